Source: an optimization exercise on an open RTL-to-GDS flow (aim: small area, a short achievable clock period and few clock cycles per item). Production flows keep margins and buffers that such runs may drop. At most, simulation tests tie the RTL to the original design; equivalence was not proved. Runs are listed by start time; runs that overlapped did not see each other's results, and the first one shown may already differ from the original design. Not every run is shown, and edits may drop behaviour that the tests do not exercise. The RTL of run 6 was laid out without a check of its function.

===== design/flow/run.sh =====
#!/bin/bash
# synth_recipe.tcl (not shown) runs the flow's synth.tcl, then flattens the netlist and writes it again
# the make line also repeats each setting of config.mk as NAME=value (left out here)
make -C /OpenROAD-flow-scripts/flow DESIGN_CONFIG=/design/flow/config.mk WORK_HOME=/design/flow/orfs CLKGATE_MAP_FILE= SYNTH_SCRIPT=/design/flow/synth_recipe.tcl finish

===== design/flow/config.mk =====
export PLATFORM = sky130hd
export DESIGN_NAME = fir_top
export DESIGN_NICKNAME = fir_top
export VERILOG_FILES = /design/flow/design.v
export SDC_FILE = /design/flow/constraint.sdc
export NUM_CORES = 4
export LEC_CHECK = 0
export CAP_MARGIN = 20
export CORE_MARGIN = 2
export CORE_UTILIZATION = 40
export SLEW_MARGIN = 20

===== design/flow/constraint.sdc =====
create_clock -name core_clock -period 33.0 [get_ports {clk}]
set_input_delay 6.6000 -clock core_clock [delete_from_list [all_inputs] [get_ports {clk}]]
set_output_delay 6.6000 -clock core_clock [all_outputs]
set_load 0.01 [all_outputs]

===== design/flow/design.v =====
`timescale 1ns / 1ps
module CLA #(parameter bits = 64) (  
input [bits-1:0] A, B,  
input Cin,   
output [bits-1:0] Sum,  
output Cout  
);
wire [bits-1:0]P_in, G_in;  
wire [bits-1:0]carries;  
assign Cout = carries[bits-1];  
PFA PFA0(
.A(A[0]),
.B(B[0]),
.Cin(Cin),
.P(P_in[0]),
.G(G_in[0]),
.S(Sum[0])
);
genvar i;
generate  
    for(i=1; i<bits; i=i+1) begin : PFAS
        PFA PFA_I(
            .A(A[i]),
            .B(B[i]),
            .Cin(carries[i-1]),
            .P(P_in[i]),
            .G(G_in[i]),
            .S(Sum[i])        
        );    
    end
endgenerate
CLL #(.bits(bits)) CLL_INST(
.Cin(Cin),
.P(P_in),
.G(G_in),
.Cout(carries)
);
endmodule
module CLL #(parameter bits = 8) (
    input Cin,
    input [bits-1: 0] P, G, 
    output [bits-1: 0] Cout
);
CARRY_GEN INST0(
        .G(G[0]),
        .P(P[0]),
        .Cin(Cin),
        .Cout(Cout[0])        
);
genvar i;
generate  
    for(i=1; i < bits; i=i+1) begin : CARRIES
        CARRY_GEN INST_I(
        .G(G[i]),
        .P(P[i]),
        .Cin(Cout[i-1]),
        .Cout(Cout[i])        
        );
    end
endgenerate
endmodule
module ADD_HALF(
    output cout,
    output sum,
    input a,
    input b
);
    xor(sum, a, b);
    and(cout, a, b);
endmodule
module PFA(
    input A, B, Cin,
    output P, G, S
);
    assign P = A ^ B;    
    assign G = A & B;    
    assign S = Cin ^ P;  
endmodule
module FULL_ADDER(
    input a,b,cin,
    output cout,sum
);
wire half1_cout, half1_sum, half2_cout;
ADD_HALF HALF1(
.cout(half1_cout),
.sum(half1_sum),
.a(a),
.b(b)
);
ADD_HALF HALF2(
.cout(half2_cout),
.sum(sum),
.a(cin),
.b(half1_sum)
);
or(cout, half2_cout, half1_cout);
endmodule
module CARRY_GEN(
    input G, P, Cin,
    output Cout    
);
assign Cout = G | P&Cin;  
endmodule
module ARRAY_MULTIPLIER #(parameter bits = 32) (
    input [bits-1:0] a, b,
    output [bits*2-1:0] p
);
wire [bits-1:0]     carries [bits-1:1];
wire [bits*2-1:0]   sums [bits-1:1];
assign p[0] = a[0] & b[0];  
genvar i,j;
generate
    for(i=1; i < bits; i=i+1) begin : GEN_PARTIALS
        for(j=0; j < bits; j=j+1) begin: GEN_ADDERS   
            if(i==1) begin 
                if(j==0) begin
                    ADD_HALF INSTF_HA_FIRST (
                        .a(a[i]&b[j]),
                        .b(a[i-1]&b[i]),
                        .sum(p[i]),
                        .cout(carries[i][j])
                    );            
                end 
                else if(j==(bits-1)) begin
                    ADD_HALF INSTF_HA_LAST (
                        .a(a[i]&b[j]),
                        .b(carries[i][j-1]),
                        .sum(sums[i][j]),
                        .cout(carries[i][j])  
                    );
                end  
                else begin
                    FULL_ADDER INSTF_FA (
                        .a(a[i]&b[j]),
                        .b(a[i-1]&b[j+1]),
                        .cin(carries[i][j-1]),
                        .sum(sums[i][j]),
                        .cout(carries[i][j])       
                    );
                end
            end  
            else if(i==(bits-1)) begin
                if(j==0) begin 
                    ADD_HALF INSTL_HA_FIRST (
                        .a(sums[i-1][j+1]),
                        .b(a[i]&b[j]),
                        .sum(p[i+j]),
                        .cout(carries[i][j]) 
                    );                
                end
                else if(j==(bits-1)) begin
                    FULL_ADDER INSTL_FA_LAST (
                        .a(carries[i-1][j]),
                        .b(a[i]&b[j]),
                        .cin(carries[i][j-1]),
                        .sum(p[i+j]),
                        .cout(p[i+j+1])
                    );
                end
                else begin
                    FULL_ADDER INSTL_FA (
                        .a(sums[i-1][j+1]),
                        .b(a[i]&b[j]),
                        .cin(carries[i][j-1]),                  
                        .sum(p[i+j]),
                        .cout(carries[i][j])
                    );                
                end
            end  
            else begin
                if(j==0) begin
                    ADD_HALF INSTB_HA_FIRST (
                        .a(sums[i-1][j+1]),
                        .b(a[i]&b[j]),
                        .sum(p[i]),
                        .cout(carries[i][j])
                    );
                end
                else if(j==(bits-1)) begin
                    FULL_ADDER INSTB_FA_LAST (
                        .a(carries[i-1][j]),
                        .b(a[i]&b[j]),
                        .cin(carries[i][j-1]),
                        .sum(sums[i][j]),                    
                        .cout(carries[i][j])
                    );
                end
                else begin
                    FULL_ADDER INSTB_FA (
                        .a(sums[i-1][j+1]),
                        .b(a[i]&b[j]),
                        .cin(carries[i][j-1]),
                        .sum(sums[i][j]),
                        .cout(carries[i][j])                        
                    );          
                end
            end  
        end  
    end  
endgenerate
endmodule
`timescale 1ns / 1ps
module fir_top (
    input         clk,
    input         rst,
    input         coef_we,
    input  [2:0]  coef_addr,
    input  [15:0] coef_data,
    input         x_valid,
    output        x_ready,
    input  [15:0] x_in,
    output        y_valid,
    output [31:0] y
);
localparam BITS  = 16;
localparam ORDER = 4;
wire take = x_valid & ~rst;
assign x_ready = 1'b1;
reg y_valid_r;
always @(posedge clk) begin
    if (rst) y_valid_r <= 1'b0;
    else     y_valid_r <= x_valid;
end
assign y_valid = y_valid_r;
wire [BITS*2-1:0] tap_data [ORDER:0];
assign y = tap_data[0];
genvar i;
generate
for (i = ORDER; i >= 0; i = i - 1) begin : TAPS
    wire load = coef_we & ~rst & (coef_addr == i);
    if (i == ORDER) begin : M
        TAP_M #(BITS) TAP_M_INST (
            .coef(coef_data),
            .load(load),
            .x(x_in),
            .clr(rst),
            .enable(take),
            .clk(clk),
            .out(tap_data[i])
        );
    end else begin : X
        TAP_X #(BITS) TAP_X_INST (
            .coef(coef_data),
            .load(load),
            .x(x_in),
            .prev_stage(tap_data[i+1]),
            .clr(rst),
            .enable(take),
            .clk(clk),
            .out(tap_data[i])
        );
    end
end
endgenerate
endmodule
module TAP_M #(parameter BITS = 16) (
input [BITS-1:0] coef,
input load,
input [BITS-1:0] x,
input clr,
input enable,
input clk,
output reg [BITS*2-1:0] out
);
reg [BITS-1:0] tap_reg;
always @(posedge clk) begin
    if (clr)       tap_reg <= {BITS{1'b0}};
    else if (load) tap_reg <= coef;
end
wire [BITS*2-1:0] mult_out;
ARRAY_MULTIPLIER #(BITS) MULT (
.a(tap_reg),
.b(x),
.p(mult_out)
);
always @(posedge clk) begin
    if (clr)         out <= {(BITS*2){1'b0}};
    else if (enable) out <= mult_out;
end
endmodule
module TAP_X #(parameter BITS = 16) (
input [BITS-1:0] coef,
input load,
input [BITS-1:0] x,
input [BITS*2-1:0] prev_stage,
input clr,
input enable,
input clk,
output reg [BITS*2-1:0] out
);
reg [BITS-1:0] tap_reg;
always @(posedge clk) begin
    if (clr)       tap_reg <= {BITS{1'b0}};
    else if (load) tap_reg <= coef;
end
wire [BITS*2-1:0] mult_out;
ARRAY_MULTIPLIER #(BITS) MULT (
.a(tap_reg),
.b(x),
.p(mult_out)
);
wire [BITS*2-1:0] cla_out;
CLA #(BITS*2) ADDER(
.A(mult_out),
.B(prev_stage),
.Cin(1'b0),
.Sum(cla_out),
.Cout()
);
always @(posedge clk) begin
    if (clr)         out <= {(BITS*2){1'b0}};
    else if (enable) out <= cla_out;
end
endmodule

==> results of run 1 <==
-- cell usage after synthesis (31+ instances only) --
master,count,area share
o21ai_0,33,0.0037
ha_1,84,0.024
nand2_1,162,0.014
mux2i_1,47,0.011
nor2_1,160,0.014
and2_1,1133,0.16
a21oi_1,49,0.0055
a211oi_1,112,0.019
inv_1,407,0.034
fa_1,1240,0.56
dfxtp_1,241,0.11
buf_2,31,0.0035
nand3_1,65,0.0073
clkbuf_1,254,0.021
-- cell families after synthesis --
logic type               count (synthesis)  synth area share
buffers and inverters                  712            0.0617
AND/OR/NAND/NOR                       1548             0.199
multiplexers                            47            0.0106
flip-flops                             241             0.108
AO/OA/AOI/OAI                          241            0.0368
XOR/XNOR                                 8           0.00158
other                                    1         0.0000843
adder cells (fa/ha/maj)               1324             0.582
-- routing by layer --
layer,wire length (microns),track usage
met2,50600,0.342
met3,3320,0.0217
met4,2100,0.0382
met1,39200,0.225
met5,34,0
-- how the worst max path moves through the flow --
stage | startpoint | endpoint | slack [ns]
after floorplan | x_in[1] | TAPS[0].X.TAP_X_INST.out[31] | 4.75
after global placement | x_in[1] | TAPS[1].X.TAP_X_INST.out[31] | 3.29
after detailed placement | x_in[1] | TAPS[2].X.TAP_X_INST.out[31] | 3.06
after CTS | x_in[1] | TAPS[2].X.TAP_X_INST.out[31] | 3.64
after global routing | x_in[1] | TAPS[2].X.TAP_X_INST.out[31] | 2.77
final | x_in[1] | TAPS[2].X.TAP_X_INST.out[31] | 3.80
-- final cells by class --
class / instances / area, sq um
Inverter: 407 / 1530
Multi-Input combinational cell: 3169 / 36900
Clock inverter: 11 / 141
Tap cell: 1488 / 1860
Timing Repair Buffer: 108 / 917
Sequential cell: 241 / 4820
Fill cell: 10800 / 63300
Antenna cell: 3 / 7.51
Clock buffer: 48 / 1020
-- stage by stage --
step | instances | hold WS [ns] | setup WS (ns) | cell area [sq um] | util
2_1_floorplan | 4122 | 0.450 | 4.75 | 44500 | -
4_1_cts | 5472 | 0.483 | 3.64 | 47200 | 0.427
3_3_place_gp | 5413 | 0.462 | 3.29 | 46000 | 0.417
6_report | 5475 | 0.479 | 3.80 | 47200 | 0.427
3_5_place_dp | 5413 | 0.475 | 3.06 | 46000 | 0.417
5_1_grt | 5472 | 0.511 | 2.77 | 47200 | 0.427
-- worst max-delay path, delay by kind of cell --
| family | cells | cell delay, ns |
|---|---|---|
| and+or+nand+nor | 1 | 0.22 |
| xor gates and xnor gates | 2 | 0.41 |
| AOI/OAI and AO/OA | 1 | 0.12 |
| adders and majority gates | 45 | 20.76 |
| buffers and inverters | 8 | 1.43 |
==> flow_summary.toml, run 1 <==
[timing]
finClkSkew_ns = 0.0198
setup-tns-final_ns = 0
fin_crit_sh = 0.885
rsz0062_at_grt = "no"
finalSetupViolCount = 0
maxSlewHeadroom = 0.294
finalHoldViolCount = 0
max_freq_mhz = 34.3
min_period_ns = 29.20
drv_slew = 0
tightest_slew_ns = 1.06

[synthesis]
ys_seq_area_frac = 0.108
async_flop_share = 0
synth_seq_cells = 241
synth_area_sq_um = 44500
postSynthCellCount = 4122
ys_types = 35
yosys_warnings = 4
synth-edff-count = 0
syn_avg_cell_area_sq_um = 10.8
synth-main-ff-cell = "dfxtp_1"

[global_routing]
grt_pass1_wl_mm = 164
grt_max_degree = 167
antenna_found_initial = 6
gr-total-overflow = 0
grt_pass1_vias = 31400
grt_use_total = 0.183

[floorplanning]
die-area_sq_um = 114000
die_x_microns = 337
core_area_sq_um = 111000
die_h_microns = 337
start_util = 0.402
rows = 122
boundaryPins = 73

[worst_setup_path]
r2r_end = "TAPS[3].X.TAP_X_INST.out[31]"
worst_setup_path_end_kind = "register"
slowest_delay_ns = 0.61
rrSetupSlack_ns = 10.28
reg2reg_depth = 55
cpMostUsedCell = "fa_1"
crit_path_max_fanout = 49
r2r-start = "TAPS[3].X.TAP_X_INST.tap_reg[0]"
critPathArrivalTime_ns = 29.58
critical_path_class = "in2reg"
crit_slowest_cell = "fa_1"
cp.required_ns = 33.38
startpoint_type = "primary input"

[final_layout]
finalNetCount = 5324
most-common-layout-cells = "fa_1, and2_1, inv_1"
areaGrowthSynthToFinish_pct = 6.17
largest_reg_flops = 128
final_common_cell = "fa_1"
drive_gt1_frac = 0.0356

[min_path]
hold_end = "TAPS[4].M.TAP_M_INST.out[0]"
hp-class = "reg2reg"
hold_depth = 2
min_from = "TAPS[4].M.TAP_M_INST.out[0]"

[drt]
antenna_left = 0
first_pass_iters = 5
detail_route.iter0.violations = 999
vias_per_cell = 4.94
drc = 0
wirelength_mm = 95.3
via_count = 27100
detail_route.wl_per_cell_microns = 17.4

[clocking]
clkTransAtPathRegs_ns = 0.06
clk_latency_ns = 0.56
postCtsSetupRepairBufs = 0
postCtsHoldBufs = 0
clock_path_buffers = 3
ctsResizeCount = 0
cts_tree = "built"
cts_buffers = 34
cts.sinks = 241
htreeDepth = 2
cts_root_buf = "clkbuf_16"

[placed_design]
hpwl_mm = 74.5
numPortBuffers = 71
gp_congestion = 0.776

[run]
maxCapViolCount = 0

[status]
outcome = "finished clean"
Testbench counts, summed over its fixed seeds: cycles 8,224, items 8,192.
Power of run 1 is not shown: the default activity estimate is doubtful for this run.
--- run 2: outline of the changes from run 1 ---
design/flow/design.v: 314 -> 3806 lines; modules unchanged: 0
  fir_sop: new, 3747 lines, shown in part
  FA: new, 4 lines
  fir_top: edited, 53 -> 54 lines
  removed: CLA, CLL, ADD_HALF, PFA, FULL_ADDER, CARRY_GEN, ARRAY_MULTIPLIER, TAP_M, TAP_X
  code outside the modules changed too, not shown
==> module fir_sop as of run 2, first 54 of 3747 lines <==
module fir_sop (
    input  [15:0] h0, h1, h2, h3, h4,
    input  [15:0] x0, x1, x2, x3, x4,
    output [31:0] acc
);
wire pp0_0_0 = ~(h0[0] & x0[0]);
wire pp0_0_1 = ~(h0[0] & x0[1]);
wire pp0_0_2 = ~(h0[0] & x0[2]);
wire pp0_0_3 = ~(h0[0] & x0[3]);
wire pp0_0_4 = ~(h0[0] & x0[4]);
wire pp0_0_5 = ~(h0[0] & x0[5]);
wire pp0_0_6 = ~(h0[0] & x0[6]);
wire pp0_0_7 = ~(h0[0] & x0[7]);
wire pp0_0_8 = ~(h0[0] & x0[8]);
wire pp0_0_9 = ~(h0[0] & x0[9]);
wire pp0_0_10 = ~(h0[0] & x0[10]);
wire pp0_0_11 = ~(h0[0] & x0[11]);
wire pp0_0_12 = ~(h0[0] & x0[12]);
wire pp0_0_13 = ~(h0[0] & x0[13]);
wire pp0_0_14 = ~(h0[0] & x0[14]);
wire pp0_0_15 = ~(h0[0] & x0[15]);
wire pp0_1_0 = ~(h0[1] & x0[0]);
wire pp0_1_1 = ~(h0[1] & x0[1]);
wire pp0_1_2 = ~(h0[1] & x0[2]);
wire pp0_1_3 = ~(h0[1] & x0[3]);
wire pp0_1_4 = ~(h0[1] & x0[4]);
wire pp0_1_5 = ~(h0[1] & x0[5]);
wire pp0_1_6 = ~(h0[1] & x0[6]);
wire pp0_1_7 = ~(h0[1] & x0[7]);
wire pp0_1_8 = ~(h0[1] & x0[8]);
wire pp0_1_9 = ~(h0[1] & x0[9]);
wire pp0_1_10 = ~(h0[1] & x0[10]);
wire pp0_1_11 = ~(h0[1] & x0[11]);
wire pp0_1_12 = ~(h0[1] & x0[12]);
wire pp0_1_13 = ~(h0[1] & x0[13]);
wire pp0_1_14 = ~(h0[1] & x0[14]);
wire pp0_1_15 = ~(h0[1] & x0[15]);
wire pp0_2_0 = ~(h0[2] & x0[0]);
wire pp0_2_1 = ~(h0[2] & x0[1]);
wire pp0_2_2 = ~(h0[2] & x0[2]);
wire pp0_2_3 = ~(h0[2] & x0[3]);
wire pp0_2_4 = ~(h0[2] & x0[4]);
wire pp0_2_5 = ~(h0[2] & x0[5]);
wire pp0_2_6 = ~(h0[2] & x0[6]);
wire pp0_2_7 = ~(h0[2] & x0[7]);
wire pp0_2_8 = ~(h0[2] & x0[8]);
wire pp0_2_9 = ~(h0[2] & x0[9]);
wire pp0_2_10 = ~(h0[2] & x0[10]);
wire pp0_2_11 = ~(h0[2] & x0[11]);
wire pp0_2_12 = ~(h0[2] & x0[12]);
wire pp0_2_13 = ~(h0[2] & x0[13]);
wire pp0_2_14 = ~(h0[2] & x0[14]);
wire pp0_2_15 = ~(h0[2] & x0[15]);
wire pp0_3_0 = ~(h0[3] & x0[0]);
==> module FA as of run 2 <==
module FA (input a, b, ci, output s, co);
assign s = a ^ b ^ ci;
assign co = (a & b) | (a & ci) | (b & ci);
endmodule
==> module fir_top as of run 2 <==
module fir_top (
    input         clk,
    input         rst,
    input         coef_we,
    input  [2:0]  coef_addr,
    input  [15:0] coef_data,
    input         x_valid,
    output        x_ready,
    input  [15:0] x_in,
    output        y_valid,
    output [31:0] y
);
wire take = x_valid & ~rst;
assign x_ready = 1'b1;
reg [15:0] h0, h1, h2, h3, h4;
reg [15:0] x0, x1, x2, x3, x4;
reg        v1, v2;
reg [31:0] y_r;
always @(posedge clk) begin
    if (rst) begin
        h0 <= 16'd0; h1 <= 16'd0; h2 <= 16'd0; h3 <= 16'd0; h4 <= 16'd0;
    end else if (coef_we) begin
        case (coef_addr)
            3'd0: h0 <= coef_data;
            3'd1: h1 <= coef_data;
            3'd2: h2 <= coef_data;
            3'd3: h3 <= coef_data;
            3'd4: h4 <= coef_data;
            default: ;
        endcase
    end
end
always @(posedge clk) begin
    if (rst) begin
        x0 <= 16'd0; x1 <= 16'd0; x2 <= 16'd0; x3 <= 16'd0; x4 <= 16'd0;
    end else if (x_valid) begin
        x0 <= x_in; x1 <= x0; x2 <= x1; x3 <= x2; x4 <= x3;
    end
end
always @(posedge clk) begin
    if (rst) begin
        v1 <= 1'b0;
        v2 <= 1'b0;
    end else begin
        v1 <= x_valid;
        v2 <= v1;
    end
end
wire [31:0] acc;
fir_sop SOP (.h0(h0), .h1(h1), .h2(h2), .h3(h3), .h4(h4), .x0(x0), .x1(x1), .x2(x2), .x3(x3), .x4(x4), .acc(acc));
always @(posedge clk) y_r <= acc;
assign y_valid = v2;
assign y = y_r;
endmodule
--- a/design/flow/config.mk
+++ b/design/flow/config.mk
@@ -9,3 +9,5 @@
 export CORE_MARGIN = 2
 export CORE_UTILIZATION = 40
 export SLEW_MARGIN = 20
+export SYNTH_HIERARCHICAL = 1
+export SYNTH_MINIMUM_KEEP_SIZE = 0
==> run 2 against run 1 <==
Compared with the run above:
- via count grew 5.0%
- clock skew grew 0.0045 ns
- cell count shrank 13%
- design area shrank 13%
- register-to-register slack gained 12 ns
- area after synthesis shrank 13%
- count of clock-buffer cells in the layout shrank 31
- worst hold slack lost 0.030 ns
- fmax grew to 2.7 times the previous value
==> flow_summary.toml, run 2 <==
[worst_setup_path]
r2r-start = "x3[0]"
startpoint = "x3[0]"
cp.required_ns = 33.41
crit_path_max_fanout = 18
critical_path_class = "reg2reg"
worst_setup_path_end_kind = "register"
critPathArrivalTime_ns = 11.30
startpoint_type = "register"

[timing]
setup-tns-final_ns = 0
min_period_ns = 10.88
rsz0062_at_grt = "no"
hold_slack_ns = 0.449
finClkSkew_ns = 0.0244
drv_slew = 0
finalSetupViolCount = 0
tightest_slew_ns = 1.01
maxSlewHeadroom = 0.324
fin_crit_sh = 0.330
max_freq_mhz = 91.9
finalHoldViolCount = 0

[clocking]
ctsResizeCount = 0
clkTransAtPathRegs_ns = 0.09
postCtsHoldBufs = 0
cts.sinks = 194
postCtsSetupRepairBufs = 0
htreeDepth = 4
cts_buffers = 17
cts_tree = "built"
clock_path_buffers = 2
cts_root_buf = "clkbuf_16"
clk_latency_ns = 0.54

[drt]
via_count = 28400
antenna_left = 0
detail_route.wl_per_cell_microns = 33.6
drc = 0
vias_per_cell = 5.99
detail_route.iter0.violations = 3464
first_pass_iters = 8
wirelength_mm = 160

[global_routing]
grt_max_degree = 95
grt_pass1_vias = 31300
gr-total-overflow = 0
antenna_found_initial = 3
grt_use_total = 0.337
grt_pass1_wl_mm = 230

[synthesis]
postSynthCellCount = 3595
ys_seq_area_frac = 0.101
synth_common_cells = "nand2_1, fa_1, clkbuf_1, dfxtp_1, mux2i_1"
synth_seq_cells = 194
syn_avg_cell_area_sq_um = 10.7
synthTopCellsByArea = "fa_1, nand2_1, dfxtp_1"
synth-main-ff-cell = "dfxtp_1"
synth_area_sq_um = 38600
synth_top_cell_area_share = 0.638
synth_most_common_cell = "nand2_1"
async_flop_share = 0
synth-edff-count = 0
ys_types = 57
yosys.area.top_type = "fa_1"
yosys_warnings = 7

[final_layout]
areaGrowthSynthToFinish_pct = 6.79
finalNetCount = 4752
final_common_cell = "nand2_1"
largest_reg_flops = 32
utilization = 0.432
most-common-layout-cells = "nand2_1, fa_1, dfxtp_1"
largest_register = "y_r"
drive_gt1_frac = 0.0557

[placed_design]
numPortBuffers = 71
hpwl_mm = 121
gp_congestion = 1.04

[floorplanning]
die_h_microns = 315
die_x_microns = 315
die-area_sq_um = 98900
boundaryPins = 73
rows = 113
start_util = 0.405
core_area_sq_um = 95300

[status]
outcome = "finished clean"

[run]
maxCapViolCount = 0

[min_path]
hp-class = "reg2reg"
min_from = "v1"
run 2: cell count changes after synthesis, sizes merged, moves of 16 or more:
cell,previous run,this run
inv,407,36
a211oi,112,2
nor2,160,90
nand3,65,3
a21oi,49,13
nand2b,2,96
mux2i,47,160
dfxtp,241,194
a31o,16,0
ha,84,15
clkbuf,254,325
nand2,163,1287
o21ai,48,4
and2,1133,3
run 2: routing by layer:
| metal | GRT usage | share of wire | vias up |
|---|---|---|---|
| li1 | - | - | 10500 |
| met1 | 0.387 | 0.31 | 14800 |
| met2 | 0.500 | 0.44 | 2365 |
| met3 | 0.106 | 0.12 | 779 |
| met4 | 0.314 | 0.12 | 0 |
| met5 | 0 | 0 | - |
run 2: through the flow:
stage          setup WS [ns]  cell area (sq um)  cells
2_1_floorplan          23.37              38600   3595
3_3_place_gp           22.29              40500   4714
3_5_place_dp           22.18              40500   4714
4_1_cts                22.14              41200   4746
5_1_grt                21.83              41200   4746
6_report               22.12              41200   4748
run 2: modules after synthesis (local to each module, per instance):
module / area, sq um / cells inside / flip-flops and latches
FA: 20.0 / 1 / 0
fir_sop: 7310 / 1789 / 0
fir_top: 6660 / 577 / 194
run 2: worst paths after layout:
check	endpoint	slack, ns	depth (start not counted)
max reg2reg	y_r[31]	22.12	26
max	y_r[31]	22.12	26
min reg2reg	v2	0.45	1
min	v2	0.45	1
run 2: logic make-up after synthesis:
family          after synthesis  share of synthesized area
simple gates               1522                      0.159
fa+ha+maj                  1245                      0.643
buf+inv                     399                     0.0405
flops                       194                      0.101
mux                         161                     0.0418
compound gates               47                    0.00928
xor+xnor                     26                    0.00590
other cells                   1                  0.0000972
run 2: area by class of cell:
class / instances / area, sq um
clock buffer: 17 / 425
multi-input combinational: 3002 / 33100
sequential: 194 / 3880
timing repair buffer: 217 / 1800
tap: 1265 / 1580
fill: 9047 / 54100
inverter: 36 / 135
antenna: 2 / 5.00
clock inverter: 15 / 224
run 2: critical path: stages (launching register included):
cell       delay (ns)
dfxtp_1          0.93
nand2_1          0.16
fa_1             0.56
fa_1             0.47
fa_1             0.51
fa_1             0.43
fa_1             0.41
fa_1             0.43
fa_1             0.42
fa_1             0.40
fa_1             0.39
fa_1             0.39
fa_1             0.44
fa_1             0.40
fa_1             0.39
fa_1             0.46
fa_1             0.41
fa_1             0.41
fa_1             0.39
fa_1             0.38
inv_1            0.07
ha_1             0.21
nor3b_1          0.67
nand4_1          0.39
o211ai_2         0.32
a2111oi_0        0.13
nand4b_1         0.20
Testbench counts for the RTL of run 2, summed over its fixed seeds: cycles 8,256, items 8,192.
Power of run 2 is not shown: the default activity estimate is doubtful for this run.
==> run 3: too many edits to list; what changed since run 2 <==
design/flow/design.v: 3806 -> 3828 lines; modules unchanged: 2
  fir_sop: edited, 3747 -> 3765 lines, shown in part
  HAN: new, 4 lines
==> module fir_sop, changes in run 3, first 35 of 3730 lines <==
@@ -1284,2464 +1284,2482 @@
 wire pp4_15_14 = ~(h4[15] & x4[14]);
 wire pp4_15_15 = ~(h4[15] & x4[15]);
 wire f0_s, f0_c;
-FA f0 (.a(pp0_0_0), .b(pp1_0_0), .ci(pp2_0_0), .s(f0_s), .co(f0_c));
+FA f0 (.a(pp0_0_12), .b(pp0_10_2), .ci(pp0_11_1), .s(f0_s), .co(f0_c));
 wire f1_s, f1_c;
-FA f1 (.a(pp3_0_0), .b(pp4_0_0), .ci(f0_s), .s(f1_s), .co(f1_c));
+FA f1 (.a(pp0_0_13), .b(pp0_10_3), .ci(pp0_11_2), .s(f1_s), .co(f1_c));
 wire f2_s, f2_c;
-FA f2 (.a(pp0_0_1), .b(pp0_1_0), .ci(pp1_0_1), .s(f2_s), .co(f2_c));
+FA f2 (.a(pp0_12_1), .b(pp0_13_0), .ci(pp0_1_12), .s(f2_s), .co(f2_c));
 wire f3_s, f3_c;
-FA f3 (.a(pp1_1_0), .b(pp2_0_1), .ci(pp2_1_0), .s(f3_s), .co(f3_c));
+FA f3 (.a(pp0_2_11), .b(pp0_3_10), .ci(pp0_4_9), .s(f3_s), .co(f3_c));
 wire f4_s, f4_c;
-FA f4 (.a(pp3_0_1), .b(pp3_1_0), .ci(pp4_0_1), .s(f4_s), .co(f4_c));
+FA f4 (.a(pp0_5_8), .b(pp0_6_7), .ci(pp0_7_6), .s(f4_s), .co(f4_c));
 wire f5_s, f5_c;
-FA f5 (.a(pp4_1_0), .b(f0_c), .ci(f2_s), .s(f5_s), .co(f5_c));
+FA f5 (.a(pp0_0_14), .b(pp0_10_4), .ci(pp0_11_3), .s(f5_s), .co(f5_c));
 wire f6_s, f6_c;
-FA f6 (.a(f3_s), .b(f4_s), .ci(f1_c), .s(f6_s), .co(f6_c));
+FA f6 (.a(pp0_12_2), .b(pp0_13_1), .ci(pp0_14_0), .s(f6_s), .co(f6_c));
 wire f7_s, f7_c;
-FA f7 (.a(pp0_0_2), .b(pp0_1_1), .ci(pp0_2_0), .s(f7_s), .co(f7_c));
+FA f7 (.a(pp0_1_13), .b(pp0_2_12), .ci(pp0_3_11), .s(f7_s), .co(f7_c));
 wire f8_s, f8_c;
-FA f8 (.a(pp1_0_2), .b(pp1_1_1), .ci(pp1_2_0), .s(f8_s), .co(f8_c));
+FA f8 (.a(pp0_4_10), .b(pp0_5_9), .ci(pp0_6_8), .s(f8_s), .co(f8_c));
 wire f9_s, f9_c;
-FA f9 (.a(pp2_0_2), .b(pp2_1_1), .ci(pp2_2_0), .s(f9_s), .co(f9_c));
+FA f9 (.a(pp0_7_7), .b(pp0_8_6), .ci(pp0_9_5), .s(f9_s), .co(f9_c));
 wire f10_s, f10_c;
-FA f10 (.a(pp3_0_2), .b(pp3_1_1), .ci(pp3_2_0), .s(f10_s), .co(f10_c));
==> module HAN as of run 3 <==
module HAN (input a, b, output s, co);
assign s = ~(a ^ b);
assign co = a | b;
endmodule
==> run 3 against run 2 <==
Compared with the run above:
- via count grew 4.6%
- synthesized cell count increased by 5.4%
- core utilization shrank 0.33 points
- cell count increased by 4.6%
- register-to-register slack improved by 2.3 ns
- setup slack gained 2.3 ns
- count of clock-buffer cells in the layout unchanged
- sequential cell count did not move
- routed wire length is 1.2% lower
- die area up 2.3%
- critical path type unchanged
- largest cell class unchanged
==> flow_summary.toml, run 3 <==
[global_routing]
antenna_found_initial = 0
grt_pass1_wl_mm = 229
grt_max_degree = 120
grt_pass1_vias = 32900
grt_use_total = 0.322
gr-total-overflow = 0

[clocking]
clkTransAtPathRegs_ns = 0.10
cts_root_buf = "clkbuf_16"
htreeDepth = 4
clk_latency_ns = 0.54
cts_tree = "built"
cts.sinks = 194
clock_path_buffers = 2
ctsResizeCount = 0
postCtsSetupRepairBufs = 0
postCtsHoldBufs = 0
cts_buffers = 17

[placed_design]
gp_congestion = 1.00
numPortBuffers = 71
hpwl_mm = 113

[synthesis]
postSynthCellCount = 3790
synthTopCellsByArea = "fa_1, nand2_1, dfxtp_1"
ys_seq_area_frac = 0.0984
synth-edff-count = 0
yosys.area_share.simple = 0.153
ys_types = 51
synth_seq_cells = 194
synthAdderAreaFrac = 0.633
synthXorXnorAreaFrac = 0.00688
syn_avg_cell_area_sq_um = 10.4
synth_top_cell_area_share = 0.616
synth_mux_area_frac = 0.0406
yosys_warnings = 7
synth_compound_area_frac = 0.0153
synth_common_cells = "nand2_1, fa_1, clkbuf_1, dfxtp_1, inv_1"
synth_top_family_by_area = "adder cells"
async_flop_share = 0
synth_most_common_cell = "nand2_1"
yosys.area.top_type = "fa_1"
synth_area_sq_um = 39500
synth-main-ff-cell = "dfxtp_1"

[timing]
rsz0062_at_grt = "no"
drv_slew = 0
finClkSkew_ns = 0.0249
setup-tns-final_ns = 0
maxSlewHeadroom = 0.120
finalSetupViolCount = 0
fin_crit_sh = 0.261
min_period_ns = 8.63
finalHoldViolCount = 0
tightest_slew_ns = 1.32
max_freq_mhz = 116

[final_layout]
final_common_cell = "nand2_1"
most-common-layout-cells = "nand2_1, fa_1, dfxtp_1"
utilization = 0.429
fillers = 9366
drive_gt1_frac = 0.0533
largest_reg_flops = 32
areaGrowthSynthToFinish_pct = 6.65
largest_register = "y_r"
finalNetCount = 4970

[worst_setup_path]
crit_chain = "nand2_1 > fa_1 > fa_1 > fa_1 > fa_1 > fa_1 > fa_1 > fa_1 > fa_1 > fa_1 > fa_1 > inv_1 > ha_1 > a21o_1 > or4_4 > a2111oi_4 > o31ai_2 > a21oi_2 > o21ai_2 > xor2_1"
worst_setup_path_end_kind = "register"
cpMostUsedCell = "fa_1"
slowest_delay_ns = 1.21
critical_path_class = "reg2reg"
startpoint_type = "register"
cp.required_ns = 33.43
crit_path_max_fanout = 18
crit_slowest_cell = "dfxtp_1"
critPathArrivalTime_ns = 9.05

[floorplanning]
core_area_sq_um = 98100
boundaryPins = 73
die-area_sq_um = 101000
rows = 115
start_util = 0.402
die_x_microns = 318
die_h_microns = 318

[drt]
vias_per_cell = 5.99
via_count = 29700
first_pass_iters = 6
met2_length_mm = 70.0
detail_route.wl_per_cell_microns = 31.8
dr_wl_met3_mm = 20.1
wl_met1_mm = 50.9
drc = 0
detail_route.iter0.violations = 3643
antenna_left = 0
wirelength_mm = 158
highest_layer = "met5"

[min_path]
hp-class = "reg2reg"

[status]
outcome = "finished clean"

[run]
maxCapViolCount = 0
==> run 3: cell families (layout without fill, tap and decap cells) <==
logic type,Yosys count,after routing
AND/OR/NAND/NOR,1516,1516
other,1,6
multiplexers,160,160
flip-flops,194,194
AO/OA/AOI/OAI,86,86
buffers and inverters,532,416
XOR/XNOR,31,31
adder cells (fa/ha/maj),1270,1270
==> run 3: final cells by class <==
| cell class | instances | area, sq um | area share |
|---|---|---|---|
| Antenna cell | 5 | 12.5 | 0.000297 |
| Clock buffer | 17 | 425 | 0.0101 |
| Clock inverter | 15 | 214 | 0.00508 |
| Inverter | 169 | 634 | 0.0151 |
| Multi-Input combinational cell | 3064 | 33500 | 0.796 |
| Sequential cell | 194 | 3890 | 0.0924 |
| Tap cell | 1287 | 1610 | 0.0383 |
| Timing Repair Buffer | 215 | 1790 | 0.0425 |
==> run 3: critical path, delay by kind of cell (launching register included) <==
kind,cells,cell delay (ns)
compound gates,5,1.26
xor+xnor,1,0.14
fa+ha+maj,11,5.16
buf+inv,1,0.06
flops,1,1.21
simple gates,2,0.67
==> run 3: per-module statistics from Yosys, one instance, submodules excluded <==
module | flops+latches | cells | times used | area, sq um
fir_sop | 0 | 1875 | 1 | 7840
fir_top | 194 | 577 | 1 | 6660
HAN | 0 | 5 | 25 | 27.5
FA | 0 | 1 | 1213 | 20.0
==> run 3: path summary, 6_finish.rpt <==
check,start,to,slack [ns],depth (start not counted)
worst max register to register,x2[2],y_r[28],24.38,20
worst max-delay path,x2[2],y_r[28],24.38,20
worst min register to register,v1,v2,0.45,1
worst min-delay path,v1,v2,0.45,1
==> run 3: through the flow <==
step           hold WS [ns]  area (sq um)  setup slack [ns]  cells
3_5_place_dp          0.430         41400             24.44   4929
4_1_cts               0.458         42100             24.56   4961
3_3_place_gp          0.423         41400             24.48   4929
2_1_floorplan         0.414         39500             25.35   3790
5_1_grt               0.470         42100             24.24   4961
6_report              0.452         42100             24.38   4966
==> run 3: layer usage <==
metal	up-vias	GRT usage
met5	-	0.00378
met4	2	0.271
met3	907	0.102
met2	2447	0.487
met1	15400	0.373
li1	11000	-
Testbench counts for the RTL of run 3, summed over its fixed seeds: cycles 8,256, items 8,192.
Power of run 3 is not shown: the default activity estimate is doubtful for this run.
==> run 4, diff against run 3 <==
--- a/design/flow/design.v
+++ b/design/flow/design.v
@@ -1333,8 +1333,8 @@
 FA f23 (.a(pp1_8_7), .b(pp1_9_6), .ci(pp2_0_15), .s(f23_s), .co(f23_c));
 wire f24_s, f24_c;
 FA f24 (.a(pp2_10_5), .b(pp2_11_4), .ci(pp2_12_3), .s(f24_s), .co(f24_c));
-wire g0_s, g0_c;
-HAN g0 (.a(pp2_13_2), .b(pp2_14_1), .s(g0_s), .co(g0_c));
+wire ha0_s, ha0_c;
+HAN ha0 (.a(pp2_13_2), .b(pp2_14_1), .s(ha0_s), .co(ha0_c));
 wire f25_s, f25_c;
 FA f25 (.a(pp0_10_6), .b(pp0_11_5), .ci(pp0_12_4), .s(f25_s), .co(f25_c));
 wire f26_s, f26_c;
@@ -1359,8 +1359,8 @@
 FA f35 (.a(pp2_10_6), .b(pp2_11_5), .ci(pp2_12_4), .s(f35_s), .co(f35_c));
 wire f36_s, f36_c;
 FA f36 (.a(pp2_13_3), .b(pp2_14_2), .ci(pp2_15_1), .s(f36_s), .co(f36_c));
-wire g1_s, g1_c;
-HAN g1 (.a(pp2_1_15), .b(pp2_2_14), .s(g1_s), .co(g1_c));
+wire ha1_s, ha1_c;
+HAN ha1 (.a(pp2_1_15), .b(pp2_2_14), .s(ha1_s), .co(ha1_c));
 wire f37_s, f37_c;
 FA f37 (.a(pp0_10_7), .b(pp0_11_6), .ci(pp0_12_5), .s(f37_s), .co(f37_c));
 wire f38_s, f38_c;
@@ -1395,12 +1395,12 @@
 FA f52 (.a(pp1_12_6), .b(pp1_13_5), .ci(pp1_14_4), .s(f52_s), .co(f52_c));
 wire f53_s, f53_c;
 FA f53 (.a(pp0_10_9), .b(pp0_11_8), .ci(pp0_12_7), .s(f53_s), .co(f53_c));
-wire g2_s, g2_c;
-HAN g2 (.a(pp0_13_6), .b(pp0_14_5), .s(g2_s), .co(g2_c));
+wire ha2_s, ha2_c;
+HAN ha2 (.a(pp0_13_6), .b(pp0_14_5), .s(ha2_s), .co(ha2_c));
 wire f54_s, f54_c;
 FA f54 (.a(pp0_0_8), .b(pp0_1_7), .ci(pp0_2_6), .s(f54_s), .co(f54_c));
-wire g3_s, g3_c;
-HAN g3 (.a(pp0_3_5), .b(pp0_4_4), .s(g3_s), .co(g3_c));
+wire ha3_s, ha3_c;
+HAN ha3 (.a(pp0_3_5), .b(pp0_4_4), .s(ha3_s), .co(ha3_c));
 wire f55_s, f55_c;
 FA f55 (.a(pp0_0_9), .b(pp0_1_8), .ci(pp0_2_7), .s(f55_s), .co(f55_c));
 wire f56_s, f56_c;
@@ -1455,8 +1455,8 @@
 FA f80 (.a(pp2_7_4), .b(pp2_8_3), .ci(pp2_9_2), .s(f80_s), .co(f80_c));
 wire f81_s, f81_c;
 FA f81 (.a(pp3_0_11), .b(pp3_10_1), .ci(pp3_11_0), .s(f81_s), .co(f81_c));
-wire g4_s, g4_c;
-HAN g4 (.a(pp3_1_10), .b(pp3_2_9), .s(g4_s), .co(g4_c));
+wire ha4_s, ha4_c;
+HAN ha4 (.a(pp3_1_10), .b(pp3_2_9), .s(ha4_s), .co(ha4_c));
 wire f82_s, f82_c;
 FA f82 (.a(pp0_12_0), .b(pp0_1_11), .ci(pp0_2_10), .s(f82_s), .co(f82_c));
 wire f83_s, f83_c;
@@ -1491,8 +1491,8 @@
 FA f97 (.a(pp3_6_6), .b(pp3_7_5), .ci(pp3_8_4), .s(f97_s), .co(f97_c));
 wire f98_s, f98_c;
 FA f98 (.a(pp3_9_3), .b(pp4_0_12), .ci(pp4_10_2), .s(f98_s), .co(f98_c));
-wire g5_s, g5_c;
-HAN g5 (.a(pp4_11_1), .b(pp4_12_0), .s(g5_s), .co(g5_c));
+wire ha5_s, ha5_c;
+HAN ha5 (.a(pp4_11_1), .b(pp4_12_0), .s(ha5_s), .co(ha5_c));
 wire f99_s, f99_c;
 FA f99 (.a(pp0_8_5), .b(pp0_9_4), .ci(pp1_0_13), .s(f99_s), .co(f99_c));
 wire f100_s, f100_c;
@@ -1531,8 +1531,8 @@
 FA f116 (.a(pp4_3_10), .b(pp4_4_9), .ci(pp4_5_8), .s(f116_s), .co(f116_c));
 wire f117_s, f117_c;
 FA f117 (.a(pp4_6_7), .b(pp4_7_6), .ci(pp4_8_5), .s(f117_s), .co(f117_c));
-wire g6_s, g6_c;
-HAN g6 (.a(pp4_9_4), .b(f0_c), .s(g6_s), .co(g6_c));
+wire ha6_s, ha6_c;
+HAN ha6 (.a(pp4_9_4), .b(f0_c), .s(ha6_s), .co(ha6_c));
 wire f118_s, f118_c;
 FA f118 (.a(pp1_4_10), .b(pp1_5_9), .ci(pp1_6_8), .s(f118_s), .co(f118_c));
 wire f119_s, f119_c;
@@ -1573,8 +1573,8 @@
 FA f136 (.a(f4_c), .b(f10_s), .ci(f11_s), .s(f136_s), .co(f136_c));
 wire f137_s, f137_c;
 FA f137 (.a(f12_s), .b(f5_s), .ci(f6_s), .s(f137_s), .co(f137_c));
-wire g7_s, g7_c;
-HAN g7 (.a(f7_s), .b(f8_s), .s(g7_s), .co(g7_c));
+wire ha7_s, ha7_c;
+HAN ha7 (.a(f7_s), .b(f8_s), .s(ha7_s), .co(ha7_c));
 wire f138_s, f138_c;
 FA f138 (.a(pp2_15_0), .b(pp2_1_14), .ci(pp2_2_13), .s(f138_s), .co(f138_c));
 wire f139_s, f139_c;
@@ -1604,7 +1604,7 @@
 wire f151_s, f151_c;
 FA f151 (.a(pp4_7_8), .b(pp4_8_7), .ci(pp4_9_6), .s(f151_s), .co(f151_c));
 wire f152_s, f152_c;
-FA f152 (.a(g0_s), .b(f10_c), .ci(f11_c), .s(f152_s), .co(f152_c));
+FA f152 (.a(ha0_s), .b(f10_c), .ci(f11_c), .s(f152_s), .co(f152_c));
 wire f153_s, f153_c;
 FA f153 (.a(f12_c), .b(f5_c), .ci(f6_c), .s(f153_s), .co(f153_c));
 wire f154_s, f154_c;
@@ -1642,7 +1642,7 @@
 wire f170_s, f170_c;
 FA f170 (.a(pp4_6_10), .b(pp4_7_9), .ci(pp4_8_8), .s(f170_s), .co(f170_c));
 wire f171_s, f171_c;
-FA f171 (.a(pp4_9_7), .b(g0_c), .ci(g1_s), .s(f171_s), .co(f171_c));
+FA f171 (.a(pp4_9_7), .b(ha0_c), .ci(ha1_s), .s(f171_s), .co(f171_c));
 wire f172_s, f172_c;
 FA f172 (.a(f13_c), .b(f14_c), .ci(f15_c), .s(f172_s), .co(f172_c));
 wire f173_s, f173_c;
@@ -1686,7 +1686,7 @@
 wire f192_s, f192_c;
 FA f192 (.a(pp4_6_11), .b(pp4_7_10), .ci(pp4_8_9), .s(f192_s), .co(f192_c));
 wire f193_s, f193_c;
-FA f193 (.a(pp4_9_8), .b(g1_c), .ci(f25_c), .s(f193_s), .co(f193_c));
+FA f193 (.a(pp4_9_8), .b(ha1_c), .ci(f25_c), .s(f193_s), .co(f193_c));
 wire f194_s, f194_c;
 FA f194 (.a(f26_c), .b(f27_c), .ci(f28_c), .s(f194_s), .co(f194_c));
 wire f195_s, f195_c;
@@ -1780,7 +1780,7 @@
 wire f239_s, f239_c;
 FA f239 (.a(pp4_6_13), .b(pp4_7_12), .ci(pp4_8_11), .s(f239_s), .co(f239_c));
 wire f240_s, f240_c;
-FA f240 (.a(pp4_9_10), .b(g2_s), .ci(f47_c), .s(f240_s), .co(f240_c));
+FA f240 (.a(pp4_9_10), .b(ha2_s), .ci(f47_c), .s(f240_s), .co(f240_c));
 wire f241_s, f241_c;
 FA f241 (.a(f48_c), .b(f49_c), .ci(f50_c), .s(f241_s), .co(f241_c));
 wire f242_s, f242_c;
@@ -1940,9 +1940,9 @@
 wire f319_s, f319_c;
 FA f319 (.a(pp4_5_4), .b(pp4_6_3), .ci(pp4_7_2), .s(f319_s), .co(f319_c));
 wire f320_s, f320_c;
-FA f320 (.a(pp4_8_1), .b(pp4_9_0), .ci(g3_c), .s(f320_s), .co(f320_c));
-wire g8_s, g8_c;
-HAN g8 (.a(f54_c), .b(f55_s), .s(g8_s), .co(g8_c));
+FA f320 (.a(pp4_8_1), .b(pp4_9_0), .ci(ha3_c), .s(f320_s), .co(f320_c));
+wire ha8_s, ha8_c;
+HAN ha8 (.a(f54_c), .b(f55_s), .s(ha8_s), .co(ha8_c));
 wire f321_s, f321_c;
 FA f321 (.a(pp2_4_6), .b(pp2_5_5), .ci(pp2_6_4), .s(f321_s), .co(f321_c));
 wire f322_s, f322_c;
@@ -1969,8 +1969,8 @@
 FA f332 (.a(f60_s), .b(f61_s), .ci(f62_s), .s(f332_s), .co(f332_c));
 wire f333_s, f333_c;
 FA f333 (.a(f63_s), .b(f64_s), .ci(f65_s), .s(f333_s), .co(f333_c));
-wire g9_s, g9_c;
-HAN g9 (.a(f66_s), .b(f67_s), .s(g9_s), .co(g9_c));
+wire ha9_s, ha9_c;
+HAN ha9 (.a(f66_s), .b(f67_s), .s(ha9_s), .co(ha9_c));
 wire f334_s, f334_c;
 FA f334 (.a(pp3_3_8), .b(pp3_4_7), .ci(pp3_5_6), .s(f334_s), .co(f334_c));
 wire f335_s, f335_c;
@@ -1984,7 +1984,7 @@
 wire f339_s, f339_c;
 FA f339 (.a(pp4_6_5), .b(pp4_7_4), .ci(pp4_8_3), .s(f339_s), .co(f339_c));
 wire f340_s, f340_c;
-FA f340 (.a(pp4_9_2), .b(g4_s), .ci(f60_c), .s(f340_s), .co(f340_c));
+FA f340 (.a(pp4_9_2), .b(ha4_s), .ci(f60_c), .s(f340_s), .co(f340_c));
 wire f341_s, f341_c;
 FA f341 (.a(f61_c), .b(f62_c), .ci(f63_c), .s(f341_s), .co(f341_c));
 wire f342_s, f342_c;
@@ -2006,7 +2006,7 @@
 wire f350_s, f350_c;
 FA f350 (.a(pp4_7_5), .b(pp4_8_4), .ci(pp4_9_3), .s(f350_s), .co(f350_c));
 wire f351_s, f351_c;
-FA f351 (.a(g4_c), .b(g5_s), .ci(f69_c), .s(f351_s), .co(f351_c));
+FA f351 (.a(ha4_c), .b(ha5_s), .ci(f69_c), .s(f351_s), .co(f351_c));
 wire f352_s, f352_c;
 FA f352 (.a(f70_c), .b(f71_c), .ci(f72_c), .s(f352_s), .co(f352_c));
 wire f353_s, f353_c;
@@ -2028,7 +2028,7 @@
 wire f361_s, f361_c;
 FA f361 (.a(f96_s), .b(f97_s), .ci(f98_s), .s(f361_s), .co(f361_c));
 wire f362_s, f362_c;
-FA f362 (.a(g5_c), .b(f82_c), .ci(f83_c), .s(f362_s), .co(f362_c));
+FA f362 (.a(ha5_c), .b(f82_c), .ci(f83_c), .s(f362_s), .co(f362_c));
 wire f363_s, f363_c;
 FA f363 (.a(f84_c), .b(f85_c), .ci(f86_c), .s(f363_s), .co(f363_c));
 wire f364_s, f364_c;
@@ -2054,7 +2054,7 @@
 wire f374_s, f374_c;
 FA f374 (.a(f1_s), .b(f2_s), .ci(f3_s), .s(f374_s), .co(f374_c));
 wire f375_s, f375_c;
-FA f375 (.a(f4_s), .b(f99_s), .ci(g6_s), .s(f375_s), .co(f375_c));
+FA f375 (.a(f4_s), .b(f99_s), .ci(ha6_s), .s(f375_s), .co(f375_c));
 wire f376_s, f376_c;
 FA f376 (.a(f100_c), .b(f101_c), .ci(f102_c), .s(f376_s), .co(f376_c));
 wire f377_s, f377_c;
@@ -2080,7 +2080,7 @@
 wire f387_s, f387_c;
 FA f387 (.a(f132_s), .b(f133_s), .ci(f134_s), .s(f387_s), .co(f387_c));
 wire f388_s, f388_c;
-FA f388 (.a(f9_s), .b(g6_c), .ci(g7_s), .s(f388_s), .co(f388_c));
+FA f388 (.a(f9_s), .b(ha6_c), .ci(ha7_s), .s(f388_s), .co(f388_c));
 wire f389_s, f389_c;
 FA f389 (.a(f135_s), .b(f136_s), .ci(f137_s), .s(f389_s), .co(f389_c));
 wire f390_s, f390_c;
@@ -2104,7 +2104,7 @@
 wire f399_s, f399_c;
 FA f399 (.a(f148_s), .b(f149_s), .ci(f150_s), .s(f399_s), .co(f399_c));
 wire f400_s, f400_c;
-FA f400 (.a(f151_s), .b(g7_c), .ci(f135_c), .s(f400_s), .co(f400_c));
+FA f400 (.a(f151_s), .b(ha7_c), .ci(f135_c), .s(f400_s), .co(f400_c));
 wire f401_s, f401_c;
 FA f401 (.a(f136_c), .b(f137_c), .ci(f152_s), .s(f401_s), .co(f401_c));
 wire f402_s, f402_c;
@@ -2224,7 +2224,7 @@
 wire f459_s, f459_c;
 FA f459 (.a(f240_s), .b(f241_s), .ci(f242_s), .s(f459_s), .co(f459_c));
 wire f460_s, f460_c;
-FA f460 (.a(pp4_9_11), .b(g2_c), .ci(f222_c), .s(f460_s), .co(f460_c));
+FA f460 (.a(pp4_9_11), .b(ha2_c), .ci(f222_c), .s(f460_s), .co(f460_c));
 wire f461_s, f461_c;
 FA f461 (.a(f223_c), .b(f224_c), .ci(f225_c), .s(f461_s), .co(f461_c));
 wire f462_s, f462_c;
@@ -2377,16 +2377,16 @@
 FA f535 (.a(pp0_11_15), .b(pp0_12_14), .ci(pp0_13_13), .s(f535_s), .co(f535_c));
 wire f536_s, f536_c;
 FA f536 (.a(pp0_14_12), .b(pp0_15_11), .ci(pp1_11_15), .s(f536_s), .co(f536_c));
-wire g10_s, g10_c;
-HAN g10 (.a(pp0_0_3), .b(pp0_1_2), .s(g10_s), .co(g10_c));
+wire ha10_s, ha10_c;
+HAN ha10 (.a(pp0_0_3), .b(pp0_1_2), .s(ha10_s), .co(ha10_c));
 wire f537_s, f537_c;
 FA f537 (.a(pp0_0_4), .b(pp0_1_3), .ci(pp0_2_2), .s(f537_s), .co(f537_c));
 wire f538_s, f538_c;
 FA f538 (.a(pp0_3_1), .b(pp0_4_0), .ci(pp1_0_4), .s(f538_s), .co(f538_c));
 wire f539_s, f539_c;
 FA f539 (.a(pp1_1_3), .b(pp1_2_2), .ci(pp1_3_1), .s(f539_s), .co(f539_c));
-wire g11_s, g11_c;
-HAN g11 (.a(pp1_4_0), .b(pp2_0_4), .s(g11_s), .co(g11_c));
+wire ha11_s, ha11_c;
+HAN ha11 (.a(pp1_4_0), .b(pp2_0_4), .s(ha11_s), .co(ha11_c));
 wire f540_s, f540_c;
 FA f540 (.a(pp0_3_2), .b(pp0_4_1), .ci(pp0_5_0), .s(f540_s), .co(f540_c));
 wire f541_s, f541_c;
@@ -2399,8 +2399,8 @@
 FA f544 (.a(pp2_3_2), .b(pp2_4_1), .ci(pp2_5_0), .s(f544_s), .co(f544_c));
 wire f545_s, f545_c;
 FA f545 (.a(pp3_0_5), .b(pp3_1_4), .ci(pp3_2_3), .s(f545_s), .co(f545_c));
-wire g12_s, g12_c;
-HAN g12 (.a(pp3_3_2), .b(pp3_4_1), .s(g12_s), .co(g12_c));
+wire ha12_s, ha12_c;
+HAN ha12 (.a(pp3_3_2), .b(pp3_4_1), .s(ha12_s), .co(ha12_c));
 wire f546_s, f546_c;
 FA f546 (.a(pp1_5_1), .b(pp1_6_0), .ci(pp2_0_6), .s(f546_s), .co(f546_c));
 wire f547_s, f547_c;
@@ -2433,14 +2433,14 @@
 FA f560 (.a(f288_c), .b(f289_c), .ci(f290_s), .s(f560_s), .co(f560_c));
 wire f561_s, f561_c;
 FA f561 (.a(f291_s), .b(f292_s), .ci(f293_s), .s(f561_s), .co(f561_c));
-wire g13_s, g13_c;
-HAN g13 (.a(f294_s), .b(f295_s), .s(g13_s), .co(g13_c));
+wire ha13_s, ha13_c;
+HAN ha13 (.a(f294_s), .b(f295_s), .s(ha13_s), .co(ha13_c));
 wire f562_s, f562_c;
 FA f562 (.a(pp4_2_6), .b(pp4_3_5), .ci(pp4_4_4), .s(f562_s), .co(f562_c));
 wire f563_s, f563_c;
 FA f563 (.a(pp4_5_3), .b(pp4_6_2), .ci(pp4_7_1), .s(f563_s), .co(f563_c));
 wire f564_s, f564_c;
-FA f564 (.a(pp4_8_0), .b(g3_s), .ci(f290_c), .s(f564_s), .co(f564_c));
+FA f564 (.a(pp4_8_0), .b(ha3_s), .ci(f290_c), .s(f564_s), .co(f564_c));
 wire f565_s, f565_c;
 FA f565 (.a(f291_c), .b(f292_c), .ci(f293_c), .s(f565_s), .co(f565_c));
 wire f566_s, f566_c;
@@ -2470,7 +2470,7 @@
 wire f578_s, f578_c;
 FA f578 (.a(f319_s), .b(f56_s), .ci(f57_s), .s(f578_s), .co(f578_c));
 wire f579_s, f579_c;
-FA f579 (.a(f58_s), .b(f59_s), .ci(g8_s), .s(f579_s), .co(f579_c));
+FA f579 (.a(f58_s), .b(f59_s), .ci(ha8_s), .s(f579_s), .co(f579_c));
 wire f580_s, f580_c;
 FA f580 (.a(f309_c), .b(f310_c), .ci(f311_c), .s(f580_s), .co(f580_c));
 wire f581_s, f581_c;
@@ -2486,7 +2486,7 @@
 wire f586_s, f586_c;
 FA f586 (.a(f328_s), .b(f329_s), .ci(f68_s), .s(f586_s), .co(f586_c));
 wire f587_s, f587_c;
-FA f587 (.a(f320_c), .b(g8_c), .ci(g9_s), .s(f587_s), .co(f587_c));
+FA f587 (.a(f320_c), .b(ha8_c), .ci(ha9_s), .s(f587_s), .co(f587_c));
 wire f588_s, f588_c;
 FA f588 (.a(f330_s), .b(f331_s), .ci(f332_s), .s(f588_s), .co(f588_c));
 wire f589_s, f589_c;
@@ -2500,7 +2500,7 @@
 wire f593_s, f593_c;
 FA f593 (.a(f337_s), .b(f338_s), .ci(f339_s), .s(f593_s), .co(f593_c));
 wire f594_s, f594_c;
-FA f594 (.a(g9_c), .b(f330_c), .ci(f331_c), .s(f594_s), .co(f594_c));
+FA f594 (.a(ha9_c), .b(f330_c), .ci(f331_c), .s(f594_s), .co(f594_c));
 wire f595_s, f595_c;
 FA f595 (.a(f332_c), .b(f333_c), .ci(f340_s), .s(f595_s), .co(f595_c));
 wire f596_s, f596_c;
@@ -2799,8 +2799,8 @@
 FA f742 (.a(pp1_1_2), .b(pp1_2_1), .ci(pp1_3_0), .s(f742_s), .co(f742_c));
 wire f743_s, f743_c;
 FA f743 (.a(pp2_0_3), .b(pp2_1_2), .ci(pp2_2_1), .s(f743_s), .co(f743_c));
-wire g14_s, g14_c;
-HAN g14 (.a(pp2_3_0), .b(pp3_0_3), .s(g14_s), .co(g14_c));
+wire ha14_s, ha14_c;
+HAN ha14 (.a(pp2_3_0), .b(pp3_0_3), .s(ha14_s), .co(ha14_c));
 wire f744_s, f744_c;
 FA f744 (.a(pp2_1_3), .b(pp2_2_2), .ci(pp2_3_1), .s(f744_s), .co(f744_c));
 wire f745_s, f745_c;
@@ -2810,21 +2810,21 @@
 wire f747_s, f747_c;
 FA f747 (.a(pp4_0_4), .b(pp4_1_3), .ci(pp4_2_2), .s(f747_s), .co(f747_c));
 wire f748_s, f748_c;
-FA f748 (.a(pp4_3_1), .b(pp4_4_0), .ci(g10_c), .s(f748_s), .co(f748_c));
+FA f748 (.a(pp4_3_1), .b(pp4_4_0), .ci(ha10_c), .s(f748_s), .co(f748_c));
 wire f749_s, f749_c;
 FA f749 (.a(pp3_5_0), .b(pp4_0_5), .ci(pp4_1_4), .s(f749_s), .co(f749_c));
 wire f750_s, f750_c;
 FA f750 (.a(pp4_2_3), .b(pp4_3_2), .ci(pp4_4_1), .s(f750_s), .co(f750_c));
 wire f751_s, f751_c;
-FA f751 (.a(pp4_5_0), .b(g11_c), .ci(g12_s), .s(f751_s), .co(f751_c));
+FA f751 (.a(pp4_5_0), .b(ha11_c), .ci(ha12_s), .s(f751_s), .co(f751_c));
 wire f752_s, f752_c;
 FA f752 (.a(f537_c), .b(f538_c), .ci(f539_c), .s(f752_s), .co(f752_c));
 wire f753_s, f753_c;
 FA f753 (.a(f285_s), .b(f540_s), .ci(f541_s), .s(f753_s), .co(f753_c));
-wire g15_s, g15_c;
-HAN g15 (.a(f542_s), .b(f543_s), .s(g15_s), .co(g15_c));
+wire ha15_s, ha15_c;
+HAN ha15 (.a(f542_s), .b(f543_s), .s(ha15_s), .co(ha15_c));
 wire f754_s, f754_c;
-FA f754 (.a(g12_c), .b(f540_c), .ci(f541_c), .s(f754_s), .co(f754_c));
+FA f754 (.a(ha12_c), .b(f540_c), .ci(f541_c), .s(f754_s), .co(f754_c));
 wire f755_s, f755_c;
 FA f755 (.a(f542_c), .b(f543_c), .ci(f544_c), .s(f755_s), .co(f755_c));
 wire f756_s, f756_c;
@@ -2844,7 +2844,7 @@
 wire f763_s, f763_c;
 FA f763 (.a(f554_s), .b(f555_s), .ci(f556_s), .s(f763_s), .co(f763_c));
 wire f764_s, f764_c;
-FA f764 (.a(f557_s), .b(f558_s), .ci(g13_s), .s(f764_s), .co(f764_c));
+FA f764 (.a(f557_s), .b(f558_s), .ci(ha13_s), .s(f764_s), .co(f764_c));
 wire f765_s, f765_c;
 FA f765 (.a(f553_c), .b(f559_s), .ci(f560_s), .s(f765_s), .co(f765_c));
 wire f766_s, f766_c;
@@ -2852,7 +2852,7 @@
 wire f767_s, f767_c;
 FA f767 (.a(f557_c), .b(f558_c), .ci(f54_s), .s(f767_s), .co(f767_c));
 wire f768_s, f768_c;
-FA f768 (.a(f562_s), .b(f563_s), .ci(g13_c), .s(f768_s), .co(f768_c));
+FA f768 (.a(f562_s), .b(f563_s), .ci(ha13_c), .s(f768_s), .co(f768_c));
 wire f769_s, f769_c;
 FA f769 (.a(f559_c), .b(f560_c), .ci(f561_c), .s(f769_s), .co(f769_c));
 wire f770_s, f770_c;
@@ -3103,24 +3103,24 @@
 FA f892 (.a(pp0_14_15), .b(pp0_15_14), .ci(pp1_14_15), .s(f892_s), .co(f892_c));
 wire f893_s, f893_c;
 FA f893 (.a(pp1_15_14), .b(pp2_14_15), .ci(pp2_15_14), .s(f893_s), .co(f893_c));
-wire g16_s, g16_c;
-HAN g16 (.a(pp0_0_1), .b(pp0_1_0), .s(g16_s), .co(g16_c));
+wire ha16_s, ha16_c;
+HAN ha16 (.a(pp0_0_1), .b(pp0_1_0), .s(ha16_s), .co(ha16_c));
 wire f894_s, f894_c;
 FA f894 (.a(pp1_0_2), .b(pp1_1_1), .ci(pp1_2_0), .s(f894_s), .co(f894_c));
 wire f895_s, f895_c;
 FA f895 (.a(pp2_0_2), .b(pp2_1_1), .ci(pp2_2_0), .s(f895_s), .co(f895_c));
-wire g17_s, g17_c;
-HAN g17 (.a(pp3_0_2), .b(pp3_1_1), .s(g17_s), .co(g17_c));
+wire ha17_s, ha17_c;
+HAN ha17 (.a(pp3_0_2), .b(pp3_1_1), .s(ha17_s), .co(ha17_c));
 wire f896_s, f896_c;
 FA f896 (.a(pp3_1_2), .b(pp3_2_1), .ci(pp3_3_0), .s(f896_s), .co(f896_c));
 wire f897_s, f897_c;
 FA f897 (.a(pp4_0_3), .b(pp4_1_2), .ci(pp4_2_1), .s(f897_s), .co(f897_c));
 wire f898_s, f898_c;
-FA f898 (.a(pp4_3_0), .b(g10_s), .ci(g14_s), .s(f898_s), .co(f898_c));
-wire g18_s, g18_c;
-HAN g18 (.a(f740_c), .b(f741_s), .s(g18_s), .co(g18_c));
+FA f898 (.a(pp4_3_0), .b(ha10_s), .ci(ha14_s), .s(f898_s), .co(f898_c));
+wire ha18_s, ha18_c;
+HAN ha18 (.a(f740_c), .b(f741_s), .s(ha18_s), .co(ha18_c));
 wire f899_s, f899_c;
-FA f899 (.a(g11_s), .b(g14_c), .ci(f741_c), .s(f899_s), .co(f899_c));
+FA f899 (.a(ha11_s), .b(ha14_c), .ci(f741_c), .s(f899_s), .co(f899_c));
 wire f900_s, f900_c;
 FA f900 (.a(f742_c), .b(f743_c), .ci(f537_s), .s(f900_s), .co(f900_c));
 wire f901_s, f901_c;
@@ -3134,11 +3134,11 @@
 wire f905_s, f905_c;
 FA f905 (.a(f749_s), .b(f750_s), .ci(f748_c), .s(f905_s), .co(f905_c));
 wire f906_s, f906_c;
-FA f906 (.a(g15_s), .b(f751_s), .ci(f752_s), .s(f906_s), .co(f906_c));
+FA f906 (.a(ha15_s), .b(f751_s), .ci(f752_s), .s(f906_s), .co(f906_c));
 wire f907_s, f907_c;
 FA f907 (.a(f749_c), .b(f750_c), .ci(f751_c), .s(f907_s), .co(f907_c));
 wire f908_s, f908_c;
-FA f908 (.a(g15_c), .b(f752_c), .ci(f553_s), .s(f908_s), .co(f908_c));
+FA f908 (.a(ha15_c), .b(f752_c), .ci(f553_s), .s(f908_s), .co(f908_c));
 wire f909_s, f909_c;
 FA f909 (.a(f753_c), .b(f754_s), .ci(f755_s), .s(f909_s), .co(f909_c));
 wire f910_s, f910_c;
@@ -3331,24 +3331,24 @@
 FA f1003 (.a(pp0_15_15), .b(pp1_15_15), .ci(pp2_15_15), .s(f1003_s), .co(f1003_c));
 wire f1004_s, f1004_c;
 FA f1004 (.a(pp1_0_1), .b(pp1_1_0), .ci(pp2_0_1), .s(f1004_s), .co(f1004_c));
-wire g19_s, g19_c;
-HAN g19 (.a(pp2_1_0), .b(pp3_0_1), .s(g19_s), .co(g19_c));
+wire ha19_s, ha19_c;
+HAN ha19 (.a(pp2_1_0), .b(pp3_0_1), .s(ha19_s), .co(ha19_c));
 wire f1005_s, f1005_c;
 FA f1005 (.a(pp3_2_0), .b(pp4_0_2), .ci(pp4_1_1), .s(f1005_s), .co(f1005_c));
 wire f1006_s, f1006_c;
-FA f1006 (.a(pp4_2_0), .b(g16_c), .ci(g17_s), .s(f1006_s), .co(f1006_c));
-wire g20_s, g20_c;
-HAN g20 (.a(f740_s), .b(f894_s), .s(g20_s), .co(g20_c));
+FA f1006 (.a(pp4_2_0), .b(ha16_c), .ci(ha17_s), .s(f1006_s), .co(f1006_c));
+wire ha20_s, ha20_c;
+HAN ha20 (.a(f740_s), .b(f894_s), .s(ha20_s), .co(ha20_c));
 wire f1007_s, f1007_c;
-FA f1007 (.a(g17_c), .b(f894_c), .ci(f895_c), .s(f1007_s), .co(f1007_c));
+FA f1007 (.a(ha17_c), .b(f894_c), .ci(f895_c), .s(f1007_s), .co(f1007_c));
 wire f1008_s, f1008_c;
 FA f1008 (.a(f742_s), .b(f743_s), .ci(f896_s), .s(f1008_s), .co(f1008_c));
 wire f1009_s, f1009_c;
-FA f1009 (.a(f897_s), .b(g18_s), .ci(f898_s), .s(f1009_s), .co(f1009_c));
+FA f1009 (.a(f897_s), .b(ha18_s), .ci(f898_s), .s(f1009_s), .co(f1009_c));
 wire f1010_s, f1010_c;
 FA f1010 (.a(f896_c), .b(f897_c), .ci(f898_c), .s(f1010_s), .co(f1010_c));
 wire f1011_s, f1011_c;
-FA f1011 (.a(g18_c), .b(f748_s), .ci(f899_s), .s(f1011_s), .co(f1011_c));
+FA f1011 (.a(ha18_c), .b(f748_s), .ci(f899_s), .s(f1011_s), .co(f1011_c));
 wire f1012_s, f1012_c;
 FA f1012 (.a(f900_s), .b(f901_s), .ci(f902_s), .s(f1012_s), .co(f1012_c));
 wire f1013_s, f1013_c;
@@ -3507,18 +3507,18 @@
 FA f1089 (.a(f893_c), .b(f999_c), .ci(f1003_s), .s(f1089_s), .co(f1089_c));
 wire f1090_s, f1090_c;
 FA f1090 (.a(f1000_c), .b(f1001_c), .ci(f1002_c), .s(f1090_s), .co(f1090_c));
-wire g21_s, g21_c;
-HAN g21 (.a(pp0_0_0), .b(pp1_0_0), .s(g21_s), .co(g21_c));
+wire ha21_s, ha21_c;
+HAN ha21 (.a(pp0_0_0), .b(pp1_0_0), .s(ha21_s), .co(ha21_c));
 wire f1091_s, f1091_c;
 FA f1091 (.a(pp3_1_0), .b(pp4_0_1), .ci(pp4_1_0), .s(f1091_s), .co(f1091_c));
-wire g22_s, g22_c;
-HAN g22 (.a(g16_s), .b(g19_s), .s(g22_s), .co(g22_c));
+wire ha22_s, ha22_c;
+HAN ha22 (.a(ha16_s), .b(ha19_s), .s(ha22_s), .co(ha22_c));
 wire f1092_s, f1092_c;
-FA f1092 (.a(g19_c), .b(f1004_c), .ci(f1005_s), .s(f1092_s), .co(f1092_c));
+FA f1092 (.a(ha19_c), .b(f1004_c), .ci(f1005_s), .s(f1092_s), .co(f1092_c));
 wire f1093_s, f1093_c;
-FA f1093 (.a(f895_s), .b(g20_s), .ci(f1006_s), .s(f1093_s), .co(f1093_c));
+FA f1093 (.a(f895_s), .b(ha20_s), .ci(f1006_s), .s(f1093_s), .co(f1093_c));
 wire f1094_s, f1094_c;
-FA f1094 (.a(f1005_c), .b(f1006_c), .ci(g20_c), .s(f1094_s), .co(f1094_c));
+FA f1094 (.a(f1005_c), .b(f1006_c), .ci(ha20_c), .s(f1094_s), .co(f1094_c));
 wire f1095_s, f1095_c;
 FA f1095 (.a(f1007_s), .b(f1008_s), .ci(f1009_s), .s(f1095_s), .co(f1095_c));
 wire f1096_s, f1096_c;
@@ -3631,12 +3631,12 @@
 FA f1149 (.a(f1086_c), .b(f1087_c), .ci(f1090_s), .s(f1149_s), .co(f1149_c));
 wire f1150_s, f1150_c;
 FA f1150 (.a(f1003_c), .b(f1088_c), .ci(f1089_c), .s(f1150_s), .co(f1150_c));
-wire g23_s, g23_c;
-HAN g23 (.a(pp2_0_0), .b(pp3_0_0), .s(g23_s), .co(g23_c));
+wire ha23_s, ha23_c;
+HAN ha23 (.a(pp2_0_0), .b(pp3_0_0), .s(ha23_s), .co(ha23_c));
 wire f1151_s, f1151_c;
-FA f1151 (.a(g21_c), .b(f1004_s), .ci(f1091_s), .s(f1151_s), .co(f1151_c));
+FA f1151 (.a(ha21_c), .b(f1004_s), .ci(f1091_s), .s(f1151_s), .co(f1151_c));
 wire f1152_s, f1152_c;
-FA f1152 (.a(f1091_c), .b(g22_c), .ci(f1092_s), .s(f1152_s), .co(f1152_c));
+FA f1152 (.a(f1091_c), .b(ha22_c), .ci(f1092_s), .s(f1152_s), .co(f1152_c));
 wire f1153_s, f1153_c;
 FA f1153 (.a(f1092_c), .b(f1093_c), .ci(f1094_s), .s(f1153_s), .co(f1153_c));
 wire f1154_s, f1154_c;
@@ -3695,10 +3695,10 @@
 FA f1180 (.a(f1148_s), .b(f1146_c), .ci(f1149_s), .s(f1180_s), .co(f1180_c));
 wire f1181_s, f1181_c;
 FA f1181 (.a(f1150_s), .b(f1090_c), .ci(f1148_c), .s(f1181_s), .co(f1181_c));
-wire g24_s, g24_c;
-HAN g24 (.a(pp4_0_0), .b(g21_s), .s(g24_s), .co(g24_c));
+wire ha24_s, ha24_c;
+HAN ha24 (.a(pp4_0_0), .b(ha21_s), .s(ha24_s), .co(ha24_c));
 wire f1182_s, f1182_c;
-FA f1182 (.a(g23_c), .b(g22_s), .ci(f1151_s), .s(f1182_s), .co(f1182_c));
+FA f1182 (.a(ha23_c), .b(ha22_s), .ci(f1151_s), .s(f1182_s), .co(f1182_c));
 wire f1183_s, f1183_c;
 FA f1183 (.a(f1151_c), .b(f1093_s), .ci(f1152_s), .s(f1183_s), .co(f1183_c));
 wire f1184_s, f1184_c;
@@ -3759,9 +3759,210 @@
 FA f1211 (.a(f1147_c), .b(f1180_s), .ci(f1179_c), .s(f1211_s), .co(f1211_c));
 wire f1212_s, f1212_c;
 FA f1212 (.a(f1149_c), .b(f1181_s), .ci(f1180_c), .s(f1212_s), .co(f1212_c));
-wire [31:0] ra = {~f1211_c, ~f1210_c, ~f1209_c, ~f1208_c, ~f1207_c, ~f1206_c, ~f1205_c, ~f1204_c, ~f1203_c, ~f1202_c, ~f1201_c, ~f1200_c, ~f1199_c, ~f1198_c, ~f1197_c, ~f1196_c, ~f1195_c, ~f1194_c, ~f1193_c, ~f1192_c, ~f1191_c, ~f1190_c, ~f1189_c, ~f1188_c, ~f1187_c, ~f1186_c, ~f1185_c, ~f1184_c, ~f1183_c, ~f1182_c, ~g24_c, ~g24_s};
-wire [31:0] rb = {~f1212_s, ~f1211_s, ~f1210_s, ~f1209_s, ~f1208_s, ~f1207_s, ~f1206_s, ~f1205_s, ~f1204_s, ~f1203_s, ~f1202_s, ~f1201_s, ~f1200_s, ~f1199_s, ~f1198_s, ~f1197_s, ~f1196_s, ~f1195_s, ~f1194_s, ~f1193_s, ~f1192_s, ~f1191_s, ~f1190_s, ~f1189_s, ~f1188_s, ~f1187_s, ~f1186_s, ~f1185_s, ~f1184_s, ~f1183_s, ~f1182_s, ~g23_s};
-assign acc = ra + rb;
+wire r0_s, r0_c;
+FA r0 (.a(ha23_s), .b(ha24_s), .ci(1'b1), .s(r0_s), .co(r0_c));
+assign acc[0] = ~r0_s;
+wire r1_s, r1_c;
+FA r1 (.a(ha24_c), .b(f1182_s), .ci(r0_c), .s(r1_s), .co(r1_c));
+assign acc[1] = ~r1_s;
+wire r2_s, r2_c;
+FA r2 (.a(f1182_c), .b(f1183_s), .ci(r1_c), .s(r2_s), .co(r2_c));
+assign acc[2] = ~r2_s;
+wire r3_s, r3_c;
+FA r3 (.a(f1183_c), .b(f1184_s), .ci(r2_c), .s(r3_s), .co(r3_c));
+assign acc[3] = ~r3_s;
+wire r4_s, r4_c;
+FA r4 (.a(f1184_c), .b(f1185_s), .ci(r3_c), .s(r4_s), .co(r4_c));
+assign acc[4] = ~r4_s;
+wire r5_s, r5_c;
+FA r5 (.a(f1185_c), .b(f1186_s), .ci(r4_c), .s(r5_s), .co(r5_c));
+assign acc[5] = ~r5_s;
+wire r6_s, r6_c;
+FA r6 (.a(f1186_c), .b(f1187_s), .ci(r5_c), .s(r6_s), .co(r6_c));
+assign acc[6] = ~r6_s;
+wire r7_s, r7_c;
+FA r7 (.a(f1187_c), .b(f1188_s), .ci(r6_c), .s(r7_s), .co(r7_c));
+assign acc[7] = ~r7_s;
+wire g8, p8;
+PG pg8 (.a(f1188_c), .b(f1189_s), .g(g8), .p(p8));
+wire g9, p9;
+PG pg9 (.a(f1189_c), .b(f1190_s), .g(g9), .p(p9));
+wire g10, p10;
+PG pg10 (.a(f1190_c), .b(f1191_s), .g(g10), .p(p10));
+wire g11, p11;
+PG pg11 (.a(f1191_c), .b(f1192_s), .g(g11), .p(p11));
+wire g12, p12;
+PG pg12 (.a(f1192_c), .b(f1193_s), .g(g12), .p(p12));
+wire g13, p13;
+PG pg13 (.a(f1193_c), .b(f1194_s), .g(g13), .p(p13));
+wire g14, p14;
+PG pg14 (.a(f1194_c), .b(f1195_s), .g(g14), .p(p14));
+wire g15, p15;
+PG pg15 (.a(f1195_c), .b(f1196_s), .g(g15), .p(p15));
+wire g16, p16;
+PG pg16 (.a(f1196_c), .b(f1197_s), .g(g16), .p(p16));
+wire g17, p17;
+PG pg17 (.a(f1197_c), .b(f1198_s), .g(g17), .p(p17));
+wire g18, p18;
+PG pg18 (.a(f1198_c), .b(f1199_s), .g(g18), .p(p18));
+wire g19, p19;
+PG pg19 (.a(f1199_c), .b(f1200_s), .g(g19), .p(p19));
+wire g20, p20;
+PG pg20 (.a(f1200_c), .b(f1201_s), .g(g20), .p(p20));
+wire g21, p21;
+PG pg21 (.a(f1201_c), .b(f1202_s), .g(g21), .p(p21));
+wire g22, p22;
+PG pg22 (.a(f1202_c), .b(f1203_s), .g(g22), .p(p22));
+wire g23, p23;
+PG pg23 (.a(f1203_c), .b(f1204_s), .g(g23), .p(p23));
+wire g24, p24;
+PG pg24 (.a(f1205_s), .b(f1204_c), .g(g24), .p(p24));
+wire g25, p25;
+PG pg25 (.a(f1205_c), .b(f1206_s), .g(g25), .p(p25));
+wire g26, p26;
+PG pg26 (.a(f1206_c), .b(f1207_s), .g(g26), .p(p26));
+wire g27, p27;
+PG pg27 (.a(f1207_c), .b(f1208_s), .g(g27), .p(p27));
+wire g28, p28;
+PG pg28 (.a(f1208_c), .b(f1209_s), .g(g28), .p(p28));
+wire g29, p29;
+PG pg29 (.a(f1210_s), .b(f1209_c), .g(g29), .p(p29));
+wire g30, p30;
+PG pg30 (.a(f1210_c), .b(f1211_s), .g(g30), .p(p30));
+wire g31, p31;
+PG pg31 (.a(f1212_s), .b(f1211_c), .g(g31), .p(p31));
+wire k1_1_g;
+GRY k1_1 (.gh(g8), .ph(p8), .gl(r7_c), .g(k1_1_g));
+wire k1_3_g, k1_3_p;
+BLK k1_3 (.gh(g10), .ph(p10), .gl(g9), .pl(p9), .g(k1_3_g), .p(k1_3_p));
+wire k1_5_g, k1_5_p;
+BLK k1_5 (.gh(g12), .ph(p12), .gl(g11), .pl(p11), .g(k1_5_g), .p(k1_5_p));
+wire k1_7_g, k1_7_p;
+BLK k1_7 (.gh(g14), .ph(p14), .gl(g13), .pl(p13), .g(k1_7_g), .p(k1_7_p));
+wire k1_9_g, k1_9_p;
+BLK k1_9 (.gh(g16), .ph(p16), .gl(g15), .pl(p15), .g(k1_9_g), .p(k1_9_p));
+wire k1_11_g, k1_11_p;
+BLK k1_11 (.gh(g18), .ph(p18), .gl(g17), .pl(p17), .g(k1_11_g), .p(k1_11_p));
+wire k1_13_g, k1_13_p;
+BLK k1_13 (.gh(g20), .ph(p20), .gl(g19), .pl(p19), .g(k1_13_g), .p(k1_13_p));
+wire k1_15_g, k1_15_p;
+BLK k1_15 (.gh(g22), .ph(p22), .gl(g21), .pl(p21), .g(k1_15_g), .p(k1_15_p));
+wire k1_17_g, k1_17_p;
+BLK k1_17 (.gh(g24), .ph(p24), .gl(g23), .pl(p23), .g(k1_17_g), .p(k1_17_p));
+wire k1_19_g, k1_19_p;
+BLK k1_19 (.gh(g26), .ph(p26), .gl(g25), .pl(p25), .g(k1_19_g), .p(k1_19_p));
+wire k1_21_g, k1_21_p;
+BLK k1_21 (.gh(g28), .ph(p28), .gl(g27), .pl(p27), .g(k1_21_g), .p(k1_21_p));
+wire k1_23_g, k1_23_p;
+BLK k1_23 (.gh(g30), .ph(p30), .gl(g29), .pl(p29), .g(k1_23_g), .p(k1_23_p));
+wire k2_2_g;
+GRY k2_2 (.gh(g9), .ph(p9), .gl(k1_1_g), .g(k2_2_g));
+wire k2_3_g;
+GRY k2_3 (.gh(k1_3_g), .ph(k1_3_p), .gl(k1_1_g), .g(k2_3_g));
+wire k2_6_g, k2_6_p;
+BLK k2_6 (.gh(g13), .ph(p13), .gl(k1_5_g), .pl(k1_5_p), .g(k2_6_g), .p(k2_6_p));
+wire k2_7_g, k2_7_p;
+BLK k2_7 (.gh(k1_7_g), .ph(k1_7_p), .gl(k1_5_g), .pl(k1_5_p), .g(k2_7_g), .p(k2_7_p));
+wire k2_10_g, k2_10_p;
+BLK k2_10 (.gh(g17), .ph(p17), .gl(k1_9_g), .pl(k1_9_p), .g(k2_10_g), .p(k2_10_p));
+wire k2_11_g, k2_11_p;
+BLK k2_11 (.gh(k1_11_g), .ph(k1_11_p), .gl(k1_9_g), .pl(k1_9_p), .g(k2_11_g), .p(k2_11_p));
+wire k2_14_g, k2_14_p;
+BLK k2_14 (.gh(g21), .ph(p21), .gl(k1_13_g), .pl(k1_13_p), .g(k2_14_g), .p(k2_14_p));
+wire k2_15_g, k2_15_p;
+BLK k2_15 (.gh(k1_15_g), .ph(k1_15_p), .gl(k1_13_g), .pl(k1_13_p), .g(k2_15_g), .p(k2_15_p));
+wire k2_18_g, k2_18_p;
+BLK k2_18 (.gh(g25), .ph(p25), .gl(k1_17_g), .pl(k1_17_p), .g(k2_18_g), .p(k2_18_p));
+wire k2_19_g, k2_19_p;
+BLK k2_19 (.gh(k1_19_g), .ph(k1_19_p), .gl(k1_17_g), .pl(k1_17_p), .g(k2_19_g), .p(k2_19_p));
+wire k2_22_g, k2_22_p;
+BLK k2_22 (.gh(g29), .ph(p29), .gl(k1_21_g), .pl(k1_21_p), .g(k2_22_g), .p(k2_22_p));
+wire k2_23_g, k2_23_p;
+BLK k2_23 (.gh(k1_23_g), .ph(k1_23_p), .gl(k1_21_g), .pl(k1_21_p), .g(k2_23_g), .p(k2_23_p));
+wire k4_4_g;
+GRY k4_4 (.gh(g11), .ph(p11), .gl(k2_3_g), .g(k4_4_g));
+wire k4_5_g;
+GRY k4_5 (.gh(k1_5_g), .ph(k1_5_p), .gl(k2_3_g), .g(k4_5_g));
+wire k4_6_g;
+GRY k4_6 (.gh(k2_6_g), .ph(k2_6_p), .gl(k2_3_g), .g(k4_6_g));
+wire k4_7_g;
+GRY k4_7 (.gh(k2_7_g), .ph(k2_7_p), .gl(k2_3_g), .g(k4_7_g));
+wire k4_12_g, k4_12_p;
+BLK k4_12 (.gh(g19), .ph(p19), .gl(k2_11_g), .pl(k2_11_p), .g(k4_12_g), .p(k4_12_p));
+wire k4_13_g, k4_13_p;
+BLK k4_13 (.gh(k1_13_g), .ph(k1_13_p), .gl(k2_11_g), .pl(k2_11_p), .g(k4_13_g), .p(k4_13_p));
+wire k4_14_g, k4_14_p;
+BLK k4_14 (.gh(k2_14_g), .ph(k2_14_p), .gl(k2_11_g), .pl(k2_11_p), .g(k4_14_g), .p(k4_14_p));
+wire k4_15_g, k4_15_p;
+BLK k4_15 (.gh(k2_15_g), .ph(k2_15_p), .gl(k2_11_g), .pl(k2_11_p), .g(k4_15_g), .p(k4_15_p));
+wire k4_20_g, k4_20_p;
+BLK k4_20 (.gh(g27), .ph(p27), .gl(k2_19_g), .pl(k2_19_p), .g(k4_20_g), .p(k4_20_p));
+wire k4_21_g, k4_21_p;
+BLK k4_21 (.gh(k1_21_g), .ph(k1_21_p), .gl(k2_19_g), .pl(k2_19_p), .g(k4_21_g), .p(k4_21_p));
+wire k4_22_g, k4_22_p;
+BLK k4_22 (.gh(k2_22_g), .ph(k2_22_p), .gl(k2_19_g), .pl(k2_19_p), .g(k4_22_g), .p(k4_22_p));
+wire k4_23_g, k4_23_p;
+BLK k4_23 (.gh(k2_23_g), .ph(k2_23_p), .gl(k2_19_g), .pl(k2_19_p), .g(k4_23_g), .p(k4_23_p));
+wire k8_8_g;
+GRY k8_8 (.gh(g15), .ph(p15), .gl(k4_7_g), .g(k8_8_g));
+wire k8_9_g;
+GRY k8_9 (.gh(k1_9_g), .ph(k1_9_p), .gl(k4_7_g), .g(k8_9_g));
+wire k8_10_g;
+GRY k8_10 (.gh(k2_10_g), .ph(k2_10_p), .gl(k4_7_g), .g(k8_10_g));
+wire k8_11_g;
+GRY k8_11 (.gh(k2_11_g), .ph(k2_11_p), .gl(k4_7_g), .g(k8_11_g));
+wire k8_12_g;
+GRY k8_12 (.gh(k4_12_g), .ph(k4_12_p), .gl(k4_7_g), .g(k8_12_g));
+wire k8_13_g;
+GRY k8_13 (.gh(k4_13_g), .ph(k4_13_p), .gl(k4_7_g), .g(k8_13_g));
+wire k8_14_g;
+GRY k8_14 (.gh(k4_14_g), .ph(k4_14_p), .gl(k4_7_g), .g(k8_14_g));
+wire k8_15_g;
+GRY k8_15 (.gh(k4_15_g), .ph(k4_15_p), .gl(k4_7_g), .g(k8_15_g));
+wire k8_24_g, k8_24_p;
+BLK k8_24 (.gh(g31), .ph(p31), .gl(k4_23_g), .pl(k4_23_p), .g(k8_24_g), .p(k8_24_p));
+wire k16_16_g;
+GRY k16_16 (.gh(g23), .ph(p23), .gl(k8_15_g), .g(k16_16_g));
+wire k16_17_g;
+GRY k16_17 (.gh(k1_17_g), .ph(k1_17_p), .gl(k8_15_g), .g(k16_17_g));
+wire k16_18_g;
+GRY k16_18 (.gh(k2_18_g), .ph(k2_18_p), .gl(k8_15_g), .g(k16_18_g));
+wire k16_19_g;
+GRY k16_19 (.gh(k2_19_g), .ph(k2_19_p), .gl(k8_15_g), .g(k16_19_g));
+wire k16_20_g;
+GRY k16_20 (.gh(k4_20_g), .ph(k4_20_p), .gl(k8_15_g), .g(k16_20_g));
+wire k16_21_g;
+GRY k16_21 (.gh(k4_21_g), .ph(k4_21_p), .gl(k8_15_g), .g(k16_21_g));
+wire k16_22_g;
+GRY k16_22 (.gh(k4_22_g), .ph(k4_22_p), .gl(k8_15_g), .g(k16_22_g));
+wire k16_23_g;
+GRY k16_23 (.gh(k4_23_g), .ph(k4_23_p), .gl(k8_15_g), .g(k16_23_g));
+wire k16_24_g;
+GRY k16_24 (.gh(k8_24_g), .ph(k8_24_p), .gl(k8_15_g), .g(k16_24_g));
+assign acc[8] = ~(p8 ^ r7_c);
+assign acc[9] = ~(p9 ^ k1_1_g);
+assign acc[10] = ~(p10 ^ k2_2_g);
+assign acc[11] = ~(p11 ^ k2_3_g);
+assign acc[12] = ~(p12 ^ k4_4_g);
+assign acc[13] = ~(p13 ^ k4_5_g);
+assign acc[14] = ~(p14 ^ k4_6_g);
+assign acc[15] = ~(p15 ^ k4_7_g);
+assign acc[16] = ~(p16 ^ k8_8_g);
+assign acc[17] = ~(p17 ^ k8_9_g);
+assign acc[18] = ~(p18 ^ k8_10_g);
+assign acc[19] = ~(p19 ^ k8_11_g);
+assign acc[20] = ~(p20 ^ k8_12_g);
+assign acc[21] = ~(p21 ^ k8_13_g);
+assign acc[22] = ~(p22 ^ k8_14_g);
+assign acc[23] = ~(p23 ^ k8_15_g);
+assign acc[24] = ~(p24 ^ k16_16_g);
+assign acc[25] = ~(p25 ^ k16_17_g);
+assign acc[26] = ~(p26 ^ k16_18_g);
+assign acc[27] = ~(p27 ^ k16_19_g);
+assign acc[28] = ~(p28 ^ k16_20_g);
+assign acc[29] = ~(p29 ^ k16_21_g);
+assign acc[30] = ~(p30 ^ k16_22_g);
+assign acc[31] = ~(p31 ^ k16_23_g);
 endmodule
 module FA (input a, b, ci, output s, co);
 assign s = a ^ b ^ ci;
@@ -3771,6 +3972,17 @@
 assign s = ~(a ^ b);
 assign co = a | b;
 endmodule
+module PG (input a, b, output g, p);
+assign g = a & b;
+assign p = a ^ b;
+endmodule
+module BLK (input gh, ph, gl, pl, output g, p);
+assign g = gh | (ph & gl);
+assign p = ph & pl;
+endmodule
+module GRY (input gh, ph, gl, output g);
+assign g = gh | (ph & gl);
+endmodule
 `timescale 1ns / 1ps
 module fir_top (
     input         clk,
@@ -3784,44 +3996,35 @@
     output        y_valid,
     output [31:0] y
 );
-wire take = x_valid & ~rst;
 assign x_ready = 1'b1;
 reg [15:0] h0, h1, h2, h3, h4;
 reg [15:0] x0, x1, x2, x3, x4;
-reg        v1, v2;
+reg        rst_q, v1, v2;
 reg [31:0] y_r;
+wire we = coef_we & ~rst;
 always @(posedge clk) begin
-    if (rst) begin
-        h0 <= 16'd0; h1 <= 16'd0; h2 <= 16'd0; h3 <= 16'd0; h4 <= 16'd0;
-    end else if (coef_we) begin
-        case (coef_addr)
-            3'd0: h0 <= coef_data;
-            3'd1: h1 <= coef_data;
-            3'd2: h2 <= coef_data;
-            3'd3: h3 <= coef_data;
-            3'd4: h4 <= coef_data;
-            default: ;
-        endcase
-    end
+    rst_q <= rst;
+    v1 <= x_valid & ~rst;
+    v2 <= v1 & ~rst;
 end
 always @(posedge clk) begin
-    if (rst) begin
-        x0 <= 16'd0; x1 <= 16'd0; x2 <= 16'd0; x3 <= 16'd0; x4 <= 16'd0;
-    end else if (x_valid) begin
-        x0 <= x_in; x1 <= x0; x2 <= x1; x3 <= x2; x4 <= x3;
-    end
+    if (we && coef_addr == 3'd0) h0 <= coef_data; else if (rst_q) h0 <= 16'd0;
+    if (we && coef_addr == 3'd1) h1 <= coef_data; else if (rst_q) h1 <= 16'd0;
+    if (we && coef_addr == 3'd2) h2 <= coef_data; else if (rst_q) h2 <= 16'd0;
+    if (we && coef_addr == 3'd3) h3 <= coef_data; else if (rst_q) h3 <= 16'd0;
+    if (we && coef_addr == 3'd4) h4 <= coef_data; else if (rst_q) h4 <= 16'd0;
 end
 always @(posedge clk) begin
-    if (rst) begin
-        v1 <= 1'b0;
-        v2 <= 1'b0;
-    end else begin
-        v1 <= x_valid;
-        v2 <= v1;
+    x0 <= x_in;
+    if (rst_q) begin
+        x1 <= 16'd0; x2 <= 16'd0; x3 <= 16'd0; x4 <= 16'd0;
+    end else if (v1) begin
+        x1 <= x0; x2 <= x1; x3 <= x2; x4 <= x3;
     end
 end
 wire [31:0] acc;
-fir_sop SOP (.h0(h0), .h1(h1), .h2(h2), .h3(h3), .h4(h4), .x0(x0), .x1(x1), .x2(x2), .x3(x3), .x4(x4), .acc(acc));
+fir_sop SOP (.h0(h0), .h1(h1), .h2(h2), .h3(h3), .h4(h4),
+             .x0(x0), .x1(x1), .x2(x2), .x3(x3), .x4(x4), .acc(acc));
 always @(posedge clk) y_r <= acc;
 assign y_valid = v2;
 assign y = y_r;
==> run 4 against run 3 <==
Compared with the run above:
- worst hold slack better by 0.064 ns
- highest routed layer unchanged
- routed wire length fell by 8.2%
- critical endpoint is now h1[9]
- synthesized cell count shrank 6.2%
- count of clock-buffer cells in the layout unchanged
==> flow_summary.toml, run 4 <==
[worst_setup_path]
crit_family = "buffers and inverters"
slowest_delay_ns = 0.91
crit_chain = "clkdlybuf4s50_1 > nor2b_1 > a41o_1"
crit_buf_inv = 1
critical_path_class = "in2reg"
startpoint = "coef_we"
crit_path_max_fanout = 18
cp.required_ns = 33.16
r2r-start = "x0[8]"
crit_cells = 3
worst_setup_path_end_kind = "register"
startpoint_type = "primary input"
reg2reg_depth = 18
crit_slowest_cell = "clkdlybuf4s50_1"
critPathArrivalTime_ns = 8.60

[global_routing]
gr-total-overflow = 0
grt_max_degree = 49
grt_pass1_vias = 30900
grt_pass1_wl_mm = 212
grt_use_total = 0.290
antenna_found_initial = 0

[final_layout]
most-common-layout-cells = "nand2_1, fa_1, buf_4"
fillers = 9543
drive_gt1_frac = 0.0651
largest_register = "y_r"
finalNetCount = 4735
diodes = 0
utilization = 0.413
final_common_cell = "nand2_1"
largest_reg_flops = 32
areaGrowthSynthToFinish_pct = 2.05
design_area_sq_um = 41400

[min_path]
hp-class = "reg2reg"
min_from = "x1[8]"
hold_depth = 2

[timing]
rsz0062_at_grt = "no"
drv_slew = 0
finClkSkew_ns = 0.0346
maxSlewHeadroom = 0.128
setup-tns-final_ns = 0
finalHoldViolCount = 0
tightest_slew_ns = 1.31
fin_ws_ns = 24.55
min_period_ns = 8.45
max_freq_mhz = 118
finalSetupViolCount = 0
fin_crit_sh = 0.256

[drt]
wirelength_mm = 145
vias_per_cell = 5.78
detail_route.iter0.violations = 2821
drc = 0
antenna_left = 0
detail_route.wl_per_cell_microns = 30.2
first_pass_iters = 8
via_count = 27700

[clocking]
clock_path_buffers = 2
clk_latency_ns = 0.54
cts_buffers = 17
postCtsSetupRepairBufs = 0
postCtsHoldBufs = 0
cts.sinks = 195
clkTransAtPathRegs_ns = 0.09
ctsResizeCount = 0
htreeDepth = 4
cts_tree = "built"
cts_root_buf = "clkbuf_16"

[floorplanning]
die_x_microns = 323
die_h_microns = 323
boundaryPins = 73
rows = 116
die-area_sq_um = 104000
start_util = 0.405
core_area_sq_um = 100000

[synthesis]
syn_avg_cell_area_sq_um = 11.4
ys_seq_area_frac = 0.116
synth_seq_cells = 195
async_flop_share = 0
synth_top_cell_area_share = 0.602
postSynthCellCount = 3555
yosys.area.top_type = "fa_1"
synth_common_cells = "nand2_1, fa_1, buf_6, buf_4, dfxtp_1"
synth_most_common_cell = "nand2_1"
synth-edff-count = 80
yosys_warnings = 7
synth-main-ff-cell = "dfxtp_1"
synth_area_sq_um = 40600
ys_types = 29
synthTopCellsByArea = "fa_1, nand2_1, edfxtp_1"

[status]
outcome = "finished clean"

[placed_design]
post-place-ws_ns = 24.04
postPlaceCellArea_sq_um = 40800
hpwl_mm = 107
numPortBuffers = 71
gp_congestion = 1.00

[run]
maxCapViolCount = 0
-- run 4: cell count changes in the layout (fill, tap and decap cells not counted), moves of 30 or more --
cell | previous run | this run
inv_1 | 169 | 110
nand2_1 | 1291 | 1256
nand2b_1 | 99 | 1
a21o_1 | 21 | 53
nor3_1 | 0 | 49
dfxtp_1 | 189 | 112
nand2_2 | 0 | 30
mux2i_1 | 160 | 64
edfxtp_1 | 0 | 80
-- run 4: metal layers --
| layer | track usage | routed length (microns) | share of wire |
|---|---|---|---|
| met5 | 0.00556 | 80 | 0.00055 |
| met4 | 0.212 | 13500 | 0.093 |
| met3 | 0.0983 | 19800 | 0.14 |
| met2 | 0.432 | 62900 | 0.43 |
| met1 | 0.351 | 48700 | 0.34 |
-- run 4: worst min-delay path: cells and delay by family, from the launching register on --
family        cells  cell delay, ns
mux               1            0.07
flops             1            0.33
simple gates      1            0.08
-- run 4: kinds of logic after synthesis --
group | after synthesis | synth area share
AOI/OAI and AO/OA | 57 | 0.0107
DFF | 195 | 0.116
other | 2 | 0.000185
buffers and inverters | 463 | 0.0887
and+or+nand+nor | 1480 | 0.146
xor gates and xnor gates | 24 | 0.00518
muxes | 64 | 0.0158
adders and majority gates | 1270 | 0.617
-- run 4: area by class of cell --
type / instances / area (sq um) / share of cell area
multi-input combinational: 2897 / 32300 / 0.779
sequential: 195 / 4710 / 0.114
timing repair buffer: 205 / 1720 / 0.0414
tap: 1357 / 1700 / 0.0410
clock buffer: 17 / 425 / 0.0103
inverter: 110 / 413 / 0.00996
clock inverter: 15 / 174 / 0.00420
-- run 4: path summary, 6_finish.rpt --
| check | endpoint | slack (ns) |
|---|---|---|
| worst max-delay path | h1[9] | 24.55 |
| worst min-delay path | x2[8] | 0.52 |
| worst max register to register | y_r[30] | 25.11 |
| worst min register to register | x2[8] | 0.52 |
-- run 4: stage by stage --
stage / hold slack [ns] / cells
floorplan: 0.462 / 3555
global placement: 0.471 / 4764
CTS: 0.512 / 4796
global route: 0.560 / 4796
detailed placement: 0.494 / 4764
finish: 0.515 / 4796
-- run 4: Yosys stat by module, one instance, submodules excluded --
module | cells | cell area [sq um] | copies in the design
GRY | 1 | 7.51 | 23
PG | 1 | 12.5 | 24
HAN | 5 | 27.5 | 25
fir_top | 471 | 6380 | 1
FA | 1 | 20.0 | 1221
fir_sop | 1633 | 8220 | 1
BLK | 2 | 13.8 | 29
Testbench counts for the RTL of run 4, summed over its fixed seeds: cycles 8,256, items 8,192.
Power of run 4 is not shown: the default activity estimate is doubtful for this run.
==> run 5, diff against run 4 <==
==> design/flow/flow/run.sh (new file) <==
#!/bin/bash
set -euo pipefail
MARGIN=${REPAIR_MARGIN:-25}
bash standard.sh \
  "BUFFER_PORTS_ARGS=-buffer_cell sky130_fd_sc_hd__buf_2" \
  "SETUP_SLACK_MARGIN=$MARGIN" \
  finish > standard_flow.log 2>&1
==> design/flow/standard.sh (new file) <==
#!/bin/bash
# synth_recipe.tcl (not shown) runs the flow's synth.tcl, then flattens the netlist and writes it again
# the make line also repeats each setting of config.mk as NAME=value (left out here)
make -C /OpenROAD-flow-scripts/flow DESIGN_CONFIG=/design/flow/config.mk WORK_HOME=/design/flow/orfs CLKGATE_MAP_FILE= SYNTH_SCRIPT=/design/flow/synth_recipe.tcl "${@:-finish}"
removed: design/flow/run.sh
==> run 5 against run 4 <==
Compared with the run above:
- design area down 0.89%
- clock skew down 0.0045 ns
- core utilization down 0.37 points
- largest cell class unchanged
==> flow_summary.toml, run 5 <==
[global_routing]
grt-busiest-layer = "met2"
gr-total-overflow = 0
grt_util_met3 = 0.101
grt_use_total = 0.292
grt_pass1_wl_mm = 213
grt_util_met2 = 0.431
antenna_found_initial = 1
grtUsageMet1 = 0.361
grt_max_degree = 70
grt_pass1_vias = 30800

[timing]
min_period_ns = 7.79
fin_crit_sh = 0.236
finalHoldViolCount = 0
setup-tns-final_ns = 0
max_freq_mhz = 128
tightest_slew_ns = 1.36
finalSetupViolCount = 0
rsz0062_at_grt = "no"
maxSlewHeadroom = 0.0936
finClkSkew_ns = 0.0300
drv_slew = 0

[synthesis]
synth_seq_cells = 195
synth_top_cell_area_share = 0.602
yosys.area.top_type = "fa_1"
synthAdderAreaFrac = 0.617
synth_mux_area_frac = 0.0158
synth_compound_area_frac = 0.0107
yosys_warnings = 7
synth_top_family_by_area = "adder cells"
postSynthCellCount = 3555
ys_seq_area_frac = 0.116
syn_avg_cell_area_sq_um = 11.4
synth_common_cells = "nand2_1, fa_1, buf_6, buf_4, dfxtp_1"
yosys.area_share.simple = 0.146
ys_types = 29
synthTopCellsByArea = "fa_1, nand2_1, edfxtp_1"
synth_most_common_cell = "nand2_1"
synth-main-ff-cell = "dfxtp_1"
async_flop_share = 0
synth_area_sq_um = 40600
synthXorXnorAreaFrac = 0.00518
synth-edff-count = 80

[drt]
detail_route.wl_per_cell_microns = 30.5
antenna_left = 0
via_count = 27800
wirelength_mm = 146
first_pass_iters = 5
detail_route.iter0.violations = 3196
drc = 0
vias_per_cell = 5.80

[final_layout]
final_common_cell = "nand2_1"
largest_reg_flops = 32
largest_register = "y_r"
most-common-layout-cells = "nand2_1, fa_1, buf_4"
drive_gt1_frac = 0.0831
utilization = 0.409
multi_input_area_sq_um = 32300
seqCellArea_sq_um = 4710
areaGrowthSynthToFinish_pct = 1.14
fillers = 9593
finalNetCount = 4727

[floorplanning]
start_util = 0.405
die-area_sq_um = 104000
boundaryPins = 73
die_h_microns = 323
die_x_microns = 323
core_area_sq_um = 100000
rows = 116

[placed_design]
numPortBuffers = 71
gp_congestion = 1.00
hpwl_mm = 107

[clocking]
cts_tree = "built"
clkTransAtPathRegs_ns = 0.10
cts_buffers = 17
htreeDepth = 4
cts_root_buf = "clkbuf_16"
clock_path_buffers = 2
postCtsHoldBufs = 0
clk_latency_ns = 0.53
cts.sinks = 195

[worst_setup_path]
crit_cells = 18
reg2reg_depth = 18
crit_chain = "nand2_1 > fa_1 > fa_1 > fa_1 > fa_1 > fa_1 > fa_1 > fa_1 > fa_1 > fa_1 > fa_1 > ha_1 > and2_1 > a21o_1 > a21o_1 > a21o_1 > a21o_1 > xnor2_1"
critPathArrivalTime_ns = 8.23
slowest_delay_ns = 1.08
crit_path_max_fanout = 16
worst_setup_path_end_kind = "register"
critical_path_class = "reg2reg"
crit_family = "adder cells"
crit_slowest_cell = "edfxtp_1"
cp.required_ns = 33.43
startpoint_type = "register"
cpMostUsedCell = "fa_1"
crit_buf_inv = 0

[status]
outcome = "finished clean"

[min_path]
hold_depth = 2
hp-class = "reg2reg"

[run]
maxCapViolCount = 0
==> run 5: changes by cell type in the layout (fill, tap and decap cells not counted), moves of 3 or more <==
| cell | delta |
|---|---|
| buf_2 | +71 |
| clkdlybuf4s50_1 | -71 |
| buf_4 | -11 |
| inv_6 | +4 |
| buf_12 | +3 |
| clkinv_4 | -3 |
| inv_8 | -3 |
==> run 5: what timing repair did <==
| action | in CTS | in global routing |
|---|---|---|
| setup endpoints to repair | 0 | 8 |
| buffers inserted | 0 | 6 |
| gates resized for setup | 0 | 1 |
==> run 5: cells by family (layout without fill, tap and decap cells) <==
family / count (synthesis) / in the layout
simple gates: 1480 / 1480
fa+ha+maj: 1270 / 1270
buf+inv: 463 / 339
flops: 195 / 195
mux: 64 / 64
xor+xnor: 24 / 24
compound gates: 57 / 57
other cells: 2 / 3
==> run 5: worst reg2reg max path, delay by kind of cell, from the launching register on <==
kind	cells	cell delay, ns
adder cells (fa/ha/maj)	11	5.17
flip-flops	1	1.08
AO/OA/AOI/OAI	4	0.95
AND/OR/NAND/NOR	2	0.39
XOR/XNOR	1	0.12
==> run 5: area by class of cell <==
type / instances / area share
antenna: 1 / 0.0000609
clock buffer: 18 / 0.0105
clock inverter: 14 / 0.00433
inverter: 110 / 0.0101
multi-input combinational: 2897 / 0.786
sequential: 195 / 0.115
tap: 1357 / 0.0413
timing repair buffer: 197 / 0.0326
==> run 5: metal layers <==
metal  part of all wire  routed length [microns]
met3               0.13                    19500
met1               0.35                    51000
met4              0.082                    12000
met2               0.43                    63400
met5            0.00045                       65
==> run 5: modules after synthesis, one instance, submodules excluded <==
module | flops+latches | area [sq um]
fir_top | 195 | 6380
fir_sop | 0 | 8220
FA | 0 | 20.0
BLK | 0 | 13.8
HAN | 0 | 27.5
PG | 0 | 12.5
GRY | 0 | 7.51
==> run 5: final timing paths <==
kind         startpoint  endpoint  slack [ns]
max               h0[9]   y_r[31]       25.21
min              x4[15]    x4[15]        0.50
max reg2reg       h0[9]   y_r[31]       25.21
min reg2reg      x4[15]    x4[15]        0.50
==> run 5: metrics by stage <==
| stage | setup WS (ns) | instance area, sq um | instances | hold slack [ns] |
|---|---|---|---|---|
| after floorplan | 25.04 | 40600 | 3555 | 0.462 |
| after global placement | 24.78 | 40400 | 4750 | 0.474 |
| after detailed placement | 24.77 | 40400 | 4750 | 0.483 |
| after CTS | 25.27 | 41000 | 4782 | 0.504 |
| after global routing | 25.02 | 41100 | 4788 | 0.525 |
| final | 25.21 | 41100 | 4789 | 0.500 |
Power of run 5 is not shown: the default activity estimate is doubtful for this run.
==> run 6, diff against run 5 <==
--- a/design/flow/design.v
+++ b/design/flow/design.v
@@ -1334,7 +1334,7 @@
 wire f24_s, f24_c;
 FA f24 (.a(pp2_10_5), .b(pp2_11_4), .ci(pp2_12_3), .s(f24_s), .co(f24_c));
 wire ha0_s, ha0_c;
-HAN ha0 (.a(pp2_13_2), .b(pp2_14_1), .s(ha0_s), .co(ha0_c));
+FA ha0 (.a(pp2_13_2), .b(pp2_14_1), .ci(1'b1), .s(ha0_s), .co(ha0_c));
 wire f25_s, f25_c;
 FA f25 (.a(pp0_10_6), .b(pp0_11_5), .ci(pp0_12_4), .s(f25_s), .co(f25_c));
 wire f26_s, f26_c;
@@ -1360,7 +1360,7 @@
 wire f36_s, f36_c;
 FA f36 (.a(pp2_13_3), .b(pp2_14_2), .ci(pp2_15_1), .s(f36_s), .co(f36_c));
 wire ha1_s, ha1_c;
-HAN ha1 (.a(pp2_1_15), .b(pp2_2_14), .s(ha1_s), .co(ha1_c));
+FA ha1 (.a(pp2_1_15), .b(pp2_2_14), .ci(1'b1), .s(ha1_s), .co(ha1_c));
 wire f37_s, f37_c;
 FA f37 (.a(pp0_10_7), .b(pp0_11_6), .ci(pp0_12_5), .s(f37_s), .co(f37_c));
 wire f38_s, f38_c;
@@ -1396,11 +1396,11 @@
 wire f53_s, f53_c;
 FA f53 (.a(pp0_10_9), .b(pp0_11_8), .ci(pp0_12_7), .s(f53_s), .co(f53_c));
 wire ha2_s, ha2_c;
-HAN ha2 (.a(pp0_13_6), .b(pp0_14_5), .s(ha2_s), .co(ha2_c));
+FA ha2 (.a(pp0_13_6), .b(pp0_14_5), .ci(1'b1), .s(ha2_s), .co(ha2_c));
 wire f54_s, f54_c;
 FA f54 (.a(pp0_0_8), .b(pp0_1_7), .ci(pp0_2_6), .s(f54_s), .co(f54_c));
 wire ha3_s, ha3_c;
-HAN ha3 (.a(pp0_3_5), .b(pp0_4_4), .s(ha3_s), .co(ha3_c));
+FA ha3 (.a(pp0_3_5), .b(pp0_4_4), .ci(1'b1), .s(ha3_s), .co(ha3_c));
 wire f55_s, f55_c;
 FA f55 (.a(pp0_0_9), .b(pp0_1_8), .ci(pp0_2_7), .s(f55_s), .co(f55_c));
 wire f56_s, f56_c;
@@ -1456,7 +1456,7 @@
 wire f81_s, f81_c;
 FA f81 (.a(pp3_0_11), .b(pp3_10_1), .ci(pp3_11_0), .s(f81_s), .co(f81_c));
 wire ha4_s, ha4_c;
-HAN ha4 (.a(pp3_1_10), .b(pp3_2_9), .s(ha4_s), .co(ha4_c));
+FA ha4 (.a(pp3_1_10), .b(pp3_2_9), .ci(1'b1), .s(ha4_s), .co(ha4_c));
 wire f82_s, f82_c;
 FA f82 (.a(pp0_12_0), .b(pp0_1_11), .ci(pp0_2_10), .s(f82_s), .co(f82_c));
 wire f83_s, f83_c;
@@ -1492,7 +1492,7 @@
 wire f98_s, f98_c;
 FA f98 (.a(pp3_9_3), .b(pp4_0_12), .ci(pp4_10_2), .s(f98_s), .co(f98_c));
 wire ha5_s, ha5_c;
-HAN ha5 (.a(pp4_11_1), .b(pp4_12_0), .s(ha5_s), .co(ha5_c));
+FA ha5 (.a(pp4_11_1), .b(pp4_12_0), .ci(1'b1), .s(ha5_s), .co(ha5_c));
 wire f99_s, f99_c;
 FA f99 (.a(pp0_8_5), .b(pp0_9_4), .ci(pp1_0_13), .s(f99_s), .co(f99_c));
 wire f100_s, f100_c;
@@ -1532,7 +1532,7 @@
 wire f117_s, f117_c;
 FA f117 (.a(pp4_6_7), .b(pp4_7_6), .ci(pp4_8_5), .s(f117_s), .co(f117_c));
 wire ha6_s, ha6_c;
-HAN ha6 (.a(pp4_9_4), .b(f0_c), .s(ha6_s), .co(ha6_c));
+FA ha6 (.a(pp4_9_4), .b(f0_c), .ci(1'b1), .s(ha6_s), .co(ha6_c));
 wire f118_s, f118_c;
 FA f118 (.a(pp1_4_10), .b(pp1_5_9), .ci(pp1_6_8), .s(f118_s), .co(f118_c));
 wire f119_s, f119_c;
@@ -1574,7 +1574,7 @@
 wire f137_s, f137_c;
 FA f137 (.a(f12_s), .b(f5_s), .ci(f6_s), .s(f137_s), .co(f137_c));
 wire ha7_s, ha7_c;
-HAN ha7 (.a(f7_s), .b(f8_s), .s(ha7_s), .co(ha7_c));
+FA ha7 (.a(f7_s), .b(f8_s), .ci(1'b1), .s(ha7_s), .co(ha7_c));
 wire f138_s, f138_c;
 FA f138 (.a(pp2_15_0), .b(pp2_1_14), .ci(pp2_2_13), .s(f138_s), .co(f138_c));
 wire f139_s, f139_c;
@@ -1942,7 +1942,7 @@
 wire f320_s, f320_c;
 FA f320 (.a(pp4_8_1), .b(pp4_9_0), .ci(ha3_c), .s(f320_s), .co(f320_c));
 wire ha8_s, ha8_c;
-HAN ha8 (.a(f54_c), .b(f55_s), .s(ha8_s), .co(ha8_c));
+FA ha8 (.a(f54_c), .b(f55_s), .ci(1'b1), .s(ha8_s), .co(ha8_c));
 wire f321_s, f321_c;
 FA f321 (.a(pp2_4_6), .b(pp2_5_5), .ci(pp2_6_4), .s(f321_s), .co(f321_c));
 wire f322_s, f322_c;
@@ -1970,7 +1970,7 @@
 wire f333_s, f333_c;
 FA f333 (.a(f63_s), .b(f64_s), .ci(f65_s), .s(f333_s), .co(f333_c));
 wire ha9_s, ha9_c;
-HAN ha9 (.a(f66_s), .b(f67_s), .s(ha9_s), .co(ha9_c));
+FA ha9 (.a(f66_s), .b(f67_s), .ci(1'b1), .s(ha9_s), .co(ha9_c));
 wire f334_s, f334_c;
 FA f334 (.a(pp3_3_8), .b(pp3_4_7), .ci(pp3_5_6), .s(f334_s), .co(f334_c));
 wire f335_s, f335_c;
@@ -2378,7 +2378,7 @@
 wire f536_s, f536_c;
 FA f536 (.a(pp0_14_12), .b(pp0_15_11), .ci(pp1_11_15), .s(f536_s), .co(f536_c));
 wire ha10_s, ha10_c;
-HAN ha10 (.a(pp0_0_3), .b(pp0_1_2), .s(ha10_s), .co(ha10_c));
+FA ha10 (.a(pp0_0_3), .b(pp0_1_2), .ci(1'b1), .s(ha10_s), .co(ha10_c));
 wire f537_s, f537_c;
 FA f537 (.a(pp0_0_4), .b(pp0_1_3), .ci(pp0_2_2), .s(f537_s), .co(f537_c));
 wire f538_s, f538_c;
@@ -2386,7 +2386,7 @@
 wire f539_s, f539_c;
 FA f539 (.a(pp1_1_3), .b(pp1_2_2), .ci(pp1_3_1), .s(f539_s), .co(f539_c));
 wire ha11_s, ha11_c;
-HAN ha11 (.a(pp1_4_0), .b(pp2_0_4), .s(ha11_s), .co(ha11_c));
+FA ha11 (.a(pp1_4_0), .b(pp2_0_4), .ci(1'b1), .s(ha11_s), .co(ha11_c));
 wire f540_s, f540_c;
 FA f540 (.a(pp0_3_2), .b(pp0_4_1), .ci(pp0_5_0), .s(f540_s), .co(f540_c));
 wire f541_s, f541_c;
@@ -2400,7 +2400,7 @@
 wire f545_s, f545_c;
 FA f545 (.a(pp3_0_5), .b(pp3_1_4), .ci(pp3_2_3), .s(f545_s), .co(f545_c));
 wire ha12_s, ha12_c;
-HAN ha12 (.a(pp3_3_2), .b(pp3_4_1), .s(ha12_s), .co(ha12_c));
+FA ha12 (.a(pp3_3_2), .b(pp3_4_1), .ci(1'b1), .s(ha12_s), .co(ha12_c));
 wire f546_s, f546_c;
 FA f546 (.a(pp1_5_1), .b(pp1_6_0), .ci(pp2_0_6), .s(f546_s), .co(f546_c));
 wire f547_s, f547_c;
@@ -2434,7 +2434,7 @@
 wire f561_s, f561_c;
 FA f561 (.a(f291_s), .b(f292_s), .ci(f293_s), .s(f561_s), .co(f561_c));
 wire ha13_s, ha13_c;
-HAN ha13 (.a(f294_s), .b(f295_s), .s(ha13_s), .co(ha13_c));
+FA ha13 (.a(f294_s), .b(f295_s), .ci(1'b1), .s(ha13_s), .co(ha13_c));
 wire f562_s, f562_c;
 FA f562 (.a(pp4_2_6), .b(pp4_3_5), .ci(pp4_4_4), .s(f562_s), .co(f562_c));
 wire f563_s, f563_c;
@@ -2800,7 +2800,7 @@
 wire f743_s, f743_c;
 FA f743 (.a(pp2_0_3), .b(pp2_1_2), .ci(pp2_2_1), .s(f743_s), .co(f743_c));
 wire ha14_s, ha14_c;
-HAN ha14 (.a(pp2_3_0), .b(pp3_0_3), .s(ha14_s), .co(ha14_c));
+FA ha14 (.a(pp2_3_0), .b(pp3_0_3), .ci(1'b1), .s(ha14_s), .co(ha14_c));
 wire f744_s, f744_c;
 FA f744 (.a(pp2_1_3), .b(pp2_2_2), .ci(pp2_3_1), .s(f744_s), .co(f744_c));
 wire f745_s, f745_c;
@@ -2822,7 +2822,7 @@
 wire f753_s, f753_c;
 FA f753 (.a(f285_s), .b(f540_s), .ci(f541_s), .s(f753_s), .co(f753_c));
 wire ha15_s, ha15_c;
-HAN ha15 (.a(f542_s), .b(f543_s), .s(ha15_s), .co(ha15_c));
+FA ha15 (.a(f542_s), .b(f543_s), .ci(1'b1), .s(ha15_s), .co(ha15_c));
 wire f754_s, f754_c;
 FA f754 (.a(ha12_c), .b(f540_c), .ci(f541_c), .s(f754_s), .co(f754_c));
 wire f755_s, f755_c;
@@ -3104,13 +3104,13 @@
 wire f893_s, f893_c;
 FA f893 (.a(pp1_15_14), .b(pp2_14_15), .ci(pp2_15_14), .s(f893_s), .co(f893_c));
 wire ha16_s, ha16_c;
-HAN ha16 (.a(pp0_0_1), .b(pp0_1_0), .s(ha16_s), .co(ha16_c));
+FA ha16 (.a(pp0_0_1), .b(pp0_1_0), .ci(1'b1), .s(ha16_s), .co(ha16_c));
 wire f894_s, f894_c;
 FA f894 (.a(pp1_0_2), .b(pp1_1_1), .ci(pp1_2_0), .s(f894_s), .co(f894_c));
 wire f895_s, f895_c;
 FA f895 (.a(pp2_0_2), .b(pp2_1_1), .ci(pp2_2_0), .s(f895_s), .co(f895_c));
 wire ha17_s, ha17_c;
-HAN ha17 (.a(pp3_0_2), .b(pp3_1_1), .s(ha17_s), .co(ha17_c));
+FA ha17 (.a(pp3_0_2), .b(pp3_1_1), .ci(1'b1), .s(ha17_s), .co(ha17_c));
 wire f896_s, f896_c;
 FA f896 (.a(pp3_1_2), .b(pp3_2_1), .ci(pp3_3_0), .s(f896_s), .co(f896_c));
 wire f897_s, f897_c;
@@ -3118,7 +3118,7 @@
 wire f898_s, f898_c;
 FA f898 (.a(pp4_3_0), .b(ha10_s), .ci(ha14_s), .s(f898_s), .co(f898_c));
 wire ha18_s, ha18_c;
-HAN ha18 (.a(f740_c), .b(f741_s), .s(ha18_s), .co(ha18_c));
+FA ha18 (.a(f740_c), .b(f741_s), .ci(1'b1), .s(ha18_s), .co(ha18_c));
 wire f899_s, f899_c;
 FA f899 (.a(ha11_s), .b(ha14_c), .ci(f741_c), .s(f899_s), .co(f899_c));
 wire f900_s, f900_c;
@@ -3332,13 +3332,13 @@
 wire f1004_s, f1004_c;
 FA f1004 (.a(pp1_0_1), .b(pp1_1_0), .ci(pp2_0_1), .s(f1004_s), .co(f1004_c));
 wire ha19_s, ha19_c;
-HAN ha19 (.a(pp2_1_0), .b(pp3_0_1), .s(ha19_s), .co(ha19_c));
+FA ha19 (.a(pp2_1_0), .b(pp3_0_1), .ci(1'b1), .s(ha19_s), .co(ha19_c));
 wire f1005_s, f1005_c;
 FA f1005 (.a(pp3_2_0), .b(pp4_0_2), .ci(pp4_1_1), .s(f1005_s), .co(f1005_c));
 wire f1006_s, f1006_c;
 FA f1006 (.a(pp4_2_0), .b(ha16_c), .ci(ha17_s), .s(f1006_s), .co(f1006_c));
 wire ha20_s, ha20_c;
-HAN ha20 (.a(f740_s), .b(f894_s), .s(ha20_s), .co(ha20_c));
+FA ha20 (.a(f740_s), .b(f894_s), .ci(1'b1), .s(ha20_s), .co(ha20_c));
 wire f1007_s, f1007_c;
 FA f1007 (.a(ha17_c), .b(f894_c), .ci(f895_c), .s(f1007_s), .co(f1007_c));
 wire f1008_s, f1008_c;
@@ -3508,11 +3508,11 @@
 wire f1090_s, f1090_c;
 FA f1090 (.a(f1000_c), .b(f1001_c), .ci(f1002_c), .s(f1090_s), .co(f1090_c));
 wire ha21_s, ha21_c;
-HAN ha21 (.a(pp0_0_0), .b(pp1_0_0), .s(ha21_s), .co(ha21_c));
+FA ha21 (.a(pp0_0_0), .b(pp1_0_0), .ci(1'b1), .s(ha21_s), .co(ha21_c));
 wire f1091_s, f1091_c;
 FA f1091 (.a(pp3_1_0), .b(pp4_0_1), .ci(pp4_1_0), .s(f1091_s), .co(f1091_c));
 wire ha22_s, ha22_c;
-HAN ha22 (.a(ha16_s), .b(ha19_s), .s(ha22_s), .co(ha22_c));
+FA ha22 (.a(ha16_s), .b(ha19_s), .ci(1'b1), .s(ha22_s), .co(ha22_c));
 wire f1092_s, f1092_c;
 FA f1092 (.a(ha19_c), .b(f1004_c), .ci(f1005_s), .s(f1092_s), .co(f1092_c));
 wire f1093_s, f1093_c;
@@ -3632,7 +3632,7 @@
 wire f1150_s, f1150_c;
 FA f1150 (.a(f1003_c), .b(f1088_c), .ci(f1089_c), .s(f1150_s), .co(f1150_c));
 wire ha23_s, ha23_c;
-HAN ha23 (.a(pp2_0_0), .b(pp3_0_0), .s(ha23_s), .co(ha23_c));
+FA ha23 (.a(pp2_0_0), .b(pp3_0_0), .ci(1'b1), .s(ha23_s), .co(ha23_c));
 wire f1151_s, f1151_c;
 FA f1151 (.a(ha21_c), .b(f1004_s), .ci(f1091_s), .s(f1151_s), .co(f1151_c));
 wire f1152_s, f1152_c;
@@ -3696,7 +3696,7 @@
 wire f1181_s, f1181_c;
 FA f1181 (.a(f1150_s), .b(f1090_c), .ci(f1148_c), .s(f1181_s), .co(f1181_c));
 wire ha24_s, ha24_c;
-HAN ha24 (.a(pp4_0_0), .b(ha21_s), .s(ha24_s), .co(ha24_c));
+FA ha24 (.a(pp4_0_0), .b(ha21_s), .ci(1'b1), .s(ha24_s), .co(ha24_c));
 wire f1182_s, f1182_c;
 FA f1182 (.a(ha23_c), .b(ha22_s), .ci(f1151_s), .s(f1182_s), .co(f1182_c));
 wire f1183_s, f1183_c;
@@ -3968,10 +3968,6 @@
 assign s = a ^ b ^ ci;
 assign co = (a & b) | (a & ci) | (b & ci);
 endmodule
-module HAN (input a, b, output s, co);
-assign s = ~(a ^ b);
-assign co = a | b;
-endmodule
 module PG (input a, b, output g, p);
 assign g = a & b;
 assign p = a ^ b;
@@ -4001,18 +3997,24 @@
 reg [15:0] x0, x1, x2, x3, x4;
 reg        rst_q, v1, v2;
 reg [31:0] y_r;
-wire we = coef_we & ~rst;
 always @(posedge clk) begin
     rst_q <= rst;
     v1 <= x_valid & ~rst;
     v2 <= v1 & ~rst;
 end
+wire [15:0] hd = coef_data & {16{~rst}};
+wire [4:0]  hen;
+assign hen[0] = rst | (coef_we && coef_addr == 3'd0);
+assign hen[1] = rst | (coef_we && coef_addr == 3'd1);
+assign hen[2] = rst | (coef_we && coef_addr == 3'd2);
+assign hen[3] = rst | (coef_we && coef_addr == 3'd3);
+assign hen[4] = rst | (coef_we && coef_addr == 3'd4);
 always @(posedge clk) begin
-    if (we && coef_addr == 3'd0) h0 <= coef_data; else if (rst_q) h0 <= 16'd0;
-    if (we && coef_addr == 3'd1) h1 <= coef_data; else if (rst_q) h1 <= 16'd0;
-    if (we && coef_addr == 3'd2) h2 <= coef_data; else if (rst_q) h2 <= 16'd0;
-    if (we && coef_addr == 3'd3) h3 <= coef_data; else if (rst_q) h3 <= 16'd0;
-    if (we && coef_addr == 3'd4) h4 <= coef_data; else if (rst_q) h4 <= 16'd0;
+    if (hen[0]) h0 <= hd;
+    if (hen[1]) h1 <= hd;
+    if (hen[2]) h2 <= hd;
+    if (hen[3]) h3 <= hd;
+    if (hen[4]) h4 <= hd;
 end
 always @(posedge clk) begin
     x0 <= x_in;
==> design/flow/flow/run.sh (replaced) <==
#!/bin/bash
set -euo pipefail
MARGIN=25.6
bash standard.sh \
  "BUFFER_PORTS_ARGS=-buffer_cell sky130_fd_sc_hd__buf_2" \
  "SETUP_SLACK_MARGIN=$MARGIN" \
  finish > standard_flow.log 2>&1
==> run 6 against run 5 <==
Compared with the run above:
- still clean on timing, DRC and antenna
- critical endpoint is now y[13]
- global-route usage up 0.22 points
- largest cell class unchanged
- synthesized cell count down 5.7%
- setup slack better by 0.19 ns
==> flow_summary.toml, run 6 <==
[synthesis]
synth_area_sq_um = 39900
synth_mux_area_frac = 0.0160
ys_types = 22
synth_compound_area_frac = 0.0108
yosys.area.top_type = "fa_1"
synth_top_cell_area_share = 0.625
yosys_warnings = 7
synth_most_common_cell = "fa_1"
syn_avg_cell_area_sq_um = 11.9
synthXorXnorAreaFrac = 0.00526
synthTopCellsByArea = "fa_1, nand2_1, edfxtp_1"
synth_top_family_by_area = "adder cells"
synth-main-ff-cell = "dfxtp_1"
async_flop_share = 0
synth_common_cells = "fa_1, nand2_1, buf_6, buf_4, dfxtp_1"
postSynthCellCount = 3352
synth_seq_cells = 195
yosys.area_share.simple = 0.138
ys_seq_area_frac = 0.118
synthAdderAreaFrac = 0.632
synth-edff-count = 80

[clocking]
cts_root_buf = "clkbuf_16"
cts_buffers = 17
cts_tree = "built"
clkTransAtPathRegs_ns = 0.11
postCtsHoldBufs = 0
clk_latency_ns = 0.54
htreeDepth = 4
clock_path_buffers = 2
cts.sinks = 195

[min_path]
hold_end = "x1[14]"
hp-class = "reg2reg"
min_from = "x1[14]"
hold_depth = 2

[drt]
wirelength_mm = 145
drc = 0
detail_route.iter0.violations = 3079
antenna_left = 0
detail_route.wl_per_cell_microns = 31.3
first_pass_iters = 6
vias_per_cell = 5.82
via_count = 27000

[worst_setup_path]
r2r_end = "y_r[31]"
crit_chain = "buf_6"
crit_slowest_cell = "dfxtp_2"
startpoint_type = "register"
worst_setup_path_end_kind = "primary output"
reg2reg_depth = 18
crit_buf_inv = 1
r2r-start = "x3[15]"
cp.required_ns = 26.40
slowest_delay_ns = 0.35
critPathArrivalTime_ns = 1.00
crit_path_max_fanout = 1
crit_family = "flip-flops"
critical_path_class = "reg2out"
rrSetupSlack_ns = 25.75

[final_layout]
fin_cells = 4636
most-common-layout-cells = "fa_1, nand2_1, buf_4"
drive_gt1_frac = 0.124
final_common_cell = "fa_1"
largest_reg_flops = 32
areaGrowthSynthToFinish_pct = 4.63
largest_register = "y_r"
finalNetCount = 4644

[global_routing]
antenna_found_initial = 0
grt_max_degree = 65
grt_pass1_wl_mm = 211
grt_pass1_vias = 30500
grt_use_total = 0.294
gr-total-overflow = 0

[timing]
min_period_ns = 7.60
maxSlewHeadroom = 0.289
rsz0062_at_grt = "yes"
finalSetupViolCount = 0
finClkSkew_ns = 0.0331
finalHoldViolCount = 0
setup-tns-final_ns = 0
max_freq_mhz = 132
fin_crit_sh = 0.230
drv_slew = 0
tightest_slew_ns = 1.07

[placed_design]
dp_cells = 4516
numPortBuffers = 71
hpwl_mm = 107
gp_congestion = 1.00

[floorplanning]
die_h_microns = 320
core_area_sq_um = 98700
rows = 115
die-area_sq_um = 102000
boundaryPins = 73
start_util = 0.405
die_x_microns = 320

[run]
maxCapViolCount = 0

[status]
outcome = "finished clean"
## run 6: kinds of logic after synthesis
logic type      count (synthesis)
simple gates                 1394
fa+ha+maj                    1270
buf+inv                       346
flops                         195
mux                            64
compound gates                 57
xor+xnor                       24
other cells                     2
## run 6: worst max-delay path by stage
| stage | start | end | slack, ns | depth (start not counted) |
|---|---|---|---|---|
| floorplan | coef_addr[0] | h1[0] | 25.58 | 2 |
| global placement | rst | h1[2] | 25.15 | 2 |
| detailed placement | rst | h1[2] | 25.11 | 2 |
| CTS | y_r[13] | y[13] | 25.35 | 1 |
| global route | y_r[13] | y[13] | 25.38 | 1 |
| finish | y_r[13] | y[13] | 25.40 | 1 |
## run 6: cell type report
cell class | count | area, sq um
inverter | 9 | 33.8
fill | 9335 | 56900
antenna | 1 | 2.50
clock buffer | 19 | 433
sequential | 195 | 4840
multi-input combinational | 2836 | 32200
tap | 1287 | 1610
clock inverter | 13 | 170
timing repair buffer | 276 | 2520
## run 6: repair_timing
action / in CTS / in global routing
setup buffers: 85 / 2
endpoints found under the setup margin: 46 / 60
resized for setup: 76 / 63
## run 6: per-module statistics from Yosys, one instance, submodules excluded
| module | copies in the design | cells | cell area, sq um | flops+latches |
|---|---|---|---|---|
| BLK | 29 | 2 | 13.8 | 0 |
| fir_sop | 1 | 1633 | 8220 | 0 |
| FA | 1246 | 1 | 20.0 | 0 |
| fir_top | 1 | 368 | 5900 | 195 |
| GRY | 23 | 1 | 7.51 | 0 |
| PG | 24 | 1 | 12.5 | 0 |
## run 6: worst register-to-register path: cells and delay by family (launching register included)
kind	cells	cell delay, ns
AO/OA/AOI/OAI	2	0.52
XOR/XNOR	1	0.12
AND/OR/NAND/NOR	4	0.75
flip-flops	1	0.59
adder cells (fa/ha/maj)	10	4.84
buffers and inverters	1	0.34
## run 6: stage by stage
step,utilization,hold slack [ns],setup slack (ns),instance area (sq um)
after detailed placement,0.403,0.485,25.11,39800
after global placement,0.403,0.474,25.15,39800
after global routing,0.423,0.532,25.38,41800
final,0.423,0.500,25.40,41800
after CTS,0.421,0.505,25.35,41600
after floorplan,-,0.462,25.58,40100
## run 6: layer usage
layer	GRT usage	vias to the layer above	routed length, microns
met5	0	-	0
met4	0.183	0	11600
li1	-	9920	-
met2	0.445	2198	64500
met1	0.364	14300	49400
met3	0.0966	613	19600
Power of run 6 is not shown: the default activity estimate is doubtful for this run.
## Run 7: large edit since run 6, in outline
design/flow/design.v: 4033 -> 3092 lines; modules unchanged: 4
  fir_sop: edited, 3966 -> 3005 lines, shown in part
  DEC: new, 5 lines
  SEL3: new, 3 lines
  SEL2: new, 3 lines
  fir_top: edited, 51 -> 60 lines
==> module fir_sop as of run 7, first 34 of 3005 lines <==
module fir_sop (
    input  [15:0] h0, h1, h2, h3, h4,
    input  [17:1] t0, t1, t2, t3, t4,
    input  [15:0] x0, x1, x2, x3, x4,
    output [31:0] acc
);
wire s1_0_0, s2_0_0, s3_0_0;
DEC dec0_0 (.x0(x0[0]), .x1(x0[1]), .s1(s1_0_0), .s2(s2_0_0), .s3(s3_0_0));
wire pp0_0_0 = ~(h0[0] & x0[0]);
wire pp0_0_1;
SEL3 sel0_0_1 (.s1(s1_0_0), .a(h0[1]), .s2(s2_0_0), .b(h0[0]), .s3(s3_0_0), .c(t0[1]), .y(pp0_0_1));
wire pp0_0_2;
SEL3 sel0_0_2 (.s1(s1_0_0), .a(h0[2]), .s2(s2_0_0), .b(h0[1]), .s3(s3_0_0), .c(t0[2]), .y(pp0_0_2));
wire pp0_0_3;
SEL3 sel0_0_3 (.s1(s1_0_0), .a(h0[3]), .s2(s2_0_0), .b(h0[2]), .s3(s3_0_0), .c(t0[3]), .y(pp0_0_3));
wire pp0_0_4;
SEL3 sel0_0_4 (.s1(s1_0_0), .a(h0[4]), .s2(s2_0_0), .b(h0[3]), .s3(s3_0_0), .c(t0[4]), .y(pp0_0_4));
wire pp0_0_5;
SEL3 sel0_0_5 (.s1(s1_0_0), .a(h0[5]), .s2(s2_0_0), .b(h0[4]), .s3(s3_0_0), .c(t0[5]), .y(pp0_0_5));
wire pp0_0_6;
SEL3 sel0_0_6 (.s1(s1_0_0), .a(h0[6]), .s2(s2_0_0), .b(h0[5]), .s3(s3_0_0), .c(t0[6]), .y(pp0_0_6));
wire pp0_0_7;
SEL3 sel0_0_7 (.s1(s1_0_0), .a(h0[7]), .s2(s2_0_0), .b(h0[6]), .s3(s3_0_0), .c(t0[7]), .y(pp0_0_7));
wire pp0_0_8;
SEL3 sel0_0_8 (.s1(s1_0_0), .a(h0[8]), .s2(s2_0_0), .b(h0[7]), .s3(s3_0_0), .c(t0[8]), .y(pp0_0_8));
wire pp0_0_9;
SEL3 sel0_0_9 (.s1(s1_0_0), .a(h0[9]), .s2(s2_0_0), .b(h0[8]), .s3(s3_0_0), .c(t0[9]), .y(pp0_0_9));
wire pp0_0_10;
SEL3 sel0_0_10 (.s1(s1_0_0), .a(h0[10]), .s2(s2_0_0), .b(h0[9]), .s3(s3_0_0), .c(t0[10]), .y(pp0_0_10));
wire pp0_0_11;
SEL3 sel0_0_11 (.s1(s1_0_0), .a(h0[11]), .s2(s2_0_0), .b(h0[10]), .s3(s3_0_0), .c(t0[11]), .y(pp0_0_11));
wire pp0_0_12;
SEL3 sel0_0_12 (.s1(s1_0_0), .a(h0[12]), .s2(s2_0_0), .b(h0[11]), .s3(s3_0_0), .c(t0[12]), .y(pp0_0_12));
wire pp0_0_13;
==> module DEC as of run 7 <==
module DEC (input x0, x1, output s1, s2, s3);
assign s1 = x0 & ~x1;
assign s2 = ~x0 & x1;
assign s3 = x0 & x1;
endmodule
==> module SEL3 as of run 7 <==
module SEL3 (input s1, a, s2, b, s3, c, output y);
assign y = ~((s1 & a) | (s2 & b) | (s3 & c));
endmodule
==> module SEL2 as of run 7 <==
module SEL2 (input s2, b, s3, c, output y);
assign y = ~((s2 & b) | (s3 & c));
endmodule
==> module fir_top as of run 7 <==
module fir_top (
    input         clk,
    input         rst,
    input         coef_we,
    input  [2:0]  coef_addr,
    input  [15:0] coef_data,
    input         x_valid,
    output        x_ready,
    input  [15:0] x_in,
    output        y_valid,
    output [31:0] y
);
assign x_ready = 1'b1;
reg [15:0] h0, h1, h2, h3, h4;
reg [17:1] t0, t1, t2, t3, t4;
reg [15:0] x0, x1, x2, x3, x4;
reg [15:0] data_q;
reg [2:0]  addr_q;
reg        we_q, rst_q, v1, v2;
reg [31:0] y_r;
always @(posedge clk) begin
    data_q <= coef_data;
    addr_q <= coef_addr;
    we_q   <= coef_we & ~rst;
    rst_q  <= rst;
    v1     <= x_valid & ~rst;
    v2     <= v1 & ~rst;
end
wire [17:0] m3 = {2'b00, data_q} + {1'b0, data_q, 1'b0};
wire [15:0] hd = data_q & {16{~rst_q}};
wire [17:1] td = m3[17:1] & {17{~rst_q}};
wire [4:0]  hen;
assign hen[0] = rst_q | (we_q && addr_q == 3'd0);
assign hen[1] = rst_q | (we_q && addr_q == 3'd1);
assign hen[2] = rst_q | (we_q && addr_q == 3'd2);
assign hen[3] = rst_q | (we_q && addr_q == 3'd3);
assign hen[4] = rst_q | (we_q && addr_q == 3'd4);
always @(posedge clk) begin
    if (hen[0]) begin h0 <= hd; t0 <= td; end
    if (hen[1]) begin h1 <= hd; t1 <= td; end
    if (hen[2]) begin h2 <= hd; t2 <= td; end
    if (hen[3]) begin h3 <= hd; t3 <= td; end
    if (hen[4]) begin h4 <= hd; t4 <= td; end
end
always @(posedge clk) begin
    x0 <= x_in;
    if (rst_q) begin
        x1 <= 16'd0; x2 <= 16'd0; x3 <= 16'd0; x4 <= 16'd0;
    end else if (v1) begin
        x1 <= x0; x2 <= x1; x3 <= x2; x4 <= x3;
    end
end
wire [31:0] acc;
fir_sop SOP (.h0(h0), .h1(h1), .h2(h2), .h3(h3), .h4(h4),
             .t0(t0), .t1(t1), .t2(t2), .t3(t3), .t4(t4),
             .x0(x0), .x1(x1), .x2(x2), .x3(x3), .x4(x4), .acc(acc));
always @(posedge clk) y_r <= acc;
assign y_valid = v2;
assign y = y_r;
endmodule
==> design/flow/flow/run.sh (replaced) <==
#!/bin/bash
# Standard layout (standard.sh, unchanged synthesis), with two
# changes to how it is made:
#  - ports are buffered with buf_2 instead of the default port buffer cell;
set -euo pipefail
MARGIN=25.4
bash standard.sh \
  "BUFFER_PORTS_ARGS=-buffer_cell sky130_fd_sc_hd__buf_2" \
  "SETUP_SLACK_MARGIN=$MARGIN" \
  "SKIP_GATE_CLONING=1" \
  finish > standard_flow.log 2>&1
==> run 7 against run 6 <==
Compared with the run above:
- clock skew shrank 0.0055 ns
- first-iteration DRC count grew to 3.0 times the previous value
- critical path depth is the same
- non-clock buffer count shrank 123
- via count grew 4.0%
- global-route usage grew 8.4 points
- register-to-register slack lost 0.13 ns
- setup slack lost 0.0057 ns
- routed wire length grew 9.1%
- cell count shrank 23%
- worst hold slack gained 0.051 ns
- die area shrank 19%
- critical path type unchanged
- critical endpoint is now y[31]
- largest cell class unchanged
==> flow_summary.toml, run 7 <==
[clocking]
cts_buffers = 37
cts_tree = "built"
clock_path_buffers = 3
cts_root_buf = "clkbuf_16"
clkTransAtPathRegs_ns = 0.06
clk_latency_ns = 0.60
postCtsSetupRepairBufs = 0
htreeDepth = 2
cts.sinks = 300
postCtsHoldBufs = 0

[synthesis]
yosys_warnings = 7
yosys.area.top_type = "fa_1"
synth_top_cell_area_share = 0.425
async_flop_share = 0
synth_common_cells = "fa_1, a222oi_1, edfxtp_1, dfxtp_1, nand2_1"
ys_seq_area_frac = 0.237
synth_most_common_cell = "fa_1"
synth-edff-count = 165
synth_seq_cells = 300
synth_area_sq_um = 32300
postSynthCellCount = 2280
synthTopCellsByArea = "fa_1, a222oi_1, edfxtp_1"
syn_avg_cell_area_sq_um = 14.2
ys_types = 56
synth-main-ff-cell = "edfxtp_1"

[global_routing]
grt_pass1_wl_mm = 222
antenna_found_initial = 4
grt_pass1_vias = 28100
grt_max_degree = 68
grt_use_total = 0.378
gr-total-overflow = 0

[min_path]
hold_depth = 2
hold_end = "x4[1]"
hp-class = "reg2reg"
min_from = "x4[1]"

[floorplanning]
core_area_sq_um = 80200
rows = 104
boundaryPins = 73
start_util = 0.403
die_h_microns = 288
die-area_sq_um = 83000
die_x_microns = 288

[timing]
tightest_slew_ns = 1.27
finalSetupViolCount = 0
finClkSkew_ns = 0.0276
rsz0062_at_grt = "yes"
finalHoldViolCount = 0
max_freq_mhz = 131
min_period_ns = 7.61
setup-tns-final_ns = 0
maxSlewHeadroom = 0.148
fin_crit_sh = 0.231
drv_slew = 0

[placed_design]
dp_cells = 3490
hpwl_mm = 121
numPortBuffers = 71
postPlaceCellArea_sq_um = 34600
gp_congestion = 1.05

[worst_setup_path]
cp.required_ns = 26.40
crit_path_max_fanout = 1
critPathArrivalTime_ns = 1.01
startpoint_type = "register"
rrSetupSlack_ns = 25.62
reg2reg_depth = 17
crit_family = "flip-flops"
slowest_delay_ns = 0.32
r2r_end = "y_r[26]"
crit_chain = "buf_6"
worst_setup_path_end_kind = "primary output"
critical_path_class = "reg2out"
r2r-start = "h0[0]"
crit_slowest_cell = "dfxtp_2"
crit_buf_inv = 1

[final_layout]
finalNetCount = 3234
areaGrowthSynthToFinish_pct = 11.4
largest_reg_flops = 32
fin_cells = 3558
diodes = 0
utilization = 0.448
design_area_sq_um = 35900
most-common-layout-cells = "fa_1, a222oi_1, edfxtp_1"
largest_register = "y_r"
drive_gt1_frac = 0.147
fillers = 7311
final_common_cell = "fa_1"

[drt]
drc = 0
via_count = 28100
antenna_left = 0
detail_route.wl_per_cell_microns = 44.5
vias_per_cell = 7.90
wirelength_mm = 158
first_pass_iters = 15
detail_route.iter0.violations = 9288

[run]
maxCapViolCount = 0

[status]
outcome = "finished clean"
## run 7: cell count changes after synthesis, moves of 30 or more
| cell | delta |
|---|---|
| nand2_1 | -1148 |
| edfxtp_1 | +85 |
| a22oi_2 | +40 |
| buf_6 | -162 |
| nand2_2 | -30 |
| fa_1 | -560 |
| a222oi_1 | +600 |
| nor2b_1 | +41 |
| and2_2 | +40 |
| and2b_2 | +40 |
| buf_4 | -159 |
## run 7: worst max-delay path by stage
| stage | startpoint | end | cells past startpoint |
|---|---|---|---|
| after floorplan | y_r[0] | y[0] | 0 |
| after global placement | h0[0] | y_r[26] | 17 |
| after detailed placement | h0[0] | y_r[26] | 17 |
| after CTS | y_r[29] | y[29] | 1 |
| after global routing | y_r[28] | y[28] | 1 |
| final | y_r[31] | y[31] | 1 |
## run 7: repair_timing
item / CTS / global route
gates cloned: 0 / 0
resized for setup: 12 / 14
setup endpoints to repair: 33 / 33
## run 7: layout make-up
| type | instances | area, sq um | share of cell area |
|---|---|---|---|
| clock inverter | 15 | 140 | 0.00390 |
| inverter | 18 | 67.6 | 0.00188 |
| clock buffer | 53 | 1080 | 0.0300 |
| sequential | 300 | 7680 | 0.214 |
| tap | 1060 | 1330 | 0.0369 |
| timing repair buffer | 153 | 1050 | 0.0293 |
| multi-input combinational | 1959 | 24600 | 0.684 |
## run 7: per-layer routing
layer | vias up | share of wire | global-route usage
met5 | - | 0.000082 | 0.00233
met4 | 2 | 0.060 | 0.164
met3 | 605 | 0.16 | 0.162
met2 | 2888 | 0.42 | 0.549
met1 | 14500 | 0.36 | 0.491
li1 | 10100 | - | -
## run 7: kinds of logic after synthesis
group | after synthesis | share of synthesized area
xor gates and xnor gates | 28 | 0.00760
other | 2 | 0.000233
buffers and inverters | 47 | 0.00601
DFF | 300 | 0.237
AOI/OAI and AO/OA | 742 | 0.225
muxes | 67 | 0.0209
adders and majority gates | 726 | 0.441
and+or+nand+nor | 368 | 0.0623
## run 7: through the flow
step           hold WS (ns)  worst slack, ns
4_1_cts               0.548            25.36
3_3_place_gp          0.507            25.84
2_1_floorplan         0.491            26.07
3_5_place_dp          0.534            25.72
6_report              0.552            25.39
5_1_grt               0.576            25.36
## run 7: per-module statistics from Yosys (local to each module, per instance)
module   cells  area, sq um  copies in the design
fir_sop    123          594                     1
fir_top    607         9690                     1
SEL3         1         10.0                   600
DEC          3         22.5                    40
SEL2         1         12.5                    40
FA           1         20.0                   685
GRY          1         7.51                    23
PG           1         12.5                    24
BLK          2         13.8                    29
Testbench counts for the RTL of run 7, summed over its fixed seeds: cycles 8,256, items 8,192.
Power of run 7 is not shown: the default activity estimate is doubtful for this run.
==> run 8, diff against run 7 <==
--- a/design/flow/config.mk
+++ b/design/flow/config.mk
@@ -6,8 +6,11 @@
 export NUM_CORES = 4
 export LEC_CHECK = 0
 export CAP_MARGIN = 20
+export CELL_PAD_IN_SITES_DETAIL_PLACEMENT = 1
+export CELL_PAD_IN_SITES_GLOBAL_PLACEMENT = 1
 export CORE_MARGIN = 2
 export CORE_UTILIZATION = 40
+export PLACE_DENSITY = 0.45
 export SLEW_MARGIN = 20
 export SYNTH_HIERARCHICAL = 1
 export SYNTH_MINIMUM_KEEP_SIZE = 0
==> run 8 against run 7 <==
Compared with the run above:
- design area is 0.72% higher
- cell count is 0.42% higher
- non-clock buffer count is 3 higher
- synthesized cell count stayed put
- largest cell class unchanged
- highest routed layer unchanged
==> flow_summary.toml, run 8 <==
[status]
outcome = "finished clean"

[synthesis]
synth_top_cell_area_share = 0.425
async_flop_share = 0
synth_area_sq_um = 32300
synth_common_cells = "fa_1, a222oi_1, edfxtp_1, dfxtp_1, nand2_1"
postSynthCellCount = 2280
synth_seq_cells = 300
yosys_warnings = 7
ys_seq_area_frac = 0.237
yosys.area.top_type = "fa_1"
synth-edff-count = 165
synth-main-ff-cell = "edfxtp_1"
ys_types = 56
synth_most_common_cell = "fa_1"
synthTopCellsByArea = "fa_1, a222oi_1, edfxtp_1"
syn_avg_cell_area_sq_um = 14.2

[final_layout]
drive_gt1_frac = 0.154
largest_register = "y_r"
largest_reg_flops = 32
fillers = 8104
fin_cells = 3573
areaGrowthSynthToFinish_pct = 12.2
most-common-layout-cells = "fa_1, a222oi_1, edfxtp_1"
finalNetCount = 3241
final_common_cell = "fa_1"

[timing]
rsz0062_at_grt = "yes"
min_period_ns = 7.63
max_freq_mhz = 131
hold_slack_ns = 0.544
finalHoldViolCount = 0
drv_slew = 0
maxSlewHeadroom = 0.239
tightest_slew_ns = 1.14
finalSetupViolCount = 0
setup-tns-final_ns = 0
fin_ws_ns = 25.37
fin_crit_sh = 0.231
finClkSkew_ns = 0.0322

[global_routing]
grt_pass1_wl_mm = 231
gr-total-overflow = 0
grt_use_total = 0.399
grt_max_degree = 53
grt_pass1_vias = 29700
antenna_found_initial = 3

[worst_setup_path]
r2r-start = "x0[10]"
crit_buf_inv = 1
crit_family = "flip-flops"
cp.required_ns = 26.40
critical_path_class = "reg2out"
worst_setup_path_end_kind = "primary output"
rrSetupSlack_ns = 25.51
r2r_end = "y_r[29]"
slowest_delay_ns = 0.31
critPathArrivalTime_ns = 1.03
startpoint_type = "register"
crit_path_max_fanout = 1
crit_chain = "buf_2"
reg2reg_depth = 17
startpoint = "y_r[10]"
crit_slowest_cell = "dfxtp_1"

[clocking]
clock_path_buffers = 3
clkTransAtPathRegs_ns = 0.06
cts_root_buf = "clkbuf_16"
cts_buffers = 41
cts.sinks = 300
htreeDepth = 2
cts_tree = "built"
clk_latency_ns = 0.61

[placed_design]
hpwl_mm = 127
dp_cells = 3490
gp_congestion = 0.977
post-place-ws_ns = 25.35
numPortBuffers = 71

[floorplanning]
boundaryPins = 73
rows = 104
die_h_microns = 288
die_x_microns = 288
die-area_sq_um = 83000
core_area_sq_um = 80200
start_util = 0.403

[min_path]
hp-class = "reg2reg"
hold_depth = 2
hold_end = "x4[13]"
min_from = "x4[13]"

[drt]
detail_route.iter0.violations = 7956
vias_per_cell = 7.87
antenna_left = 0
drc = 0
wirelength_mm = 166
first_pass_iters = 14
via_count = 28100
detail_route.wl_per_cell_microns = 46.5

[run]
maxCapViolCount = 0
-- run 8: Yosys stat by module (local to each module, per instance), excerpt --
| module | cells inside | copies in the design | flops+latches |
|---|---|---|---|
| GRY | 1 | 23 | 0 |
| FA | 1 | 685 | 0 |
| DEC | 3 | 40 | 0 |
| fir_top | 607 | 1 | 300 |
| SEL2 | 1 | 40 | 0 |
| SEL3 | 1 | 600 | 0 |
| fir_sop | 123 | 1 | 0 |
-- run 8: final cells by class --
cell class,count,area (sq um),share of cell area
multi-input cells,1959,24600,0.680
flip-flops and latches,300,7680,0.212
well taps,1060,1330,0.0366
clock buffers,53,1100,0.0304
repair buffers,156,1080,0.0297
clock inverters,23,335,0.00926
inverters,18,67.6,0.00187
diodes,4,10.0,0.000276
-- run 8: through the flow --
stage,utilization,cell area [sq um]
finish,0.452,36200
global placement,0.432,34600
CTS,0.450,36100
global route,0.452,36200
floorplan,-,32400
detailed placement,0.432,34600
-- run 8: how the worst max path moves through the flow --
stage | to | slack, ns | cells past startpoint
after floorplan | y[0] | 26.07 | 0
after global placement | y_r[29] | 25.40 | 17
after detailed placement | y_r[30] | 25.35 | 17
after CTS | y_valid | 25.34 | 1
after global routing | y_valid | 25.34 | 1
final | y[10] | 25.37 | 1
-- run 8: kinds of logic after synthesis --
group | Yosys count | synth area share
AOI/OAI and AO/OA | 742 | 0.225
xor gates and xnor gates | 28 | 0.00760
adders and majority gates | 726 | 0.441
buffers and inverters | 47 | 0.00601
DFF | 300 | 0.237
muxes | 67 | 0.0209
other | 2 | 0.000233
and+or+nand+nor | 368 | 0.0623
-- run 8: per-layer routing --
layer  GRT usage  up-vias  share of wire
li1            -    10100              -
met1       0.510    14600           0.35
met2       0.578     2694           0.43
met3       0.126      658           0.13
met4       0.275        4          0.086
met5           0        -        0.00016
-- run 8: what timing repair did --
action | CTS | global route
gates resized for setup | 12 | 23
hold buffers | 0 | 0
pin swaps | 0 | 1
buffers inserted | 0 | 0
endpoints found under the setup margin | 41 | 42
Power of run 8 is not shown: the default activity estimate is doubtful for this run.
==> run 9, diff against run 8 <==
==> design/flow/flow/run.sh (replaced) <==
#!/bin/bash
# Standard layout (standard.sh, unchanged synthesis), with these
# changes to how it is made:
#  - ports are buffered with buf_2 instead of the default port buffer cell;
#  - global routing leaves more of met1 free (flow/fastroute.tcl).
# Each tool's output is in orfs/logs/; make's own output is in
# standard_flow.log.
set -euo pipefail
MARGIN=25.4
bash standard.sh \
  "BUFFER_PORTS_ARGS=-buffer_cell sky130_fd_sc_hd__buf_2" \
  "SETUP_SLACK_MARGIN=$MARGIN" \
  "SKIP_GATE_CLONING=1" \
  "FASTROUTE_TCL=$PWD/flow/fastroute.tcl" \
  finish > standard_flow.log 2>&1
==> design/flow/flow/fastroute.tcl (new file) <==
# Global routing setup: as the platform's fastroute.tcl, but met1 keeps
# more of its capacity free (the cell pins crowd it), so global routes
# move up to met2/met3 and the detailed router has fewer met1 conflicts.
set_global_routing_layer_adjustment met1 0.5
set_global_routing_layer_adjustment met2-met5 0.2

set_routing_layers -clock met3-met5
set_routing_layers -signal met1-met5
--- a/design/flow/config.mk
+++ b/design/flow/config.mk
@@ -10,6 +10,8 @@
 export CELL_PAD_IN_SITES_GLOBAL_PLACEMENT = 1
 export CORE_MARGIN = 2
 export CORE_UTILIZATION = 40
+export CTS_CLUSTER_DIAMETER = 80
+export CTS_CLUSTER_SIZE = 25
 export PLACE_DENSITY = 0.45
 export SLEW_MARGIN = 20
 export SYNTH_HIERARCHICAL = 1
==> run 9 against run 8 <==
Compared with the run above:
- still clean
- critical endpoint is now y_valid
- cell count fell by 0.70%
- sequential share of layout area rose by 0.20 points
- design area fell by 0.93%
- worst hold slack improved by 0.020 ns
- non-clock buffer count rose by 3
- area after synthesis did not move
==> flow_summary.toml, run 9 <==
[floorplanning]
start_util = 0.403
die_h_microns = 288
die_x_microns = 288
rows = 104
core_area_sq_um = 80200
boundaryPins = 73
die-area_sq_um = 83000

[synthesis]
synth_mux_area_frac = 0.0209
yosys.area_share.simple = 0.0623
synthAdderAreaFrac = 0.441
ys_types = 56
ys_seq_area_frac = 0.237
postSynthCellCount = 2280
synth_area_sq_um = 32300
synth_top_family_by_area = "adder cells"
synth_seq_cells = 300
synth_most_common_cell = "fa_1"
synthTopCellsByArea = "fa_1, a222oi_1, edfxtp_1"
syn_avg_cell_area_sq_um = 14.2
synth_top_cell_area_share = 0.425
synth_compound_area_frac = 0.225
synth_common_cells = "fa_1, a222oi_1, edfxtp_1, dfxtp_1, nand2_1"
yosys_warnings = 7
synth-edff-count = 165
synthXorXnorAreaFrac = 0.00760
synth-main-ff-cell = "edfxtp_1"
yosys.area.top_type = "fa_1"
async_flop_share = 0

[clocking]
cts_tree = "built"
cts_root_buf = "clkbuf_16"
cts.sinks = 300
htreeDepth = 1
cts_buffers = 27
clkTransAtPathRegs_ns = 0.10
clock_path_buffers = 3
clk_latency_ns = 0.64

[drt]
antenna_left = 0
vias_per_cell = 7.87
drc = 0
detail_route.wl_per_cell_microns = 47.5
detail_route.iter0.violations = 5291
via_count = 27900
first_pass_iters = 13
wirelength_mm = 169

[timing]
setup-tns-final_ns = 0
tightest_slew_ns = 1.20
fin_crit_sh = 0.233
finalHoldViolCount = 0
min_period_ns = 7.68
finalSetupViolCount = 0
rsz0062_at_grt = "yes"
maxSlewHeadroom = 0.200
finClkSkew_ns = 0.0251
max_freq_mhz = 130
drv_slew = 0

[min_path]
hp-class = "reg2reg"
hold_end = "x4[3]"
min_from = "x4[3]"
hold_depth = 2

[final_layout]
multi_input_area_sq_um = 24600
largest_register = "y_r"
finalNetCount = 3230
fillers = 8092
largest_reg_flops = 32
final_common_cell = "fa_1"
drive_gt1_frac = 0.151
seqCellArea_sq_um = 7690
areaGrowthSynthToFinish_pct = 11.1
most-common-layout-cells = "fa_1, a222oi_1, edfxtp_1"

[run]
maxCapViolCount = 0

[global_routing]
gr-total-overflow = 0
grt_pass1_vias = 31800
grt_use_total = 0.465
grt_pass1_wl_mm = 236
antenna_found_initial = 6
grt_max_degree = 71

[worst_setup_path]
reg2reg_depth = 17
crit_buf_inv = 1
crit_path_max_fanout = 1
critPathArrivalTime_ns = 1.08
crit_family = "flip-flops"
rrSetupSlack_ns = 25.41
r2r_end = "y_r[30]"
crit_cells = 1
worst_setup_path_end_kind = "primary output"
slowest_delay_ns = 0.31
startpoint_type = "register"
critical_path_class = "reg2out"
crit_chain = "buf_2"
r2r-start = "x2[1]"
crit_slowest_cell = "dfxtp_1"
cp.required_ns = 26.40

[placed_design]
hpwl_mm = 128
gp_congestion = 1.02
numPortBuffers = 71

[status]
outcome = "finished clean"
==> run 9: cell counts after synthesis <==
No cell type changed its count.
==> run 9: per-layer routing <==
layer,share of wire,global-route usage
met5,0.0014,0.0163
met4,0.092,0.308
met3,0.16,0.284
met2,0.42,0.588
met1,0.33,0.650
==> run 9: logic make-up after synthesis <==
logic type               count (synthesis)
XOR/XNOR                                28
multiplexers                            67
buffers and inverters                   47
adder cells (fa/ha/maj)                726
other                                    2
AND/OR/NAND/NOR                        368
AO/OA/AOI/OAI                          742
flip-flops                             300
==> run 9: worst max-delay path by stage <==
stage,from,to,slack [ns]
2_1_floorplan,y_r[0],y[0],26.07
3_3_place_gp,x0[14],y_r[29],25.38
3_5_place_dp,x0[14],y_r[31],25.21
4_1_cts,v2,y_valid,25.29
5_1_grt,v2,y_valid,25.28
6_report,v2,y_valid,25.32
==> run 9: stage by stage <==
stage,setup WS (ns),cells,instance area [sq um],hold slack (ns),utilization
floorplan,26.07,2306,32400,0.491,-
global placement,25.38,3493,34600,0.515,0.432
detailed placement,25.21,3493,34600,0.544,0.432
CTS,25.29,3543,35700,0.563,0.446
global route,25.28,3546,35900,0.584,0.447
finish,25.32,3548,35900,0.564,0.447
==> run 9: final cells by class <==
| cell class | instances | share of cell area |
|---|---|---|
| sequential | 300 | 0.214 |
| multi-input combinational | 1959 | 0.687 |
| inverter | 18 | 0.00188 |
| clock inverter | 19 | 0.00848 |
| timing repair buffer | 159 | 0.0309 |
| antenna | 2 | 0.000140 |
| tap | 1060 | 0.0370 |
| clock buffer | 31 | 0.0204 |
==> run 9: modules after synthesis (local to each module, per instance) <==
module	cells inside	copies in the design
PG	1	24
SEL2	1	40
FA	1	685
fir_sop	123	1
SEL3	1	600
fir_top	607	1
GRY	1	23
BLK	2	29
DEC	3	40
==> run 9: repair_timing <==
action                                  CTS  global route
resized for setup                        11            29
endpoints found under the setup margin   42            41
setup buffers                             0             3
endpoints found under the hold margin     0             0
hold buffers                              0             0
Power of run 9 is not shown: the default activity estimate is doubtful for this run.
## Run 10: large edit since run 9, in outline
design/flow/design.v: 3092 -> 3088 lines; modules unchanged: 8
  fir_sop: edited, 3005 -> 3001 lines, shown in part
==> module fir_sop, changes in run 10, first 34 of 2323 lines <==
@@ -1448,1478 +1448,1464 @@
 FA f0 (.a(pp0_0_10), .b(pp0_1_8), .ci(pp0_2_6), .s(f0_s), .co(f0_c));
 wire f1_s, f1_c;
 FA f1 (.a(pp0_0_11), .b(pp0_1_9), .ci(pp0_2_7), .s(f1_s), .co(f1_c));
-wire ha0_s, ha0_c;
-FA ha0 (.a(pp0_3_5), .b(pp0_4_3), .ci(1'b1), .s(ha0_s), .co(ha0_c));
 wire f2_s, f2_c;
-FA f2 (.a(pp0_0_12), .b(pp0_1_10), .ci(pp0_2_8), .s(f2_s), .co(f2_c));
+FA f2 (.a(pp0_3_5), .b(pp0_4_3), .ci(pp0_5_1), .s(f2_s), .co(f2_c));
 wire f3_s, f3_c;
-FA f3 (.a(pp0_3_6), .b(pp0_4_4), .ci(pp0_5_2), .s(f3_s), .co(f3_c));
+FA f3 (.a(pp0_0_12), .b(pp0_1_10), .ci(pp0_2_8), .s(f3_s), .co(f3_c));
 wire f4_s, f4_c;
-FA f4 (.a(pp0_6_0), .b(pp1_0_12), .ci(pp1_1_10), .s(f4_s), .co(f4_c));
+FA f4 (.a(pp0_3_6), .b(pp0_4_4), .ci(pp0_5_2), .s(f4_s), .co(f4_c));
 wire f5_s, f5_c;
-FA f5 (.a(pp1_2_8), .b(pp1_3_6), .ci(pp1_4_4), .s(f5_s), .co(f5_c));
-wire ha1_s, ha1_c;
-FA ha1 (.a(pp1_5_2), .b(pp1_6_0), .ci(1'b1), .s(ha1_s), .co(ha1_c));
+FA f5 (.a(pp0_6_0), .b(pp1_0_12), .ci(pp1_1_10), .s(f5_s), .co(f5_c));
 wire f6_s, f6_c;
-FA f6 (.a(pp0_0_13), .b(pp0_1_11), .ci(pp0_2_9), .s(f6_s), .co(f6_c));
+FA f6 (.a(pp1_2_8), .b(pp1_3_6), .ci(pp1_4_4), .s(f6_s), .co(f6_c));
 wire f7_s, f7_c;
-FA f7 (.a(pp0_3_7), .b(pp0_4_5), .ci(pp0_5_3), .s(f7_s), .co(f7_c));
+FA f7 (.a(pp1_5_2), .b(pp1_6_0), .ci(pp2_0_12), .s(f7_s), .co(f7_c));
 wire f8_s, f8_c;
-FA f8 (.a(pp0_6_1), .b(pp1_0_13), .ci(pp1_1_11), .s(f8_s), .co(f8_c));
+FA f8 (.a(pp0_0_13), .b(pp0_1_11), .ci(pp0_2_9), .s(f8_s), .co(f8_c));
 wire f9_s, f9_c;
-FA f9 (.a(pp1_2_9), .b(pp1_3_7), .ci(pp1_4_5), .s(f9_s), .co(f9_c));
+FA f9 (.a(pp0_3_7), .b(pp0_4_5), .ci(pp0_5_3), .s(f9_s), .co(f9_c));
 wire f10_s, f10_c;
-FA f10 (.a(pp1_5_3), .b(pp1_6_1), .ci(pp2_0_13), .s(f10_s), .co(f10_c));
==> design/flow/config.mk (replaced) <==
export PLATFORM = sky130hd
export DESIGN_NAME = fir_top
export DESIGN_NICKNAME = fir_top
export VERILOG_FILES = /design/flow/design.v
export SDC_FILE = /design/flow/constraint.sdc
export NUM_CORES = 4
export LEC_CHECK = 0
export CAP_MARGIN = 20
export CORE_MARGIN = 2
export CORE_UTILIZATION = 40
export SLEW_MARGIN = 20
export SYNTH_HIERARCHICAL = 1
export SYNTH_MINIMUM_KEEP_SIZE = 0
==> run 10 against run 9 <==
Compared with the run above:
- register-to-register slack gained 0.16 ns
- routed wire length shrank 0.94%
- cell count grew 0.59%
- design area grew 0.70%
- setup slack gained 0.016 ns
- sequential share of layout area shrank 0.16 points
- clock skew grew 0.022 ns
- critical path depth is the same
- critical endpoint is now y[31]
- largest cell class unchanged
==> flow_summary.toml, run 10 <==
[status]
outcome = "finished clean"

[timing]
fin_crit_sh = 0.232
finalSetupViolCount = 0
drv_slew = 0
max_freq_mhz = 131
finClkSkew_ns = 0.0470
tightest_slew_ns = 1.22
hold_slack_ns = 0.563
maxSlewHeadroom = 0.186
finalHoldViolCount = 0
rsz0062_at_grt = "yes"
min_period_ns = 7.66
setup-tns-final_ns = 0

[clocking]
clkTransAtPathRegs_ns = 0.07
htreeDepth = 2
clock_path_buffers = 3
cts_tree = "built"
clk_latency_ns = 0.61
cts.sinks = 300
postCtsHoldBufs = 0
cts_buffers = 38
cts_root_buf = "clkbuf_16"

[synthesis]
synth-main-ff-cell = "edfxtp_1"
synth_most_common_cell = "fa_1"
synth_area_sq_um = 32200
synth_top_cell_area_share = 0.421
synth_common_cells = "fa_1, a222oi_1, edfxtp_1, dfxtp_1, nand2_1"
syn_avg_cell_area_sq_um = 14.1
synth_seq_cells = 300
yosys_warnings = 7
postSynthCellCount = 2280
ys_types = 56
ys_seq_area_frac = 0.238
synth-edff-count = 165
synthTopCellsByArea = "fa_1, a222oi_1, edfxtp_1"
yosys.area.top_type = "fa_1"
async_flop_share = 0

[worst_setup_path]
crit_path_max_fanout = 1
crit_chain = "buf_6"
r2r-start = "x2[14]"
crit_buf_inv = 1
startpoint = "y_r[31]"
startpoint_type = "register"
worst_setup_path_end_kind = "primary output"
cp.required_ns = 26.40
critical_path_class = "reg2out"
slowest_delay_ns = 0.35
critPathArrivalTime_ns = 1.06
crit_family = "flip-flops"
crit_slowest_cell = "dfxtp_2"

[min_path]
hp-class = "reg2reg"
min_from = "x1[1]"

[final_layout]
most-common-layout-cells = "fa_1, a222oi_1, edfxtp_1"
largest_reg_flops = 32
final_common_cell = "fa_1"
largest_register = "y_r"
drive_gt1_frac = 0.164
utilization = 0.456
finalNetCount = 3242
areaGrowthSynthToFinish_pct = 12.3

[floorplanning]
boundaryPins = 73
die_x_microns = 288
die-area_sq_um = 82700
die_h_microns = 288
start_util = 0.406
core_area_sq_um = 79300
rows = 103

[drt]
detail_route.wl_per_cell_microns = 46.8
first_pass_iters = 15
antenna_left = 0
via_count = 27600
vias_per_cell = 7.72
wirelength_mm = 167
drc = 0
detail_route.iter0.violations = 5956

[global_routing]
grt_max_degree = 61
grt_pass1_vias = 29700
grt_pass1_wl_mm = 231
antenna_found_initial = 5
gr-total-overflow = 0
grt_use_total = 0.459

[placed_design]
numPortBuffers = 71
hpwl_mm = 130
gp_congestion = 1.04

[run]
maxCapViolCount = 0
## run 10: path summary, 6_finish.rpt
kind                                 to  slack (ns)  depth (start not counted)
worst max register to register  y_r[31]       25.57                         17
worst min register to register    x1[1]        0.56                          2
worst max-delay path              y[31]       25.34                          1
worst min-delay path              x1[1]        0.56                          2
## run 10: cell type report
class	instances	area, sq um
diodes	4	10.0
clock inverters	18	163
fillers	7066	43100
flip-flops and latches	300	7680
clock buffers	52	1130
well taps	1050	1310
inverters	16	60.1
multi-input cells	1953	24500
repair buffers	176	1240
## run 10: metal layers
| metal | vias up | share of wire | global-route usage |
|---|---|---|---|
| met5 | - | 0.0033 | 0.0576 |
| met4 | 16 | 0.055 | 0.180 |
| met3 | 508 | 0.20 | 0.357 |
| met2 | 2680 | 0.42 | 0.589 |
| met1 | 14200 | 0.32 | 0.623 |
| li1 | 10200 | - | - |
## run 10: cells by family after synthesis
kind of cell | Yosys count | share of synthesized area
multiplexers | 67 | 0.0210
AND/OR/NAND/NOR | 371 | 0.0631
adder cells (fa/ha/maj) | 718 | 0.437
buffers and inverters | 45 | 0.00580
XOR/XNOR | 30 | 0.00817
other | 2 | 0.000233
flip-flops | 300 | 0.238
AO/OA/AOI/OAI | 747 | 0.227
## run 10: what timing repair did
action,CTS,global route
pin swaps,0,1
endpoints found under the setup margin,43,44
cloned,0,0
resized for setup,12,23
buffers inserted,0,0
## run 10: per-module statistics from Yosys (local to each module, per instance)
module   cells inside  area, sq um
fir_top           607         9690
fir_sop           123          604
DEC                 3         22.5
FA                  1         20.0
BLK                 2         13.8
PG                  1         12.5
SEL2                1         12.5
SEL3                1         10.0
GRY                 1         7.51
## run 10: stage by stage
stage | cells | setup slack [ns] | cell area, sq um
after floorplan | 2298 | 26.07 | 32200
after global placement | 3494 | 25.30 | 34700
after detailed placement | 3494 | 25.33 | 34700
after CTS | 3564 | 25.32 | 36000
after global routing | 3565 | 25.33 | 36100
final | 3569 | 25.34 | 36100
Testbench counts for the RTL of run 10, summed over its fixed seeds: cycles 8,256, items 8,192.
Power of run 10 is not shown: the default activity estimate is doubtful for this run.
==> run 11, diff against run 10 <==
==> design/flow/flow/run.sh (replaced) <==
#!/bin/bash
# Standard layout (standard.sh, unchanged synthesis), with these
# changes to how it is made:
#  - ports are buffered with buf_2 instead of the default port buffer cell;
#  - global routing leaves more of met1 free (flow/fastroute.tcl);
#  - clock tree synthesis as ORFS runs it, but without dummy loads.
# Each tool's output is in orfs/logs/; make's own output is in
# standard_flow.log.
set -euo pipefail
MARGIN=25.4
bash standard.sh \
  "BUFFER_PORTS_ARGS=-buffer_cell sky130_fd_sc_hd__buf_2" \
  "SETUP_SLACK_MARGIN=$MARGIN" \
  "SKIP_GATE_CLONING=1" \
  "FASTROUTE_TCL=$PWD/flow/fastroute.tcl" \
  "CTS_ARGS=-sink_clustering_enable -repair_clock_nets -dont_use_dummy_load" \
  finish > standard_flow.log 2>&1
==> run 11 against run 10 <==
Compared with the run above:
- critical path depth unchanged
- still clean on timing, DRC and antenna
- synthesized cell count unchanged
- largest cell class unchanged
- via count decreased by 0.66%
- worst hold slack got worse by 0.0041 ns
- fmax increased by 0.33%
- critical path type unchanged
- clock skew decreased by 0.0083 ns
- routed wire length decreased by 0.28%
- area after synthesis unchanged
- count of clock-buffer cells in the layout decreased by 14
- first-iteration DRC count decreased by 1.6%
==> flow_summary.toml, run 11 <==
[synthesis]
synth_area_sq_um = 32200
postSynthCellCount = 2280
synthXorXnorAreaFrac = 0.00817
syn_avg_cell_area_sq_um = 14.1
synthAdderAreaFrac = 0.437
synth-edff-count = 165
synth_compound_area_frac = 0.227
synth_seq_cells = 300
yosys.area_share.simple = 0.0631
synth-main-ff-cell = "edfxtp_1"
synth_most_common_cell = "fa_1"
ys_types = 56
synth_common_cells = "fa_1, a222oi_1, edfxtp_1, dfxtp_1, nand2_1"
synth_mux_area_frac = 0.0210
synth_top_family_by_area = "adder cells"
ys_seq_area_frac = 0.238
synth_top_cell_area_share = 0.421
yosys_warnings = 7
synthTopCellsByArea = "fa_1, a222oi_1, edfxtp_1"
yosys.area.top_type = "fa_1"
async_flop_share = 0

[worst_setup_path]
crit_buf_inv = 1
critPathArrivalTime_ns = 1.03
worst_setup_path_end_kind = "primary output"
crit_cells = 1
r2r_end = "y_r[23]"
rrSetupSlack_ns = 25.60
slowest_delay_ns = 0.35
crit_family = "flip-flops"
startpoint_type = "register"
reg2reg_depth = 17
crit_path_max_fanout = 1
r2r-start = "x1[6]"
cp.required_ns = 26.40
critical_path_class = "reg2out"
crit_slowest_cell = "dfxtp_2"
crit_chain = "buf_6"

[clocking]
cts.sinks = 300
htreeDepth = 2
cts_tree = "built"
clk_latency_ns = 0.59
postCtsSetupRepairBufs = 0
cts_root_buf = "clkbuf_16"
clkTransAtPathRegs_ns = 0.06
postCtsHoldBufs = 0
cts_buffers = 38
clock_path_buffers = 3

[floorplanning]
rows = 103
start_util = 0.406
die-area_sq_um = 82700
die_h_microns = 288
core_area_sq_um = 79300
boundaryPins = 73
die_x_microns = 288

[final_layout]
largest_reg_flops = 32
most-common-layout-cells = "fa_1, a222oi_1, edfxtp_1"
final_common_cell = "fa_1"
utilization = 0.451
largest_register = "y_r"
areaGrowthSynthToFinish_pct = 11.2
finalNetCount = 3241
drive_gt1_frac = 0.156

[drt]
dr_wl_met3_mm = 33.4
first_pass_iters = 14
highest_layer = "met5"
met2_length_mm = 70.6
wl_met1_mm = 52.6
detail_route.iter0.violations = 5858
via_count = 27400
vias_per_cell = 7.74
detail_route.wl_per_cell_microns = 47.1
antenna_left = 0
wirelength_mm = 167
drc = 0

[timing]
drv_slew = 0
maxSlewHeadroom = 0.199
min_period_ns = 7.63
setup-tns-final_ns = 0
finalSetupViolCount = 0
max_freq_mhz = 131
rsz0062_at_grt = "yes"
finalHoldViolCount = 0
finClkSkew_ns = 0.0387
tightest_slew_ns = 1.19
fin_crit_sh = 0.231

[run]
maxCapViolCount = 0

[placed_design]
gp_congestion = 1.04
hpwl_mm = 130
numPortBuffers = 71

[min_path]
hold_end = "x4[15]"
hp-class = "reg2reg"
hold_depth = 2
min_from = "x4[15]"

[global_routing]
antenna_found_initial = 4
gr-total-overflow = 0
grt_pass1_wl_mm = 230
grt_pass1_vias = 29600
grt_max_degree = 61
grt_use_total = 0.458

[status]
outcome = "finished clean"
-- run 11: kinds of logic (layout without fill, tap and decap cells) --
kind of cell / after synthesis / in the layout
mux: 67 / 67
flops: 300 / 300
simple gates: 371 / 371
xor+xnor: 30 / 30
other cells: 2 / 23
buf+inv: 45 / 229
compound gates: 747 / 747
fa+ha+maj: 718 / 718
-- run 11: worst max-delay path by stage --
| stage | slack [ns] | from | end |
|---|---|---|---|
| 6_report | 25.37 | y_r[31] | y[31] |
| 5_1_grt | 25.35 | y_r[31] | y[31] |
| 4_1_cts | 25.33 | y_r[31] | y[31] |
| 3_5_place_dp | 25.33 | x0[14] | y_r[28] |
| 3_3_place_gp | 25.30 | x0[12] | y_r[28] |
| 2_1_floorplan | 26.07 | y_r[0] | y[0] |
-- run 11: what timing repair did --
item / 4_1_cts / 5_1_grt
cloned: 0 / 0
pin swaps: 0 / 1
gates resized for setup: 13 / 22
endpoints found under the setup margin: 42 / 40
-- run 11: Yosys stat by module, one instance, submodules excluded --
| module | flip-flops and latches | area (sq um) | times used |
|---|---|---|---|
| PG | 0 | 12.5 | 26 |
| fir_sop | 0 | 604 | 1 |
| FA | 0 | 20.0 | 675 |
| DEC | 0 | 22.5 | 40 |
| SEL3 | 0 | 10.0 | 600 |
| SEL2 | 0 | 12.5 | 40 |
| BLK | 0 | 13.8 | 32 |
| GRY | 0 | 7.51 | 25 |
| fir_top | 300 | 9690 | 1 |
-- run 11: area by class of cell --
class | count | area, sq um
Fill cell | 7085 | 43500
Multi-Input combinational cell | 1953 | 24500
Sequential cell | 300 | 7680
Tap cell | 1050 | 1310
Timing Repair Buffer | 175 | 1240
Clock buffer | 38 | 951
Inverter | 16 | 60.1
Antenna cell | 3 | 7.51
-- run 11: metal layers --
layer | up-vias | global-route usage
li1 | 10100 | -
met1 | 14100 | 0.616
met2 | 2667 | 0.591
met3 | 504 | 0.359
met4 | 24 | 0.175
met5 | - | 0.0866
-- run 11: metrics by stage --
step | worst slack, ns | hold WS (ns) | std cells | cell area (sq um)
after CTS | 25.33 | 0.561 | 3532 | 35700
final | 25.37 | 0.558 | 3535 | 35800
after global placement | 25.30 | 0.526 | 3494 | 34700
after floorplan | 26.07 | 0.491 | 2298 | 32200
after global routing | 25.35 | 0.579 | 3532 | 35800
after detailed placement | 25.33 | 0.544 | 3494 | 34700
Power of run 11 is not shown: the default activity estimate is doubtful for this run.
==> run 12, diff against run 11 <==
--- a/design/flow/config.mk
+++ b/design/flow/config.mk
@@ -5,9 +5,9 @@
 export SDC_FILE = /design/flow/constraint.sdc
 export NUM_CORES = 4
 export LEC_CHECK = 0
-export CAP_MARGIN = 20
+export CAP_MARGIN = 10
 export CORE_MARGIN = 2
 export CORE_UTILIZATION = 40
-export SLEW_MARGIN = 20
+export SLEW_MARGIN = 10
 export SYNTH_HIERARCHICAL = 1
 export SYNTH_MINIMUM_KEEP_SIZE = 0
==> run 12 against run 11 <==
Compared with the run above:
- still clean on timing, DRC and antenna
- cell count unchanged
- first-iteration DRC count fell by 0.34%
- design area about the same
- area after synthesis did not move
- synthesized cell count unchanged
- setup slack gained 0.0041 ns
- critical endpoint is now y[0]
==> flow_summary.toml, run 12 <==
[placed_design]
numPortBuffers = 71
dp_cells = 3494
hpwl_mm = 130
gp_congestion = 1.04

[drt]
detail_route.wl_per_cell_microns = 47.1
via_count = 27500
dr_wl_met3_mm = 32.5
detail_route.iter0.violations = 5838
first_pass_iters = 17
wl_met1_mm = 53.3
wirelength_mm = 167
vias_per_cell = 7.78
met2_length_mm = 71.7
drc = 0
antenna_left = 0
highest_layer = "met5"

[synthesis]
syn_avg_cell_area_sq_um = 14.1
synthTopCellsByArea = "fa_1, a222oi_1, edfxtp_1"
synth_most_common_cell = "fa_1"
synth-edff-count = 165
ys_seq_area_frac = 0.238
synth-main-ff-cell = "edfxtp_1"
async_flop_share = 0
yosys_warnings = 7
ys_types = 56
synth_seq_cells = 300
postSynthCellCount = 2280
synth_common_cells = "fa_1, a222oi_1, edfxtp_1, dfxtp_1, nand2_1"
synth_area_sq_um = 32200
yosys.area.top_type = "fa_1"
synth_top_cell_area_share = 0.421

[worst_setup_path]
crit_family = "flip-flops"
reg2reg_depth = 17
crit_path_max_fanout = 1
endpoint = "y[0]"
cp.required_ns = 26.40
crit_chain = "buf_6"
rrSetupSlack_ns = 25.56
r2r_end = "y_r[31]"
worst_setup_path_end_kind = "primary output"
startpoint = "y_r[0]"
r2r-start = "x1[6]"
critical_path_class = "reg2out"
critPathArrivalTime_ns = 1.03
crit_cells = 1
slowest_delay_ns = 0.32
crit_buf_inv = 1
startpoint_type = "register"
crit_slowest_cell = "dfxtp_2"

[global_routing]
grt_max_degree = 61
gr-total-overflow = 0
grt_pass1_vias = 29500
antenna_found_initial = 5
grt_pass1_wl_mm = 230
grt_use_total = 0.458

[timing]
hold_slack_ns = 0.558
rsz0062_at_grt = "yes"
tightest_slew_ns = 1.29
setup-tns-final_ns = 0
max_freq_mhz = 131
fin_crit_sh = 0.231
drv_slew = 0
finalSetupViolCount = 0
maxSlewHeadroom = 0.136
finClkSkew_ns = 0.0441
min_period_ns = 7.63
finalHoldViolCount = 0

[floorplanning]
die_x_microns = 288
core_area_sq_um = 79300
boundaryPins = 73
die-area_sq_um = 82700
die_h_microns = 288
rows = 103
start_util = 0.406

[clocking]
cts_buffers = 39
postCtsHoldBufs = 0
clkTransAtPathRegs_ns = 0.06
cts_tree = "built"
cts.sinks = 300
clk_latency_ns = 0.58
clock_path_buffers = 3
htreeDepth = 2
cts_root_buf = "clkbuf_16"

[run]
maxCapViolCount = 0

[final_layout]
largest_reg_flops = 32
seqCellArea_sq_um = 7680
finalNetCount = 3242
fin_cells = 3535
multi_input_area_sq_um = 24500
fillers = 7099
drive_gt1_frac = 0.156
areaGrowthSynthToFinish_pct = 11.2
utilization = 0.451
most-common-layout-cells = "fa_1, a222oi_1, edfxtp_1"
largest_register = "y_r"
final_common_cell = "fa_1"

[min_path]
hp-class = "reg2reg"

[status]
outcome = "finished clean"
[run 12: cell counts after synthesis]
Identical to the previous run, type by type.
[run 12: worst min-delay path by stage]
stage | start | to | cells after the start | slack, ns
finish | x4[15] | x4[15] | 2 | 0.56
global route | x4[13] | x4[13] | 2 | 0.58
CTS | x4[6] | x4[6] | 2 | 0.56
detailed placement | x0[13] | x1[13] | 2 | 0.54
global placement | x0[15] | x1[15] | 2 | 0.53
floorplan | x4[15] | x4[15] | 2 | 0.49
[run 12: logic make-up after synthesis]
group                      after synthesis  share of synthesized area
muxes                                   67                     0.0210
xor gates and xnor gates                30                    0.00817
and+or+nand+nor                        371                     0.0631
DFF                                    300                      0.238
buffers and inverters                   45                    0.00580
other                                    2                   0.000233
AOI/OAI and AO/OA                      747                      0.227
adders and majority gates              718                      0.437
[run 12: cell type report]
cell class,instances,area share
diodes,2,0.000140
repair buffers,175,0.0344
clock buffers,39,0.0273
flip-flops and latches,300,0.215
inverters,16,0.00168
well taps,1050,0.0367
multi-input cells,1953,0.685
[run 12: tightest hold or removal path, stage by stage (launching register included)]
cell and delay, ns:
dfxtp_1 0.33, mux2i_1 0.13, nor2_1 0.05
[run 12: modules after synthesis, one instance, submodules excluded]
module,times used,flip-flops and latches
fir_top,1,300
fir_sop,1,0
DEC,40,0
FA,675,0
BLK,32,0
PG,26,0
SEL2,40,0
SEL3,600,0
GRY,25,0
[run 12: per-stage QoR]
step           worst slack, ns  cell area (sq um)
2_1_floorplan            26.07              32200
3_3_place_gp             25.30              34700
3_5_place_dp             25.32              34700
4_1_cts                  25.35              35700
5_1_grt                  25.36              35800
6_report                 25.37              35800
[run 12: routing by layer]
layer | up-vias | GRT usage
met4 | 28 | 0.159
met3 | 496 | 0.349
li1 | 10100 | -
met5 | - | 0.102
met1 | 14100 | 0.621
met2 | 2722 | 0.598
[run 12: what timing repair did]
| item | in CTS | in global routing |
|---|---|---|
| setup buffers | 0 | 0 |
| endpoints found under the setup margin | 40 | 42 |
| gates resized for setup | 14 | 21 |
| pin swaps | 0 | 1 |
| gates cloned | 0 | 0 |
Power of run 12 is not shown: the default activity estimate is doubtful for this run.
==> run 13, diff against run 12 <==
==> design/flow/design.v: back to that of run 7 <==
--- a/design/flow/config.mk
+++ b/design/flow/config.mk
@@ -5,9 +5,9 @@
 export SDC_FILE = /design/flow/constraint.sdc
 export NUM_CORES = 4
 export LEC_CHECK = 0
-export CAP_MARGIN = 10
+export CAP_MARGIN = 20
 export CORE_MARGIN = 2
 export CORE_UTILIZATION = 40
-export SLEW_MARGIN = 10
+export SLEW_MARGIN = 20
 export SYNTH_HIERARCHICAL = 1
 export SYNTH_MINIMUM_KEEP_SIZE = 0
==> run 13 against run 12 <==
Compared with the run above:
- still clean on timing, DRC and antenna
- sequential share of layout area about the same
- design area about the same
- worst hold slack lost 0.015 ns
- core utilization fell by 0.53 points
- die area increased by 0.33%
- sequential cell count unchanged
- global-route usage down 1.2 points
- routed wire length fell by 2.6%
- non-clock buffer count fell by 12
==> flow_summary.toml, run 13 <==
[global_routing]
antenna_found_initial = 3
grt_pass1_wl_mm = 227
grt_max_degree = 74
grt_use_total = 0.446
gr-total-overflow = 0
grt_pass1_vias = 29500

[clocking]
cts_root_buf = "clkbuf_16"
clk_latency_ns = 0.59
cts.sinks = 300
htreeDepth = 2
cts_tree = "built"
clkTransAtPathRegs_ns = 0.06
cts_buffers = 37
clock_path_buffers = 3
postCtsHoldBufs = 0

[timing]
finClkSkew_ns = 0.0409
maxSlewHeadroom = 0.206
finalHoldViolCount = 0
fin_crit_sh = 0.231
max_freq_mhz = 131
tightest_slew_ns = 1.19
drv_slew = 0
rsz0062_at_grt = "yes"
min_period_ns = 7.61
finalSetupViolCount = 0
setup-tns-final_ns = 0

[floorplanning]
start_util = 0.403
boundaryPins = 73
die_x_microns = 288
core_area_sq_um = 80200
rows = 104
die-area_sq_um = 83000
die_h_microns = 288

[placed_design]
gp_congestion = 1.02
numPortBuffers = 71
hpwl_mm = 125

[drt]
first_pass_iters = 17
detail_route.wl_per_cell_microns = 45.8
vias_per_cell = 7.70
drc = 0
via_count = 27200
antenna_left = 0
wirelength_mm = 162
detail_route.iter0.violations = 5738

[final_layout]
largest_reg_flops = 32
largest_register = "y_r"
final_common_cell = "fa_1"
fillers = 7349
most-common-layout-cells = "fa_1, a222oi_1, edfxtp_1"
drive_gt1_frac = 0.148
finalNetCount = 3244
multi_input_area_sq_um = 24600
areaGrowthSynthToFinish_pct = 10.8
seqCellArea_sq_um = 7680

[run]
maxCapViolCount = 0

[synthesis]
ys_seq_area_frac = 0.237
postSynthCellCount = 2280
synth_top_cell_area_share = 0.425
async_flop_share = 0
synth_most_common_cell = "fa_1"
yosys.area.top_type = "fa_1"
synth_area_sq_um = 32300
syn_avg_cell_area_sq_um = 14.2
synth-main-ff-cell = "edfxtp_1"
ys_types = 56
synth_common_cells = "fa_1, a222oi_1, edfxtp_1, dfxtp_1, nand2_1"
yosys_warnings = 7
synth_seq_cells = 300
synth-edff-count = 165
synthTopCellsByArea = "fa_1, a222oi_1, edfxtp_1"

[worst_setup_path]
crit_path_max_fanout = 1
critPathArrivalTime_ns = 1.01
slowest_delay_ns = 0.32
crit_buf_inv = 1
worst_setup_path_end_kind = "primary output"
crit_family = "flip-flops"
cp.required_ns = 26.40
crit_chain = "buf_6"
startpoint_type = "register"
crit_slowest_cell = "dfxtp_2"
critical_path_class = "reg2out"

[min_path]
hp-class = "reg2reg"

[status]
outcome = "finished clean"
## run 13: cell types whose count changed in the layout (fill, tap and decap cells not counted), sizes merged
| cell | delta |
|---|---|
| a21o | -5 |
| and2 | -3 |
| buf | -12 |
| clkbuf | -2 |
| conb | +8 |
| diode | -1 |
| fa | +10 |
| ha | -2 |
| inv | +2 |
| xnor2 | -2 |
## run 13: final timing paths
| kind | startpoint | end | slack (ns) | depth (start not counted) |
|---|---|---|---|---|
| worst min register to register | x4[7] | x4[7] | 0.54 | 2 |
| worst min-delay path | x4[7] | x4[7] | 0.54 | 2 |
| worst max register to register | x3[10] | y_r[28] | 25.46 | 17 |
| worst max-delay path | y_r[1] | y[1] | 25.39 | 1 |
## run 13: logic make-up after synthesis
logic type,share of synthesized area
other,0.000233
flip-flops,0.237
adder cells (fa/ha/maj),0.441
multiplexers,0.0209
AO/OA/AOI/OAI,0.225
buffers and inverters,0.00601
XOR/XNOR,0.00760
AND/OR/NAND/NOR,0.0623
## run 13: metrics by stage
step / utilization / instances / hold slack (ns) / area (sq um) / worst slack, ns
CTS: 0.444 / 3533 / 0.550 / 35600 / 25.36
detailed placement: 0.433 / 3496 / 0.534 / 34700 / 25.29
global route: 0.446 / 3537 / 0.590 / 35700 / 25.36
global placement: 0.433 / 3495 / 0.507 / 34700 / 25.35
floorplan: - / 2306 / 0.491 / 32400 / 26.07
finish: 0.446 / 3538 / 0.544 / 35800 / 25.39
## run 13: per-layer routing
layer,vias up,global-route usage,share of wire
li1,10100,-,-
met1,14000,0.641,0.33
met2,2648,0.573,0.43
met3,496,0.308,0.18
met4,10,0.191,0.061
met5,-,0.0180,0.0013
## run 13: what timing repair did
| item | in CTS | in global routing |
|---|---|---|
| setup endpoints to repair | 25 | 30 |
| resized for setup | 3 | 21 |
| setup buffers | 0 | 4 |
## run 13: per-module statistics from Yosys, one instance, submodules excluded
module   flops+latches  cell area [sq um]
DEC                  0               22.5
FA                   0               20.0
fir_top            300               9690
SEL2                 0               12.5
SEL3                 0               10.0
fir_sop              0                594
GRY                  0               7.51
BLK                  0               13.8
PG                   0               12.5
## run 13: layout make-up
class                   count  share of cell area
inverters                  18             0.00189
well taps                1060              0.0371
clock buffers              37              0.0259
diodes                      1           0.0000700
flip-flops and latches    300               0.215
multi-input cells        1959               0.689
repair buffers            163              0.0309
Testbench counts for the RTL of run 13, summed over its fixed seeds: cycles 8,256, items 8,192.
Power of run 13 is not shown: the default activity estimate is doubtful for this run.

## port drivers added, routing unchanged
How much do the figures lean on ideal ports? The routed layouts below were timed once more, with nothing changed but the port constraints. Step 1: set_driving_cell puts a clkbuf_16 on clk and a buf_2 on each other input, an assumption about the parent block. Step 2 times the ports against the registers' clock, not the clock port: input delays grow and output delays shrink by t, the midpoint of the rising clock arrivals with the driver on. Slacks: ideal ports / drivers / drivers and shift; pairs: ideal ports / drivers.
run | shift t [ns] | setup slack, ns | worst setup path after step 2 | worst register clock-pin slew, ns | cell pins on the clock port's net
run 1 | 0.615 | 3.804 / 3.839 / 3.224 | input to register | 0.06 / 0.06 | 1
run 2 | 0.603 | 22.117 / 22.117 / 22.117 | register to register | 0.10 / 0.10 | 1
run 3 | 0.600 | 24.375 / 24.375 / 24.375 | register to register | 0.10 / 0.10 | 1
run 4 | 0.593 | 24.553 / 24.601 / 24.008 | input to register | 0.10 / 0.10 | 1
run 5 | 0.587 | 25.207 / 25.207 / 24.764 | input to register | 0.10 / 0.10 | 1
run 6 | 0.592 | 25.395 / 25.327 / 25.125 | input to register | 0.11 / 0.11 | 1
run 7 | 0.657 | 25.390 / 25.315 / 25.618 | register to register | 0.08 / 0.08 | 1
run 8 | 0.659 | 25.372 / 25.302 / 25.512 | register to register | 0.06 / 0.06 | 1
run 9 | 0.701 | 25.325 / 25.252 / 25.405 | register to register | 0.10 / 0.10 | 1
run 10 | 0.657 | 25.340 / 25.275 / 25.572 | register to register | 0.07 / 0.07 | 1
run 11 | 0.637 | 25.366 / 25.301 / 25.601 | register to register | 0.07 / 0.07 | 1
run 12 | 0.640 | 25.370 / 25.296 / 25.562 | register to register | 0.06 / 0.06 | 1
run 13 | 0.641 | 25.386 / 25.310 / 25.462 | register to register | 0.07 / 0.07 | 1
After both steps every run listed still meets setup and hold. For run 1, which loses most, drivers alone change the setup slack by +0.035 ns; drivers and shift together by -0.580 ns.
